This is an optimization exercise on Yosys and OpenROAD, whose aim is small area, not a production implementation.
Function was checked by simulation only, so behaviour that the tests miss may differ from the original.
The runs stand in the order in which they began. Some may have run side by side, so a run need not build on the results above it, and the first need not be the original design.
The series may have gaps, and a smaller design here may also do less where the tests do not look.
Power and IR drop assume default switching activity.

==> flow/run.sh <==
#!/bin/bash
# synth_recipe.tcl (not shown) runs the flow's synth.tcl, then flattens the netlist and writes it again
# the make line also repeats each setting of config.mk as NAME=value (left out here)
make -C /OpenROAD-flow-scripts/flow DESIGN_CONFIG=/design/flow/config.mk WORK_HOME=/design/flow/orfs CLKGATE_MAP_FILE= SYNTH_SCRIPT=/design/flow/synth_recipe.tcl finish
==> flow/config.mk <==
export PLATFORM = sky130hd
export DESIGN_NAME = top2
export DESIGN_NICKNAME = top2
export VERILOG_FILES = /design/flow/design.v
export SDC_FILE = /design/flow/constraint.sdc
export NUM_CORES = 4
export LEC_CHECK = 0
export CAP_MARGIN = 20
export CORE_MARGIN = 2
export CORE_UTILIZATION = 40
export SLEW_MARGIN = 20
==> flow/constraint.sdc <==
create_clock -name core_clock -period 15.0 [get_ports {clock}]
set_input_delay 3.0000 -clock core_clock [delete_from_list [all_inputs] [get_ports {clock}]]
set_output_delay 3.0000 -clock core_clock [all_outputs]
set_load 0.01 [all_outputs]
==> flow/design.v <==
module PC(input clock,input rst,
		  input			i_memread,
		  input			i_bus_block,
		  input			i_LW_block,
		  input			i_skip_cs,
		  input			i_jump_cs,
		  input[31:0]	i_jump_addr,
		  input[31:0]	i_skip_addr,
		  input[31:0]	i_memdat,
		  input[31:0]	i_nowjumpstraddr,
		  input			i_jump_risk_block,
	  	  output[31:0] 	o_instraddr,
	  	  output		o_instrnop );
	reg[31:0]	instraddr;
	reg		instr_nop;
	reg		LW_block;	
	reg[1:0]	PC_add;
	assign	o_instrnop=instr_nop;
	assign	o_instraddr[31:0]=instraddr[31:0];
	always@(posedge clock or negedge rst)begin
		if(!rst)	LW_block<=1'h0;
		else  LW_block<=i_LW_block;
	end
	always@(posedge clock or negedge rst)begin
		if(!rst)begin	
				instraddr<=32'h4;
				instr_nop<=1'h0;
			end
	 	else if(((i_memread==1)&&(i_memdat==32'h0))
	 			||(i_LW_block==1)
	 			||(i_bus_block==1)
	 			||(i_jump_risk_block==1))begin
	 		if((i_jump_risk_block==1))
	 			instraddr[31:0]<=i_nowjumpstraddr[31:0];
	 		else
		 		instraddr[31:0]<=instraddr[31:0]; 
		 	if((i_memread==1)&&(i_memdat==32'h0))instr_nop<=1'h1;
		 	else instr_nop<=1'h0;
		end
		else if(i_skip_cs==1)begin
			instraddr[31:0]<=instraddr[31:0]+i_skip_addr[31:0];
			instr_nop<=1'h0;
		end
		else if(i_jump_cs==1)begin
			instraddr[31:0]<=instraddr[31:0]+i_jump_addr[31:0]-4;
			instr_nop<=1'h0;
		end
		else begin
			instraddr[31:0]<=instraddr[31:0]+4;
			instr_nop<=1'h0;
		end
	end
endmodule
module coding(
			input[31:0] 	i_i_instr,
			output reg[6:0]	o_op,
			output reg[2:0]	o_fun3,
			output reg[6:0]	o_fun7,
			output reg[4:0]	o_rd,
			output reg[4:0]	o_rs1,
			output reg[4:0]	o_rs2);
		always@(*)begin
			o_op[6:0]<=i_i_instr[6:0];
			o_fun3[2:0]<=i_i_instr[14:12];
			o_fun7[6:0]<=i_i_instr[31:25];
			o_rd[4:0]<=i_i_instr[11:7];
			o_rs1[4:0]<=i_i_instr[19:15];
			o_rs2[4:0]<=i_i_instr[24:20];
		end
endmodule
module skip(
			input[31:0]	i_i_instr,			  
			input[6:0]	i_op,
			output reg		 o_skip_cs,
			output reg[31:0] o_skip_addr);
	always@(*)begin
		if(i_op[6:0]==7'h6F)begin
			o_skip_cs=1'h1;
			o_skip_addr[31:0]={{11{i_i_instr[31]}},i_i_instr[31],i_i_instr[19:12],i_i_instr[20],i_i_instr[30:21],1'h0};
		end
		else if(i_op[6:0]==7'h17)begin
			o_skip_cs=1'h1;
			o_skip_addr[31:0]={i_i_instr[31:12],12'h0};
		end
		else begin
			o_skip_cs=1'h0;
			o_skip_addr[31:0]=32'h0;
		end
	end
endmodule
module jump_input(
				input[4:0]	i_rs1,
				input[4:0]	i_rs2,
				input[6:0]	i_op,
				input[4:0]	i_EX_rd,
				input[6:0]	i_EX_op,
				input[4:0]	i_MEM_rd,
				input[6:0]	i_MEM_op,
				input[6:0]	i_WB_op,
				input[4:0]	i_WB_rd,
				input[31:0]	i_EX_aludat,
				input[31:0]	i_MEM_aludat,
				input[31:0]	i_reg_writedat,
				input[31:0]	i_ID_reg_readdat1,
				input[31:0]	i_ID_reg_readdat2,
				output reg[31:0]	o_regdat1,
				output reg[31:0]	o_regdat2,
				output reg			o_jump_risk_block);
		reg[1:0]	rs1_select;
		reg[1:0]	rs2_select;
		reg			EX_risk; 
		reg			MEM_risk;
		reg			WB_risk;
		always@(*)begin
			if((i_op[6:0]==7'h63)
				&&(i_EX_op[6:0]!=7'h23)
				&&(i_EX_op[6:0]!=7'h63))
					EX_risk=1;
			else EX_risk=0;
		end
		always@(*)begin
			if((i_op[6:0]==7'h63)
				&&(i_MEM_op[6:0]!=7'h23)
				&&(i_MEM_op[6:0]!=7'h63))
					MEM_risk=1;		
			else MEM_risk=0;
		end
		always@(*)begin	
			if((i_op[6:0]==7'h63)
				&&(i_WB_op[6:0]!=7'h23)
				&&(i_WB_op[6:0]!=7'h63))
					WB_risk=1;		
			else WB_risk=0;		
		end
		always@(*)begin
			case(rs1_select[1:0])
				2'h0:o_regdat1[31:0]=i_ID_reg_readdat1[31:0];
				2'h1:o_regdat1[31:0]=i_EX_aludat[31:0];
				2'h2:o_regdat1[31:0]=i_MEM_aludat[31:0];
				2'h3:o_regdat1[31:0]=i_reg_writedat[31:0];
			endcase
		end		
		always@(*)begin
			if((EX_risk==1)
				&&(i_EX_rd[4:0]==i_rs1[4:0])
				&&(i_EX_rd[4:0]!=0)
				&&(i_EX_op[6:0]!=7'h03))
					rs1_select[1:0]=2'h1; 
			else if((MEM_risk==1)
					&&(i_MEM_rd[4:0]!=0)
					&&(i_EX_rd[4:0]!=i_rs1[4:0])
					&&(i_MEM_op[6:0]!=7'h03)
					&&(i_MEM_rd[4:0]==i_rs1[4:0]))
					rs1_select[1:0]=2'h2;
			else if((WB_risk==1)
					&&(i_WB_rd[4:0]!=0)
					&&(i_EX_rd[4:0]!=i_rs1[4:0])
					&&(i_MEM_rd[4:0]!=i_rs1[4:0])
					&&(i_WB_rd[4:0]==i_rs1[4:0]))
					rs1_select[1:0]=2'h3;
			else	rs1_select[1:0]=2'h0;
		end
		always@(*)begin
			case(rs2_select[1:0])
				2'h0:o_regdat2[31:0]=i_ID_reg_readdat2[31:0];
				2'h1:o_regdat2[31:0]=i_EX_aludat[31:0];
				2'h2:o_regdat2[31:0]=i_MEM_aludat[31:0];
				2'h3:o_regdat2[31:0]=i_reg_writedat[31:0];
			endcase
		end		
		always@(*)begin
			if((EX_risk==1)
				&&(i_EX_rd[4:0]==i_rs2[4:0])
				&&(i_EX_rd[4:0]!=0)
				&&(i_EX_op[6:0]!=7'h03))
					rs2_select[1:0]=2'h1; 
			else if((MEM_risk==1)
					&&(i_MEM_rd[4:0]!=0)
					&&(i_EX_rd[4:0]!=i_rs2[4:0])
					&&(i_MEM_op[6:0]!=7'h03)
					&&(i_MEM_rd[4:0]==i_rs2[4:0]))
					rs2_select[1:0]=2'h2;
			else if((WB_risk==1)
					&&(i_WB_rd[4:0]!=0)
					&&(i_EX_rd[4:0]!=i_rs2[4:0])
					&&(i_MEM_rd[4:0]!=i_rs2[4:0])
					&&(i_WB_rd[4:0]==i_rs2[4:0]))
					rs2_select[1:0]=2'h3;
			else	rs2_select[1:0]=2'h0;
		end		
		always@(*)begin
			if((i_op[6:0]==7'h63)
				&&(i_EX_op[6:0]==7'h03)
				&&((i_EX_rd[4:0]==i_rs1[4:0])
				||(i_EX_rd[4:0]==i_rs2[4:0])))
					o_jump_risk_block=1'h1;
			else if((i_op[6:0]==7'h63)
					&&(i_EX_op[6:0]!=7'h03)
					&&(i_MEM_op[6:0]==7'h03)
					&&((i_MEM_rd[4:0]==i_rs1[4:0])
					||(i_MEM_rd[4:0]==i_rs2[4:0])))
					o_jump_risk_block=1'h1;
			else	o_jump_risk_block=1'h0;
		end
endmodule
module jump(
			input[4:0]	i_rd,
			input[6:0]	i_op,
			input[4:0]	i_rs2,
			input[2:0]	i_fun3,
			input[6:0]	i_fun7,
			input[31:0] i_regdat1,
			input[31:0]	i_regdat2,
			input		i_ID_jump_risk_block,
			output reg[31:0]	o_jump_addr,
			output reg			o_jump_cs);
	reg[31:0]	JALR_jump_addr;
	reg			JALR_jump_cs;
	reg[31:0]	SB_jump_addr;
	reg			SB_jump_cs;
	always@(*)begin
		if(i_ID_jump_risk_block==1)begin
			o_jump_addr[31:0]=32'h0;
			o_jump_cs=1'h0;
		end
		else begin
			case(i_op[6:0])
				7'h67:begin
						o_jump_addr[31:0]=JALR_jump_addr[31:0];
						o_jump_cs=JALR_jump_cs;
					end
				7'h63:begin
						o_jump_addr[31:0]=SB_jump_addr[31:0];
						o_jump_cs=SB_jump_cs;
					end
				default:begin
						o_jump_addr[31:0]=32'h0;
						o_jump_cs=1'h0;
					end
			endcase
		end
	end
	always@(*)begin
		if(i_op[6:0]==7'h67)begin	 
			JALR_jump_addr[31:0]=({{20{i_fun7[6]}},i_fun7[6:0],i_rs2[4:0]}+i_regdat1[31:0])&32'hfffffffe;
			JALR_jump_cs=1'h1;
		end
		else begin
			JALR_jump_addr[31:0]=32'h0;
			JALR_jump_cs=1'h0;
		end
	end
	always@(*)begin
		if(i_op[6:0]==7'h63)
			SB_jump_addr[31:0]={{19{i_fun7[6]}},i_fun7[6],i_rd[0],i_fun7[5:0],i_rd[4:1],1'h0};
		else	SB_jump_addr[31:0]<=32'h0;
	end
	always@(*)begin
		if(i_op[6:0]==7'h63)
			case(i_fun3[2:0])
				3'h0:SB_jump_cs=(i_regdat1[31:0]==i_regdat2[31:0]);
				3'h1:SB_jump_cs=(i_regdat1[31:0]!=i_regdat2[31:0]);
				3'h4:SB_jump_cs=((i_regdat1[31:0]&32'hffffffff)<(i_regdat2[31:0]&32'hffffffff));	 
				3'h6:SB_jump_cs=((i_regdat1[31:0]&32'h7fffffff)<(i_regdat2[31:0]&32'h7fffffff)); 
				3'h5:SB_jump_cs=((i_regdat1[31:0]&32'hffffffff)>=(i_regdat2[31:0]&32'hffffffff));	 
				3'h7:SB_jump_cs=((i_regdat1[31:0]&32'h7fffffff)>=(i_regdat2[31:0]&32'h7fffffff)); 
				default:SB_jump_cs=1'h0;
			endcase			
		else	SB_jump_cs=1'h0;
	end
endmodule
module IF_ID_reg(	input clock,input rst,
					input[6:0]		i_op,
					input[31:0]		i_instraddr,
					input[2:0]		i_fun3,
					input[6:0]		i_fun7,
					input[4:0]		i_rd,
					input[4:0]		i_rs1,
					input[4:0]		i_rs2,
					input			i_instrnop,
					input			i_bus_block,
					input			i_LW_block,
					input			i_jump_cs,
					input			i_jump_risk_block,
					output [6:0] 	o_op,
					output [2:0]	o_fun3,
					output [6:0]	o_fun7,
					output [4:0]	o_rd,
					output [4:0]	o_rs1,
					output[31:0]	o_instraddr,
					output [4:0]	o_rs2);
	reg[31:0] instraddr;
	reg[6:0] op;
	reg[2:0] fun3;
	reg[6:0] fun7;
	reg[4:0] rd;
	reg[4:0] rs1;
	reg[4:0] rs2;
	assign	o_instraddr[31:0]=instraddr[31:0];
	assign	o_op[6:0]=op[6:0];
	assign	o_fun3[2:0]=fun3[2:0];
	assign  o_fun7[6:0]=fun7[6:0];
	assign	o_rd[4:0]=rd[4:0];
	assign  o_rs1[4:0]=rs1[4:0];
	assign	o_rs2[4:0]=rs2[4:0];
	always@(posedge clock or negedge rst)begin
		if(!rst)begin
			op<=7'h0;
			fun3<=3'h0;
			fun7<=7'h0;
			rd<=5'h0;
			rs1<=5'h0;
			rs2<=5'h0;
			instraddr<=32'h0;
		end
		else if((i_instrnop==1)
				||(i_bus_block==1)
				||(i_LW_block==1)
				||(i_jump_cs==1)
				||(i_jump_risk_block==1))begin
			op<=7'h0;
			fun3<=3'h0;
			fun7<=7'h0;
			rd<=5'h0;
			rs1<=5'h0;
			rs2<=5'h0;
		end
		else begin
			instraddr[31:0]<=i_instraddr[31:0];
			op[6:0]<=i_op[6:0];
			fun3[2:0]<=i_fun3[2:0];
			fun7[6:0]<=i_fun7[6:0];
			rd[4:0]<=i_rd[4:0];
			rs1[4:0]<=i_rs1[4:0];
			rs2[4:0]<=i_rs2[4:0];
		end
	end
endmodule
module ID_EX_reg(input clock, input rst,
				 input[31:0]	i_regdat1,
				 input[31:0]	i_regdat2,				
				 input[2:0]		i_fun3,
				 input[6:0]		i_fun7,
				 input[4:0]		i_rs1,
				 input[4:0]		i_rs2,
				 input[4:0]		i_rd,				 
				 input[31:0]	i_memstraddr,
				 input[6:0]		i_op,				 
				 output[6:0]	o_fun7,
				 output[4:0]	o_rs1,
				 output[4:0]	o_rs2,
				 output[31:0]	o_regdat1,
				 output[31:0]	o_regdat2,
				 output[4:0]	o_rd ,
				 output[31:0]	o_memstraddr,
				 output[6:0]	o_op,
				 output[2:0]	o_fun3);
	reg[31:0]	regdat1;
	reg[31:0]	regdat2;
	reg[2:0]	fun3;
	reg[6:0]	fun7;
	reg[4:0]	rs2;
	reg[4:0]	rs1;
	reg[4:0]	rd;
	reg[31:0]	memstraddr;
	reg[6:0]	op;
	assign	o_fun3[2:0]=fun3[2:0];
	assign	o_memstraddr[31:0]=memstraddr[31:0];
	assign	o_op[6:0]=op[6:0];
	assign	o_regdat1[31:0]=regdat1[31:0];
	assign	o_regdat2[31:0]=regdat2[31:0];
	assign	o_rs2[4:0]=rs2[4:0];
	assign	o_rs1[4:0]=rs1[4:0];
	assign	o_fun7[6:0]=fun7[6:0];
	assign	o_rd[4:0]=rd[4:0];
	always@(posedge clock or negedge rst)begin
		if(!rst)begin
			regdat1<=32'h0;
			regdat2<=32'h0;
			fun3<=3'h0;
			fun7<=7'h0;
			rs2<=5'h0;
			rs1<=5'h0;
			rd<=5'h0;
			op<=7'h0;
			memstraddr<=32'h0;
		end
		else begin
			regdat1[31:0]<=i_regdat1[31:0];
			regdat2[31:0]<=i_regdat2[31:0];
			fun3[2:0]<=i_fun3[2:0];
			fun7[6:0]<=i_fun7[6:0];
			rs2[4:0]<=i_rs2[4:0];
			rs1[4:0]<=i_rs1[4:0];
			rd<=i_rd[4:0];
			op[6:0]<=i_op[6:0];
			memstraddr[31:0]<=i_memstraddr[31:0];
		end
	end 
endmodule
module EX_MEM_reg(input clock,input rst,
				  input[31:0] 	i_aludat,
				  input 		i_aluzero,
				  input[4:0] 	i_rd,
				  input[31:0] 	i_regdat2,
				  input[6:0]	i_op,
				  input[2:0]	i_fun3,
				  output[2:0]	o_fun3,
				  output[6:0]	o_op,
				  output[31:0] 	o_aludat,
				  output 		o_aluzero,
				  output[4:0] 	o_rd,
				  output[31:0] 	o_regdat2 );
	reg[31:0]	aludat;
	reg			zero;
	reg[4:0]	rd;
	reg[31:0]	regdat2;
	reg[6:0]	op;
	reg[2:0]	fun3;
	assign	o_fun3[2:0]=fun3[2:0];
	assign	o_op[6:0]=op[6:0];	
	assign	o_aludat[31:0]=aludat[31:0];
	assign	o_aluzero=zero;
	assign	o_rd=rd;
	assign	o_regdat2=regdat2;
	always@(posedge clock or negedge rst)begin
		if(!rst)begin
			aludat<=32'h0;
			zero<=0;
			rd<=5'h0;
			regdat2<=32'h0;
			op<=7'h0;
			fun3<=3'h0;
		end
		else begin
			aludat[31:0]<=i_aludat[31:0];
			zero<=i_aluzero;
			rd[4:0]<=i_rd[4:0];
			regdat2[31:0]<=i_regdat2[31:0];
			op[6:0]<=i_op[6:0];			
			fun3[2:0]<=i_fun3[2:0];
		end
	end
endmodule
module MEM_WB_reg(input clock,input rst,
				  input[31:0] 	i_aludat,
				  input[31:0] 	i_memdat,
				  input[4:0]	i_rd,
				  input[6:0]	i_op,
				  output		o_regwritecs,
				  output[31:0]	o_reg_writedat,
				  output[4:0] 	o_rd,
				  output[6:0]	o_op );
	reg[4:0] rd;
	reg[31:0] reg_writedat;
	reg		regwritecs;
	reg[6:0]	op;
	assign o_op[6:0]=op[6:0];
	assign o_reg_writedat[31:0]=reg_writedat[31:0];
	assign o_regwritecs=regwritecs;
	assign o_rd[4:0]=rd[4:0];
	always@(posedge clock or negedge rst)begin
		if(!rst)begin
			rd<=5'h0;
			reg_writedat<=32'h0;
			regwritecs<=1'h0;
			op<=7'h0;
		end
		else	begin
			op[6:0]<=i_op[6:0];
			rd[4:0]<=i_rd[4:0];
			reg_writedat[31:0]<=(i_op[6:0]==7'h03)?i_memdat[31:0]:i_aludat[31:0];
			if((i_op[6:0]==7'h23)
				||(i_op[6:0]==7'h63)
				||(i_op[6:0]==0))	
				regwritecs<=1'h0;
			else if(i_op[6:0])	regwritecs<=1'h1;
			else regwritecs<=1'h0;
		end
	end
endmodule
module aluinput(	
				input[2:0]	i_fun3,
				input[6:0]	i_op,
				input[31:0]	i_regdat1,
				input[31:0]	i_regdat2,
				input[4:0]	i_rs1,
				input[4:0]	i_rs2,
				input[4:0]	i_rd,
				input[6:0]	i_fun7,
				input[1:0]	i_alu_A_select,
				input[1:0]	i_alu_B_select,
				input[31:0] i_MEM_aludat,
				input[31:0]	i_reg_writedat,
				input[31:0]	i_memstraddr,
				output reg[3:0]	o_operation,
				output reg[31:0]	o_A,
				output reg[31:0]	o_B);
	reg[3:0]	operation_R;	
	reg[3:0]	operation_LS;
	reg[31:0]	o_B1;	
	reg[31:0]	o_A1;
	always@(*)begin
		case(i_alu_A_select)
			2'h0:o_A1[31:0]=i_regdat1[31:0];
			2'h1:o_A1[31:0]=i_MEM_aludat[31:0];
			2'h2:o_A1[31:0]=i_reg_writedat[31:0];
			default:o_A1[31:0]=i_regdat1[31:0];
		endcase
	end
	always@(*)begin
		case(i_alu_B_select)
			2'h0:o_B1[31:0]=i_regdat2[31:0];
			2'h1:o_B1[31:0]=i_MEM_aludat[31:0];
			2'h2:o_B1[31:0]=i_reg_writedat[31:0];
			default:o_B1[31:0]=i_regdat2[31:0];
		endcase
	end
	always@(*)begin
		case(i_op[6:0])
			7'h37:o_A[31:0]=12'h0;
			7'h6F:o_A[31:0]=i_memstraddr[31:0];
			7'h67:o_A[31:0]=i_memstraddr[31:0];
			7'h17:o_A[31:0]=i_memstraddr[31:0];
			default:o_A[31:0]=o_A1[31:0];
		endcase
	end
	always@(*)begin
		case(i_op[6:0])
			7'h33:o_B[31:0]=o_B1[31:0];
			7'h03:o_B[31:0]={{20{i_fun7[6]}},i_fun7[6:0],i_rs2[4:0]};
			7'h23:o_B[31:0]={{20{i_fun7[6]}},i_fun7[6:0],i_rd[4:0]};
			7'h13:begin
							if((i_fun3[2:0]==1)||(i_fun3[2:0]==5))	o_B[31:0]={27'h0,i_rs2[4:0]};	
							else o_B[31:0]={20'h0,i_fun7[6:0],i_rs2[4:0]};
						end
			7'h6F:o_B[31:0]=32'h4;
			7'h67:o_B[31:0]=32'h4;
			7'h37:o_B[31:0]={i_fun7[6:0],i_rs2[4:0],i_rs1[4:0],i_fun3[2:0],12'h0};
			7'h17:o_B[31:0]={i_fun7[6:0],i_rs2[4:0],i_rs1[4:0],i_fun3[2:0],12'h0};
			7'h0:o_B[31:0]=32'h0;
			default:o_B[31:0]=32'h0;
		endcase
	end
	always@(*)begin
		case(i_op[6:0])
			7'h33:o_operation[3:0]=operation_R[3:0];
			7'h13:o_operation[3:0]=operation_R[3:0];
			7'h03:o_operation[3:0]=4'h0;
			7'h23:o_operation[3:0]=4'h0;
			7'h6F:o_operation[3:0]=4'h0;
			7'h67:o_operation[3:0]=4'h0;
			7'h37:o_operation[3:0]=4'h0;
			7'h17:o_operation[3:0]=4'h0;
			default:o_operation[3:0]=4'h0;
		endcase
	end
	always@(*)begin
		if((i_op[6:0]==7'h13)||(i_op[6:0]==7'h33))begin
			if((i_fun3[2:0]==0)&&(i_op[6:0]==7'h33)&&(i_fun7[6:0]==7'h20))
				operation_R[3:0]=4'h8;
			else if((i_fun3[2:0]==5)&&(i_fun7[6:0]==7'h20))
				operation_R[3:0]=4'hD;
			else	operation_R[3:0]={1'h0,i_fun3[2:0]};
		end
		else operation_R[3:0]={1'h0,i_fun3[2:0]};
	end
endmodule
module alu(input[3:0] i_operation,input[31:0] i_A,input[31:0] i_B,
			output reg[31:0] o_aluout,output o_zero);
	assign o_zero=(o_aluout==0);
	always@(i_operation,i_A,i_B)begin
		case(i_operation)
			4'h0:o_aluout=i_A+i_B;
			4'h8:o_aluout=i_A-i_B;
			4'h1:o_aluout=i_A<<i_B[4:0];
			4'h2:o_aluout=(i_A<i_B);
			4'h3:o_aluout=(i_A<i_B);	 
			4'h4:o_aluout=((~i_A)&i_B)|(i_A&(~i_B));
			4'h5:o_aluout=i_A>>i_B[4:0];
			4'hD:o_aluout=i_A>>>i_B[4:0]; 
			4'h6:o_aluout=i_A|i_B;
			4'h7:o_aluout=i_A&i_B;
			default:o_aluout=0;
		endcase
	end
endmodule
module register(input i_clock,input i_rst,input[4:0] i_rs1,input[4:0] i_rs2,
				output reg[31:0] o_read_dat1,output reg[31:0] o_read_dat2,
				input i_write_cs,input[4:0] i_rd,input[31:0] regdat);
		reg[31:0]	regfile[31:0];
		always@(*)begin
			if((i_write_cs==1)&&((i_rd[4:0])==i_rs1[4:0])&&((i_rd[4:0])==i_rs2[4:0]))begin
				o_read_dat1[31:0]=regdat[31:0];
				o_read_dat2[31:0]=regdat[31:0];
			end
			else if(i_write_cs==1&&(i_rd[4:0])==i_rs1[4:0])begin
				o_read_dat1[31:0]=regdat[31:0];
				o_read_dat2=regfile[i_rs2];
			end
			else if(i_write_cs==1&&(i_rd[4:0])==i_rs2[4:0])begin
				o_read_dat2[31:0]=regdat[31:0];
				o_read_dat1=regfile[i_rs1];
			end
			else begin
					o_read_dat1=regfile[i_rs1];
					o_read_dat2=regfile[i_rs2];
			end
		end
		always@(posedge i_clock or negedge i_rst)begin
			if(!i_rst)begin
				regfile[0]<=32'h0;
				regfile[1]<=32'h02;
				regfile[2]<=32'h01;
				regfile[3]<=32'h20;
				regfile[4]<=32'h15;
				regfile[5]<=32'h25;
				regfile[6]<=32'h11;
				regfile[7]<=32'h22;
				regfile[8]<=32'h55;
				regfile[9]<=32'h01;
				regfile[10]<=32'h02;
				regfile[11]<=32'h05;
				regfile[12]<=32'h50;
				regfile[13]<=32'h20;
				regfile[14]<=32'h10;
				regfile[15]<=32'h13;
				regfile[16]<=32'h03;
				regfile[17]<=32'h30;
				regfile[18]<=32'h33;
				regfile[19]<=32'h43;
				regfile[20]<=32'h34;
				regfile[21]<=32'h44;
				regfile[22]<=32'h54;
				regfile[23]<=32'h45;
				regfile[24]<=32'h57;
				regfile[25]<=32'h56;
				regfile[26]<=32'h65;
				regfile[27]<=32'h66;
				regfile[28]<=32'h12;
				regfile[29]<=32'h75;
				regfile[30]<=32'h77;
				regfile[31]<=32'h27;
			end
			else if(i_write_cs)
				regfile[i_rd]<=regdat[31:0];
		end
endmodule
module io(clock,
		  rst,
		  i_iodat,
		  i_memaddress,
		  i_memread_cs,
		  i_memwrite_cs,
		  i_memstraddress,
		  i_instrnop,
		  i_writedat,
		  o_bus_block,
		  o_instr_read,
		  o_instruction,
		  o_memreaddat,
		  o_ioaddr,
		  o_iodat );
	input clock;
	input rst;
	input[31:0]		i_iodat;
	input[31:0]		i_memaddress;
	input			i_memread_cs;
	input			i_memwrite_cs;
	input[31:0]		i_memstraddress;
	input			i_instrnop;
	input[31:0]		i_writedat;
	output reg[31:0]	o_iodat;
	output reg		o_bus_block;
	output 			o_instr_read;
	output reg[31:0]	o_instruction;
	output reg[31:0]	o_memreaddat;
	output reg[31:0]	o_ioaddr;
	reg 	instr_read;  
	reg[31:0]	instruction;
	assign o_instr_read=instr_read;
	always@(posedge clock or negedge rst)begin
		if(!rst)	instruction<=32'h0;
		else if((i_memread_cs!=1)&&(i_memwrite_cs!=1)) instruction[31:0]<=i_iodat[31:0];
	end
	always@(*)begin
		if((i_memread_cs==1)||(i_memwrite_cs==1))begin
			 instr_read=0;
			 o_instruction[31:0]=instruction[31:0];  
			 o_bus_block=1;			  
			 o_ioaddr[31:0]=i_memaddress[31:0];
			 if(i_memread_cs==1)begin
			 	o_memreaddat[31:0]=i_iodat[31:0];
			 	o_iodat[31:0]<=32'h0;
			 end
			 else begin
			    o_iodat[31:0]=i_writedat[31:0];
			    o_memreaddat[31:0]=32'h0;
			 end
		end
		else begin
			 instr_read=1;
			 o_bus_block=0;	
			 o_instruction[31:0]=i_iodat[31:0];
			 o_ioaddr[31:0]=i_memstraddress[31:0];
			 o_memreaddat[31:0]=32'h0;
			 o_iodat[31:0]=32'h0;
		end
	end
endmodule
module cpu(i_instr,clock,rst,i_bus_block,o_memstraddr,o_instrnop,o_memaddr,o_memread_cs,o_memwrite_cs,i_memreaddat,o_memwritedat);
	input	clock,rst;
	input	i_bus_block;
	output[31:0]	o_memstraddr;
	wire[31:0]	o_memstraddr;
	output	o_instrnop;
	wire	o_instrnop;
	wire[6:0] IF_op;
	wire[2:0] IF_fun3;
	wire[6:0] IF_fun7;
	wire[4:0] IF_rd;
	wire[4:0] IF_rs1;
	wire[4:0] IF_rs2;
	wire	  IF_skip_cs;
	wire[31:0] IF_skip_addr;
	input[31:0] i_instr;
	wire[6:0]	ID_op;
	wire[2:0]	ID_fun3;
	wire[6:0]	ID_fun7;
	wire[4:0]	ID_rd;
	wire[4:0]	ID_rs1;
	wire[4:0]	ID_rs2;
	wire[31:0]	ID_memstraddr;
	wire		ID_jump_cs;
	wire[31:0]	ID_jump_addr;
	wire[31:0]	ID_jump_regdat1;
	wire[31:0]	ID_jump_regdat2;
	wire		ID_jump_risk_block;
	reg			ID_LW_block;
	reg[1:0]	alu_A_select;
	reg[1:0]	alu_B_select;
	wire[31:0]	ID_read_dat1;
	wire[31:0]	ID_read_dat2;
	wire[31:0]	EX_memstraddr;
	wire[31:0]	EX_regdat1;
	wire[31:0]	EX_regdat2;
	wire[6:0]	EX_fun7;
	wire[6:0]	EX_op;
	wire[4:0]	EX_rs1;
	wire[4:0]	EX_rs2;
	wire[4:0]	EX_rd;
	wire[3:0]   EX_operation;
	wire[31:0]	EX_A;
	wire[31:0]	EX_B;
	wire[2:0]	EX_fun3;
	wire[31:0]	aludat;
	wire		zero;
	wire[31:0]	MEM_aludat;
	wire[6:0]	MEM_op;
	wire[4:0]	MEM_rd;
	wire[31:0]	MEM_regdat2;
	wire[2:0]	MEM_fun3;
	wire[2:0]	MEM_load_WHB;
	wire[1:0]	MEM_store_WHB;
	output reg[31:0] o_memaddr;
	output reg	    o_memread_cs;
	output reg	    o_memwrite_cs;
	output reg[31:0] o_memwritedat;
	input[31:0]  i_memreaddat;
	reg[31:0]	memreaddat;
	wire[31:0]   reg_writedat;
	wire		WB_regwritecs;
	wire[4:0]	WB_rd;	
	wire[6:0]	WB_op;
	PC instr(
			.clock(clock),
			.rst(rst),
			.i_bus_block(i_bus_block),
			.i_LW_block(ID_LW_block),
			.i_memread(o_memread_cs),
			.i_memdat(memreaddat[31:0]),
			.i_jump_cs(ID_jump_cs),
			.i_jump_addr(ID_jump_addr[31:0]),
			.i_skip_cs(IF_skip_cs),
			.i_skip_addr(IF_skip_addr[31:0]),
			.i_jump_risk_block(ID_jump_risk_block),
			.i_nowjumpstraddr(ID_memstraddr[31:0]),
			.o_instraddr(o_memstraddr[31:0]),
			.o_instrnop(o_instrnop));	
	coding instrcoding(
				.i_i_instr(i_instr[31:0]),
				.o_op(IF_op[6:0]),
				.o_fun3(IF_fun3[2:0]),
				.o_fun7(IF_fun7[6:0]),
				.o_rd(IF_rd[4:0]),
				.o_rs1(IF_rs1[4:0]),
				.o_rs2(IF_rs2[4:0]));	
	skip unconditional(
				  .i_i_instr(i_instr[31:0]),
				  .i_op(IF_op[6:0]),
				  .o_skip_cs(IF_skip_cs),
				  .o_skip_addr(IF_skip_addr[31:0]));
	IF_ID_reg if_id(
				.clock(clock),
				.rst(rst),
				.i_instraddr(o_memstraddr[31:0]),
				.i_op(IF_op[6:0]),
				.i_fun3(IF_fun3[2:0]),
				.i_fun7(IF_fun7[6:0]),
				.i_rd(IF_rd[4:0]),
				.i_rs1(IF_rs1[4:0]),
				.i_rs2(IF_rs2[4:0]),
				.i_instrnop(o_instrnop),
				.i_bus_block(i_bus_block),
				.i_LW_block(ID_LW_block),
				.i_jump_cs(ID_jump_cs),
				.i_jump_risk_block(ID_jump_risk_block),
				.o_op(ID_op[6:0]),
				.o_fun3(ID_fun3[2:0]),
				.o_fun7(ID_fun7[6:0]),
				.o_rd(ID_rd[4:0]),
				.o_rs1(ID_rs1[4:0]),
				.o_instraddr(ID_memstraddr[31:0]),
				.o_rs2(ID_rs2[4:0]));
	jump_input risk_jump(
						.i_rs1(ID_rs1[4:0]),
						.i_rs2(ID_rs2[4:0]),
						.i_op(ID_op[6:0]),
						.i_EX_rd(EX_rd[4:0]),
						.i_EX_op(EX_op[6:0]),
						.i_MEM_rd(MEM_rd[4:0]),
						.i_MEM_op(MEM_op[6:0]),
						.i_WB_rd(WB_rd[4:0]),
						.i_WB_op(WB_op[6:0]),
						.i_EX_aludat(aludat[31:0]),
						.i_MEM_aludat(MEM_aludat[31:0]),
						.i_reg_writedat(reg_writedat[31:0]),
						.i_ID_reg_readdat1(ID_read_dat1[31:0]),
						.i_ID_reg_readdat2(ID_read_dat2[31:0]),
						.o_regdat1(ID_jump_regdat1[31:0]),
						.o_regdat2(ID_jump_regdat2[31:0]),
						.o_jump_risk_block(ID_jump_risk_block));
	jump condition(
				.i_rd(ID_rd[4:0]),
				.i_op(ID_op[6:0]),
				.i_rs2(ID_rs2[4:0]),
				.i_fun3(ID_fun3[2:0]),
				.i_fun7(ID_fun7[6:0]),
				.i_regdat1(ID_jump_regdat1[31:0]),
				.i_regdat2(ID_jump_regdat2[31:0]),
				.i_ID_jump_risk_block(ID_jump_risk_block),
				.o_jump_addr(ID_jump_addr[31:0]),
				.o_jump_cs(ID_jump_cs));
	register regfile(
				.i_clock(clock),
				.i_rst(rst),
				.i_rs1(ID_rs1[4:0]),
				.i_rs2(ID_rs2[4:0]),
				.o_read_dat1(ID_read_dat1[31:0]),
				.o_read_dat2(ID_read_dat2[31:0]),
				.i_write_cs(WB_regwritecs),
				.i_rd(WB_rd[4:0]),
				.regdat(reg_writedat[31:0]));
	always@(*)begin
		if((ID_op[6:0]==7'h03)
			&&(IF_op[6:0]!=7'h63)
			&&((ID_rd[4:0]==IF_rs1[4:0])
			||(ID_rd[4:0]==IF_rs2[4:0])))
			ID_LW_block=1;
		else
			ID_LW_block=0;
	end
	ID_EX_reg id_ex(
				.clock(clock),
				.rst(rst),
				.i_memstraddr(ID_memstraddr[31:0]),
				.i_op(ID_op[6:0]),
				.i_fun3(ID_fun3[2:0]),
				.i_fun7(ID_fun7[6:0]),
				.i_rs1(ID_rs1[4:0]),
				.i_rs2(ID_rs2[4:0]),
				.i_rd(ID_rd[4:0]),
				.i_regdat1(ID_read_dat1[31:0]),
				.i_regdat2(ID_read_dat2[31:0]),				
				.o_regdat1(EX_regdat1[31:0]),
				.o_regdat2(EX_regdat2[31:0]),
				.o_fun7(EX_fun7[6:0]),
				.o_rd(EX_rd[4:0]),
				.o_rs1(EX_rs1[4:0]),
				.o_rs2(EX_rs2[4:0]),
				.o_memstraddr(EX_memstraddr[31:0]),
				.o_op(EX_op[6:0]),
				.o_fun3(EX_fun3[2:0]));
	aluinput aluin(
				  .i_fun3(EX_fun3[2:0]),
				  .i_op(EX_op[6:0]),
				  .i_regdat1(EX_regdat1[31:0]),
				  .i_regdat2(EX_regdat2[31:0]),
				  .i_rs1(EX_rs1[4:0]),
				  .i_rs2(EX_rs2[4:0]),
				  .i_rd(EX_rd[4:0]),
				  .i_fun7(EX_fun7[6:0]),
				  .i_alu_A_select(alu_A_select[1:0]),
				  .i_alu_B_select(alu_B_select[1:0]),
				  .i_MEM_aludat(MEM_aludat[31:0]),
				  .i_reg_writedat(reg_writedat[31:0]),
				  .i_memstraddr(EX_memstraddr[31:0]),
				  .o_operation(EX_operation[3:0]),
				  .o_A(EX_A[31:0]),
				  .o_B(EX_B[31:0]));
	alu alu(
			.i_operation(EX_operation[3:0]),
			.i_A(EX_A[31:0]),
			.i_B(EX_B[31:0]),			
			.o_aluout(aludat[31:0]), 
			.o_zero(zero));
	always@(*)begin
		if((MEM_op[6:0]!=7'h23)
			&&(MEM_op[6:0]!=7'h63)
			&&(MEM_rd[4:0]==EX_rs1[4:0])
			&&(MEM_rd[4:0]!=0)		
			&&(MEM_op[6:0]!=7'h03)) 
				alu_A_select[1:0]=2'h1;  
		else if((WB_op[6:0]!=7'h23)
				&&(WB_op[6:0]!=7'h63)
				&&(WB_rd[4:0]!=0)
				&&(WB_rd[4:0]==EX_rs1[4:0])
				&&((MEM_rd[4:0]!=EX_rs1[4:0])))
				alu_A_select[1:0]=2'h2;
		else alu_A_select=2'h0;	
	end
	always@(*)begin
		if((MEM_op[6:0]!=7'h23)
			&&(MEM_op[6:0]!=7'h63)
			&&(MEM_rd[4:0]==EX_rs2[4:0])
			&&(MEM_rd[4:0]!=0)
			&&(MEM_op[6:0]!=7'h03)) 
				alu_B_select[1:0]=2'h1;  
		else if((WB_op[6:0]!=7'h23)
				&&(WB_op[6:0]!=7'h63)
				&&(WB_rd[4:0]!=0)
				&&(WB_rd[4:0]==EX_rs2[4:0])
				&&((MEM_rd[4:0]!=EX_rs2[4:0])))
				alu_B_select[1:0]=2'h2;
		else alu_B_select=2'h0;						
	end
	EX_MEM_reg ex_mem(
					.clock(clock),
					.rst(rst),
					.i_aludat(aludat[31:0]),
					.i_aluzero(zero),
					.i_fun3(EX_fun3[2:0]),
					.i_op(EX_op[6:0]),
					.i_rd(EX_rd[4:0]),
					.i_regdat2(EX_regdat2[31:0]),
					.o_fun3(MEM_fun3[2:0]),	
					.o_aludat(MEM_aludat[31:0]),
					.o_aluzero(MEM_zero),
					.o_op(MEM_op[6:0]),
					.o_rd(MEM_rd[4:0]),
					.o_regdat2(MEM_regdat2[31:0]));
	always@(*)begin
		if((MEM_op[6:0]==7'h03)||(MEM_op[6:0]==7'h23))	
			o_memaddr=MEM_aludat[31:0];
		else 
			o_memaddr=32'h0;
	end
	always@(*)begin
		if(MEM_op[6:0]==7'h23)begin
			o_memwrite_cs=1'h1;
			case(MEM_fun3[2:0])
				3'h0:o_memwritedat=MEM_regdat2[7:0];
				3'h1:o_memwritedat=MEM_regdat2[15:0];
				3'h2:o_memwritedat=MEM_regdat2[31:0];
				default:o_memwritedat=32'h0;
			endcase
		end
		else begin
			o_memwrite_cs=1'h0;
			o_memwritedat=32'h0;
		end
	end
	always@(*)begin
		if(MEM_op[6:0]==7'h03)begin
			o_memread_cs=1'h1;
			case(MEM_fun3[2:0])
				3'h2:memreaddat[31:0]=i_memreaddat[31:0];
				3'h1:memreaddat[31:0]={{16{i_memreaddat[15]}},i_memreaddat[15:0]};
				3'h0:memreaddat[31:0]={{24{i_memreaddat[7]}},i_memreaddat[7:0]};
				3'h5:memreaddat[31:0]={16'h0,i_memreaddat[15:0]};
				3'h4:memreaddat[31:0]={24'h0,i_memreaddat[7:0]};
				default:memreaddat[31:0]=32'h0;
			endcase
		end
		else begin
			memreaddat[31:0]=32'h0;
			o_memread_cs=1'h0;
		end
	end
	MEM_WB_reg mem_wb(
					.clock(clock),
					.rst(rst),
					.i_op(MEM_op[6:0]),
					.i_aludat(MEM_aludat[31:0]),
					.i_memdat(memreaddat[31:0]),
					.i_rd(MEM_rd[4:0]),
					.o_regwritecs(WB_regwritecs),
					.o_reg_writedat(reg_writedat[31:0]),
					.o_rd(WB_rd[4:0]),
					.o_op(WB_op[6:0]));
endmodule
module top2(i_iodat,o_iodat,o_ioaddr,clock,rst,memread,memwrite_cs );
	input clock,rst;
	input[31:0] i_iodat;
	output[31:0] o_iodat;
	output	memread;
	output	memwrite_cs;
	output[31:0] o_ioaddr;
	wire	memread_cs;
	wire	memwrite_cs;
	wire	instrnop;
	wire	bus_block;
	wire	instr_read;
	wire[31:0] memaddress;
	wire[31:0] memreaddat;
	wire[31:0] memstraddress;
	wire[31:0] writedat;
	wire[31:0] instruction;
	assign	memread=(instr_read|memread_cs);
	io busarbitration(
					.clock(clock),
					.rst(rst),
					.i_iodat(i_iodat[31:0]),
					.i_instrnop(instrnop),
					.i_memread_cs(memread_cs),
					.i_memwrite_cs(memwrite_cs),
					.i_memstraddress(memstraddress[31:0]),
					.i_memaddress(memaddress[31:0]),
					.i_writedat(writedat[31:0]),
					.o_iodat(o_iodat[31:0]),
					.o_instr_read(instr_read),
					.o_bus_block(bus_block),
					.o_memreaddat(memreaddat[31:0]),				
					.o_instruction(instruction[31:0]),
					.o_ioaddr(o_ioaddr[31:0]));
	cpu	a(
		.clock(clock),
		.rst(rst),
		.i_instr(instruction[31:0]),
		.i_bus_block(bus_block),
		.o_memstraddr(memstraddress[31:0]),
		.o_memaddr(memaddress[31:0]),
		.o_memread_cs(memread_cs),
		.o_memwrite_cs(memwrite_cs),
		.i_memreaddat(memreaddat[31:0]),
		.o_memwritedat(writedat[31:0]),
		.o_instrnop(instrnop));
endmodule
==> results_tabular.tex, run 1 <==
\begin{tabular}{lr}
\hline
Metric & Value \\
\hline
\multicolumn{2}{l}{\textbf{Detailed routing}} \\
Met2 layer wire length in the routed design & 162.3 mm \\
Average vias per placed instance & 7.183 \\
Pre-antenna DRT Iters & 10 \\
Number of DRC markers in iteration 0 & 13697 \\
Total met3 wirelength after detailed routing & 66.62 mm \\
Final antenna-violating net count & 0 \\
Routed metal-1 wire length & 147.5 mm \\
Count of vias placed by the detailed router & 77903 \\
Drt drc & 0 \\
Routed wire length & 417.0 mm \\
Post-DR wirelength/cell & 38.45 µm \\
Top routing layer used & met5 \\
\multicolumn{2}{l}{\textbf{Power and ir drop}} \\
Pwr per Cell Area & 181.0 nW/µm² \\
Power after layout & 0.01670 W \\
Leak pwr & 40.22 nW \\
Maximum resistive drop on vdd & 0.1375 mV \\
\multicolumn{2}{l}{\textbf{Cells and area}} \\
Number of nets in the final layout & 8301 \\
Share of post-route cells with drive strength above 1 & 0.2274 \\
Most frequent cells in the layout & sky130\_fd\_sc\_hd\_\_dfrtp\_1, sky130\_fd\_sc\_hd\_\_mux2\_2, sky130\_fd\_sc\_hd\_\_nand2\_1, sky130\_fd\_sc\_hd\_\_o21ai\_0, sky130\_fd\_sc\_hd\_\_nor2\_1 \\
Most frequent standard cell in the layout excluding fill and tap cells & sky130\_fd\_sc\_hd\_\_dfrtp\_1 \\
Layout overhead on the synthesized area & 12.46\% \\
\multicolumn{2}{l}{\textbf{Timing}} \\
Minimum period implied by the final worst setup slack & 13.55 ns \\
Worst slew margin & 0.05725 \\
Final setup violation count & 0 \\
Period utilisation layout & 0.9032 \\
Setup repair after global routing missed its margin & false \\
Final setup skew & 0.06340 ns \\
Fmax & 0.07381 GHz \\
Worst-margin pin slew & 1.410 ns \\
Setup tns final & 0 ns \\
Max-slew violation count & 0 \\
Number of endpoints with negative hold slack in the final report & 0 \\
Final worst setup slack & 1.452 ns \\
\multicolumn{2}{l}{\textbf{Critical path}} \\
Critical-path cell with the highest stage delay & sky130\_fd\_sc\_hd\_\_dfrtp\_1 \\
Most frequent cell on the critical path & sky130\_fd\_sc\_hd\_\_o21ai\_0 \\
Maximum fanout encountered on the critical timing path & 32 \\
Number of buffer and inverter stages on the critical path & 3 \\
R2R cell count & 55 \\
Longest individual stage delay on the worst path & 0.81 ns \\
Type of element launching the critical path & flop \\
Dominant delay contributor by cell family on the critical path & compound AO/OA/AOI/OAI gates \\
Required @ worst endpoint & 15.71 ns \\
Critical Path Sink Type & flop \\
Crit Path Class & flop to flop \\
Critical path arrival & 14.26 ns \\
Critical Path Stages & 55 \\
\multicolumn{2}{l}{\textbf{Logic synthesis}} \\
Avg Inst Size Synth & 10.04 µm² \\
Post-Syn Instances & 8170 \\
Number of warnings issued by yosys & 16 \\
Sequential element share of the synthesized area & 0.4296 \\
Most used flip-flop cell after synthesis & sky130\_fd\_sc\_hd\_\_dfrtp\_1 \\
Proportion of synthesized flip-flops having asynchronous set or reset & 1.000 \\
Distinct cell type count of the synthesized netlist & 96 \\
Post-synthesis net count & 8460 \\
Synthesized area & 82030 µm² \\
Number of enable-type register cells in the synthesized netlist & 0 \\
Post-synthesis register bit count & 1404 \\
\multicolumn{2}{l}{\textbf{CTS}} \\
Post-CTS setup-driven buffer insertion count & 0 \\
Clock tree from TritonCTS & done \\
Clock root buffer & sky130\_fd\_sc\_hd\_\_clkbuf\_16 \\
PostCTS Resize Cnt & 0 \\
H-tree level count & 4 \\
Buffers from clock root to sink, at most & 3 \\
CTS sink cnt & 1404 \\
Clock latency on the worst-skew pair & 0.86 ns \\
Clock-pin slew reported for the worst setup and hold paths after clock tree synthesis & 0.06 ns \\
TritonCTS buffer count & 158 \\
Quantity of hold-fixing buffers added after cts & 0 \\
\multicolumn{2}{l}{\textbf{Placement}} \\
Final estimated routing congestion in global placement & 1.055 \\
Dpl ws & 1.933 ns \\
HPWL reported at the end of detailed placement & 260.3 mm \\
Input/output buffers & 99 \\
\multicolumn{2}{l}{\textbf{Worst hold path}} \\
Count of cells along the worst hold path & 0 \\
Hold crit path type & flop to flop \\
\multicolumn{2}{l}{\textbf{Floorplan}} \\
Die height & 456.9 µm \\
Core outline area & 204200 µm² \\
Area of the die & 208700 µm² \\
Std-Cell Rows & 166 \\
Io pins & 100 \\
Overall die width & 456.9 µm \\
Effective utilization at floorplan & 0.4018 \\
\multicolumn{2}{l}{\textbf{Global routing}} \\
Gr ovfl total & 0 \\
Global-route wire length before repair & 574.0 mm \\
Vias in the first global route & 73277 \\
Largest net degree at the start of global routing & 168 \\
Global router's overall resource usage & 0.3857 \\
Number of antenna violations at the first check in global routing & 41 \\
\multicolumn{2}{l}{\textbf{Outcome}} \\
Outcome & timing/DRC/antenna clean \\
\multicolumn{2}{l}{\textbf{Job}} \\
Number of violations of the max-capacitance limit & 0 \\
\hline
\end{tabular}
## cells by family after synthesis
logic type      Yosys count  share of synthesized area
compound gates         2429                     0.2115
simple gates           1809                     0.1010
flops                  1404                     0.4296
mux                    1144                     0.1553
buf+inv                 958                    0.04493
fa+ha+maj               256                    0.03950
xor+xnor                170                    0.01815
## power breakdown
part           leakage, nW  switching [W]  internal, W
Sequential            18.2        0.00147      0.00512
Clock                 2.67        0.00176      0.00240
Combinational         19.3        0.00371      0.00224
## per-layer routing
metal / track usage / vias to the layer above
li1: - / 30214
met3: 0.1797 / 2281
met2: 0.5261 / 7100
met1: 0.4717 / 38268
met5: 0.01148 / -
met4: 0.2819 / 40
## worst paths after layout
path / slack (ns) / start / to
max: 1.45 / a.mem_wb.rd[2] / a.instr.instraddr[31]
min: 0.37 / a.ex_mem.op[3] / a.mem_wb.op[3]
max reg2reg: 1.45 / a.mem_wb.rd[2] / a.instr.instraddr[31]
min reg2reg: 0.37 / a.ex_mem.op[3] / a.mem_wb.op[3]
max in group asynchronous: 9.65 / rst / a.regfile.regfile[18][11]
min in group asynchronous: 2.08 / rst / a.ex_mem.regdat2[28]
## metrics by stage
stage          std cells  instance area [µm²]  utilization  hold slack [ns]
5_1_grt            10827                92200       0.4516           0.3871
4_1_cts            10823                92120       0.4512           0.3647
3_3_place_gp       10538                86630       0.4243           0.3583
2_1_floorplan       8170                82030            -           0.3487
6_report           10846                92250       0.4518           0.3684
3_5_place_dp       10538                86630       0.4243           0.3612
## cell type report
cell class	count	area, µm²
repair buffers	384	3202
diodes	22	55.05
clock buffers	225	4568
flip-flops and latches	1404	35250
inverters	255	957.2
fillers	19103	111900
multi-input cells	5808	43940
well taps	2688	3363
clock inverters	60	922.1
## worst reg2reg max path, delay by kind of cell (launching register included)
kind,cells,cell delay (ns)
buffers and inverters,3,0.25
XOR/XNOR,2,0.35
AO/OA/AOI/OAI,34,8.20
adder cells (fa/ha/maj),5,1.61
AND/OR/NAND/NOR,9,1.55
flip-flops,1,0.81
multiplexers,2,0.68
## cells in the mapped netlist (all sizes together), types with 20 or more instances
master	count	area share
a21o	49	0.0045
ha	251	0.038
o22ai	44	0.0034
o21a	57	0.0052
a22oi	357	0.033
nand4	153	0.012
o21ai	501	0.031
nor4	25	0.0019
dfrtp	1319	0.40
buf	114	0.0063
or3	20	0.0015
xor2	55	0.0059
o211ai	60	0.0056
or2	23	0.0018
a21oi	319	0.020
o31ai	25	0.0023
nand3	142	0.0087
clkbuf	589	0.027
nand2	646	0.030
mux2	1026	0.14
and2	58	0.0044
nor2b	49	0.0037
xnor2	115	0.012
inv	255	0.012
a22o	329	0.035
a31oi	21	0.0016
o221ai	50	0.0054
nor2	506	0.023
o32ai	62	0.0066
nor3	75	0.0046
mux2i	118	0.014
dfstp	85	0.027
a211oi	63	0.0058
a221oi	371	0.040
nand2b	37	0.0028
## flip-flops by register name (all words and copies together), names as in the netlist, 6 cells and up
name	cells
a.mem_wb.reg_writedat	32
a.id_ex.memstraddr	32
a.id_ex.fun7	7
busarbitration.instruction	32
a.if_id.instraddr	32
a.if_id.op	7
a.ex_mem.op	7
a.ex_mem.aludat	32
a.if_id.fun7	7
a.id_ex.regdat2	32
a.mem_wb.op	6
a.instr.instraddr	32
a.id_ex.op	7
a.ex_mem.regdat2	32
a.id_ex.regdat1	32
a.regfile.regfile	1024
==> run 2, diff against run 1 <==
==> flow/design.v (replaced) <==
module top2(i_iodat,o_iodat,o_ioaddr,clock,rst,memread,memwrite_cs);
	input clock,rst;
	input[31:0] i_iodat;
	output[31:0] o_iodat;
	output[31:0] o_ioaddr;
	output memread;
	output memwrite_cs;
	localparam OP_R=7'h33, OP_I=7'h13, OP_L=7'h03, OP_JALR=7'h67, OP_S=7'h23,
	           OP_B=7'h63, OP_LUI=7'h37, OP_AUIPC=7'h17, OP_JAL=7'h6F;
	reg[31:0] pc;		 
	reg       nop;		 
	reg[31:0] d_pc;
	reg[31:0] d_ins;
	reg[31:0] e_a;		 
	reg[31:0] e_b;		 
	reg[4:0]  e_rd;
	reg[2:0]  e_f3;
	reg[6:0]  e_f7;
	reg       e_alu, e_sub;
	reg       e_L, e_S, e_B, e_W;
	reg[1:0]  e_asel, e_bsel;
	reg[31:0] m_alu;
	reg[31:0] m_sd;		 
	reg[4:0]  m_rd;
	reg[2:0]  m_f3;
	reg       m_L, m_S, m_B, m_W;
	reg[31:0] w_data;
	reg[4:0]  w_rd;
	reg       w_wr, w_fwd;
	reg[31:0] rf[0:31];
	reg[31:0] vld;
	wire bus = m_L|m_S;
	assign memwrite_cs = m_S;
	assign memread = ~m_S;
	assign o_iodat = m_sd;
	assign o_ioaddr = bus ? m_alu : pc;
	reg[31:0] ld;
	always @(*) begin
		case(m_f3)
			3'h2: ld = i_iodat;
			3'h1: ld = {{16{i_iodat[15]}},i_iodat[15:0]};
			3'h0: ld = {{24{i_iodat[7]}},i_iodat[7:0]};
			3'h5: ld = {16'h0,i_iodat[15:0]};
			3'h4: ld = {24'h0,i_iodat[7:0]};
			default: ld = 32'h0;
		endcase
	end
	wire ldzero = (ld==32'h0);
	wire[31:0] ins = i_iodat;
	wire[6:0] f_op = ins[6:0];
	wire f_jal = (f_op==OP_JAL);
	wire f_auipc = (f_op==OP_AUIPC);
	wire skip = f_jal|f_auipc;
	wire[31:0] skip_addr = f_jal ? {{12{ins[31]}},ins[19:12],ins[20],ins[30:21],1'b0}
	                             : {ins[31:12],12'h0};
	wire[6:0] d_op = d_ins[6:0];
	wire[4:0] d_rd = d_ins[11:7];
	wire[2:0] d_f3 = d_ins[14:12];
	wire[4:0] d_rs1 = d_ins[19:15];
	wire[4:0] d_rs2 = d_ins[24:20];
	wire[6:0] d_f7 = d_ins[31:25];
	wire d_isR = (d_op==OP_R);
	wire d_isI = (d_op==OP_I);
	wire d_isL = (d_op==OP_L);
	wire d_isS = (d_op==OP_S);
	wire d_isB = (d_op==OP_B);
	wire d_isJALR = (d_op==OP_JALR);
	wire d_isJAL = (d_op==OP_JAL);
	wire d_isLUI = (d_op==OP_LUI);
	wire d_isAUIPC = (d_op==OP_AUIPC);
	localparam[223:0] RK = {7'h27,7'h77,7'h75,7'h12,7'h66,7'h65,7'h56,7'h57,
	                        7'h45,7'h54,7'h44,7'h34,7'h43,7'h33,7'h30,7'h03,
	                        7'h13,7'h10,7'h20,7'h50,7'h05,7'h02,7'h01,7'h55,
	                        7'h22,7'h11,7'h25,7'h15,7'h20,7'h01,7'h02,7'h00};
	wire wt1 = w_wr & (w_rd==d_rs1);
	wire wt2 = w_wr & (w_rd==d_rs2);
	reg[31:0] sv1, sk1, sv2, sk2;
	integer ri;
	always @(*) begin
		for(ri=0; ri<32; ri=ri+1) begin
			sv1[ri] = (d_rs1==ri) & ~wt1 & vld[ri];
			sk1[ri] = (d_rs1==ri) & ~wt1 & ~vld[ri];
			sv2[ri] = (d_rs2==ri) & ~wt2 & vld[ri];
			sk2[ri] = (d_rs2==ri) & ~wt2 & ~vld[ri];
		end
	end
	reg[6:0] kd1, kd2;
	integer kb, ki;
	always @(*) begin
		for(kb=0; kb<7; kb=kb+1) begin
			kd1[kb] = 1'b0; kd2[kb] = 1'b0;
			for(ki=0; ki<32; ki=ki+1) if(RK[ki*7+kb]) begin
				kd1[kb] = kd1[kb] | sk1[ki];
				kd2[kb] = kd2[kb] | sk2[ki];
			end
		end
	end
	wire[32:0] s1x = {wt1, sv1};
	wire[32:0] s2x = {wt2, sv2};
	wire[31:0] rd1, rd2;
	genvar gb, gk;
	generate for(gb=0; gb<32; gb=gb+1) begin: rdb
		wire[32:0] dx = {w_data[gb], rf[31][gb], rf[30][gb], rf[29][gb], rf[28][gb], rf[27][gb], rf[26][gb],
		                 rf[25][gb], rf[24][gb], rf[23][gb], rf[22][gb], rf[21][gb], rf[20][gb], rf[19][gb],
		                 rf[18][gb], rf[17][gb], rf[16][gb], rf[15][gb], rf[14][gb], rf[13][gb], rf[12][gb],
		                 rf[11][gb], rf[10][gb], rf[9][gb], rf[8][gb], rf[7][gb], rf[6][gb], rf[5][gb],
		                 rf[4][gb], rf[3][gb], rf[2][gb], rf[1][gb], rf[0][gb]};
		wire[10:0] y1, y2;
		for(gk=0; gk<11; gk=gk+1) begin: grp
			rf_aoi u1(.a1(s1x[3*gk]), .a2(dx[3*gk]), .b1(s1x[3*gk+1]), .b2(dx[3*gk+1]),
			          .c1(s1x[3*gk+2]), .c2(dx[3*gk+2]), .y(y1[gk]));
			rf_aoi u2(.a1(s2x[3*gk]), .a2(dx[3*gk]), .b1(s2x[3*gk+1]), .b2(dx[3*gk+1]),
			          .c1(s2x[3*gk+2]), .c2(dx[3*gk+2]), .y(y2[gk]));
		end
		if(gb<7) begin: k
			assign rd1[gb] = ~&y1 | kd1[gb];
			assign rd2[gb] = ~&y2 | kd2[gb];
		end else begin: nk
			assign rd1[gb] = ~&y1;
			assign rd2[gb] = ~&y2;
		end
	end endgenerate
	wire ex_risk = d_isB & ~(e_S|e_B);
	wire mem_risk = d_isB & ~(m_S|m_B);
	wire wb_risk = d_isB & w_fwd;
	wire[31:0] aludat;
	reg[31:0] v1, v2;
	always @(*) begin
		if(ex_risk && e_rd==d_rs1 && e_rd!=0 && !e_L) v1 = aludat;
		else if(mem_risk && m_rd!=0 && e_rd!=d_rs1 && !m_L && m_rd==d_rs1) v1 = m_alu;
		else if(wb_risk && w_rd!=0 && e_rd!=d_rs1 && m_rd!=d_rs1 && w_rd==d_rs1) v1 = w_data;
		else v1 = rd1;
	end
	always @(*) begin
		if(ex_risk && e_rd==d_rs2 && e_rd!=0 && !e_L) v2 = aludat;
		else if(mem_risk && m_rd!=0 && e_rd!=d_rs2 && !m_L && m_rd==d_rs2) v2 = m_alu;
		else if(wb_risk && w_rd!=0 && e_rd!=d_rs2 && m_rd!=d_rs2 && w_rd==d_rs2) v2 = w_data;
		else v2 = rd2;
	end
	wire jrb = d_isB & ((e_L & (e_rd==d_rs1 || e_rd==d_rs2)) |
	                    (~e_L & m_L & (m_rd==d_rs1 || m_rd==d_rs2)));
	wire beq = (v1==v2);
	wire blt31 = (v1[30:0] < v2[30:0]);
	wire blt = (v1[31]^v2[31]) ? v2[31] : blt31;
	reg bcond;
	always @(*) begin
		case(d_f3)
			3'h0: bcond = beq;
			3'h1: bcond = ~beq;
			3'h4: bcond = blt;
			3'h5: bcond = ~blt;
			3'h6: bcond = blt31;
			3'h7: bcond = ~blt31;
			default: bcond = 1'b0;
		endcase
	end
	wire jump = ~jrb & (d_isJALR | (d_isB & bcond));
	wire[13:0] jimm = (d_isJALR ? {{2{d_ins[31]}},d_ins[31:20]}
	                            : {d_ins[31],d_ins[31],d_ins[7],d_ins[30:25],d_ins[11:8],1'b0}) - 14'd4;
	wire lwb = d_isL & (f_op!=OP_B) & (d_rd==ins[19:15] || d_rd==ins[24:20]);
	wire stall = bus | lwb | jrb;
	wire jr = d_isJALR & ~skip;
	wire c0 = jr & rd1[0] & jimm[0];
	wire[31:0] px = skip ? skip_addr : {{18{jimm[13]}},jimm[13:1],c0};
	wire[31:0] py = jr ? {rd1[31:1],c0} : 32'h0;
	wire[31:0] cs_s = pc ^ px ^ py;
	wire[31:0] cs_c = (pc & px) | (pc & py) | (px & py);
	wire[31:0] pc_x = cs_s + {cs_c[30:0],1'b0};
	wire[31:0] pc_4 = pc + 32'h4;
	wire[31:0] pc_nx = (skip|jump) ? pc_x : pc_4;
	always @(posedge clock or negedge rst) begin
		if(!rst) begin
			pc <= 32'h4;
			nop <= 1'b0;
		end else begin
			nop <= m_L & ldzero;
			if(stall) begin
				if(jrb) pc <= d_pc;
			end else
				pc <= pc_nx;
		end
	end
	wire flush = nop | bus | lwb | jump | jrb;
	always @(posedge clock or negedge rst) begin
		if(!rst)
			d_ins <= 32'h0;
		else if(flush)
			d_ins <= 32'h0;
		else
			d_ins <= ins;
	end
	always @(posedge clock) begin
		d_pc <= pc;
	end
	wire d_pcrel = d_isJAL|d_isJALR|d_isAUIPC;
	wire d_noA = d_pcrel|d_isLUI;
	wire e_fw3 = ~(e_S|e_B|e_L);
	wire m_fw2 = ~(m_S|m_B);
	wire[1:0] n_asel = d_noA ? 2'h0 :
	                   (e_fw3 && e_rd==d_rs1 && e_rd!=0) ? 2'h1 :
	                   (m_fw2 && m_rd!=0 && m_rd==d_rs1 && e_rd!=d_rs1) ? 2'h2 : 2'h0;
	wire[1:0] n_bsel = ~d_isR ? 2'h0 :
	                   (e_fw3 && e_rd==d_rs2 && e_rd!=0) ? 2'h1 :
	                   (m_fw2 && m_rd!=0 && m_rd==d_rs2 && e_rd!=d_rs2) ? 2'h2 : 2'h0;
	reg[31:0] n_b;
	always @(*) begin
		case(d_op)
			OP_R, OP_S: n_b = rd2;
			OP_L: n_b = {{20{d_ins[31]}},d_ins[31:20]};
			OP_I: n_b = (d_f3==3'h1 || d_f3==3'h5) ? {27'h0,d_rs2} : {20'h0,d_ins[31:20]};
			OP_JAL, OP_JALR: n_b = 32'h4;
			OP_LUI, OP_AUIPC: n_b = {d_ins[31:12],12'h0};
			default: n_b = 32'h0;
		endcase
	end
	always @(posedge clock or negedge rst) begin
		if(!rst) begin
			e_rd <= 5'h0;
			e_L <= 1'b0; e_S <= 1'b0; e_B <= 1'b0; e_W <= 1'b0;
		end else begin
			e_rd <= d_rd;
			e_L <= d_isL; e_S <= d_isS; e_B <= d_isB; e_W <= (d_op!=7'h0) & ~d_isS & ~d_isB;
		end
	end
	always @(posedge clock) begin
		e_a <= d_isLUI ? 32'h0 : d_pcrel ? d_pc : rd1;
		e_b <= n_b;
		e_f3 <= d_f3; e_f7 <= d_f7;
		e_alu <= d_isR|d_isI;
		e_sub <= d_isR & (d_f3==3'h0) & (d_f7==7'h20);
		e_asel <= n_asel; e_bsel <= n_bsel;
	end
	wire[31:0] A = e_asel==2'h1 ? m_alu : e_asel==2'h2 ? w_data : e_a;
	wire[31:0] B = e_bsel==2'h1 ? m_alu : e_bsel==2'h2 ? w_data :
	               e_S ? {{20{e_f7[6]}},e_f7,e_rd} : e_b;
	wire[2:0] op3 = e_alu ? e_f3 : 3'h0;
	wire inv = (op3==3'h0) ? e_sub : (op3==3'h2 || op3==3'h3);
	wire[31:0] Bx = B ^ {32{inv}};
	wire[31:0] ag = A & Bx;
	wire[31:0] ap = A ^ Bx;
	reg[31:0] aG, aP;
	integer al, aj;
	always @(*) begin
		aG = ag; aP = ap;
		aG[0] = ag[0] | (ap[0] & inv);
		for(al=1; al<=5; al=al+1)
			for(aj=(1<<al)-1; aj<32; aj=aj+(1<<al)) begin
				aG[aj] = aG[aj] | (aP[aj] & aG[aj-(1<<(al-1))]);
				aP[aj] = aP[aj] & aP[aj-(1<<(al-1))];
			end
		for(al=4; al>0; al=al-1)
			for(aj=(1<<al)+(1<<(al-1))-1; aj<32; aj=aj+(1<<al)) begin
				aG[aj] = aG[aj] | (aP[aj] & aG[aj-(1<<(al-1))]);
				aP[aj] = aP[aj] & aP[aj-(1<<(al-1))];
			end
	end
	wire[31:0] sum = ap ^ {aG[30:0],inv};
	wire cout = aG[31];
	function [31:0] rev(input[31:0] x);
		integer k;
		for(k=0; k<32; k=k+1) rev[k] = x[31-k];
	endfunction
	wire left = ~op3[2];
	wire[31:0] shr = (left ? rev(A) : A) >> B[4:0];
	wire[31:0] shl = rev(shr);
	reg[31:0] alu_r;
	always @(*) begin
		case(op3)
			3'h0: alu_r = sum;
			3'h1: alu_r = shl;
			3'h2, 3'h3: alu_r = {31'h0,~cout};
			3'h4: alu_r = ap;
			3'h5: alu_r = shr;
			3'h6: alu_r = ap | ag;
			default: alu_r = ag;
		endcase
	end
	assign aludat = alu_r;
	reg[31:0] sd;
	always @(*) begin
		case(e_f3)
			3'h0: sd = {24'h0,e_b[7:0]};
			3'h1: sd = {16'h0,e_b[15:0]};
			3'h2: sd = e_b;
			default: sd = 32'h0;
		endcase
	end
	always @(posedge clock or negedge rst) begin
		if(!rst) begin
			m_sd <= 32'h0; m_rd <= 5'h0;
			m_L <= 1'b0; m_S <= 1'b0; m_B <= 1'b0; m_W <= 1'b0;
		end else begin
			m_sd <= e_S ? sd : 32'h0;
			m_rd <= e_rd;
			m_L <= e_L; m_S <= e_S; m_B <= e_B; m_W <= e_W;
		end
	end
	always @(posedge clock) begin
		m_alu <= aludat;
		m_f3 <= e_f3;
	end
	always @(posedge clock or negedge rst) begin
		if(!rst) begin
			w_rd <= 5'h0; w_wr <= 1'b0; w_fwd <= 1'b0;
		end else begin
			w_rd <= m_rd;
			w_wr <= m_W;
			w_fwd <= ~(m_S|m_B);
		end
	end
	always @(posedge clock) begin
		w_data <= m_L ? ld : m_alu;
	end
	always @(posedge clock or negedge rst) begin
		if(!rst) vld <= 32'h0;
		else if(w_wr) vld[w_rd] <= 1'b1;
	end
	always @(posedge clock) begin
		if(w_wr) rf[w_rd] <= w_data;
	end
endmodule
module rf_aoi(input a1, input a2, input b1, input b2, input c1, input c2, output y);
	assign y = ~((a1&a2)|(b1&b2)|(c1&c2));
endmodule
--- a/flow/config.mk
+++ b/flow/config.mk
@@ -10,2 +10,5 @@
 export CORE_UTILIZATION = 40
+export CTS_CLUSTER_DIAMETER = 80
+export CTS_CLUSTER_SIZE = 25
 export SLEW_MARGIN = 20
+export SYNTH_HIERARCHICAL = 1
==> run 2 against run 1 <==
Against the previous run: still clean; via count decreased by 27%; utilization down 0.26 points; die area fell by 19%; critical path depth shrank 18; clock power is about 40% lower; clock skew up 0.058 ns; setup slack gained 2.5 ns; sequential power down about 20%; non-clock buffer count down 64; synthesized cell count decreased by 33%; first-iteration DRC count decreased by 0.56%; synthesized area decreased by 19%; critical endpoint is now pc[30]; largest cell class is now registers; largest power group unchanged.
==> results_tabular.tex, run 2 <==
\begin{tabular}{lr}
\hline
Metric & Value \\
\hline
\multicolumn{2}{l}{\textbf{Power and ir drop}} \\
Pwr per Cell Area & 152.4 nW/µm² (-16\%) \\
Leak pwr & 26.31 nW (-35\%) \\
Share of power burned in registers & 0.469 (+0.074) \\
Sw frac & 0.3980 (-0.01768) \\
Int Pwr & 0.006798 W (-30\%) \\
Maximum resistive drop on vdd & 0.1122 mV (-18\%) \\
Proportion of power drawn by the clock network & 0.219 (-0.030) \\
Power after layout & 0.01129 W (-32\%) \\
NetSw & 0.004495 W (-35\%) \\
Part of the total power dissipated in combinational logic & 0.312 (-0.044) \\
\multicolumn{2}{l}{\textbf{Critical path}} \\
Reg-to-Reg Start & e\_bsel[1] \\
Critical path arrival & 11.66 ns (-2.60 ns) \\
Required @ worst endpoint & 15.64 ns (-0.07 ns) \\
Critical Path Sink Type & flop \\
R2R cell count & 37 (-33\%) \\
Type of element launching the critical path & flop \\
Setup slack, reg-to-reg & 3.97 ns (+2.52 ns) \\
Maximum fanout encountered on the critical timing path & 22 (-31\%) \\
Termination of the worst setup path & pc[30] \\
Crit Path Class & flop to flop \\
Critical Path Stages & 37 (-33\%) \\
End of the worst register-to-register path & pc[30] \\
Critical-path cell with the highest stage delay & sky130\_fd\_sc\_hd\_\_and3\_1 \\
Number of buffer and inverter stages on the critical path & 1 (-2) \\
Longest individual stage delay on the worst path & 0.86 ns (+0.05 ns) \\
Worst setup startpoint & e\_bsel[1] \\
Dominant delay contributor by cell family on the critical path & compound AO/OA/AOI/OAI gates \\
\multicolumn{2}{l}{\textbf{Cells and area}} \\
Most frequent cells in the layout & sky130\_fd\_sc\_hd\_\_edfxtp\_1, sky130\_fd\_sc\_hd\_\_a222oi\_1, sky130\_fd\_sc\_hd\_\_nor2\_1, sky130\_fd\_sc\_hd\_\_nand2\_1, sky130\_fd\_sc\_hd\_\_a21oi\_1 \\
Share of the core filled with cells in the final layout & 0.4492 (-0.002638) \\
Flip-flop count of the largest register after layout & 1024 (unchanged) \\
Most flop-heavy register & rf \\
Share of post-route cells with drive strength above 1 & 0.09049 (-0.1369) \\
Number of nets in the final layout & 5866 (-29\%) \\
Layout overhead on the synthesized area & 11.54\% \\
Most frequent standard cell in the layout excluding fill and tap cells & sky130\_fd\_sc\_hd\_\_edfxtp\_1 \\
\multicolumn{2}{l}{\textbf{Timing}} \\
Final setup skew & 0.1216 ns (+0.05817 ns) \\
Minimum period implied by the final worst setup slack & 11.03 ns (-2.523 ns) \\
Setup repair after global routing missed its margin & false \\
Final worst setup slack & 3.975 ns (+2.523 ns) \\
Number of endpoints with negative hold slack in the final report & 0 (unchanged) \\
Setup tns final & 0 ns (unchanged) \\
Worst slew margin & 0.1407 (+0.08343) \\
Worst-margin pin slew & 1.278 ns (-0.1317 ns) \\
Max-slew violation count & 0 (unchanged) \\
Final setup violation count & 0 (unchanged) \\
Fmax & 0.09070 GHz (+23\%) \\
Period utilisation layout & 0.7350 (-0.1682) \\
\multicolumn{2}{l}{\textbf{Logic synthesis}} \\
Post-Syn Instances & 5484 (-33\%) \\
Most area-consuming cells after synthesis & sky130\_fd\_sc\_hd\_\_edfxtp\_1, sky130\_fd\_sc\_hd\_\_a222oi\_1, sky130\_fd\_sc\_hd\_\_dfrtp\_1 \\
Distinct cell type count of the synthesized netlist & 95 (-1.0\%) \\
Share of the synthesized area in the top cell type & 0.4628 (+0.06040) \\
Top cells by instance count after synthesis & sky130\_fd\_sc\_hd\_\_edfxtp\_1, sky130\_fd\_sc\_hd\_\_a222oi\_1, sky130\_fd\_sc\_hd\_\_nor2\_1 \\
Post-synth top area cell & sky130\_fd\_sc\_hd\_\_edfxtp\_1 \\
Post-synthesis net count & 5698 (-33\%) \\
Cell with the most instances after synthesis & sky130\_fd\_sc\_hd\_\_edfxtp\_1 \\
Avg Inst Size Synth & 12.12 µm² (+21\%) \\
Synthesized area & 66450 µm² (-19\%) \\
Post-synthesis register bit count & 1357 (-3.3\%) \\
Sequential element share of the synthesized area & 0.5747 (+0.1451) \\
Proportion of synthesized flip-flops having asynchronous set or reset & 0.1135 (-0.8865) \\
Most used flip-flop cell after synthesis & sky130\_fd\_sc\_hd\_\_edfxtp\_1 \\
Number of warnings issued by yosys & 7 (-9) \\
Number of enable-type register cells in the synthesized netlist & 1024 (+1024) \\
\multicolumn{2}{l}{\textbf{CTS}} \\
H-tree level count & 3 (-1) \\
PostCTS Resize Cnt & 0 (unchanged) \\
Buffers from clock root to sink, at most & 3 (unchanged) \\
Quantity of hold-fixing buffers added after cts & 0 (unchanged) \\
Clock latency on the worst-skew pair & 0.79 ns (-0.07 ns) \\
Clock root buffer & sky130\_fd\_sc\_hd\_\_clkbuf\_16 \\
Post-CTS setup-driven buffer insertion count & 0 (unchanged) \\
Clock tree from TritonCTS & done \\
TritonCTS buffer count & 78 (-51\%) \\
CTS sink cnt & 1357 (-3.3\%) \\
Clock-pin slew reported for the worst setup and hold paths after clock tree synthesis & 0.10 ns (+0.04 ns) \\
\multicolumn{2}{l}{\textbf{Job}} \\
Number of violations of the max-capacitance limit & 0 (unchanged) \\
\multicolumn{2}{l}{\textbf{Floorplan}} \\
Std-Cell Rows & 149 (-10\%) \\
Core outline area & 165000 µm² (-19\%) \\
Io pins & 100 (unchanged) \\
Die height & 411.6 µm (-9.9\%) \\
Effective utilization at floorplan & 0.4027 (+0.0009555) \\
Area of the die & 169400 µm² (-19\%) \\
Overall die width & 411.6 µm (-9.9\%) \\
\multicolumn{2}{l}{\textbf{Detailed routing}} \\
Average vias per placed instance & 7.219 (+0.51\%) \\
Drt drc & 0 (unchanged) \\
Number of DRC markers in iteration 0 & 13620 (-0.56\%) \\
Final antenna-violating net count & 0 (unchanged) \\
Count of vias placed by the detailed router & 57037 (-27\%) \\
Routed wire length & 316.4 mm (-24\%) \\
Pre-antenna DRT Iters & 31 (+21) \\
Post-DR wirelength/cell & 40.05 µm (+4.2\%) \\
\multicolumn{2}{l}{\textbf{Global routing}} \\
Largest net degree at the start of global routing & 70 (-58\%) \\
Global router's overall resource usage & 0.3615 (-0.02416) \\
Global-route wire length before repair & 428.4 mm (-25\%) \\
Gr ovfl total & 0 (unchanged) \\
Number of antenna violations at the first check in global routing & 27 (-34\%) \\
Vias in the first global route & 52007 (-29\%) \\
\multicolumn{2}{l}{\textbf{Placement}} \\
Dpl ws & 4.075 ns (+2.142 ns) \\
Final estimated routing congestion in global placement & 1.032 (-2.2\%) \\
Input/output buffers & 99 (unchanged) \\
HPWL reported at the end of detailed placement & 212.2 mm (-18\%) \\
\multicolumn{2}{l}{\textbf{Worst hold path}} \\
Count of cells along the worst hold path & 0 (unchanged) \\
Hold crit path type & flop to flop \\
\multicolumn{2}{l}{\textbf{Outcome}} \\
Outcome & timing/DRC/antenna clean \\
\hline
\end{tabular}
run 2: cell families (layout without fill, tap and decap cells):
group / count (synthesis) / after routing / synth area share
other cells: 0 / 10 / 0
mux: 157 / 157 / 0.02561
compound gates: 1684 / 1684 / 0.2003
xor+xnor: 142 / 142 / 0.01900
buf+inv: 414 / 632 / 0.02444
fa+ha+maj: 180 / 180 / 0.03932
simple gates: 1550 / 1550 / 0.1167
flops: 1357 / 1357 / 0.5747
run 2: Yosys stat by module (local to each module, per instance):
module | times used | area (µm²)
rf_aoi | 704 | 10.01
top2 | 1 | 59400
run 2: layer usage:
metal  global-route usage  share of wire
met1               0.4991           0.38
met2               0.4967           0.40
met3               0.1196           0.15
met4               0.1989          0.064
met5                    0        0.00066
run 2: worst min-delay path by stage:
stage               start  endpoint  slack (ns)
global route          m_W      w_wr        0.37
global placement      e_W       m_W        0.34
CTS                   m_W      w_wr        0.36
finish                m_W      w_wr        0.36
floorplan             e_W       m_W        0.33
detailed placement    m_W      w_wr        0.34
run 2: worst reg2reg max path: cells and delay by family, from the launching register on:
| family | cells | cell delay, ns |
|---|---|---|
| AO/OA/AOI/OAI | 20 | 4.73 |
| AND/OR/NAND/NOR | 12 | 3.57 |
| flip-flops | 1 | 0.83 |
| buffers and inverters | 1 | 0.54 |
| adder cells (fa/ha/maj) | 3 | 1.15 |
| XOR/XNOR | 1 | 0.20 |
run 2: final cells by class:
cell class / count / area, µm²
tap: 2189 / 2739
clock buffer: 91 / 2106
timing repair buffer: 320 / 2675
inverter: 182 / 683.2
clock inverter: 39 / 529.3
sequential: 1357 / 38200
multi-input combinational: 3713 / 27160
antenna: 10 / 25.02
fill: 15052 / 90880
run 2: metrics by stage:
stage / cells / cell area, µm² / hold WS (ns)
final: 7901 / 74110 / 0.3583
after global routing: 7893 / 74090 / 0.3737
after CTS: 7890 / 74050 / 0.3586
after detailed placement: 7760 / 71420 / 0.3364
after global placement: 7758 / 71380 / 0.3389
after floorplan: 5484 / 66450 / 0.3312
run 2: power groups by stage:
stage                     clock network, W  registers [W]  logic, W
after global placement                   0        0.00532   0.00334
after detailed placement                 0        0.00531   0.00336
after global routing               0.00261        0.00528   0.00364
final                              0.00248        0.00530   0.00352
after floorplan                          0        0.00514   0.00159
after CTS                          0.00248        0.00523   0.00337
==> run 3, diff against run 2 <==
--- a/flow/design.v
+++ b/flow/design.v
@@ -20,3 +20,2 @@
 	reg       e_L, e_S, e_B, e_W;
-	reg[1:0]  e_asel, e_bsel;
 	reg[31:0] m_alu;
@@ -74,4 +73,21 @@
 	                        7'h22,7'h11,7'h25,7'h15,7'h20,7'h01,7'h02,7'h00};
+	wire d_noA = d_isJAL|d_isJALR|d_isAUIPC|d_isLUI;
+	wire en1 = d_isB | ~d_noA;
+	wire en2 = d_isB | d_isR;
+	wire e_fw3 = ~(e_S|e_B|e_L);
+	wire m_fw2 = ~(m_S|m_B);
+	wire c1a = en1 & e_fw3 & (e_rd==d_rs1) & (e_rd!=5'h0);
+	wire c2a = en1 & ~c1a & m_fw2 & (m_rd!=5'h0) & (m_rd==d_rs1) & (e_rd!=d_rs1);
+	wire c3a = d_isB & ~c1a & ~c2a & w_fwd & (w_rd!=5'h0) & (e_rd!=d_rs1) & (m_rd!=d_rs1) & (w_rd==d_rs1);
+	wire c1b = en2 & e_fw3 & (e_rd==d_rs2) & (e_rd!=5'h0);
+	wire c2b = en2 & ~c1b & m_fw2 & (m_rd!=5'h0) & (m_rd==d_rs2) & (e_rd!=d_rs2);
+	wire c3b = d_isB & ~c1b & ~c2b & w_fwd & (w_rd!=5'h0) & (e_rd!=d_rs2) & (m_rd!=d_rs2) & (w_rd==d_rs2);
+	wire fex1 = c1a, fmem1 = c2a & ~m_L, fld1 = c2a & m_L & ~d_isB;
+	wire fex2 = c1b, fmem2 = c2b & ~m_L, fld2 = c2b & m_L & ~d_isB;
+	wire any1 = c1a | c2a | c3a;
+	wire any2 = c1b | c2b | c3b;
 	wire wt1 = w_wr & (w_rd==d_rs1);
 	wire wt2 = w_wr & (w_rd==d_rs2);
+	wire sw1 = (wt1 & ~any1) | c3a;
+	wire sw2 = (wt2 & ~any2) | c3b;
 	reg[31:0] sv1, sk1, sv2, sk2;
@@ -80,6 +96,6 @@
 		for(ri=0; ri<32; ri=ri+1) begin
-			sv1[ri] = (d_rs1==ri) & ~wt1 & vld[ri];
-			sk1[ri] = (d_rs1==ri) & ~wt1 & ~vld[ri];
-			sv2[ri] = (d_rs2==ri) & ~wt2 & vld[ri];
-			sk2[ri] = (d_rs2==ri) & ~wt2 & ~vld[ri];
+			sv1[ri] = (d_rs1==ri) & ~wt1 & ~any1 & vld[ri];
+			sk1[ri] = (d_rs1==ri) & ~wt1 & ~any1 & ~vld[ri];
+			sv2[ri] = (d_rs2==ri) & ~wt2 & ~any2 & vld[ri];
+			sk2[ri] = (d_rs2==ri) & ~wt2 & ~any2 & ~vld[ri];
 		end
@@ -97,4 +113,5 @@
 	end
-	wire[32:0] s1x = {wt1, sv1};
-	wire[32:0] s2x = {wt2, sv2};
+	wire[31:0] aludat;
+	wire[35:0] s1x = {fld1, fmem1, fex1, sw1, sv1};
+	wire[35:0] s2x = {fld2, fmem2, fex2, sw2, sv2};
 	wire[31:0] rd1, rd2;
@@ -102,3 +119,4 @@
 	generate for(gb=0; gb<32; gb=gb+1) begin: rdb
-		wire[32:0] dx = {w_data[gb], rf[31][gb], rf[30][gb], rf[29][gb], rf[28][gb], rf[27][gb], rf[26][gb],
+		wire[35:0] dx = {ld[gb], m_alu[gb], aludat[gb], w_data[gb],
+		                 rf[31][gb], rf[30][gb], rf[29][gb], rf[28][gb], rf[27][gb], rf[26][gb],
 		                 rf[25][gb], rf[24][gb], rf[23][gb], rf[22][gb], rf[21][gb], rf[20][gb], rf[19][gb],
@@ -107,4 +125,4 @@
 		                 rf[4][gb], rf[3][gb], rf[2][gb], rf[1][gb], rf[0][gb]};
-		wire[10:0] y1, y2;
-		for(gk=0; gk<11; gk=gk+1) begin: grp
+		wire[11:0] y1, y2;
+		for(gk=0; gk<12; gk=gk+1) begin: grp
 			rf_aoi u1(.a1(s1x[3*gk]), .a2(dx[3*gk]), .b1(s1x[3*gk+1]), .b2(dx[3*gk+1]),
@@ -122,19 +140,4 @@
 	end endgenerate
-	wire ex_risk = d_isB & ~(e_S|e_B);
-	wire mem_risk = d_isB & ~(m_S|m_B);
-	wire wb_risk = d_isB & w_fwd;
-	wire[31:0] aludat;
-	reg[31:0] v1, v2;
-	always @(*) begin
-		if(ex_risk && e_rd==d_rs1 && e_rd!=0 && !e_L) v1 = aludat;
-		else if(mem_risk && m_rd!=0 && e_rd!=d_rs1 && !m_L && m_rd==d_rs1) v1 = m_alu;
-		else if(wb_risk && w_rd!=0 && e_rd!=d_rs1 && m_rd!=d_rs1 && w_rd==d_rs1) v1 = w_data;
-		else v1 = rd1;
-	end
-	always @(*) begin
-		if(ex_risk && e_rd==d_rs2 && e_rd!=0 && !e_L) v2 = aludat;
-		else if(mem_risk && m_rd!=0 && e_rd!=d_rs2 && !m_L && m_rd==d_rs2) v2 = m_alu;
-		else if(wb_risk && w_rd!=0 && e_rd!=d_rs2 && m_rd!=d_rs2 && w_rd==d_rs2) v2 = w_data;
-		else v2 = rd2;
-	end
+	wire[31:0] v1 = rd1;
+	wire[31:0] v2 = rd2;
 	wire jrb = d_isB & ((e_L & (e_rd==d_rs1 || e_rd==d_rs2)) |
@@ -168,3 +171,11 @@
 	wire[31:0] pc_x = cs_s + {cs_c[30:0],1'b0};
-	wire[31:0] pc_4 = pc + 32'h4;
+	wire[31:0] pc_4;
+	wire[32:0] ic;
+	assign ic[2] = 1'b1;
+	assign pc_4[1:0] = pc[1:0];
+	genvar ii;
+	generate for(ii=2; ii<32; ii=ii+1) begin: inc
+		assign pc_4[ii] = pc[ii] ^ ic[ii];
+		assign ic[ii+1] = pc[ii] & ic[ii];
+	end endgenerate
 	wire[31:0] pc_nx = (skip|jump) ? pc_x : pc_4;
@@ -185,7 +196,10 @@
 		if(!rst)
-			d_ins <= 32'h0;
+			{d_ins[11:0]} <= 12'h0;
 		else if(flush)
-			d_ins <= 32'h0;
+			{d_ins[11:0]} <= 12'h0;
 		else
-			d_ins <= ins;
+			{d_ins[11:0]} <= ins[11:0];
+	end
+	always @(posedge clock) begin
+		d_ins[31:12] <= ins[31:12];
 	end
@@ -195,11 +209,2 @@
 	wire d_pcrel = d_isJAL|d_isJALR|d_isAUIPC;
-	wire d_noA = d_pcrel|d_isLUI;
-	wire e_fw3 = ~(e_S|e_B|e_L);
-	wire m_fw2 = ~(m_S|m_B);
-	wire[1:0] n_asel = d_noA ? 2'h0 :
-	                   (e_fw3 && e_rd==d_rs1 && e_rd!=0) ? 2'h1 :
-	                   (m_fw2 && m_rd!=0 && m_rd==d_rs1 && e_rd!=d_rs1) ? 2'h2 : 2'h0;
-	wire[1:0] n_bsel = ~d_isR ? 2'h0 :
-	                   (e_fw3 && e_rd==d_rs2 && e_rd!=0) ? 2'h1 :
-	                   (m_fw2 && m_rd!=0 && m_rd==d_rs2 && e_rd!=d_rs2) ? 2'h2 : 2'h0;
 	reg[31:0] n_b;
@@ -230,7 +235,5 @@
 		e_sub <= d_isR & (d_f3==3'h0) & (d_f7==7'h20);
-		e_asel <= n_asel; e_bsel <= n_bsel;
 	end
-	wire[31:0] A = e_asel==2'h1 ? m_alu : e_asel==2'h2 ? w_data : e_a;
-	wire[31:0] B = e_bsel==2'h1 ? m_alu : e_bsel==2'h2 ? w_data :
-	               e_S ? {{20{e_f7[6]}},e_f7,e_rd} : e_b;
+	wire[31:0] A = e_a;
+	wire[31:0] B = e_S ? {{20{e_f7[6]}},e_f7,e_rd} : e_b;
 	wire[2:0] op3 = e_alu ? e_f3 : 3'h0;
==> run 3 against run 2 <==
Against the previous run: fmax down 1.7%; global-route usage down 2.0 points; flip-flop and latch count decreased by 4; non-clock buffer count shrank 16; register-to-register slack got worse by 0.19 ns; largest cell class unchanged.
==> results_tabular.tex, run 3 <==
\begin{tabular}{lr}
\hline
Metric & Value \\
\hline
\multicolumn{2}{l}{\textbf{Logic synthesis}} \\
Proportion of synthesized flip-flops having asynchronous set or reset & 0.09904 (-0.01445) \\
Post-synthesis net count & 4977 (-13\%) \\
Share of the synthesized area in the top cell type & 0.4853 (+0.02254) \\
Distinct cell type count of the synthesized netlist & 89 (-6.3\%) \\
Sequential element share of the synthesized area & 0.5999 (+0.02515) \\
Cell with the most instances after synthesis & sky130\_fd\_sc\_hd\_\_edfxtp\_1 \\
Number of enable-type register cells in the synthesized netlist & 1024 (unchanged) \\
Top cells by instance count after synthesis & sky130\_fd\_sc\_hd\_\_edfxtp\_1, sky130\_fd\_sc\_hd\_\_a222oi\_1, sky130\_fd\_sc\_hd\_\_nor2\_1 \\
Avg Inst Size Synth & 13.38 µm² (+10\%) \\
Post-Syn Instances & 4735 (-14\%) \\
Most area-consuming cells after synthesis & sky130\_fd\_sc\_hd\_\_edfxtp\_1, sky130\_fd\_sc\_hd\_\_a222oi\_1, sky130\_fd\_sc\_hd\_\_dfxtp\_1 \\
Most used flip-flop cell after synthesis & sky130\_fd\_sc\_hd\_\_edfxtp\_1 \\
Post-synth top area cell & sky130\_fd\_sc\_hd\_\_edfxtp\_1 \\
Post-synthesis register bit count & 1353 (-0.29\%) \\
Synthesized area & 63360 µm² (-4.6\%) \\
Number of warnings issued by yosys & 7 (unchanged) \\
\multicolumn{2}{l}{\textbf{Global routing}} \\
Global-route wire length before repair & 391.3 mm (-8.7\%) \\
Global router's overall resource usage & 0.3417 (-0.01984) \\
Number of antenna violations at the first check in global routing & 15 (-44\%) \\
Vias in the first global route & 49134 (-5.5\%) \\
Gr ovfl total & 0 (unchanged) \\
Largest net degree at the start of global routing & 74 (+5.7\%) \\
\multicolumn{2}{l}{\textbf{Critical path}} \\
Longest individual stage delay on the worst path & 0.78 ns (-0.08 ns) \\
Type of element launching the critical path & flop \\
Reg-to-Reg Start & e\_S \\
Maximum fanout encountered on the critical timing path & 35 (+59\%) \\
Critical-path cell with the highest stage delay & sky130\_fd\_sc\_hd\_\_a221oi\_1 \\
Critical path arrival & 11.82 ns (+0.16 ns) \\
Worst setup startpoint & e\_S \\
Critical Path Sink Type & flop \\
Most frequent cell on the critical path & sky130\_fd\_sc\_hd\_\_o21ai\_0 \\
Crit Path Class & flop to flop \\
R2R cell count & 35 (-5.4\%) \\
Termination of the worst setup path & pc[29] \\
Setup slack, reg-to-reg & 3.78 ns (-0.19 ns) \\
End of the worst register-to-register path & pc[29] \\
Required @ worst endpoint & 15.60 ns (-0.04 ns) \\
\multicolumn{2}{l}{\textbf{Detailed routing}} \\
Count of vias placed by the detailed router & 52535 (-7.9\%) \\
Post-DR wirelength/cell & 40.35 µm (+0.76\%) \\
Number of DRC markers in iteration 0 & 13227 (-2.9\%) \\
Average vias per placed instance & 7.391 (+2.4\%) \\
Routed wire length & 286.8 mm (-9.4\%) \\
Final antenna-violating net count & 0 (unchanged) \\
Pre-antenna DRT Iters & 14 (-55\%) \\
Drt drc & 0 (unchanged) \\
\multicolumn{2}{l}{\textbf{Power and ir drop}} \\
Share of power burned in registers & 0.501 (+0.032) \\
Maximum resistive drop on vdd & 0.08815 mV (-21\%) \\
Sw frac & 0.3572 (-0.04079) \\
Leak pwr & 24.68 nW (-6.2\%) \\
Int Pwr & 0.006549 W (-3.7\%) \\
NetSw & 0.003640 W (-19\%) \\
Pwr per Cell Area & 143.6 nW/µm² (-5.8\%) \\
Part of the total power dissipated in combinational logic & 0.256 (-0.056) \\
Proportion of power drawn by the clock network & 0.243 (+0.024) \\
\multicolumn{2}{l}{\textbf{CTS}} \\
Buffers from clock root to sink, at most & 3 (unchanged) \\
PostCTS Resize Cnt & 0 (unchanged) \\
H-tree level count & 3 (unchanged) \\
Quantity of hold-fixing buffers added after cts & 0 (unchanged) \\
TritonCTS buffer count & 77 (-1.3\%) \\
Clock-pin slew reported for the worst setup and hold paths after clock tree synthesis & 0.09 ns (about the same) \\
Clock root buffer & sky130\_fd\_sc\_hd\_\_clkbuf\_16 \\
Clock latency on the worst-skew pair & 0.75 ns (-0.04 ns) \\
CTS sink cnt & 1353 (-0.29\%) \\
Post-CTS setup-driven buffer insertion count & 0 (unchanged) \\
Clock tree from TritonCTS & done \\
\multicolumn{2}{l}{\textbf{Placement}} \\
Input/output buffers & 99 (unchanged) \\
Placed Instance Area & 68320 µm² (-4.3\%) \\
HPWL reported at the end of detailed placement & 183.4 mm (-14\%) \\
Final estimated routing congestion in global placement & 0.9945 (-3.6\%) \\
\multicolumn{2}{l}{\textbf{Timing}} \\
Worst-margin pin slew & 1.295 ns (+0.01667 ns) \\
Final setup skew & 0.06187 ns (-0.05970 ns) \\
Setup tns final & 0 ns (unchanged) \\
Fmax & 0.08914 GHz (-1.7\%) \\
Max-slew violation count & 0 (unchanged) \\
Period utilisation layout & 0.7479 (+0.01288) \\
Worst slew margin & 0.1368 (-0.003831) \\
Setup repair after global routing missed its margin & false \\
Final setup violation count & 0 (unchanged) \\
Minimum period implied by the final worst setup slack & 11.22 ns (+0.1932 ns) \\
Number of endpoints with negative hold slack in the final report & 0 (unchanged) \\
\multicolumn{2}{l}{\textbf{Floorplan}} \\
Area of the die & 161600 µm² (-4.6\%) \\
Core outline area & 157800 µm² (-4.3\%) \\
Effective utilization at floorplan & 0.4014 (-0.001292) \\
Overall die width & 402.0 µm (-2.3\%) \\
Io pins & 100 (unchanged) \\
Std-Cell Rows & 146 (-2.0\%) \\
Die height & 402.0 µm (-2.3\%) \\
\multicolumn{2}{l}{\textbf{Outcome}} \\
Outcome & timing/DRC/antenna clean \\
\multicolumn{2}{l}{\textbf{Cells and area}} \\
Layout overhead on the synthesized area & 11.98\% \\
Final design instance area without fill & 70950 µm² (-4.3\%) \\
Number of nets in the final layout & 5218 (-11\%) \\
Most frequent cells in the layout & sky130\_fd\_sc\_hd\_\_edfxtp\_1, sky130\_fd\_sc\_hd\_\_a222oi\_1, sky130\_fd\_sc\_hd\_\_nor2\_1, sky130\_fd\_sc\_hd\_\_nand4\_1, sky130\_fd\_sc\_hd\_\_buf\_4 \\
Share of the core filled with cells in the final layout & 0.4495 (about the same) \\
Most flop-heavy register & rf \\
Flip-flop count of the largest register after layout & 1024 (unchanged) \\
Most frequent standard cell in the layout excluding fill and tap cells & sky130\_fd\_sc\_hd\_\_edfxtp\_1 \\
Share of post-route cells with drive strength above 1 & 0.1031 (+0.01265) \\
\multicolumn{2}{l}{\textbf{Job}} \\
Number of violations of the max-capacitance limit & 0 (unchanged) \\
\multicolumn{2}{l}{\textbf{Worst hold path}} \\
Hold crit path type & flop to flop \\
\hline
\end{tabular}
## run 3: per-layer routing
| metal | track usage | routed length, µm | vias to the layer above |
|---|---|---|---|
| met2 | 0.5049 | 122000 | 4674 |
| li1 | - | - | 20796 |
| met5 | 0.0002974 | 59 | - |
| met3 | 0.1109 | 43370 | 827 |
| met1 | 0.4372 | 100400 | 26228 |
| met4 | 0.2043 | 20950 | 10 |
## run 3: cell families after synthesis
family	synth area share
AO/OA/AOI/OAI	0.1906
flip-flops	0.5999
AND/OR/NAND/NOR	0.08991
buffers and inverters	0.01868
adder cells (fa/ha/maj)	0.04676
multiplexers	0.03665
XOR/XNOR	0.01756
## run 3: per-stage QoR
stage	hold slack [ns]	cells	total power, W	setup WS, ns
6_report	0.3618	7108	0.01019	3.781
5_1_grt	0.3737	7104	0.01047	3.370
4_1_cts	0.3603	7102	0.01006	4.155
3_5_place_dp	0.3395	6967	0.007654	4.238
3_3_place_gp	0.3347	6962	0.007627	4.250
2_1_floorplan	0.3290	4735	0.006329	7.010
## run 3: cell type report
class,instances,area (µm²)
sequential,1353,38010
clock inverter,41,546.8
inverter,159,596.8
fill,14309,86880
tap,2072,2592
multi-input combinational,3081,24620
timing repair buffer,304,2529
antenna,4,10.01
clock buffer,94,2042
## run 3: how the worst min path moves through the flow
stage | start | endpoint | slack, ns | cells past startpoint
2_1_floorplan | d_ins[25] | e_f7[0] | 0.33 | 0
3_5_place_dp | m_W | w_wr | 0.34 | 0
4_1_cts | m_W | w_wr | 0.36 | 0
3_3_place_gp | m_W | w_wr | 0.33 | 0
5_1_grt | e_W | m_W | 0.37 | 0
6_report | e_W | m_W | 0.36 | 0
## run 3: power groups by stage
| stage | clock network [W] | registers (W) | logic, W |
|---|---|---|---|
| 2_1_floorplan | 0 | 0.00503 | 0.00130 |
| 3_3_place_gp | 0 | 0.00515 | 0.00247 |
| 5_1_grt | 0.00261 | 0.00512 | 0.00274 |
| 4_1_cts | 0.00248 | 0.00508 | 0.00250 |
| 3_5_place_dp | 0 | 0.00516 | 0.00249 |
| 6_report | 0.00247 | 0.00510 | 0.00261 |
## run 3: worst max-delay path, delay by kind of cell (launching register included)
| kind | cells | cell delay (ns) |
|---|---|---|
| muxes | 1 | 0.32 |
| DFF | 1 | 0.33 |
| and+or+nand+nor | 6 | 1.64 |
| xor gates and xnor gates | 2 | 0.38 |
| buffers and inverters | 5 | 1.49 |
| adders and majority gates | 3 | 1.08 |
| AOI/OAI and AO/OA | 18 | 5.76 |
## run 3: Yosys stat by module (local to each module, per instance)
module,flops+latches,copies in the design,cells inside
top2,1353,1,3967
rf_aoi,0,768,1
==> run 4, diff against run 3 <==
--- a/flow/design.v
+++ b/flow/design.v
@@ -11,3 +11,2 @@
 	reg       nop;		 
-	reg[31:0] d_pc;
 	reg[31:0] d_ins;
@@ -160,4 +159,5 @@
 	wire jump = ~jrb & (d_isJALR | (d_isB & bcond));
-	wire[13:0] jimm = (d_isJALR ? {{2{d_ins[31]}},d_ins[31:20]}
-	                            : {d_ins[31],d_ins[31],d_ins[7],d_ins[30:25],d_ins[11:8],1'b0}) - 14'd4;
+	wire[21:0] jimm = (d_isJALR ? {{10{d_ins[31]}},d_ins[31:20]} :
+	                   d_isJAL ? {d_ins[31],d_ins[31],d_ins[19:12],d_ins[20],d_ins[30:21],1'b0} :
+	                   {{10{d_ins[31]}},d_ins[7],d_ins[30:25],d_ins[11:8],1'b0}) - 22'd4;
 	wire lwb = d_isL & (f_op!=OP_B) & (d_rd==ins[19:15] || d_rd==ins[24:20]);
@@ -166,3 +166,3 @@
 	wire c0 = jr & rd1[0] & jimm[0];
-	wire[31:0] px = skip ? skip_addr : {{18{jimm[13]}},jimm[13:1],c0};
+	wire[31:0] px = jrb ? 32'hfffffffc : skip ? skip_addr : {{10{jimm[21]}},jimm[21:1],c0};
 	wire[31:0] py = jr ? {rd1[31:1],c0} : 32'h0;
@@ -188,3 +188,3 @@
 			if(stall) begin
-				if(jrb) pc <= d_pc;
+				if(jrb) pc <= pc_x;
 			end else
@@ -205,5 +205,2 @@
 	end
-	always @(posedge clock) begin
-		d_pc <= pc;
-	end
 	wire d_pcrel = d_isJAL|d_isJALR|d_isAUIPC;
@@ -215,4 +212,4 @@
 			OP_I: n_b = (d_f3==3'h1 || d_f3==3'h5) ? {27'h0,d_rs2} : {20'h0,d_ins[31:20]};
-			OP_JAL, OP_JALR: n_b = 32'h4;
-			OP_LUI, OP_AUIPC: n_b = {d_ins[31:12],12'h0};
+			OP_JAL: n_b = {{10{jimm[21]}},jimm};
+			OP_LUI: n_b = {d_ins[31:12],12'h0};
 			default: n_b = 32'h0;
@@ -230,3 +227,3 @@
 	always @(posedge clock) begin
-		e_a <= d_isLUI ? 32'h0 : d_pcrel ? d_pc : rd1;
+		e_a <= d_isLUI ? 32'h0 : d_pcrel ? pc : rd1;
 		e_b <= n_b;
@@ -234,3 +231,3 @@
 		e_alu <= d_isR|d_isI;
-		e_sub <= d_isR & (d_f3==3'h0) & (d_f7==7'h20);
+		e_sub <= (d_isR & (d_f3==3'h0) & (d_f7==7'h20)) | d_isJAL;
 	end
@@ -266,3 +263,18 @@
 	wire left = ~op3[2];
-	wire[31:0] shr = (left ? rev(A) : A) >> B[4:0];
+	wire[31:0] ra = rev(A);
+	wire[31:0] s0n, s1, s2n, s3, s4n, shr;
+	genvar si;
+	generate for(si=0; si<32; si=si+1) begin: shf
+		sh_mx2i m0(.a0(A[si]), .a1(ra[si]), .s(left), .yn(s0n[si]));
+		if(si+1<32) begin: t1 sh_mx2i m(.a0(s0n[si]), .a1(s0n[si+1]), .s(B[0]), .yn(s1[si])); end
+		else begin: f1 assign s1[si] = ~(s0n[si] | B[0]); end
+		if(si+2<32) begin: t2 sh_mx2i m(.a0(s1[si]), .a1(s1[si+2]), .s(B[1]), .yn(s2n[si])); end
+		else begin: f2 assign s2n[si] = ~(s1[si] & ~B[1]); end
+		if(si+4<32) begin: t3 sh_mx2i m(.a0(s2n[si]), .a1(s2n[si+4]), .s(B[2]), .yn(s3[si])); end
+		else begin: f3 assign s3[si] = ~(s2n[si] | B[2]); end
+		if(si+8<32) begin: t4 sh_mx2i m(.a0(s3[si]), .a1(s3[si+8]), .s(B[3]), .yn(s4n[si])); end
+		else begin: f4 assign s4n[si] = ~(s3[si] & ~B[3]); end
+		if(si+16<32) begin: t5 sh_mx2i m(.a0(s4n[si]), .a1(s4n[si+16]), .s(B[4]), .yn(shr[si])); end
+		else begin: f5 assign shr[si] = ~(s4n[si] | B[4]); end
+	end endgenerate
 	wire[31:0] shl = rev(shr);
@@ -320,5 +332,19 @@
 	end
-	always @(posedge clock) begin
-		if(w_wr) rf[w_rd] <= w_data;
-	end
+	wire[31:0] we, wen;
+	genvar wi, wb;
+	generate for(wi=0; wi<32; wi=wi+1) begin: wr
+		assign we[wi] = w_wr & (w_rd==wi);
+		assign wen[wi] = ~we[wi];
+		wire[31:0] nx;
+		for(wb=0; wb<32; wb=wb+1) begin: b
+			rf_hold h(.we(we[wi]), .d(w_data[wb]), .wen(wen[wi]), .q(rf[wi][wb]), .y(nx[wb]));
+		end
+		always @(posedge clock) rf[wi] <= nx;
+	end endgenerate
+endmodule
+module sh_mx2i(input a0, input a1, input s, output yn);
+	assign yn = ~(s ? a1 : a0);
+endmodule
+module rf_hold(input we, input d, input wen, input q, output y);
+	assign y = (we & d) | (wen & q);
 endmodule
==> run 4 against run 3 <==
Against the previous run: still clean on timing, DRC and antenna; cell count up 15%; via count up 20%; power up 3.8%; count of clock-buffer cells in the layout down 2; critical endpoint is now pc[26]; largest cell class is now multi-input gates; largest power group unchanged; highest routed layer unchanged.
==> results_tabular.tex, run 4 <==
\begin{tabular}{lr}
\hline
Metric & Value \\
\hline
\multicolumn{2}{l}{\textbf{Cells and area}} \\
Most frequent standard cell in the layout excluding fill and tap cells & sky130\_fd\_sc\_hd\_\_dfxtp\_1 \\
Number of nets in the final layout & 6328 (+21\%) \\
Final design instance area without fill & 69880 µm² (-1.5\%) \\
Most frequent cells in the layout & sky130\_fd\_sc\_hd\_\_dfxtp\_1, sky130\_fd\_sc\_hd\_\_a22o\_1, sky130\_fd\_sc\_hd\_\_a222oi\_1, sky130\_fd\_sc\_hd\_\_nor2\_1, sky130\_fd\_sc\_hd\_\_buf\_4 \\
Flip-flop count of the largest register after layout & 1024 (unchanged) \\
Share of post-route cells with drive strength above 1 & 0.08611 (-0.01703) \\
Number of inserted filler cells in the final layout & 14582 (+1.9\%) \\
Layout overhead on the synthesized area & 12.81\% \\
Combined flip-flop and latch cell area & 27120 µm² (-29\%) \\
Area of the multi-input gates & 33590 µm² (+36\%) \\
Most flop-heavy register & rf \\
\multicolumn{2}{l}{\textbf{Power and ir drop}} \\
Part of the total power dissipated in combinational logic & 0.271 (+0.015) \\
Maximum resistive drop on vdd & 0.1043 mV (+18\%) \\
Int Pwr & 0.006557 W (+0.12\%) \\
Leak pwr & 27.36 nW (+11\%) \\
Pwr per Cell Area & 151.3 nW/µm² (+5.4\%) \\
Share of power burned in registers & 0.472 (-0.029) \\
NetSw & 0.004016 W (+10\%) \\
Sw frac & 0.3798 (+0.02261) \\
Proportion of power drawn by the clock network & 0.257 (+0.014) \\
\multicolumn{2}{l}{\textbf{Critical path}} \\
R2R cell count & 35 (unchanged) \\
Critical-path cell with the highest stage delay & sky130\_fd\_sc\_hd\_\_nor3\_1 \\
Reg-to-Reg Start & e\_f3[0] \\
Critical Path Sink Type & flop \\
Required @ worst endpoint & 15.67 ns (+0.07 ns) \\
Most frequent cell on the critical path & sky130\_fd\_sc\_hd\_\_a21oi\_1 \\
Worst setup startpoint & e\_f3[0] \\
Critical path arrival & 12.52 ns (+0.70 ns) \\
Crit Path Class & flop to flop \\
Maximum fanout encountered on the critical timing path & 34 (-2.9\%) \\
Longest individual stage delay on the worst path & 0.99 ns (+0.21 ns) \\
Type of element launching the critical path & flop \\
\multicolumn{2}{l}{\textbf{CTS}} \\
Clock latency on the worst-skew pair & 0.78 ns (+0.03 ns) \\
Buffers from clock root to sink, at most & 3 (unchanged) \\
PostCTS Resize Cnt & 0 (unchanged) \\
Quantity of hold-fixing buffers added after cts & 0 (unchanged) \\
Clock tree from TritonCTS & done \\
TritonCTS buffer count & 86 (+12\%) \\
Clock-pin slew reported for the worst setup and hold paths after clock tree synthesis & 0.09 ns (about the same) \\
Clock root buffer & sky130\_fd\_sc\_hd\_\_clkbuf\_16 \\
Post-CTS setup-driven buffer insertion count & 0 (unchanged) \\
H-tree level count & 3 (unchanged) \\
CTS sink cnt & 1321 (-2.4\%) \\
\multicolumn{2}{l}{\textbf{Global routing}} \\
Largest net degree at the start of global routing & 72 (-2.7\%) \\
Vias in the first global route & 55952 (+14\%) \\
Global router's overall resource usage & 0.3981 (+0.05648) \\
Global-route wire length before repair & 453.3 mm (+16\%) \\
Gr ovfl total & 0 (unchanged) \\
Number of antenna violations at the first check in global routing & 37 (+22) \\
\multicolumn{2}{l}{\textbf{Logic synthesis}} \\
Cell with the most instances after synthesis & sky130\_fd\_sc\_hd\_\_dfxtp\_1 \\
Distinct cell type count of the synthesized netlist & 93 (+4.5\%) \\
Post-synthesis net count & 6055 (+22\%) \\
Share of the synthesized area in the top cell type & 0.3836 (-0.1017) \\
Top cells by instance count after synthesis & sky130\_fd\_sc\_hd\_\_dfxtp\_1, sky130\_fd\_sc\_hd\_\_a22o\_1, sky130\_fd\_sc\_hd\_\_a222oi\_1 \\
Sequential element share of the synthesized area & 0.4378 (-0.1621) \\
Post-synth top area cell & sky130\_fd\_sc\_hd\_\_dfxtp\_1 \\
Number of enable-type register cells in the synthesized netlist & 0 (-100\%) \\
Post-synthesis register bit count & 1321 (-2.4\%) \\
Most used flip-flop cell after synthesis & sky130\_fd\_sc\_hd\_\_dfxtp\_1 \\
Synthesized area & 61940 µm² (-2.2\%) \\
Most area-consuming cells after synthesis & sky130\_fd\_sc\_hd\_\_dfxtp\_1, sky130\_fd\_sc\_hd\_\_a22o\_1, sky130\_fd\_sc\_hd\_\_a222oi\_1 \\
Post-Syn Instances & 5813 (+23\%) \\
Proportion of synthesized flip-flops having asynchronous set or reset & 0.1014 (+0.002399) \\
Number of warnings issued by yosys & 9 (+2) \\
Avg Inst Size Synth & 10.66 µm² (-20\%) \\
\multicolumn{2}{l}{\textbf{Floorplan}} \\
Effective utilization at floorplan & 0.4026 (+0.001137) \\
Overall die width & 397.5 µm (-1.1\%) \\
Io pins & 100 (unchanged) \\
Std-Cell Rows & 144 (-1.4\%) \\
Area of the die & 158000 µm² (-2.2\%) \\
Die height & 397.5 µm (-1.1\%) \\
Core outline area & 153900 µm² (-2.5\%) \\
\multicolumn{2}{l}{\textbf{Timing}} \\
Worst-margin pin slew & 1.268 ns (-0.02638 ns) \\
Setup tns final & 0 ns (unchanged) \\
Final setup skew & 0.05813 ns (-0.003736 ns) \\
Max-slew violation count & 0 (unchanged) \\
Setup repair after global routing missed its margin & false \\
Final setup violation count & 0 (unchanged) \\
Worst slew margin & 0.1479 (+0.01108) \\
Number of endpoints with negative hold slack in the final report & 0 (unchanged) \\
Period utilisation layout & 0.7904 (+0.04251) \\
Minimum period implied by the final worst setup slack & 11.86 ns (+0.6376 ns) \\
Fmax & 0.08434 GHz (-5.4\%) \\
\multicolumn{2}{l}{\textbf{Worst hold path}} \\
Hold crit path type & flop to flop \\
Count of cells along the worst hold path & 0 (unchanged) \\
Worst Min Path Start & m\_W \\
\multicolumn{2}{l}{\textbf{Outcome}} \\
Outcome & timing/DRC/antenna clean \\
\multicolumn{2}{l}{\textbf{Detailed routing}} \\
Drt drc & 0 (unchanged) \\
Post-DR wirelength/cell & 40.36 µm (about the same) \\
Final antenna-violating net count & 0 (unchanged) \\
Pre-antenna DRT Iters & 13 (-1) \\
Average vias per placed instance & 7.676 (+3.9\%) \\
Count of vias placed by the detailed router & 62910 (+20\%) \\
Number of DRC markers in iteration 0 & 17348 (+31\%) \\
Routed wire length & 330.8 mm (+15\%) \\
\multicolumn{2}{l}{\textbf{Placement}} \\
HPWL reported at the end of detailed placement & 218.6 mm (+19\%) \\
Input/output buffers & 99 (unchanged) \\
Final estimated routing congestion in global placement & 1.050 (+5.6\%) \\
Placed Instance Area & 66840 µm² (-2.2\%) \\
\multicolumn{2}{l}{\textbf{Job}} \\
Number of violations of the max-capacitance limit & 0 (unchanged) \\
\hline
\end{tabular}
## run 4: cell families (layout without fill, tap and decap cells)
logic type / Yosys count / after routing / synth area share
AOI/OAI and AO/OA: 2427 / 2427 / 0.3387
and+or+nand+nor: 1098 / 1098 / 0.09295
other: 0 / 9 / 0
buffers and inverters: 386 / 716 / 0.02375
DFF: 1321 / 1321 / 0.4378
adders and majority gates: 208 / 208 / 0.04783
xor gates and xnor gates: 125 / 125 / 0.01790
muxes: 248 / 248 / 0.04114
## run 4: cell type report
type	count	share of cell area
diodes	9	0.0003223
clock buffers	92	0.03171
clock inverters	53	0.01071
inverters	242	0.01300
multi-input cells	4106	0.4807
flip-flops and latches	1321	0.3881
well taps	2044	0.03660
repair buffers	329	0.03887
## run 4: metrics by stage
stage / utilization / hold WS (ns) / worst slack (ns) / cells / power (W)
2_1_floorplan: - / 0.3258 / 6.085 / 5813 / 0.006461
3_3_place_gp: 0.4343 / 0.3339 / 3.733 / 8035 / 0.007696
3_5_place_dp: 0.4344 / 0.3434 / 3.803 / 8037 / 0.007730
4_1_cts: 0.4536 / 0.3615 / 3.741 / 8182 / 0.01038
5_1_grt: 0.4540 / 0.3625 / 2.745 / 8189 / 0.01089
6_report: 0.4542 / 0.3569 / 3.144 / 8196 / 0.01057
## run 4: path summary, 6_finish.rpt
kind                       endpoint  slack, ns
setup / recovery             pc[26]       3.14
hold / removal                 w_wr       0.36
setup reg to reg             pc[26]       3.14
hold reg to reg                w_wr       0.36
max in group asynchronous  m_sd[25]      11.23
min in group asynchronous   vld[23]       2.26
## run 4: layer usage
metal / global-route usage / wire (µm) / part of all wire
met2: 0.5397 / 127700 / 0.39
met5: 0 / 119 / 0.00036
met1: 0.5458 / 128600 / 0.39
met3: 0.1498 / 52930 / 0.16
met4: 0.2012 / 21490 / 0.065
## run 4: per-module statistics from Yosys (local to each module, per instance)
module | flip-flops and latches | cells inside | times used
rf_aoi | 0 | 1 | 768
sh_mx2i | 0 | 1 | 161
top2 | 1321 | 3860 | 1
rf_hold | 0 | 1 | 1024
## run 4: worst max-delay path, delay by kind of cell, from the launching register on
family	cells	cell delay [ns]
flip-flops	1	0.32
XOR/XNOR	1	0.20
buffers and inverters	5	2.18
AO/OA/AOI/OAI	21	5.38
AND/OR/NAND/NOR	5	2.28
adder cells (fa/ha/maj)	3	1.36
## run 4: power groups by stage
stage	logic [W]	registers, W	clock network [W]
4_1_cts	0.00275	0.00493	0.00271
2_1_floorplan	0.00161	0.00485	0
5_1_grt	0.00302	0.00504	0.00284
6_report	0.00287	0.00499	0.00271
3_3_place_gp	0.00272	0.00498	0
3_5_place_dp	0.00273	0.00500	0
==> run 5, diff against run 4 <==
--- a/flow/design.v
+++ b/flow/design.v
@@ -164,5 +164,7 @@
 	wire stall = bus | lwb | jrb;
-	wire jr = d_isJALR & ~skip;
+	wire hold = bus | lwb;
+	wire jr = d_isJALR & ~skip & ~hold;
 	wire c0 = jr & rd1[0] & jimm[0];
-	wire[31:0] px = jrb ? 32'hfffffffc : skip ? skip_addr : {{10{jimm[21]}},jimm[21:1],c0};
+	wire[31:0] px = jrb ? 32'hfffffffc : hold ? 32'h0 :
+	                skip ? skip_addr : {{10{jimm[21]}},jimm[21:1],c0};
 	wire[31:0] py = jr ? {rd1[31:1],c0} : 32'h0;
@@ -170,3 +172,20 @@
 	wire[31:0] cs_c = (pc & px) | (pc & py) | (px & py);
-	wire[31:0] pc_x = cs_s + {cs_c[30:0],1'b0};
+	wire[31:0] xa = cs_s, xb = {cs_c[30:0],1'b0};
+	wire[31:0] xg = xa & xb, xp = xa ^ xb;
+	reg[31:0] xG, xP;
+	integer xl, xj;
+	always @(*) begin
+		xG = xg; xP = xp;
+		for(xl=1; xl<=5; xl=xl+1)
+			for(xj=(1<<xl)-1; xj<32; xj=xj+(1<<xl)) begin
+				xG[xj] = xG[xj] | (xP[xj] & xG[xj-(1<<(xl-1))]);
+				xP[xj] = xP[xj] & xP[xj-(1<<(xl-1))];
+			end
+		for(xl=4; xl>0; xl=xl-1)
+			for(xj=(1<<xl)+(1<<(xl-1))-1; xj<32; xj=xj+(1<<xl)) begin
+				xG[xj] = xG[xj] | (xP[xj] & xG[xj-(1<<(xl-1))]);
+				xP[xj] = xP[xj] & xP[xj-(1<<(xl-1))];
+			end
+	end
+	wire[31:0] pc_x = xp ^ {xG[30:0],1'b0};
 	wire[31:0] pc_4;
@@ -180,3 +199,3 @@
 	end endgenerate
-	wire[31:0] pc_nx = (skip|jump) ? pc_x : pc_4;
+	wire[31:0] pc_nx = (stall|skip|jump) ? pc_x : pc_4;
 	always @(posedge clock or negedge rst) begin
@@ -187,6 +206,3 @@
 			nop <= m_L & ldzero;
-			if(stall) begin
-				if(jrb) pc <= pc_x;
-			end else
-				pc <= pc_nx;
+			pc <= pc_nx;
 		end
--- a/flow/config.mk
+++ b/flow/config.mk
@@ -7,8 +7,8 @@
 export LEC_CHECK = 0
-export CAP_MARGIN = 20
+export CAP_MARGIN = 5
 export CORE_MARGIN = 2
-export CORE_UTILIZATION = 40
+export CORE_UTILIZATION = 55
 export CTS_CLUSTER_DIAMETER = 80
 export CTS_CLUSTER_SIZE = 25
-export SLEW_MARGIN = 20
+export SLEW_MARGIN = 5
 export SYNTH_HIERARCHICAL = 1
==> run 5 against run 4 <==
Against the previous run: the layout now fails its checks (max-capacitance violations, max-slew violations); synthesized area decreased by 0.55%; fmax grew 4.4%; register-to-register slack better by 0.50 ns; setup slack better by 0.50 ns; design area shrank 2.8%; via count shrank 0.29%; sequential share of layout area is 1.1 points higher; sequential power hardly changed; wire length is 7.6% lower; global-route usage increased by 11 points; flip-flop and latch count stayed put.
==> results_tabular.tex, run 5 <==
\begin{tabular}{lr}
\hline
Metric & Value \\
\hline
\multicolumn{2}{l}{\textbf{Timing}} \\
Fmax & 0.08807 GHz (+4.4\%) \\
Max-slew violation count & 2 (+2) \\
Worst-margin pin slew & 1.522 ns (+0.2540 ns) \\
Number of endpoints with negative hold slack in the final report & 0 (unchanged) \\
Worst slew margin & -0.02274 (-0.1707) \\
Final setup skew & 0.04422 ns (-0.01391 ns) \\
Setup tns final & 0 ns (unchanged) \\
Minimum period implied by the final worst setup slack & 11.35 ns (-0.5020 ns) \\
Period utilisation layout & 0.7570 (-0.03347) \\
Final setup violation count & 0 (unchanged) \\
Setup repair after global routing missed its margin & false \\
\multicolumn{2}{l}{\textbf{CTS}} \\
CTS sink cnt & 1321 (unchanged) \\
TritonCTS buffer count & 67 (-22\%) \\
Post-CTS setup-driven buffer insertion count & 0 (unchanged) \\
Clock latency on the worst-skew pair & 0.72 ns (-0.06 ns) \\
Clock tree from TritonCTS & done \\
PostCTS Resize Cnt & 0 (unchanged) \\
Buffers from clock root to sink, at most & 3 (unchanged) \\
H-tree level count & 3 (unchanged) \\
Clock root buffer & sky130\_fd\_sc\_hd\_\_clkbuf\_16 \\
Quantity of hold-fixing buffers added after cts & 0 (unchanged) \\
Clock-pin slew reported for the worst setup and hold paths after clock tree synthesis & 0.10 ns (about the same) \\
\multicolumn{2}{l}{\textbf{Placement}} \\
Input/output buffers & 99 (unchanged) \\
HPWL reported at the end of detailed placement & 200.9 mm (-8.1\%) \\
Placed Cells incl. Taps & 7396 (-8.0\%) \\
Final estimated routing congestion in global placement & 1.055 (+0.52\%) \\
\multicolumn{2}{l}{\textbf{Critical path}} \\
Critical path arrival & 11.91 ns (-0.61 ns) \\
Reg-to-Reg Start & e\_S \\
Type of element launching the critical path & flop \\
Dominant delay contributor by cell family on the critical path & compound AO/OA/AOI/OAI gates \\
Required @ worst endpoint & 15.56 ns (-0.11 ns) \\
Critical Path Sink Type & flop \\
Crit Path Class & flop to flop \\
Maximum fanout encountered on the critical timing path & 31 (-8.8\%) \\
Setup slack, reg-to-reg & 3.65 ns (+0.50 ns) \\
Longest individual stage delay on the worst path & 0.86 ns (-0.13 ns) \\
R2R cell count & 36 (+2.9\%) \\
Number of buffer and inverter stages on the critical path & 3 (-2) \\
End of the worst register-to-register path & pc[31] \\
Critical-path cell with the highest stage delay & sky130\_fd\_sc\_hd\_\_dfrtp\_1 \\
\multicolumn{2}{l}{\textbf{Global routing}} \\
Number of antenna violations at the first check in global routing & 20 (-46\%) \\
Global-route wire length before repair & 426.9 mm (-5.8\%) \\
Vias in the first global route & 57045 (+2.0\%) \\
Global router's overall resource usage & 0.5039 (+0.1057) \\
Gr ovfl total & 0 (unchanged) \\
Largest net degree at the start of global routing & 87 (+21\%) \\
\multicolumn{2}{l}{\textbf{Detailed routing}} \\
Final antenna-violating net count & 0 (unchanged) \\
Post-DR wirelength/cell & 40.77 µm (+1.0\%) \\
Count of vias placed by the detailed router & 62730 (-0.29\%) \\
Average vias per placed instance & 8.372 (+9.1\%) \\
Drt drc & 0 (unchanged) \\
Number of DRC markers in iteration 0 & 17637 (+1.7\%) \\
Routed wire length & 305.5 mm (-7.6\%) \\
Pre-antenna DRT Iters & 17 (+4) \\
\multicolumn{2}{l}{\textbf{Logic synthesis}} \\
Cell with the most instances after synthesis & sky130\_fd\_sc\_hd\_\_dfxtp\_1 \\
Most area-consuming cells after synthesis & sky130\_fd\_sc\_hd\_\_dfxtp\_1, sky130\_fd\_sc\_hd\_\_a22o\_1, sky130\_fd\_sc\_hd\_\_a222oi\_1 \\
Proportion of synthesized flip-flops having asynchronous set or reset & 0.1014 (unchanged) \\
Number of warnings issued by yosys & 9 (unchanged) \\
Number of enable-type register cells in the synthesized netlist & 0 (unchanged) \\
Avg Inst Size Synth & 10.78 µm² (+1.2\%) \\
Distinct cell type count of the synthesized netlist & 84 (-9.7\%) \\
Post-synth top area cell & sky130\_fd\_sc\_hd\_\_dfxtp\_1 \\
Top cells by instance count after synthesis & sky130\_fd\_sc\_hd\_\_dfxtp\_1, sky130\_fd\_sc\_hd\_\_a22o\_1, sky130\_fd\_sc\_hd\_\_a222oi\_1 \\
Most used flip-flop cell after synthesis & sky130\_fd\_sc\_hd\_\_dfxtp\_1 \\
Synthesized area & 61600 µm² (-0.55\%) \\
Post-synthesis register bit count & 1321 (unchanged) \\
Sequential element share of the synthesized area & 0.4402 (+0.002418) \\
Post-synthesis net count & 5972 (-1.4\%) \\
Share of the synthesized area in the top cell type & 0.3857 (+0.002119) \\
Post-Syn Instances & 5714 (-1.7\%) \\
\multicolumn{2}{l}{\textbf{Power and ir drop}} \\
Leak pwr & 26.85 nW (-1.9\%) \\
Maximum resistive drop on vdd & 0.1183 mV (+13\%) \\
Pwr per Cell Area & 144.7 nW/µm² (-4.3\%) \\
\multicolumn{2}{l}{\textbf{Cells and area}} \\
Flip-flop count of the largest register after layout & 1024 (unchanged) \\
Combined flip-flop and latch cell area & 27120 µm² (about the same) \\
Most frequent cells in the layout & sky130\_fd\_sc\_hd\_\_dfxtp\_1, sky130\_fd\_sc\_hd\_\_a22o\_1, sky130\_fd\_sc\_hd\_\_a222oi\_1, sky130\_fd\_sc\_hd\_\_buf\_4, sky130\_fd\_sc\_hd\_\_nor2\_1 \\
Layout overhead on the synthesized area & 10.24\% \\
Most flop-heavy register & rf \\
Number of nets in the final layout & 6235 (-1.5\%) \\
Number of inserted filler cells in the final layout & 9549 (-35\%) \\
Area of the multi-input gates & 33480 µm² (-0.34\%) \\
Most frequent standard cell in the layout excluding fill and tap cells & sky130\_fd\_sc\_hd\_\_dfxtp\_1 \\
Post-route non-filler standard cell count & 7493 (-8.6\%) \\
Share of post-route cells with drive strength above 1 & 0.08503 (-0.001086) \\
\multicolumn{2}{l}{\textbf{Floorplan}} \\
Std-Cell Rows & 122 (-15\%) \\
Effective utilization at floorplan & 0.5559 (+0.1533) \\
Area of the die & 114700 µm² (-27\%) \\
Core outline area & 110800 µm² (-28\%) \\
Overall die width & 338.7 µm (-15\%) \\
Die height & 338.7 µm (-15\%) \\
Io pins & 100 (unchanged) \\
\multicolumn{2}{l}{\textbf{Outcome}} \\
Outcome & finished with violations \\
Layout check fault list & max-capacitance violations, max-slew violations \\
\multicolumn{2}{l}{\textbf{Job}} \\
Number of violations of the max-capacitance limit & 2 (+2) \\
\multicolumn{2}{l}{\textbf{Worst hold path}} \\
Terminating pin of the worst hold path & m\_W \\
Worst Min Path Start & e\_W \\
Hold crit path type & flop to flop \\
Count of cells along the worst hold path & 0 (unchanged) \\
\hline
\end{tabular}
run 5: cell types whose count changed in the layout (fill, tap and decap cells not counted), moves of 11 or more:
| cell | change |
|---|---|
| sky130_fd_sc_hd__nor3_1 | +13 |
| sky130_fd_sc_hd__a221o_1 | -17 |
| sky130_fd_sc_hd__buf_4 | +16 |
| sky130_fd_sc_hd__mux2i_1 | -11 |
| sky130_fd_sc_hd__inv_1 | -53 |
| sky130_fd_sc_hd__nand2_1 | +20 |
| sky130_fd_sc_hd__a21oi_1 | -31 |
| sky130_fd_sc_hd__or3_1 | -19 |
| sky130_fd_sc_hd__fa_1 | +14 |
| sky130_fd_sc_hd__inv_2 | -12 |
| sky130_fd_sc_hd__clkbuf_16 | -18 |
| sky130_fd_sc_hd__and3_1 | -37 |
| sky130_fd_sc_hd__mux2_2 | +31 |
| sky130_fd_sc_hd__and3_2 | +14 |
run 5: per-stage QoR:
stage               total power [W]  setup WS, ns  utilization  hold WS [ns]  cell area (µm²)
floorplan                  0.006384         5.650            -        0.3290            61600
global placement           0.007496         4.300       0.5948        0.3321            65920
detailed placement         0.007551         4.030       0.5948        0.3371            65920
CTS                        0.009620         4.024       0.6127        0.3581            67900
global route                0.01010         3.214       0.6127        0.3645            67900
finish                     0.009830         3.646       0.6128        0.3595            67920
run 5: routing by layer:
layer	share of wire	GRT usage	wire length, µm
met3	0.18	0.2335	53800
met4	0.081	0.3209	24690
met5	0.0030	0.02708	909
met1	0.35	0.6402	107900
met2	0.39	0.6807	118200
run 5: area by class of cell:
| class | count | share of cell area |
|---|---|---|
| Clock buffer | 74 | 0.02614 |
| Antenna cell | 7 | 0.0002579 |
| Inverter | 177 | 0.009783 |
| Sequential cell | 1321 | 0.3993 |
| Tap cell | 1488 | 0.02741 |
| Clock inverter | 16 | 0.003021 |
| Multi-Input combinational cell | 4071 | 0.4929 |
| Timing Repair Buffer | 339 | 0.04114 |
run 5: how the worst max path moves through the flow:
stage | start | to | slack (ns) | cells past startpoint
3_3_place_gp | e_S | pc[31] | 4.30 | 36
6_report | e_S | pc[31] | 3.65 | 36
3_5_place_dp | e_S | pc[31] | 4.03 | 36
5_1_grt | e_S | pc[31] | 3.21 | 36
4_1_cts | e_S | pc[31] | 4.02 | 36
2_1_floorplan | e_S | pc[31] | 5.65 | 37
run 5: cell families (layout without fill, tap and decap cells):
logic type | after synthesis | in the layout | synth area share
xor+xnor | 120 | 120 | 0.01706
buf+inv | 322 | 606 | 0.01992
compound gates | 2367 | 2367 | 0.3329
simple gates | 1084 | 1084 | 0.09020
other cells | 0 | 7 | 0
flops | 1321 | 1321 | 0.4402
mux | 276 | 276 | 0.04671
fa+ha+maj | 224 | 224 | 0.05305
run 5: modules after synthesis (local to each module, per instance):
module	cells inside	cell area, µm²	flip-flops and latches
sh_mx2i	1	10.01	0
rf_aoi	1	10.01	0
rf_hold	1	8.758	0
top2	3761	43340	1321
run 5: power breakdown:
part / total (W) / internal [W] / switching (W)
Sequential: 0.00498 / 0.00425 / 0.000733
Combinational: 0.00271 / 0.00109 / 0.00162
Clock: 0.00214 / 0.000879 / 0.00126
Total: 0.00983 / 0.00622 / 0.00361
==> run 6, diff against run 5 <==
--- a/flow/design.v
+++ b/flow/design.v
@@ -296,14 +296,17 @@
 	wire[31:0] shl = rev(shr);
-	reg[31:0] alu_r;
-	always @(*) begin
-		case(op3)
-			3'h0: alu_r = sum;
-			3'h1: alu_r = shl;
-			3'h2, 3'h3: alu_r = {31'h0,~cout};
-			3'h4: alu_r = ap;
-			3'h5: alu_r = shr;
-			3'h6: alu_r = ap | ag;
-			default: alu_r = ag;
-		endcase
-	end
+	wire r_sum = (op3==3'h0), r_shl = (op3==3'h1), r_shr = (op3==3'h5);
+	wire r_p = (op3==3'h4) | (op3==3'h6), r_g = (op3==3'h6) | (op3==3'h7);
+	wire r_lt = (op3==3'h2) | (op3==3'h3);
+	wire[31:0] alu_r;
+	genvar ab;
+	generate for(ab=0; ab<32; ab=ab+1) begin: ares
+		wire ya, yb;
+		rf_aoi u(.a1(r_sum), .a2(sum[ab]), .b1(r_shl), .b2(shl[ab]), .c1(r_shr), .c2(shr[ab]), .y(ya));
+		if(ab==0) begin: lt
+			rf_aoi v(.a1(r_p), .a2(ap[ab]), .b1(r_g), .b2(ag[ab]), .c1(r_lt), .c2(~cout), .y(yb));
+		end else begin: nlt
+			assign yb = ~((r_p & ap[ab]) | (r_g & ag[ab]));
+		end
+		assign alu_r[ab] = ~(ya & yb);
+	end endgenerate
 	assign aludat = alu_r;
==> flow/flow/run.sh (new file) <==
#!/bin/bash
# The standard layout (standard.sh, all steps) with three settings changed:
# - the port buffers that global placement inserts are buf_1 cells instead of
#   the flow's default choice (every input and output port still gets one);
# - clock tree synthesis inserts no dummy loads (same clustering as
#   config.mk's CTS_CLUSTER_SIZE and CTS_CLUSTER_DIAMETER);
# - after global routing, gates off the critical paths are downsized where
#   slack allows (ORFS's RECOVER_POWER step, all paths).
# standard.sh's output goes to standard.log here; ORFS keeps each step's log
# under orfs/logs.
set -e
export BUFFER_PORTS_ARGS="-buffer_cell sky130_fd_sc_hd__buf_1"
export CTS_ARGS="-sink_clustering_enable -repair_clock_nets -sink_clustering_size 25 -sink_clustering_max_diameter 80 -dont_use_dummy_load"
export RECOVER_POWER=100
bash standard.sh > standard.log 2>&1
==> flow/standard.sh (new file) <==
#!/bin/bash
# synth_recipe.tcl (not shown) runs the flow's synth.tcl, then flattens the netlist and writes it again
# the make line also repeats each setting of config.mk as NAME=value (left out here)
make -C /OpenROAD-flow-scripts/flow DESIGN_CONFIG=/design/flow/config.mk WORK_HOME=/design/flow/orfs CLKGATE_MAP_FILE= SYNTH_SCRIPT=/design/flow/synth_recipe.tcl "${@:-finish}"
--- a/flow/config.mk
+++ b/flow/config.mk
@@ -7,3 +7,3 @@
 export LEC_CHECK = 0
-export CAP_MARGIN = 5
+export CAP_MARGIN = 15
 export CORE_MARGIN = 2
@@ -12,3 +12,3 @@
 export CTS_CLUSTER_SIZE = 25
-export SLEW_MARGIN = 5
+export SLEW_MARGIN = 15
 export SYNTH_HIERARCHICAL = 1
removed: flow/run.sh
==> run 6 against run 5 <==
Against the previous run: still fails the layout checks on max-capacitance violations, max-slew violations; wire length is 0.95% lower; die area is 1.7% lower; cell count is 3.6% lower; clock power is 7% lower; setup slack worse by 0.31 ns; utilization is 1.1 points lower; power is 3.4% lower.
==> results_tabular.tex, run 6 <==
\begin{tabular}{lr}
\hline
Metric & Value \\
\hline
\multicolumn{2}{l}{\textbf{Timing}} \\
Final worst setup slack & 3.335 ns (-0.3107 ns) \\
Final setup violation count & 0 (unchanged) \\
Period utilisation layout & 0.7777 (+0.02071) \\
Final setup skew & 0.1293 ns (+0.08506 ns) \\
Worst slew margin & -1.807 (-1.784) \\
Fmax & 0.08573 GHz (-2.7\%) \\
Minimum period implied by the final worst setup slack & 11.66 ns (+0.3107 ns) \\
Worst-margin pin slew & 4.211 ns (+2.688 ns) \\
Number of endpoints with negative hold slack in the final report & 0 (unchanged) \\
Setup repair after global routing missed its margin & false \\
Max-slew violation count & 1772 (+1770) \\
Setup tns final & 0 ns (unchanged) \\
\multicolumn{2}{l}{\textbf{Job}} \\
Number of violations of the max-capacitance limit & 57 (+55) \\
\multicolumn{2}{l}{\textbf{Critical path}} \\
Required @ worst endpoint & 15.55 ns (about the same) \\
Maximum fanout encountered on the critical timing path & 35 (+13\%) \\
Crit Path Class & flop to flop \\
Type of element launching the critical path & flop \\
Dominant delay contributor by cell family on the critical path & simple AND/OR/NAND/NOR gates \\
Critical Path Sink Type & flop \\
Critical path arrival & 12.21 ns (+0.30 ns) \\
Longest individual stage delay on the worst path & 1.52 ns (+0.66 ns) \\
Number of buffer and inverter stages on the critical path & 2 (-1) \\
Critical-path cell with the highest stage delay & sky130\_fd\_sc\_hd\_\_clkbuf\_1 \\
Most frequent cell on the critical path & sky130\_fd\_sc\_hd\_\_a21oi\_1 \\
\multicolumn{2}{l}{\textbf{Floorplan}} \\
Io pins & 100 (unchanged) \\
Std-Cell Rows & 121 (-0.82\%) \\
Core outline area & 109000 µm² (-1.6\%) \\
Overall die width & 335.8 µm (-0.84\%) \\
Die height & 335.8 µm (-0.84\%) \\
Area of the die & 112800 µm² (-1.7\%) \\
Effective utilization at floorplan & 0.5556 (about the same) \\
\multicolumn{2}{l}{\textbf{Logic synthesis}} \\
Synthesized-area fraction occupied by ao, oa, aoi and oai cells & 0.3318 (-0.001055) \\
Most area-consuming cells after synthesis & sky130\_fd\_sc\_hd\_\_dfxtp\_1, sky130\_fd\_sc\_hd\_\_a22o\_1, sky130\_fd\_sc\_hd\_\_a222oi\_1 \\
Proportion of synthesized flip-flops having asynchronous set or reset & 0.1014 (unchanged) \\
Sequential element share of the synthesized area & 0.4478 (+0.007566) \\
Top cells by instance count after synthesis & sky130\_fd\_sc\_hd\_\_dfxtp\_1, sky130\_fd\_sc\_hd\_\_a22o\_1, sky130\_fd\_sc\_hd\_\_a222oi\_1 \\
Most used flip-flop cell after synthesis & sky130\_fd\_sc\_hd\_\_dfxtp\_1 \\
Post-synthesis net count & 5757 (-3.6\%) \\
Post-synthesis share of cell area spent on full adders, half adders and majority gates & 0.04714 (-0.005906) \\
Synthesized area & 60560 µm² (-1.7\%) \\
Distinct cell type count of the synthesized netlist & 81 (-3.6\%) \\
Post-synthesis register bit count & 1321 (unchanged) \\
Number of enable-type register cells in the synthesized netlist & 0 (unchanged) \\
Post-Syn Instances & 5532 (-3.2\%) \\
Cell with the most instances after synthesis & sky130\_fd\_sc\_hd\_\_dfxtp\_1 \\
Post-synth top area cell & sky130\_fd\_sc\_hd\_\_dfxtp\_1 \\
Avg Inst Size Synth & 10.95 µm² (+1.5\%) \\
Multiplexer share of the synthesized area & 0.04686 (+0.0001418) \\
Post-synthesis share of cell area spent on xor and xnor gates & 0.01866 (+0.001595) \\
Largest family of logic cells by synthesized area & compound AO/OA/AOI/OAI gates \\
Share of the synthesized area in the top cell type & 0.3924 (+0.006630) \\
Number of warnings issued by yosys & 9 (unchanged) \\
Share of synthesized cell area in and, or, nand and nor gates & 0.09026 (about the same) \\
\multicolumn{2}{l}{\textbf{Detailed routing}} \\
Routed metal-1 wire length & 105.3 mm (-2.4\%) \\
Count of vias placed by the detailed router & 61688 (-1.7\%) \\
Met2 layer wire length in the routed design & 117.4 mm (-0.62\%) \\
Average vias per placed instance & 8.538 (+2.0\%) \\
Final antenna-violating net count & 0 (unchanged) \\
Total met3 wirelength after detailed routing & 54.17 mm (+0.67\%) \\
Post-DR wirelength/cell & 41.89 µm (+2.7\%) \\
Pre-antenna DRT Iters & 17 (unchanged) \\
Routed wire length & 302.6 mm (-0.95\%) \\
Drt drc & 0 (unchanged) \\
Top routing layer used & met5 \\
Number of DRC markers in iteration 0 & 18304 (+3.8\%) \\
\multicolumn{2}{l}{\textbf{Cells and area}} \\
Combined flip-flop and latch cell area & 27120 µm² (about the same) \\
Layout overhead on the synthesized area & 8.249\% \\
Share of post-route cells with drive strength above 1 & 0.06509 (-0.01993) \\
Share of the core filled with cells in the final layout & 0.6014 (-0.01140) \\
Flip-flop count of the largest register after layout & 1024 (unchanged) \\
Number of inserted filler cells in the final layout & 9358 (-2.0\%) \\
Most frequent standard cell in the layout excluding fill and tap cells & sky130\_fd\_sc\_hd\_\_dfxtp\_1 \\
Area of the multi-input gates & 32580 µm² (-2.7\%) \\
Most flop-heavy register & rf \\
Number of nets in the final layout & 6034 (-3.2\%) \\
Most frequent cells in the layout & sky130\_fd\_sc\_hd\_\_dfxtp\_1, sky130\_fd\_sc\_hd\_\_a22o\_1, sky130\_fd\_sc\_hd\_\_a222oi\_1, sky130\_fd\_sc\_hd\_\_nand4\_1, sky130\_fd\_sc\_hd\_\_nor2\_1 \\
\multicolumn{2}{l}{\textbf{Outcome}} \\
Layout check fault list & max-capacitance violations, max-slew violations \\
Outcome & finished with violations \\
\multicolumn{2}{l}{\textbf{Global routing}} \\
Global-route wire length before repair & 419.6 mm (-1.7\%) \\
Global router's overall resource usage & 0.5123 (+0.008415) \\
Vias in the first global route & 55595 (-2.5\%) \\
Largest net degree at the start of global routing & 72 (-17\%) \\
Number of antenna violations at the first check in global routing & 19 (-5.0\%) \\
Gr ovfl total & 0 (unchanged) \\
\multicolumn{2}{l}{\textbf{Power and ir drop}} \\
Leak pwr & 25.63 nW (-4.5\%) \\
Maximum resistive drop on vdd & 0.1100 mV (-7.0\%) \\
Pwr per Cell Area & 144.8 nW/µm² (about the same) \\
\multicolumn{2}{l}{\textbf{Placement}} \\
Input/output buffers & 99 (unchanged) \\
Final estimated routing congestion in global placement & 1.115 (+5.7\%) \\
Dpl ws & 5.111 ns (+1.081 ns) \\
HPWL reported at the end of detailed placement & 197.5 mm (-1.7\%) \\
\multicolumn{2}{l}{\textbf{CTS}} \\
Buffers from clock root to sink, at most & 3 (unchanged) \\
H-tree level count & 3 (unchanged) \\
Clock-pin slew reported for the worst setup and hold paths after clock tree synthesis & 0.09 ns (about the same) \\
CTS sink cnt & 1321 (unchanged) \\
Post-CTS setup-driven buffer insertion count & 0 (unchanged) \\
Clock tree from TritonCTS & done \\
PostCTS Resize Cnt & 0 (unchanged) \\
Quantity of hold-fixing buffers added after cts & 0 (unchanged) \\
TritonCTS buffer count & 67 (unchanged) \\
Clock root buffer & sky130\_fd\_sc\_hd\_\_clkbuf\_16 \\
Clock latency on the worst-skew pair & 0.72 ns (about the same) \\
\multicolumn{2}{l}{\textbf{Worst hold path}} \\
Hold crit path type & flop to flop \\
\hline
\end{tabular}
==> run 6: cell types whose count changed after synthesis, sizes merged, moves of 15 or more <==
cell	before	now
o21ai	112	88
nor2	245	213
inv	174	145
nor2b	37	15
o22ai	37	6
a21o	57	42
a22oi	2	36
a222oi	768	801
clkbuf	122	103
nor3	113	137
ha	162	129
a21oi	143	117
==> run 6: logic make-up after synthesis <==
logic type / after synthesis
adders and majority gates: 191
and+or+nand+nor: 1058
xor gates and xnor gates: 129
AOI/OAI and AO/OA: 2288
buffers and inverters: 273
muxes: 272
DFF: 1321
==> run 6: routing by layer <==
| metal | vias up | GRT usage |
|---|---|---|
| met5 | - | 0.008085 |
| met4 | 26 | 0.3326 |
| met3 | 1379 | 0.2129 |
| met2 | 6359 | 0.6986 |
| met1 | 29765 | 0.6607 |
| li1 | 24159 | - |
==> run 6: Yosys stat by module, one instance, submodules excluded <==
module / area (µm²) / flops+latches / cells inside
top2: 41970 / 1321 / 3546
rf_aoi: 10.01 / 0 / 1
sh_mx2i: 10.01 / 0 / 1
rf_hold: 8.758 / 0 / 1
==> run 6: power by group <==
part | switching, W | leakage (nW) | internal, W | total (W)
Clock | 0.00118 | 0.826 | 0.000802 | 0.00198
Combinational | 0.00157 | 13.5 | 0.00101 | 0.00258
Sequential | 0.000722 | 11.3 | 0.00421 | 0.00494
==> run 6: path summary, 6_finish.rpt <==
check | start | to | slack (ns) | cells after the start
setup / recovery | e_S | pc[4] | 3.34 | 28
hold / removal | m_W | w_wr | 0.37 | 0
setup reg to reg | e_S | pc[4] | 3.34 | 28
hold reg to reg | m_W | w_wr | 0.37 | 0
max in group asynchronous | rst | nop | 6.10 | 2
min in group asynchronous | rst | vld[27] | 3.56 | 1
==> run 6: layout make-up <==
| cell class | instances | share of cell area |
|---|---|---|
| multi-input combinational | 3938 | 0.4969 |
| clock buffer | 67 | 0.02557 |
| timing repair buffer | 336 | 0.02840 |
| sequential | 1321 | 0.4137 |
| tap | 1414 | 0.02699 |
| antenna | 4 | 0.0001527 |
| inverter | 145 | 0.008302 |
==> run 6: worst register-to-register path, delay by kind of cell (launching register included) <==
kind / cells / cell delay [ns]
compound gates: 10 / 2.76
xor+xnor: 1 / 0.15
fa+ha+maj: 3 / 1.19
buf+inv: 2 / 1.64
flops: 1 / 0.83
mux: 2 / 1.95
simple gates: 10 / 3.02
==> run 6: per-stage QoR <==
step | cell area (µm²) | power [W] | cells | hold slack, ns
2_1_floorplan | 60560 | 0.006314 | 5532 | 0.3258
3_3_place_gp | 64190 | 0.007347 | 7154 | 0.3442
3_5_place_dp | 64190 | 0.007388 | 7154 | 0.3372
4_1_cts | 65860 | 0.009293 | 7221 | 0.3683
5_1_grt | 65550 | 0.009758 | 7221 | 0.3703
6_report | 65560 | 0.009495 | 7225 | 0.3686
==> run 7, diff against run 6 <==
==> flow/flow/run.sh (replaced) <==
#!/bin/bash
# The standard layout (standard.sh, all steps) with two settings changed:
# - the port buffers that global placement inserts are buf_1 cells instead of
#   the flow's default choice (every input and output port still gets one);
# - clock tree synthesis inserts no dummy loads (same clustering as
#   config.mk's CTS_CLUSTER_SIZE and CTS_CLUSTER_DIAMETER).
# standard.sh's output goes to standard.log here; ORFS keeps each step's log
# under orfs/logs.
set -e
export BUFFER_PORTS_ARGS="-buffer_cell sky130_fd_sc_hd__buf_1"
export CTS_ARGS="-sink_clustering_enable -repair_clock_nets -sink_clustering_size 25 -sink_clustering_max_diameter 80 -dont_use_dummy_load"
bash standard.sh > standard.log 2>&1
==> run 7 against run 6 <==
Against the previous run: the run now finishes clean; global-route usage is the same; utilization grew 0.30 points; sequential share of layout area shrank 0.21 points; combinational power is essentially flat; setup slack gained 1.3 ns; wire length shrank 0.18%; count of clock-buffer cells in the layout is the same; critical path type unchanged.
==> results_tabular.tex, run 7 <==
\begin{tabular}{lr}
\hline
Metric & Value \\
\hline
\multicolumn{2}{l}{\textbf{Outcome}} \\
Outcome & timing/DRC/antenna clean \\
\multicolumn{2}{l}{\textbf{Timing}} \\
Worst slew margin & 0.04075 (+1.848) \\
Fmax & 0.09671 GHz (+13\%) \\
Final setup violation count & 0 (unchanged) \\
Final-layout worst hold slack & 0.3687 ns (+0.00008400 ns) \\
Period utilisation layout & 0.6893 (-0.08834) \\
Worst-margin pin slew & 1.428 ns (-2.783 ns) \\
Setup repair after global routing missed its margin & false \\
Setup tns final & 0 ns (unchanged) \\
Final setup skew & 0.1292 ns (-0.0001330 ns) \\
Minimum period implied by the final worst setup slack & 10.34 ns (-1.325 ns) \\
Number of endpoints with negative hold slack in the final report & 0 (unchanged) \\
Max-slew violation count & 0 (-100\%) \\
\multicolumn{2}{l}{\textbf{Logic synthesis}} \\
Post-synth top area cell & sky130\_fd\_sc\_hd\_\_dfxtp\_1 \\
Most area-consuming cells after synthesis & sky130\_fd\_sc\_hd\_\_dfxtp\_1, sky130\_fd\_sc\_hd\_\_a22o\_1, sky130\_fd\_sc\_hd\_\_a222oi\_1 \\
Number of enable-type register cells in the synthesized netlist & 0 (unchanged) \\
Distinct cell type count of the synthesized netlist & 81 (unchanged) \\
Proportion of synthesized flip-flops having asynchronous set or reset & 0.1014 (unchanged) \\
Avg Inst Size Synth & 10.95 µm² (unchanged) \\
Share of the synthesized area in the top cell type & 0.3924 (unchanged) \\
Top cells by instance count after synthesis & sky130\_fd\_sc\_hd\_\_dfxtp\_1, sky130\_fd\_sc\_hd\_\_a22o\_1, sky130\_fd\_sc\_hd\_\_a222oi\_1 \\
Number of warnings issued by yosys & 9 (unchanged) \\
Synthesized area & 60560 µm² (unchanged) \\
Most used flip-flop cell after synthesis & sky130\_fd\_sc\_hd\_\_dfxtp\_1 \\
Cell with the most instances after synthesis & sky130\_fd\_sc\_hd\_\_dfxtp\_1 \\
Post-Syn Instances & 5532 (unchanged) \\
Sequential element share of the synthesized area & 0.4478 (unchanged) \\
Post-synthesis register bit count & 1321 (unchanged) \\
Post-synthesis net count & 5757 (unchanged) \\
\multicolumn{2}{l}{\textbf{CTS}} \\
Clock-pin slew reported for the worst setup and hold paths after clock tree synthesis & 0.11 ns (+0.02 ns) \\
Clock root buffer & sky130\_fd\_sc\_hd\_\_clkbuf\_16 \\
Buffers from clock root to sink, at most & 3 (unchanged) \\
Post-CTS setup-driven buffer insertion count & 0 (unchanged) \\
Clock latency on the worst-skew pair & 0.72 ns (about the same) \\
PostCTS Resize Cnt & 0 (unchanged) \\
H-tree level count & 3 (unchanged) \\
Clock tree from TritonCTS & done \\
Quantity of hold-fixing buffers added after cts & 0 (unchanged) \\
TritonCTS buffer count & 67 (unchanged) \\
CTS sink cnt & 1321 (unchanged) \\
\multicolumn{2}{l}{\textbf{Cells and area}} \\
Most frequent standard cell in the layout excluding fill and tap cells & sky130\_fd\_sc\_hd\_\_dfxtp\_1 \\
Share of post-route cells with drive strength above 1 & 0.08490 (+0.01980) \\
Combined flip-flop and latch cell area & 27120 µm² (unchanged) \\
Number of inserted filler cells in the final layout & 9289 (-0.74\%) \\
Layout overhead on the synthesized area & 8.797\% \\
Number of nets in the final layout & 6034 (unchanged) \\
Most flop-heavy register & rf \\
Area of the multi-input gates & 32610 µm² (about the same) \\
Most frequent cells in the layout & sky130\_fd\_sc\_hd\_\_dfxtp\_1, sky130\_fd\_sc\_hd\_\_a22o\_1, sky130\_fd\_sc\_hd\_\_a222oi\_1, sky130\_fd\_sc\_hd\_\_buf\_4 \\
Flip-flop count of the largest register after layout & 1024 (unchanged) \\
\multicolumn{2}{l}{\textbf{Critical path}} \\
End of the worst register-to-register path & pc[31] \\
Critical path arrival & 10.90 ns (-1.31 ns) \\
Crit Path Class & flop to flop \\
Required @ worst endpoint & 15.56 ns (about the same) \\
R2R cell count & 36 (+29\%) \\
Number of buffer and inverter stages on the critical path & 3 (+1) \\
Critical-path cell with the highest stage delay & sky130\_fd\_sc\_hd\_\_a222oi\_1 \\
Reg-to-Reg Start & e\_S \\
Longest individual stage delay on the worst path & 0.91 ns (-0.61 ns) \\
Critical Path Sink Type & flop \\
Type of element launching the critical path & flop \\
Dominant delay contributor by cell family on the critical path & compound AO/OA/AOI/OAI gates \\
Maximum fanout encountered on the critical timing path & 31 (-11\%) \\
Setup slack, reg-to-reg & 4.66 ns (+1.33 ns) \\
\multicolumn{2}{l}{\textbf{Global routing}} \\
Gr ovfl total & 0 (unchanged) \\
Global router's overall resource usage & 0.5123 (unchanged) \\
Global-route wire length before repair & 419.6 mm (unchanged) \\
Number of antenna violations at the first check in global routing & 17 (-2) \\
Vias in the first global route & 55595 (unchanged) \\
Largest net degree at the start of global routing & 72 (unchanged) \\
\multicolumn{2}{l}{\textbf{Power and ir drop}} \\
Pwr per Cell Area & 144.3 nW/µm² (-0.38\%) \\
Maximum resistive drop on vdd & 0.1100 mV (about the same) \\
Leak pwr & 25.95 nW (+1.2\%) \\
\multicolumn{2}{l}{\textbf{Worst hold path}} \\
Worst Min Path Start & m\_W \\
Hold crit path type & flop to flop \\
Count of cells along the worst hold path & 0 (unchanged) \\
Terminating pin of the worst hold path & w\_wr \\
\multicolumn{2}{l}{\textbf{Placement}} \\
Final estimated routing congestion in global placement & 1.115 (unchanged) \\
Input/output buffers & 99 (unchanged) \\
HPWL reported at the end of detailed placement & 197.5 mm (unchanged) \\
\multicolumn{2}{l}{\textbf{Floorplan}} \\
Io pins & 100 (unchanged) \\
Overall die width & 335.8 µm (unchanged) \\
Die height & 335.8 µm (unchanged) \\
Area of the die & 112800 µm² (unchanged) \\
Std-Cell Rows & 121 (unchanged) \\
Core outline area & 109000 µm² (unchanged) \\
Effective utilization at floorplan & 0.5556 (unchanged) \\
\multicolumn{2}{l}{\textbf{Detailed routing}} \\
Pre-antenna DRT Iters & 15 (-2) \\
Routed wire length & 302.1 mm (-0.18\%) \\
Final antenna-violating net count & 0 (unchanged) \\
Post-DR wirelength/cell & 41.79 µm (-0.23\%) \\
Average vias per placed instance & 8.542 (about the same) \\
Drt drc & 0 (unchanged) \\
Number of DRC markers in iteration 0 & 17884 (-2.3\%) \\
Count of vias placed by the detailed router & 61750 (+0.10\%) \\
\multicolumn{2}{l}{\textbf{Job}} \\
Number of violations of the max-capacitance limit & 0 (-100\%) \\
\hline
\end{tabular}
run 7: cell counts after synthesis:
No cell type changed its count.
run 7: modules after synthesis (local to each module, per instance):
module,cells,area (µm²)
rf_aoi,1,10.01
sh_mx2i,1,10.01
top2,3546,41970
rf_hold,1,8.758
run 7: area by class of cell:
class | instances | share of cell area
diodes | 8 | 0.0003038
repair buffers | 336 | 0.03270
well taps | 1414 | 0.02685
flip-flops and latches | 1321 | 0.4116
multi-input cells | 3938 | 0.4949
clock buffers | 67 | 0.02545
inverters | 145 | 0.008260
run 7: cells by family (layout without fill, tap and decap cells):
family / after synthesis / count (layout) / synth area share
adder cells (fa/ha/maj): 191 / 191 / 0.04714
flip-flops: 1321 / 1321 / 0.4478
XOR/XNOR: 129 / 129 / 0.01866
buffers and inverters: 273 / 548 / 0.01752
multiplexers: 272 / 272 / 0.04686
AND/OR/NAND/NOR: 1058 / 1058 / 0.09026
AO/OA/AOI/OAI: 2288 / 2288 / 0.3318
other: 0 / 8 / 0
run 7: through the flow:
step	worst slack, ns	std cells	area (µm²)	total power [W]	utilization
2_1_floorplan	5.233	5532	60560	0.006314	-
3_3_place_gp	5.194	7154	64190	0.007347	0.5889
3_5_place_dp	5.111	7154	64190	0.007388	0.5889
4_1_cts	5.107	7221	65860	0.009293	0.6042
5_1_grt	4.312	7221	65870	0.009776	0.6043
6_report	4.660	7229	65890	0.009506	0.6045
run 7: layer usage:
metal,vias to the layer above,GRT usage,share of wire,routed length (µm)
li1,24176,-,-,-
met1,29867,0.6607,0.35,105700
met2,6300,0.6986,0.39,117100
met3,1389,0.2129,0.18,53700
met4,18,0.3326,0.084,25390
met5,-,0.008085,0.00052,157
run 7: how the worst max path moves through the flow:
stage	from	endpoint	slack [ns]	cells past startpoint
5_1_grt	e_S	pc[31]	4.31	36
6_report	e_S	pc[31]	4.66	36
4_1_cts	e_S	pc[31]	5.11	36
3_3_place_gp	e_S	pc[31]	5.19	36
2_1_floorplan	e_f3[0]	pc[31]	5.23	38
3_5_place_dp	e_S	pc[31]	5.11	36
run 7: power by group:
group	total, W	internal [W]	switching, W
combinational	0.00260	0.00102	0.00157
clock	0.00198	0.000802	0.00117
sequential	0.00493	0.00421	0.000720
==> run 8, diff against run 7 <==
--- a/flow/config.mk
+++ b/flow/config.mk
@@ -7,3 +7,3 @@
 export LEC_CHECK = 0
-export CAP_MARGIN = 15
+export CAP_MARGIN = 10
 export CORE_MARGIN = 2
@@ -12,3 +12,3 @@
 export CTS_CLUSTER_SIZE = 25
-export SLEW_MARGIN = 15
+export SLEW_MARGIN = 10
 export SYNTH_HIERARCHICAL = 1
==> run 8 against run 7 <==
Against the previous run: utilization is essentially flat; sequential share of layout area about the same; design area barely moved; critical path type unchanged; non-clock buffer count is the same; critical path depth is the same; register-to-register slack barely moved.
==> results_tabular.tex, run 8 <==
\begin{tabular}{lr}
\hline
Metric & Value \\
\hline
\multicolumn{2}{l}{\textbf{Cells and area}} \\
Number of nets in the final layout & 6034 (unchanged) \\
Most frequent standard cell in the layout excluding fill and tap cells & sky130\_fd\_sc\_hd\_\_dfxtp\_1 \\
Share of post-route cells with drive strength above 1 & 0.08473 (-0.0001722) \\
Final design instance area without fill & 65900 µm² (about the same) \\
Flip-flop count of the largest register after layout & 1024 (unchanged) \\
Post-route non-filler standard cell count & 7234 (+0.069\%) \\
Layout overhead on the synthesized area & 8.815\% (about the same) \\
Most frequent cells in the layout & sky130\_fd\_sc\_hd\_\_dfxtp\_1, sky130\_fd\_sc\_hd\_\_a22o\_1, sky130\_fd\_sc\_hd\_\_a222oi\_1, sky130\_fd\_sc\_hd\_\_buf\_4 \\
Most flop-heavy register & rf \\
\multicolumn{2}{l}{\textbf{Logic synthesis}} \\
Distinct cell type count of the synthesized netlist & 81 (unchanged) \\
Post-synth top area cell & sky130\_fd\_sc\_hd\_\_dfxtp\_1 \\
Sequential element share of the synthesized area & 0.4478 (unchanged) \\
Cell with the most instances after synthesis & sky130\_fd\_sc\_hd\_\_dfxtp\_1 \\
Avg Inst Size Synth & 10.95 µm² (unchanged) \\
Most area-consuming cells after synthesis & sky130\_fd\_sc\_hd\_\_dfxtp\_1, sky130\_fd\_sc\_hd\_\_a22o\_1, sky130\_fd\_sc\_hd\_\_a222oi\_1 \\
Post-Syn Instances & 5532 (unchanged) \\
Top cells by instance count after synthesis & sky130\_fd\_sc\_hd\_\_dfxtp\_1, sky130\_fd\_sc\_hd\_\_a22o\_1, sky130\_fd\_sc\_hd\_\_a222oi\_1 \\
Number of enable-type register cells in the synthesized netlist & 0 (unchanged) \\
Share of the synthesized area in the top cell type & 0.3924 (unchanged) \\
Synthesized area & 60560 µm² (unchanged) \\
Proportion of synthesized flip-flops having asynchronous set or reset & 0.1014 (unchanged) \\
Most used flip-flop cell after synthesis & sky130\_fd\_sc\_hd\_\_dfxtp\_1 \\
Number of warnings issued by yosys & 9 (unchanged) \\
Post-synthesis net count & 5757 (unchanged) \\
Post-synthesis register bit count & 1321 (unchanged) \\
\multicolumn{2}{l}{\textbf{Placement}} \\
Final estimated routing congestion in global placement & 1.115 (unchanged) \\
Placed Instance Area & 64190 µm² (unchanged) \\
Placed Cells incl. Taps & 7154 (unchanged) \\
Input/output buffers & 99 (unchanged) \\
HPWL reported at the end of detailed placement & 197.5 mm (unchanged) \\
\multicolumn{2}{l}{\textbf{Floorplan}} \\
Core outline area & 109000 µm² (unchanged) \\
Die height & 335.8 µm (unchanged) \\
Overall die width & 335.8 µm (unchanged) \\
Effective utilization at floorplan & 0.5556 (unchanged) \\
Io pins & 100 (unchanged) \\
Area of the die & 112800 µm² (unchanged) \\
Std-Cell Rows & 121 (unchanged) \\
\multicolumn{2}{l}{\textbf{Timing}} \\
Fmax & 0.09669 GHz (about the same) \\
Worst-margin pin slew & 1.460 ns (+0.03164 ns) \\
Worst slew margin & 0.01950 (-0.02125) \\
Max-slew violation count & 0 (unchanged) \\
Number of endpoints with negative hold slack in the final report & 0 (unchanged) \\
Setup tns final & 0 ns (unchanged) \\
Period utilisation layout & 0.6895 (about the same) \\
Final setup violation count & 0 (unchanged) \\
Final setup skew & 0.1265 ns (-0.002674 ns) \\
Minimum period implied by the final worst setup slack & 10.34 ns (+0.001880 ns) \\
Setup repair after global routing missed its margin & false \\
\multicolumn{2}{l}{\textbf{Detailed routing}} \\
Number of DRC markers in iteration 0 & 17842 (-0.23\%) \\
Count of vias placed by the detailed router & 61747 (-0.0049\%) \\
Average vias per placed instance & 8.536 (about the same) \\
Final antenna-violating net count & 0 (unchanged) \\
Pre-antenna DRT Iters & 15 (unchanged) \\
Routed wire length & 302.8 mm (+0.23\%) \\
Post-DR wirelength/cell & 41.85 µm (+0.16\%) \\
Drt drc & 0 (unchanged) \\
\multicolumn{2}{l}{\textbf{Critical path}} \\
Type of element launching the critical path & flop \\
Number of buffer and inverter stages on the critical path & 3 (unchanged) \\
Required @ worst endpoint & 15.56 ns (about the same) \\
Critical-path cell with the highest stage delay & sky130\_fd\_sc\_hd\_\_a222oi\_1 \\
Longest individual stage delay on the worst path & 0.91 ns (about the same) \\
Critical path arrival & 10.91 ns (about the same) \\
Crit Path Class & flop to flop \\
Dominant delay contributor by cell family on the critical path & compound AO/OA/AOI/OAI gates \\
Critical Path Sink Type & flop \\
Maximum fanout encountered on the critical timing path & 31 (unchanged) \\
\multicolumn{2}{l}{\textbf{CTS}} \\
Post-CTS setup-driven buffer insertion count & 0 (unchanged) \\
Buffers from clock root to sink, at most & 3 (unchanged) \\
H-tree level count & 3 (unchanged) \\
Clock latency on the worst-skew pair & 0.71 ns (about the same) \\
Quantity of hold-fixing buffers added after cts & 0 (unchanged) \\
Clock tree from TritonCTS & done \\
Clock-pin slew reported for the worst setup and hold paths after clock tree synthesis & 0.11 ns (about the same) \\
TritonCTS buffer count & 67 (unchanged) \\
Clock root buffer & sky130\_fd\_sc\_hd\_\_clkbuf\_16 \\
PostCTS Resize Cnt & 0 (unchanged) \\
CTS sink cnt & 1321 (unchanged) \\
\multicolumn{2}{l}{\textbf{Global routing}} \\
Vias in the first global route & 55595 (unchanged) \\
Global-route wire length before repair & 419.6 mm (unchanged) \\
Gr ovfl total & 0 (unchanged) \\
Largest net degree at the start of global routing & 72 (unchanged) \\
Global router's overall resource usage & 0.5123 (unchanged) \\
Number of antenna violations at the first check in global routing & 17 (unchanged) \\
\multicolumn{2}{l}{\textbf{Power and ir drop}} \\
Pwr per Cell Area & 144.4 nW/µm² (+0.12\%) \\
Power after layout & 0.009519 W (+0.13\%) \\
Maximum resistive drop on vdd & 0.1106 mV (+0.56\%) \\
Leak pwr & 25.95 nW (about the same) \\
\multicolumn{2}{l}{\textbf{Job}} \\
Number of violations of the max-capacitance limit & 0 (unchanged) \\
\multicolumn{2}{l}{\textbf{Worst hold path}} \\
Hold crit path type & flop to flop \\
\multicolumn{2}{l}{\textbf{Outcome}} \\
Outcome & timing/DRC/antenna clean \\
\hline
\end{tabular}
run 8: power by group:
part           total, W  internal (W)  switching, W
registers       0.00494       0.00421      0.000723
logic           0.00260       0.00103       0.00158
clock network   0.00198      0.000802       0.00118
total           0.00952       0.00604       0.00348
run 8: worst paths after layout:
check                           from  endpoint  slack, ns  cells past startpoint
worst max-delay path             e_S    pc[31]       4.66                     36
worst min-delay path             m_W      w_wr       0.37                      0
worst max register to register   e_S    pc[31]       4.66                     36
worst min register to register   m_W      w_wr       0.37                      0
max in group asynchronous        rst       nop      10.92                      2
min in group asynchronous        rst   w_rd[2]       2.51                      1
run 8: cell families after synthesis:
kind of cell / count (synthesis) / synth area share
muxes: 272 / 0.04686
and+or+nand+nor: 1058 / 0.09026
AOI/OAI and AO/OA: 2288 / 0.3318
buffers and inverters: 273 / 0.01752
adders and majority gates: 191 / 0.04714
xor gates and xnor gates: 129 / 0.01866
DFF: 1321 / 0.4478
run 8: modules after synthesis, one instance, submodules excluded:
module	area [µm²]	flops+latches
rf_aoi	10.01	0
rf_hold	8.758	0
sh_mx2i	10.01	0
top2	41970	1321
run 8: area by class of cell:
class / instances / area (µm²)
Sequential cell: 1321 / 27120
Multi-Input combinational cell: 3938 / 32610
Fill cell: 9282 / 43100
Inverter: 145 / 544.3
Timing Repair Buffer: 336 / 2155
Clock buffer: 67 / 1677
Tap cell: 1414 / 1769
Antenna cell: 13 / 32.53
run 8: per-layer routing:
| layer | track usage | share of wire | up-vias |
|---|---|---|---|
| met5 | 0.008085 | 0.00021 | - |
| li1 | - | - | 24177 |
| met4 | 0.3326 | 0.083 | 12 |
| met1 | 0.6607 | 0.35 | 29878 |
| met2 | 0.6986 | 0.39 | 6294 |
| met3 | 0.2129 | 0.18 | 1386 |
run 8: metrics by stage:
step	hold slack [ns]	util	setup slack, ns
3_5_place_dp	0.3372	0.5889	5.111
3_3_place_gp	0.3442	0.5889	5.194
4_1_cts	0.3683	0.6042	5.107
2_1_floorplan	0.3258	-	5.233
5_1_grt	0.3703	0.6043	4.312
6_report	0.3688	0.6046	4.658
run 8: worst reg2reg max path, delay by kind of cell (launching register included):
family / cells / cell delay, ns
AND/OR/NAND/NOR: 7 / 1.76
AO/OA/AOI/OAI: 14 / 3.52
buffers and inverters: 3 / 0.49
multiplexers: 2 / 0.70
flip-flops: 1 / 0.83
adder cells (fa/ha/maj): 5 / 2.04
XOR/XNOR: 5 / 0.91

what the ideal ports hide:
How much do the figures lean on ideal ports? The routed layouts below were timed once more, with nothing changed but the port constraints.
Step 1: set_driving_cell puts a clkbuf_16 on clock and a buf_2 on each other input, an assumption about the parent block.
Step 2 also shifts input and output timing later by t, the mid clock arrival at the registers, as if the neighbouring blocks saw the same clock.
a / b / c = ideal ports / drivers / drivers and shift; a / b = the first two.
run	shift t [ns]	setup WS [ns]	worst setup path after step 2
run 1	0.917	1.452 / 1.452 / 1.452	register to register
run 2	0.811	3.975 / 3.975 / 3.975	register to register
run 3	0.803	3.781 / 3.781 / 3.781	register to register
run 4	0.831	3.144 / 3.144 / 3.144	register to register
run 5	0.780	3.646 / 3.646 / 3.646	register to register
run 6	0.738	3.335 / 3.335 / 3.335	register to register
run 7	0.736	4.660 / 4.660 / 4.660	register to register
run 8	0.735	4.658 / 4.658 / 4.658	register to register
